Source: an optimization exercise on an open RTL-to-GDS flow (aim: small area, a short achievable clock period and few clock cycles per item). Production flows keep margins and buffers that such runs may drop. In this exercise RTL edits were held to simulation tests only and were not proved equivalent to the original. Order is by start time. A run may have started before the one above it ended, and the first run may already hold edits. Not every run is shown, and edits may drop behaviour that the tests do not exercise. Power is estimated from default activity; no workload was simulated.

===== flow/run.sh =====
#!/bin/bash
# synth_recipe.tcl (not shown) runs the flow's synth.tcl, then flattens the netlist and writes it again
# the make line also repeats each setting of config.mk as NAME=value (left out here)
make -C /OpenROAD-flow-scripts/flow DESIGN_CONFIG=/design/flow/config.mk WORK_HOME=/design/flow/orfs CLKGATE_MAP_FILE= SYNTH_SCRIPT=/design/flow/synth_recipe.tcl finish

===== flow/design.v =====
module regn (
    input         clk,
    input         we,
    input  [4:0]  waddr,
    input  [31:0] wdata,
    input  [4:0]  raddr1,
    input  [4:0]  raddr2,
    output [31:0] rdata1,
    output [31:0] rdata2
);
    wire [31:0] wsel;
    dec5to32 wdec(.data_in(waddr), .data_out(wsel));
    reg [31:0] r [1:31];
    integer k;
    always @(posedge clk)
        for (k = 1; k < 32; k = k + 1)
            if (we && wsel[k]) r[k] <= wdata;
    assign rdata1 = (raddr1 == 5'd0) ? 32'd0 : r[raddr1];
    assign rdata2 = (raddr2 == 5'd0) ? 32'd0 : r[raddr2];
endmodule
module alu (
    input  [2:0]  f3,
    input         alt,       
    input         cmp,       
    input  [31:0] a,
    input  [31:0] b,
    output reg [31:0] result,
    output        taken
);
    wire        sub = alt | cmp;
    wire [32:0] sum = {1'b0, a} + {1'b0, b ^ {32{sub}}} + {32'd0, sub};
    wire        ltu = ~sum[32];
    wire        lt  = (a[31] ^ b[31]) ? a[31] : sum[31];
    wire        eq  = (a == b);
    wire t = f3[2] ? (f3[1] ? ltu : lt) : eq;
    assign taken = t ^ f3[0];
    wire        left = (f3 == 3'd1);
    wire [31:0] a_rev;
    genvar i;
    generate for (i = 0; i < 32; i = i + 1) begin : rev_in
        assign a_rev[i] = a[31 - i];
    end endgenerate
    wire [31:0] sh_in = left ? a_rev : a;
    wire signed [32:0] sh_x = {alt & a[31], sh_in};
    wire signed [32:0] sh_o = sh_x >>> b[4:0];
    wire [31:0] sh_l;
    generate for (i = 0; i < 32; i = i + 1) begin : rev_out
        assign sh_l[i] = sh_o[31 - i];
    end endgenerate
    always @(*) begin
        case (f3)
            3'd0: result = sum[31:0];
            3'd1: result = sh_l;
            3'd2: result = {31'd0, lt};
            3'd3: result = {31'd0, ltu};
            3'd4: result = a ^ b;
            3'd5: result = sh_o[31:0];
            3'd6: result = a | b;
            default: result = a & b;
        endcase
    end
endmodule
module dec5to32(
    input [4:0] data_in,
    output [31:0] data_out
);
assign data_out = 32'd1 << data_in;
endmodule
module LoadStoreUnit (
    input  [31:0] rdata,
    input  [1:0]  off,
    input  [2:0]  funct3,
    output reg [31:0] data_out
);
    wire [7:0]  lb = off[1] ? (off[0] ? rdata[31:24] : rdata[23:16])
                            : (off[0] ? rdata[15:8]  : rdata[7:0]);
    wire [15:0] lh = off[1] ? rdata[31:16] : rdata[15:0];
    always @(*) begin
        case (funct3[1:0])
            2'b00:   data_out = {{24{lb[7]  & ~funct3[2]}}, lb};
            2'b01:   data_out = {{16{lh[15] & ~funct3[2]}}, lh};
            default: data_out = rdata;
        endcase
    end
endmodule
module StoreLanes (
    input  [1:0]  off,
    input  [2:0]  funct3,
    input  [31:0] data_in,
    output reg [3:0]  be,
    output reg [31:0] wdata
);
    always @(*) begin
        case (funct3[1:0])
            2'b00: begin
                be    = 4'b0001 << off;
                wdata = {4{data_in[7:0]}};
            end
            2'b01: begin
                be    = off[1] ? 4'b1100 : 4'b0011;
                wdata = {2{data_in[15:0]}};
            end
            default: begin
                be    = 4'b1111;
                wdata = data_in;
            end
        endcase
    end
endmodule
module RISC_V_Processor_V0(
    input [31:0] command,
    input clk, reset,
    output [31:0] imem_addr,
    output dmem_req,
    output dmem_we,
    output [29:0] dmem_addr,
    output [3:0] dmem_be,
    output [31:0] dmem_wdata,
    input [31:0] dmem_rdata);
    reg  [29:0] pc_f;               
    reg         v_d;
    reg  [31:0] ir_d;
    reg  [29:0] pc_d;
    reg         v_e;
    reg  [31:0] a_e, b_e, x_e;      
    reg  [2:0]  f3_e;
    reg  [2:0]  f3_st_e;            
    reg         alt_e;              
    reg         cmp_e;              
    reg         br_e, pred_e, jalr_e, link_e, ld_e, st_e, wr_e;
    reg  [4:0]  rd_e;
    reg         m_req, m_we;
    reg  [29:0] m_addr;
    reg  [3:0]  m_be;
    reg  [31:0] m_wdata;
    reg         ld_wait, ld_wb;     
    reg  [4:0]  ld_rd;
    reg  [2:0]  ld_f3;
    reg  [1:0]  ld_off;
    assign imem_addr  = {pc_f, 2'b00};
    assign dmem_req   = m_req;
    assign dmem_we    = m_we;
    assign dmem_addr  = m_addr;
    assign dmem_be    = m_be;
    assign dmem_wdata = m_wdata;
    wire [31:0] alu_res;
    wire        alu_taken;
    wire [31:0] ld_val;
    LoadStoreUnit lsu_ld(.rdata(dmem_rdata), .off(ld_off), .funct3(ld_f3), .data_out(ld_val));
    wire        wb_en  = ld_wb ? (ld_rd != 5'd0) : (v_e & wr_e);
    wire [4:0]  wb_rd  = ld_wb ? ld_rd : rd_e;
    wire [31:0] wb_val = ld_wb ? ld_val : (link_e ? x_e : alu_res);
    wire [4:0] rs1 = ir_d[19:15];
    wire [4:0] rs2 = ir_d[24:20];
    wire [31:0] rf_a, rf_b;
    regn RF(.clk(clk), .we(wb_en), .waddr(wb_rd), .wdata(wb_val),
            .raddr1(rs1), .raddr2(rs2), .rdata1(rf_a), .rdata2(rf_b));
    wire [31:0] a_val = (wb_en && wb_rd == rs1) ? wb_val : rf_a;
    wire [31:0] b_val = (wb_en && wb_rd == rs2) ? wb_val : rf_b;
    wire [4:0] opc = ir_d[6:2];
    wire [2:0] f3  = ir_d[14:12];
    wire is_lui   = opc == 5'b01101;
    wire is_auipc = opc == 5'b00101;
    wire is_jal   = opc == 5'b11011;
    wire is_jalr  = opc == 5'b11001;
    wire is_br    = opc == 5'b11000;
    wire is_ld    = opc == 5'b00000;
    wire is_st    = opc == 5'b01000;
    wire is_opi   = opc == 5'b00100;
    wire is_op    = opc == 5'b01100;
    wire [31:0] imm_i = {{21{ir_d[31]}}, ir_d[30:20]};
    wire [31:0] imm_s = {{21{ir_d[31]}}, ir_d[30:25], ir_d[11:7]};
    wire [31:0] imm_b = {{20{ir_d[31]}}, ir_d[7], ir_d[30:25], ir_d[11:8], 1'b0};
    wire [31:0] imm_u = {ir_d[31:12], 12'b0};
    wire [31:0] imm_j = {{12{ir_d[31]}}, ir_d[19:12], ir_d[20], ir_d[30:21], 1'b0};
    wire [29:0] tgt_d = pc_d + (is_jal ? imm_j[31:2] : imm_b[31:2]);
    wire        pred_d = is_br & ir_d[31];             
    wire        redir_d = v_d & (is_jal | pred_d);
    wire [31:0] a_next = is_lui ? 32'd0 : is_auipc ? {pc_d, 2'b00} : a_val;
    wire [31:0] b_next = (is_op | is_br) ? b_val :
                         is_st ? imm_s :
                         (is_lui | is_auipc) ? imm_u : imm_i;
    wire [31:0] x_next = is_st ? b_val :
                         (is_jal | is_jalr | pred_d) ? {pc_f, 2'b00} : {tgt_d, 2'b00};
    alu ALU(.f3(f3_e), .alt(alt_e), .cmp(cmp_e), .a(a_e), .b(b_e),
            .result(alu_res), .taken(alu_taken));
    wire        mispred = v_e & br_e & (alu_taken ^ pred_e);
    wire        redir_e = mispred | (v_e & jalr_e);
    wire [29:0] tgt_e   = jalr_e ? alu_res[31:2] : x_e[31:2];
    wire stall = (v_e & ld_e) | ld_wait;
    wire [3:0]  st_be;
    wire [31:0] st_data;
    StoreLanes lsu_st(.off(alu_res[1:0]), .funct3(f3_st_e), .data_in(x_e), .be(st_be), .wdata(st_data));
    always @(posedge clk) begin
        if (reset) begin
            pc_f    <= 30'd0;
            v_d     <= 1'b0;
            v_e     <= 1'b0;
            m_req   <= 1'b0;
            ld_wait <= 1'b0;
            ld_wb   <= 1'b0;
        end else begin
            ld_wait <= v_e & ld_e;
            ld_wb   <= ld_wait;
            m_req   <= v_e & (ld_e | st_e);
            if (redir_e) begin
                pc_f <= tgt_e;
                v_d  <= 1'b0;
                v_e  <= 1'b0;
            end else if (stall) begin
                v_e  <= 1'b0;
            end else begin
                v_e <= v_d;
                if (redir_d) begin
                    pc_f <= tgt_d;
                    v_d  <= 1'b0;
                end else begin
                    pc_f <= pc_f + 30'd1;
                    v_d  <= 1'b1;
                end
            end
        end
    end
    always @(posedge clk) begin
        if (!stall && !redir_e) begin
            ir_d <= command;
            pc_d <= pc_f;
            a_e  <= a_next;
            b_e  <= b_next;
            x_e  <= x_next;
            f3_e <= (is_op | is_opi | is_br) ? f3 : 3'd0;
            f3_st_e <= f3;
            alt_e <= (is_op & ir_d[30] & (f3 == 3'd0 || f3 == 3'd5)) | (is_opi & ir_d[30] & f3 == 3'd5);
            cmp_e <= ((is_op | is_opi) & (f3 == 3'd2 || f3 == 3'd3)) | is_br;
            br_e   <= is_br;
            pred_e <= pred_d;
            jalr_e <= is_jalr;
            link_e <= is_jal | is_jalr;
            ld_e   <= is_ld;
            st_e   <= is_st;
            wr_e   <= (is_op | is_opi | is_lui | is_auipc | is_jal | is_jalr) & (ir_d[11:7] != 5'd0);
            rd_e   <= ir_d[11:7];
        end
        if (v_e & (ld_e | st_e)) begin
            m_we    <= st_e;
            m_addr  <= alu_res[31:2];
            m_be    <= st_be;
            m_wdata <= st_data;
        end
        if (v_e & ld_e) begin
            ld_rd  <= rd_e;
            ld_f3  <= f3_st_e;
            ld_off <= alu_res[1:0];
        end
    end
endmodule

===== flow/config.mk =====
export PLATFORM = sky130hd
export DESIGN_NAME = RISC_V_Processor_V0
export DESIGN_NICKNAME = RISC_V_Processor_V0
export VERILOG_FILES = /design/flow/design.v
export SDC_FILE = /design/flow/constraint.sdc
export NUM_CORES = 4
export LEC_CHECK = 0
export CAP_MARGIN = 30
export CORE_MARGIN = 2
export CORE_UTILIZATION = 30
export SETUP_SLACK_MARGIN = 0.3
export SLEW_MARGIN = 30

===== flow/constraint.sdc =====
create_clock -name core_clock -period 12.5 [get_ports {clk}]
set_input_delay 2.5000 -clock core_clock [delete_from_list [all_inputs] [get_ports {clk}]]
set_output_delay 2.5000 -clock core_clock [all_outputs]
set_load 0.01 [all_outputs]

==> results of run 1 <==
final timing paths:
| kind | slack (ps) | start | cells past startpoint | end |
|---|---|---|---|---|
| worst max-delay path | 5870 | alt_e$_DFFE_PP_ | 16 | a_e[2]$_SDFFCE_PP0P_ |
| worst max register to register | 5870 | alt_e$_DFFE_PP_ | 16 | a_e[2]$_SDFFCE_PP0P_ |
| worst min register to register | 450 | rd_e[0]$_DFFE_PP_ | 0 | ld_rd[0]$_DFFE_PP_ |
| worst min-delay path | 450 | rd_e[0]$_DFFE_PP_ | 0 | ld_rd[0]$_DFFE_PP_ |
state kept, by name, summed over array words and instances, names as in the netlist, 4 cells and up:
| name | cells |
|---|---|
| RF.r | 992 |
| a_e | 32 |
| b_e | 32 |
| m_wdata | 32 |
| x_e | 32 |
| ir_d | 30 |
| m_addr | 30 |
| pc_d | 30 |
| pc_f | 30 |
| ld_rd | 5 |
| rd_e | 5 |
| m_be | 4 |
kinds of logic (layout without fill, tap and decap cells):
group	Yosys count	in the layout	share of synthesized area (%)
AOI/OAI and AO/OA	1961	1961	21.52
xor gates and xnor gates	81	81	1.082
adders and majority gates	129	129	2.485
buffers and inverters	514	745	3.031
DFF	1280	1280	58.09
muxes	197	197	3.836
other	1	15	0.005720
and+or+nand+nor	1345	1345	9.952
metal layers:
layer,vias up,share of wire [%],track usage [%]
li1,22590,-,-
met5,-,0.13,1.038
met1,28380,34,35.20
met3,1620,16,11.12
met2,6032,41,41.48
met4,22,8.7,18.85
Yosys cell counts, types with 41 or more instances:
library cell and number:
a211oi_1 54, a21o_1 73, a21oi_1 369, a221oi_1 176, a222oi_1 66, a22o_1 159, a22oi_1 545, a31oi_1 47
buf_1 41, clkbuf_1 342, edfxtp_1 1245, ha_1 127, inv_1 103, mux2_2 64, mux2i_1 96, nand2_1 365
nand3_1 116, nand4_1 147, nor2_1 331, nor3_1 115, nor4_1 45, o21ai_0 187, xnor2_1 64
power breakdown:
group,switching [mW],internal (mW)
Combinational,4.23,1.53
Clock,1.83,2.42
Sequential,0.399,6.24
final cells by class:
class / instances / share of cell area, %
diodes: 13 / 0.04251
clock buffers: 163 / 4.856
clock inverters: 92 / 1.194
inverters: 106 / 0.5200
multi-input cells: 3715 / 34.55
flip-flops and latches: 1280 / 49.78
well taps: 2854 / 4.667
repair buffers: 384 / 4.394
==> summary.txt, run 1 <==
Worst setup path
  • Crit-path cells: nor2_4, buf_4, xnor2_1, ha_1, a21oi_1, o21ai_0, a211o_1, a22o_1, or4b_1, and4_4, and3_4, o41a_1, buf_4, nor2_4, buf_4, buf_12
  • Crit path capture type: flop
  • Critical Path Max Stage Delay: 570 ps
  • Crit path arrival time: 7020 ps
  • Setup Crit Path Kind: flop to flop
  • CP max FO: 124
  • Worst setup SP type: flop
  • Worst path bufs/invs: 4
  • Worst EP required: 12890 ps
  • Crit path top cell by count: buf_4
  • Slowest cell on the critical path: buf_4
  • Delay-heaviest family, CP: buffers and inverters

Clock network
  • CTS tree: yes
  • Skew-Pair Late Insertion Delay: 810 ps
  • CTS sink count: 1280
  • CTS Buf Count: 140
  • Clk pin slew, worst setup/hold paths: 60 ps
  • Clock root cell: clkbuf_16
  • # resized after CTS: 0
  • H-tree Lvls: 4
  • Hold buffers post-CTS: 0
  • Setup Fix Bufs, Post-CTS: 0
  • CTS max path bufs: 3

GRT
  • First-pass GRT wire length: 448800 microns
  • Largest net degree at the start of global routing: 125
  • Vias in the first global route: 54510
  • All-Layer GR Usage: 28.64%
  • Grt total ovfl: 0
  • Initial antenna violation count: 22

Run
  • Maxcap violations: 0

STA
  • Crit path time final: 6633 ps
  • Tcrit/Tclk final: 53.06%
  • Final Max Slew Viols: 0
  • Slew headroom: 11.24%
  • Fmax: 150.8 MHz
  • Final setup viols: 0
  • RSZ-0062 raised after global routing: false
  • Final worst-path setup slack: 5867 ps
  • Worst hold slack: 452.0 ps
  • Setup TNS: 0 ps
  • Worst slew pin tran: 1319 ps
  • Final setup skew: 51.66 ps
  • Hold violation count in the final report: 0

Synth
  • Post-synthesis sequential area ratio: 58.09%
  • Syn. warnings: 38
  • Mapped Cells: 5508
  • Register bit total from synthesis: 1280
  • Mapped Avg Cell Area: 11.90 sq um
  • Leading area contributor after synthesis: edfxtp_1
  • Ranking of synthesized cells by area: edfxtp_1 57%, a22oi_1 6.2%, a21oi_1 2.8%
  • Syn Std Cell Area: 65560 sq um
  • Top cell type's share of synthesized area: 57.02%
  • Number of enable flip-flop cells after synthesis: 1245
  • Top_reg_cell synth: edfxtp_1
  • Post-synth ARST share: 0%
  • Yosys cell types: 89

Routing
  • Initial DRC count: 11720
  • Post-DRT Antenna Nets: 0
  • DRC Markers: 0
  • Wire per inst: 38.58 microns
  • Final WL: 332000 microns
  • Routed vias: 58640
  • Drt pass-1 iters: 12
  • Vias per inst: 6.813

Pwr
  • Leak Pwr: 25.50 nW
  • Peak supply drop: 0.0001600 V
  • Overall power: 16.64 mW
  • P per Cell Area: 217.5 nW/um^2

Placed design
  • DP Area: 71710 sq um
  • Placer Congestion: 1.002
  • PortBufs: 161
  • DPL Wire Length: 202100 microns
  • Place WS: 5967 ps
  • Inst Count DP: 8336

Outcome
  • Status: timing/DRC/antenna clean

Layout
  • Register area: 38090 sq um
  • Most frequent cells in the layout: 1245 x edfxtp_1, 545 x a22oi_1, 367 x a21oi_1
  • Final non-filler cell total: 8607
  • Fillcell total: 21070
  • Post-layout instance area: 76520 sq um
  • Share of layout cells above drive strength 1: 12.56%
  • Layout area overhead: 16.71%
  • Footprint of the multi-input gates: 26440 sq um
  • Post-layout util: 35.24%
  • Final net count: 5822
  • Commonest non-fill, non-tap cell in the layout: edfxtp_1

Min path
  • Hold Path Class: flop to flop

Die
  • Core ar.: 217200 sq um
  • Die H: 471.5 microns
  • Initial Util: 30.19%
  • Die area: 222300 sq um
  • Rows: 171
  • Chip width: 471.5 microns
  • IO Count: 166
Testbench counts, summed over its fixed seeds: cycles 38,411, instrs 26,400.
==> run 2: changes to the inputs <==
--- a/flow/design.v
+++ b/flow/design.v
@@ -187,7 +187,12 @@
     wire        mispred = v_e & br_e & (alu_taken ^ pred_e);
     wire        redir_e = mispred | (v_e & jalr_e);
     wire [29:0] tgt_e   = jalr_e ? alu_res[31:2] : x_e[31:2];
-    wire stall = (v_e & ld_e) | ld_wait;
+    wire use1   = ~(is_lui | is_auipc | is_jal);
+    wire use2   = is_op | is_br | is_st;
+    wire wr_d   = is_op | is_opi | is_lui | is_auipc | is_jal | is_jalr;
+    wire dep_ld = (rd_e != 5'd0) & ((use1 & (rs1 == rd_e)) | (use2 & (rs2 == rd_e)) |
+                                    (wr_d & (ir_d[11:7] == rd_e)));
+    wire stall  = (v_e & ld_e & v_d & (is_ld | dep_ld)) | ld_wait;
     wire [3:0]  st_be;
     wire [31:0] st_data;
     StoreLanes lsu_st(.off(alu_res[1:0]), .funct3(f3_st_e), .data_in(x_e), .be(st_be), .wdata(st_data));
@@ -222,9 +227,13 @@
         end
     end
     always @(posedge clk) begin
-        if (!stall && !redir_e) begin
+        if (!stall) begin
             ir_d <= command;
             pc_d <= pc_f;
+        end
+    end
+    always @(posedge clk) begin
+        begin
             a_e  <= a_next;
             b_e  <= b_next;
             x_e  <= x_next;
@@ -238,10 +247,10 @@
             link_e <= is_jal | is_jalr;
             ld_e   <= is_ld;
             st_e   <= is_st;
-            wr_e   <= (is_op | is_opi | is_lui | is_auipc | is_jal | is_jalr) & (ir_d[11:7] != 5'd0);
+            wr_e   <= wr_d & (ir_d[11:7] != 5'd0);
             rd_e   <= ir_d[11:7];
         end
-        if (v_e & (ld_e | st_e)) begin
+        begin
             m_we    <= st_e;
             m_addr  <= alu_res[31:2];
             m_be    <= st_be;
--- a/flow/config.mk
+++ b/flow/config.mk
@@ -7,6 +7,7 @@
 export LEC_CHECK = 0
 export CAP_MARGIN = 30
 export CORE_MARGIN = 2
-export CORE_UTILIZATION = 30
+export CORE_UTILIZATION = 55
+export CTS_CLUSTER_SIZE = 30
 export SETUP_SLACK_MARGIN = 0.3
 export SLEW_MARGIN = 30
==> run 2 against run 1 <==
Compared with the run above:
- still clean on timing, DRC and antenna
- worst hold slack worse by 78 ps
- routed wire length fell by 8.4%
- register-to-register slack improved by 130 ps
- critical path depth down 1
- combinational power shrank 56%
- final area down 6.6%
- cell count down 19%
- clock skew fell by 23 ps
==> summary.txt, run 2 <==
Outcome
  • Status: timing/DRC/antenna clean

Synth
  • Yosys cell types: 85 (-4.5%)
  • Post-synth ARST share: 0% (unchanged)
  • Post-Synth XOR/XNOR Area: 1.682% (+0.60 points)
  • Top cell type's share of synthesized area: 51.04% (-6.0 points)
  • Mapped Avg Cell Area: 11.82 sq um (-0.67%)
  • Register bit total from synthesis: 1280 (unchanged)
  • Synth top cells by count: 1062 x edfxtp_1, 340 x nor2_1, 339 x a22oi_1
  • Post-synthesis sequential area ratio: 58.02% (-0.070 points)
  • Leading area contributor after synthesis: edfxtp_1
  • Syn. warnings: 38 (unchanged)
  • Mapped Cells: 5285 (-4.0%)
  • Number of enable flip-flop cells after synthesis: 1062 (-15%)
  • Top_reg_cell synth: edfxtp_1
  • Syn Std Cell Area: 62480 sq um (-4.7%)
  • Adder-Cell Fraction of Synth Area: 2.607% (+0.12 points)
  • Synth Area in Compound Gates: 22.03% (+0.51 points)
  • Multiplexer share of the synthesized area: 3.272% (-0.56 points)
  • Ranking of synthesized cells by area: edfxtp_1 51%, dfxtp_1 7.0%, a22oi_1 4.1%
  • Most common cell in the synthesized netlist: edfxtp_1
  • Main combinational cell family by area after synthesis: compound AO/OA/AOI/OAI gates
  • Synth Area in Simple Gates: 9.257% (-0.70 points)

GRT
  • Grt peak-use layer: met2
  • Largest net degree at the start of global routing: 73 (-42%)
  • GR Util met2: 70.94% (+29 points)
  • Met1 usage: 62.76% (+28 points)
  • Grt total ovfl: 0 (unchanged)
  • All-Layer GR Usage: 51.01% (+22 points)
  • Vias in the first global route: 51350 (-5.8%)
  • First-pass GRT wire length: 411300 microns (-8.3%)
  • Initial antenna violation count: 24 (+9.1%)
  • Grt met3 use: 22.38% (+11 points)

STA
  • Final setup skew: 28.60 ps (-23.06 ps)
  • Worst slew pin tran: 1209 ps (-109.8 ps)
  • Final Max Slew Viols: 0 (unchanged)
  • Final worst-path setup slack: 5996 ps (+129.2 ps)
  • Fmax: 153.8 MHz (+2.0%)
  • Setup TNS: 0 ps (unchanged)
  • Hold violation count in the final report: 0 (unchanged)
  • RSZ-0062 raised after global routing: false
  • Crit path time final: 6504 ps (-129.2 ps)
  • Tcrit/Tclk final: 52.03% (-1.0 points)
  • Worst hold slack: 373.5 ps (-78.44 ps)
  • Final setup viols: 0 (unchanged)
  • Slew headroom: 18.75% (+7.5 points)

Layout
  • Fillcell total: 8782 (-58%)
  • Share of layout cells above drive strength 1: 11.83% (-0.73 points)
  • Final net count: 5579 (-4.2%)
  • Register area: 36260 sq um (-4.8%)
  • Biggest register: RF.r
  • Footprint of the multi-input gates: 25180 sq um (-4.8%)
  • Max FFs per register: 992 (unchanged)
  • Layout area overhead: 14.38%
  • Commonest non-fill, non-tap cell in the layout: edfxtp_1
  • Most frequent cells in the layout: 1062 x edfxtp_1, 338 x a22oi_1, 308 x a21oi_1
  • Post-layout util: 63.44% (+28 points)

Clock network
  • Clk pin slew, worst setup/hold paths: 60 ps (about the same)
  • CTS sink count: 1280 (unchanged)
  • Hold buffers post-CTS: 0 (unchanged)
  • CTS Buf Count: 135 (-3.6%)
  • Clock root cell: clkbuf_16
  • H-tree Lvls: 4 (unchanged)
  • Setup Fix Bufs, Post-CTS: 0 (unchanged)
  • # resized after CTS: 0 (unchanged)
  • CTS tree: yes
  • Skew-Pair Late Insertion Delay: 780 ps (-30 ps)
  • CTS max path bufs: 3 (unchanged)

Die
  • Core ar.: 112700 sq um (-48%)
  • Chip width: 341.1 microns (-28%)
  • IO Count: 166 (unchanged)
  • Die H: 341.1 microns (-28%)
  • Rows: 123 (-28%)
  • Initial Util: 55.47% (+25 points)
  • Die area: 116300 sq um (-48%)

Worst setup path
  • CP max FO: 31 (-75%)
  • Worst EP required: 12710 ps (-180 ps)
  • Crit path capture type: flop
  • Critical Path Max Stage Delay: 940 ps (+370 ps)
  • Worst r2r src: alt_e$_DFF_P_
  • Crit path arrival time: 6710 ps (-310 ps)
  • Crit-path cells: nor2_4, buf_4, xnor2_1, ha_1, nand2_1, o31ai_1, a22oi_1, o221ai_1, a211o_1, a31oi_1, o2111ai_1, nand3b_1, mux2_2, a21oi_1, clkinv_1
  • Slowest cell on the critical path: clkinv_1
  • Setup crit start: alt_e$_DFF_P_
  • Worst setup SP type: flop
  • Setup Crit Path Kind: flop to flop

Routing
  • Initial DRC count: 12150 (+3.6%)
  • Post-DRT Antenna Nets: 0 (unchanged)
  • Drt pass-1 iters: 17 (+5)
  • Vias per inst: 8.085 (+19%)
  • DRC Markers: 0 (unchanged)
  • Routed vias: 56630 (-3.4%)
  • Final WL: 304200 microns (-8.4%)
  • Wire per inst: 43.42 microns (+13%)

Placed design
  • Placer Congestion: 1.038 (+3.5%)
  • PortBufs: 161 (unchanged)
  • DPL Wire Length: 181500 microns (-10%)
  • Place WS: 6455 ps (+488.8 ps)

Pwr
  • P per Cell Area: 170.2 nW/um^2 (-22%)
  • Leak Pwr: 24.25 nW (-4.9%)
  • Peak supply drop: 0.0001486 V (-7.2%)

Min path
  • Worst hold start: st_e$_DFF_P_
  • Hold Path Class: flop to flop

Run
  • Maxcap violations: 0 (unchanged)
## run 2: area by class of cell
class                      count  area share [%]
sequential                  1280           50.73
multi-input combinational   3499           35.22
clock buffer                 177           5.077
timing repair buffer         353           4.412
tap                         1500           2.626
clock inverter                72           1.294
inverter                     115          0.6040
antenna                        9         0.03151
## run 2: logic make-up (layout without fill, tap and decap cells)
| family | Yosys count | in the layout |
|---|---|---|
| muxes | 155 | 155 |
| adders and majority gates | 129 | 129 |
| DFF | 1280 | 1280 |
| buffers and inverters | 507 | 717 |
| and+or+nand+nor | 1221 | 1221 |
| xor gates and xnor gates | 120 | 120 |
| other | 1 | 11 |
| AOI/OAI and AO/OA | 1872 | 1872 |
## run 2: routing by layer
layer | wire length [microns] | up-vias
met5 | 419 | -
met4 | 30630 | 28
met3 | 53490 | 1812
met2 | 121400 | 6377
met1 | 98220 | 26800
li1 | - | 21610
## run 2: worst paths after layout
check	end	slack, ps	cells after the start
min reg2reg	m_we$_DFF_P_	370	0
max reg2reg	RF.r[19][27]$_DFFE_PP_	6000	15
max	RF.r[19][27]$_DFFE_PP_	6000	15
min	m_we$_DFF_P_	370	0
## run 2: where the power goes
group / internal [mW] / switching, mW / leakage, nW
Combinational: 0.732 / 1.80 / 10.5
Sequential: 5.24 / 0.192 / 11.5
Clock: 2.41 / 1.80 / 2.21
## run 2: metrics by stage
step                power, mW  area [sq um]  cells
finish                  12.17         71470   7005
CTS                     11.98         71320   6994
detailed placement      7.882         66770   6745
global route            12.35         71450   6996
global placement        7.860         66660   6742
floorplan               6.637         62490   5286
## run 2: critical path, delay by kind of cell (launching register included)
kind            cells  cell delay [ps]
xor+xnor            1              140
fa+ha+maj           1              370
flops               1              440
simple gates        3              490
mux                 1              350
buf+inv             2             1420
compound gates      7             2690
Testbench counts for the RTL of run 2, summed over its fixed seeds: cycles 36,060, instrs 26,400.
==> run 3: changes to the inputs <==
--- a/flow/design.v
+++ b/flow/design.v
@@ -21,17 +21,18 @@
 module alu (
     input  [2:0]  f3,
     input         alt,       
-    input         cmp,       
+    input         sub,       
     input  [31:0] a,
     input  [31:0] b,
+    output [31:0] sum,
     output reg [31:0] result,
     output        taken
 );
-    wire        sub = alt | cmp;
-    wire [32:0] sum = {1'b0, a} + {1'b0, b ^ {32{sub}}} + {32'd0, sub};
-    wire        ltu = ~sum[32];
-    wire        lt  = (a[31] ^ b[31]) ? a[31] : sum[31];
-    wire        eq  = (a == b);
+    wire [32:0] s   = {1'b0, a} + {1'b0, b} + {32'd0, sub};
+    assign sum = s[31:0];
+    wire        ltu = ~s[32];
+    wire        lt  = (a[31] ^ b[31]) ? s[31] : a[31];    
+    wire        eq  = &(a ^ b);                           
     wire t = f3[2] ? (f3[1] ? ltu : lt) : eq;
     assign taken = t ^ f3[0];
     wire        left = (f3 == 3'd1);
@@ -49,7 +50,7 @@
     end endgenerate
     always @(*) begin
         case (f3)
-            3'd0: result = sum[31:0];
+            3'd0: result = sum;
             3'd1: result = sh_l;
             3'd2: result = {31'd0, lt};
             3'd3: result = {31'd0, ltu};
@@ -126,7 +127,7 @@
     reg  [2:0]  f3_e;
     reg  [2:0]  f3_st_e;            
     reg         alt_e;              
-    reg         cmp_e;              
+    reg         sub_e;              
     reg         br_e, pred_e, jalr_e, link_e, ld_e, st_e, wr_e;
     reg  [4:0]  rd_e;
     reg         m_req, m_we;
@@ -155,8 +156,6 @@
     wire [31:0] rf_a, rf_b;
     regn RF(.clk(clk), .we(wb_en), .waddr(wb_rd), .wdata(wb_val),
             .raddr1(rs1), .raddr2(rs2), .rdata1(rf_a), .rdata2(rf_b));
-    wire [31:0] a_val = (wb_en && wb_rd == rs1) ? wb_val : rf_a;
-    wire [31:0] b_val = (wb_en && wb_rd == rs2) ? wb_val : rf_b;
     wire [4:0] opc = ir_d[6:2];
     wire [2:0] f3  = ir_d[14:12];
     wire is_lui   = opc == 5'b01101;
@@ -168,6 +167,8 @@
     wire is_st    = opc == 5'b01000;
     wire is_opi   = opc == 5'b00100;
     wire is_op    = opc == 5'b01100;
+    wire use1     = ~(is_lui | is_auipc | is_jal);    
+    wire use2     = is_op | is_br | is_st;            
     wire [31:0] imm_i = {{21{ir_d[31]}}, ir_d[30:20]};
     wire [31:0] imm_s = {{21{ir_d[31]}}, ir_d[30:25], ir_d[11:7]};
     wire [31:0] imm_b = {{20{ir_d[31]}}, ir_d[7], ir_d[30:25], ir_d[11:8], 1'b0};
@@ -176,26 +177,32 @@
     wire [29:0] tgt_d = pc_d + (is_jal ? imm_j[31:2] : imm_b[31:2]);
     wire        pred_d = is_br & ir_d[31];             
     wire        redir_d = v_d & (is_jal | pred_d);
-    wire [31:0] a_next = is_lui ? 32'd0 : is_auipc ? {pc_d, 2'b00} : a_val;
-    wire [31:0] b_next = (is_op | is_br) ? b_val :
-                         is_st ? imm_s :
-                         (is_lui | is_auipc) ? imm_u : imm_i;
-    wire [31:0] x_next = is_st ? b_val :
+    wire cmp_d = ((is_op | is_opi) & (f3 == 3'd2 || f3 == 3'd3)) | is_br;
+    wire sub_d = (is_op & ir_d[30] & (f3 == 3'd0)) | cmp_d;
+    wire rr2   = is_op | is_br;                        
+    wire fwd_a = wb_en & (wb_rd == rs1) & use1;
+    wire fwd_b = wb_en & (wb_rd == rs2) & rr2;
+    wire fwd_x = wb_en & (wb_rd == rs2) & is_st;
+    wire [31:0] a_reg  = is_lui ? 32'd0 : is_auipc ? {pc_d, 2'b00} : rf_a;
+    wire [31:0] b_reg  = rr2 ? rf_b : is_st ? imm_s : (is_lui | is_auipc) ? imm_u : imm_i;
+    wire [31:0] x_reg  = is_st ? rf_b :
                          (is_jal | is_jalr | pred_d) ? {pc_f, 2'b00} : {tgt_d, 2'b00};
-    alu ALU(.f3(f3_e), .alt(alt_e), .cmp(cmp_e), .a(a_e), .b(b_e),
-            .result(alu_res), .taken(alu_taken));
+    wire [31:0] a_next = fwd_a ? wb_val : a_reg;
+    wire [31:0] b_next = (fwd_b ? wb_val : b_reg) ^ {32{sub_d}};
+    wire [31:0] x_next = fwd_x ? wb_val : x_reg;
+    wire [31:0] alu_sum;
+    alu ALU(.f3(f3_e), .alt(alt_e), .sub(sub_e), .a(a_e), .b(b_e),
+            .sum(alu_sum), .result(alu_res), .taken(alu_taken));
     wire        mispred = v_e & br_e & (alu_taken ^ pred_e);
     wire        redir_e = mispred | (v_e & jalr_e);
-    wire [29:0] tgt_e   = jalr_e ? alu_res[31:2] : x_e[31:2];
-    wire use1   = ~(is_lui | is_auipc | is_jal);
-    wire use2   = is_op | is_br | is_st;
+    wire [29:0] tgt_e   = jalr_e ? alu_sum[31:2] : x_e[31:2];
     wire wr_d   = is_op | is_opi | is_lui | is_auipc | is_jal | is_jalr;
     wire dep_ld = (rd_e != 5'd0) & ((use1 & (rs1 == rd_e)) | (use2 & (rs2 == rd_e)) |
                                     (wr_d & (ir_d[11:7] == rd_e)));
     wire stall  = (v_e & ld_e & v_d & (is_ld | dep_ld)) | ld_wait;
     wire [3:0]  st_be;
     wire [31:0] st_data;
-    StoreLanes lsu_st(.off(alu_res[1:0]), .funct3(f3_st_e), .data_in(x_e), .be(st_be), .wdata(st_data));
+    StoreLanes lsu_st(.off(alu_sum[1:0]), .funct3(f3_st_e), .data_in(x_e), .be(st_be), .wdata(st_data));
     always @(posedge clk) begin
         if (reset) begin
             pc_f    <= 30'd0;
@@ -239,8 +246,8 @@
             x_e  <= x_next;
             f3_e <= (is_op | is_opi | is_br) ? f3 : 3'd0;
             f3_st_e <= f3;
-            alt_e <= (is_op & ir_d[30] & (f3 == 3'd0 || f3 == 3'd5)) | (is_opi & ir_d[30] & f3 == 3'd5);
-            cmp_e <= ((is_op | is_opi) & (f3 == 3'd2 || f3 == 3'd3)) | is_br;
+            alt_e <= (is_op | is_opi) & ir_d[30] & (f3 == 3'd5);
+            sub_e <= sub_d;
             br_e   <= is_br;
             pred_e <= pred_d;
             jalr_e <= is_jalr;
@@ -252,14 +259,14 @@
         end
         begin
             m_we    <= st_e;
-            m_addr  <= alu_res[31:2];
+            m_addr  <= alu_sum[31:2];
             m_be    <= st_be;
             m_wdata <= st_data;
         end
         if (v_e & ld_e) begin
             ld_rd  <= rd_e;
             ld_f3  <= f3_st_e;
-            ld_off <= alu_res[1:0];
-        end
-    end
-endmodule
+            ld_off <= alu_sum[1:0];
+        end
+    end
+endmodule
==> flow/flow/run.sh (new file) <==
#!/bin/bash
set -euo pipefail
bash standard.sh SETUP_SLACK_MARGIN=8.5 finish > flow_make.log 2>&1
==> flow/standard.sh (new file) <==
#!/bin/bash
# synth_recipe.tcl (not shown) runs the flow's synth.tcl, then flattens the netlist and writes it again
# the make line also repeats each setting of config.mk as NAME=value (left out here)
make -C /OpenROAD-flow-scripts/flow DESIGN_CONFIG=/design/flow/config.mk WORK_HOME=/design/flow/orfs CLKGATE_MAP_FILE= SYNTH_SCRIPT=/design/flow/synth_recipe.tcl "${@:-finish}"
removed: flow/run.sh
==> run 3 against run 2 <==
Compared with the run above:
- still clean
- synthesized area grew 0.65%
- clock skew is 7.1 ps higher
- critical path depth shrank 6
- core utilization grew 4.1 points
- total power grew 8.6%
- global-route usage is 5.7 points higher
- first-iteration DRC count increased by 15%
- clock-buffer cell count fell by 9
- flip-flop and latch count unchanged
- final area up 7.7%
- largest cell class unchanged
==> summary.txt, run 3 <==
Outcome
  • Status: timing/DRC/antenna clean

Clock network
  • CTS sink count: 1280 (unchanged)
  • CTS Buf Count: 133 (-1.5%)
  • CTS max path bufs: 3 (unchanged)
  • Hold buffers post-CTS: 0 (unchanged)
  • CTS tree: yes
  • Clk pin slew, worst setup/hold paths: 70 ps (about the same)
  • H-tree Lvls: 4 (unchanged)
  • Clock root cell: clkbuf_16
  • Skew-Pair Late Insertion Delay: 810 ps (+30 ps)

Synth
  • Syn Std Cell Area: 62890 sq um (+0.65%)
  • Most common cell in the synthesized netlist: edfxtp_1
  • Top cell type's share of synthesized area: 50.71% (-0.33 points)
  • Syn. warnings: 38 (unchanged)
  • Post-Synth XOR/XNOR Area: 1.601% (-0.081 points)
  • Post-synth ARST share: 0% (unchanged)
  • Top_reg_cell synth: edfxtp_1
  • Yosys cell types: 93 (+9.4%)
  • Synth Area in Compound Gates: 21.86% (-0.17 points)
  • Register bit total from synthesis: 1280 (unchanged)
  • Number of enable flip-flop cells after synthesis: 1062 (unchanged)
  • Post-synthesis sequential area ratio: 57.65% (-0.38 points)
  • Multiplexer share of the synthesized area: 3.913% (+0.64 points)
  • Main combinational cell family by area after synthesis: compound AO/OA/AOI/OAI gates
  • Mapped Avg Cell Area: 11.62 sq um (-1.7%)
  • Ranking of synthesized cells by area: edfxtp_1 51%, dfxtp_1 6.9%, a22oi_1 6.5%
  • Leading area contributor after synthesis: edfxtp_1
  • Adder-Cell Fraction of Synth Area: 1.966% (-0.64 points)
  • Synth Area in Simple Gates: 9.667% (+0.41 points)
  • Synth top cells by count: 1062 x edfxtp_1, 547 x a22oi_1, 395 x a21oi_1
  • Mapped Cells: 5411 (+2.4%)

Worst setup path
  • Levels on crit path: 9 (-6)
  • Slowest cell on the critical path: nor2_4
  • Crit-path cells: nand2b_2, nor2_4, buf_4, a221oi_1, nand4_1, nor3_2, nor2_1, a21oi_1, o21ai_1
  • CP max FO: 20 (-35%)
  • Worst r2r src: ir_d[18]$_DFFE_PN_
  • Crit path arrival time: 4820 ps (-1890 ps)
  • Path depth of the worst reg2reg path: 9 (-6)
  • Reg2Reg Setup Slack: 8300 ps (+2300 ps)
  • Worst path bufs/invs: 1 (-1)
  • Delay-heaviest family, CP: simple AND/OR/NAND/NOR gates
  • Crit path capture type: flop
  • Setup Crit Path Kind: flop to flop
  • Worst EP required: 13110 ps (+400 ps)
  • Worst setup SP type: flop
  • Setup crit start: ir_d[18]$_DFFE_PN_
  • Critical Path Max Stage Delay: 870 ps (-70 ps)

Routing
  • Vias per inst: 8.331 (+3.0%)
  • DRC Markers: 0 (unchanged)
  • Final WL: 341700 microns (+12%)
  • Wire per inst: 46.36 microns (+6.8%)
  • Drt pass-1 iters: 15 (-2)
  • Post-DRT Antenna Nets: 0 (unchanged)
  • Initial DRC count: 14010 (+15%)
  • Routed vias: 61400 (+8.4%)

STA
  • Slew headroom: 21.87% (+3.1 points)
  • Hold violation count in the final report: 0 (unchanged)
  • Setup TNS: 0 ps (unchanged)
  • Final setup skew: 35.67 ps (+7.068 ps)
  • Fmax: 238.0 MHz (+55%)
  • Final Max Slew Viols: 0 (unchanged)
  • Worst slew pin tran: 1172 ps (-37.52 ps)
  • Tcrit/Tclk final: 33.62% (-18 points)
  • Final setup viols: 0 (unchanged)
  • Worst hold slack: 376.1 ps (+2.537 ps)
  • Final worst-path setup slack: 8298 ps (+2301 ps)
  • RSZ-0062 raised after global routing: true
  • Crit path time final: 4202 ps (-2301 ps)

GRT
  • Vias in the first global route: 55670 (+8.4%)
  • Largest net degree at the start of global routing: 54 (-26%)
  • First-pass GRT wire length: 454000 microns (+10%)
  • All-Layer GR Usage: 56.69% (+5.7 points)
  • Initial antenna violation count: 20 (-17%)
  • Grt total ovfl: 0 (unchanged)

Layout
  • Layout area overhead: 22.35%
  • Fillcell total: 8572 (-2.4%)
  • Post-layout util: 67.57% (+4.1 points)
  • Biggest register: RF.r
  • Register area: 36450 sq um (+0.52%)
  • Max FFs per register: 992 (unchanged)
  • Commonest non-fill, non-tap cell in the layout: edfxtp_1
  • Most frequent cells in the layout: 1062 x edfxtp_1, 545 x a22oi_1, 353 x a21oi_1
  • Post-layout instance area: 76950 sq um (+7.7%)
  • Final net count: 5892 (+5.6%)
  • Share of layout cells above drive strength 1: 21.53% (+9.7 points)
  • Final non-filler cell total: 7370 (+5.2%)
  • Footprint of the multi-input gates: 27720 sq um (+10%)

Placed design
  • Placer Congestion: 1.046 (+0.82%)
  • Place WS: 6685 ps (+229.3 ps)
  • Inst Count DP: 6848 (+1.5%)
  • DPL Wire Length: 194300 microns (+7.1%)
  • DP Area: 67350 sq um (+0.88%)
  • PortBufs: 161 (unchanged)

Die
  • Chip width: 342.2 microns (+0.32%)
  • Die H: 342.2 microns (+0.32%)
  • Rows: 124 (+0.81%)
  • Core ar.: 113900 sq um (+1.1%)
  • Die area: 117100 sq um (+0.65%)
  • Initial Util: 55.23% (-0.24 points)
  • IO Count: 166 (unchanged)

Run
  • Maxcap violations: 0 (unchanged)

Min path
  • Worst hold start: st_e$_DFF_P_
  • Hold path cells: 0 (unchanged)
  • Hold Path Class: flop to flop

Pwr
  • Peak supply drop: 0.0001603 V (+7.9%)
  • Overall power: 13.22 mW (+8.6%)
  • Leak Pwr: 26.30 nW (+8.4%)
  • P per Cell Area: 171.8 nW/um^2 (+0.90%)
[run 3: report_power, final]
group	leakage [nW]	switching (mW)	internal [mW]
Clock	2.20	1.81	2.36
Combinational	12.5	2.41	1.23
Sequential	11.6	0.189	5.22
[run 3: worst paths after layout]
check                                       to
worst min-delay path              m_we$_DFF_P_
worst max register to register  a_e[2]$_DFF_P_
worst min register to register    m_we$_DFF_P_
worst max-delay path            a_e[2]$_DFF_P_
[run 3: metal layers]
metal	GRT usage (%)	share of wire [%]	wire length [microns]
met5	8.946	0.41	1388
met4	49.08	12	40770
met3	30.25	19	63330
met2	76.59	39	132400
met1	64.35	30	103800
[run 3: cell type report]
class	instances	share of cell area, %
repair buffers	580	7.372
flip-flops and latches	1280	47.36
diodes	20	0.06504
repair inverters	11	0.1024
multi-input cells	3602	36.02
clock buffers	168	4.738
clock inverters	76	1.153
inverters	121	0.7220
well taps	1512	2.459
[run 3: logic make-up after synthesis]
logic type                 Yosys count
AOI/OAI and AO/OA                 1935
xor gates and xnor gates           115
adders and majority gates           97
buffers and inverters              541
DFF                               1280
muxes                              187
other                                1
and+or+nand+nor                   1255
[run 3: repair_timing]
item / 4_1_cts / 5_1_grt
cloned: 34 / 4
pin swaps: 93 / 70
setup buffers: 158 / 60
gates resized for setup: 521 / 202
setup endpoints to repair: 1251 / 956
Testbench counts for the RTL of run 3, summed over its fixed seeds: cycles 36,060, instrs 26,400.
==> run 4: changes to the inputs <==
--- a/flow/design.v
+++ b/flow/design.v
@@ -125,37 +125,44 @@
     reg         v_e;
     reg  [31:0] a_e, b_e, x_e;      
     reg  [2:0]  f3_e;
-    reg  [2:0]  f3_st_e;            
+    reg  [2:0]  f3_m_e;             
+    reg  [1:0]  off_e;              
     reg         alt_e;              
     reg         sub_e;              
-    reg         br_e, pred_e, jalr_e, link_e, ld_e, st_e, wr_e;
+    reg         br_e, jalr_e, link_e, ld_e, wr_e;
     reg  [4:0]  rd_e;
-    reg         m_req, m_we;
+    reg         m_req, m_we;        
     reg  [29:0] m_addr;
     reg  [3:0]  m_be;
-    reg  [31:0] m_wdata;
-    reg         ld_wait, ld_wb;     
-    reg  [4:0]  ld_rd;
-    reg  [2:0]  ld_f3;
-    reg  [1:0]  ld_off;
+    reg         w_en, w_ld;
+    reg  [4:0]  w_rd;
+    reg  [31:0] w_res;
+    reg  [2:0]  w_f3;
+    reg  [1:0]  w_off;
     assign imem_addr  = {pc_f, 2'b00};
     assign dmem_req   = m_req;
     assign dmem_we    = m_we;
     assign dmem_addr  = m_addr;
     assign dmem_be    = m_be;
-    assign dmem_wdata = m_wdata;
-    wire [31:0] alu_res;
-    wire        alu_taken;
+    assign dmem_wdata = x_e;
     wire [31:0] ld_val;
-    LoadStoreUnit lsu_ld(.rdata(dmem_rdata), .off(ld_off), .funct3(ld_f3), .data_out(ld_val));
-    wire        wb_en  = ld_wb ? (ld_rd != 5'd0) : (v_e & wr_e);
-    wire [4:0]  wb_rd  = ld_wb ? ld_rd : rd_e;
-    wire [31:0] wb_val = ld_wb ? ld_val : (link_e ? x_e : alu_res);
+    LoadStoreUnit lsu_ld(.rdata(dmem_rdata), .off(w_off), .funct3(w_f3), .data_out(ld_val));
+    wire [31:0] w_val = w_ld ? ld_val : w_res;
     wire [4:0] rs1 = ir_d[19:15];
     wire [4:0] rs2 = ir_d[24:20];
+    wire [4:0] rd  = ir_d[11:7];
     wire [31:0] rf_a, rf_b;
-    regn RF(.clk(clk), .we(wb_en), .waddr(wb_rd), .wdata(wb_val),
+    regn RF(.clk(clk), .we(w_en), .waddr(w_rd), .wdata(w_val),
             .raddr1(rs1), .raddr2(rs2), .rdata1(rf_a), .rdata2(rf_b));
+    wire [31:0] alu_res, alu_sum;
+    wire        alu_taken;
+    alu ALU(.f3(f3_e), .alt(alt_e), .sub(sub_e), .a(a_e), .b(b_e),
+            .sum(alu_sum), .result(alu_res), .taken(alu_taken));
+    wire [31:0] e_val   = link_e ? x_e : alu_res;
+    wire        e_wr    = v_e & wr_e;                  
+    wire        e_ld    = v_e & ld_e & (rd_e != 5'd0);
+    wire        redir_e = v_e & ((br_e & alu_taken) | jalr_e);
+    wire [29:0] tgt_e   = jalr_e ? alu_sum[31:2] : x_e[31:2];
     wire [4:0] opc = ir_d[6:2];
     wire [2:0] f3  = ir_d[14:12];
     wire is_lui   = opc == 5'b01101;
@@ -169,60 +176,56 @@
     wire is_op    = opc == 5'b01100;
     wire use1     = ~(is_lui | is_auipc | is_jal);    
     wire use2     = is_op | is_br | is_st;            
+    wire wr_d     = is_op | is_opi | is_lui | is_auipc | is_jal | is_jalr;
+    wire mem_d    = is_ld | is_st;
     wire [31:0] imm_i = {{21{ir_d[31]}}, ir_d[30:20]};
     wire [31:0] imm_s = {{21{ir_d[31]}}, ir_d[30:25], ir_d[11:7]};
     wire [31:0] imm_b = {{20{ir_d[31]}}, ir_d[7], ir_d[30:25], ir_d[11:8], 1'b0};
     wire [31:0] imm_u = {ir_d[31:12], 12'b0};
     wire [31:0] imm_j = {{12{ir_d[31]}}, ir_d[19:12], ir_d[20], ir_d[30:21], 1'b0};
-    wire [29:0] tgt_d = pc_d + (is_jal ? imm_j[31:2] : imm_b[31:2]);
-    wire        pred_d = is_br & ir_d[31];             
-    wire        redir_d = v_d & (is_jal | pred_d);
+    wire [29:0] tgt_d   = pc_d + (is_jal ? imm_j[31:2] : imm_b[31:2]);
+    wire        redir_d = v_d & is_jal;
+    wire e1 = e_wr & (rd_e == rs1);
+    wire e2 = e_wr & (rd_e == rs2);
+    wire w1 = w_en & (w_rd == rs1);
+    wire w2 = w_en & (w_rd == rs2);
+    wire [31:0] a_rw  = w1 ? w_val : rf_a;
+    wire [31:0] b_rw  = w2 ? w_val : rf_b;
+    wire [31:0] a_val = e1 ? e_val : a_rw;
+    wire [31:0] b_val = e2 ? e_val : b_rw;
+    wire haz_ld   = e_ld & (((rd_e == rs1) & use1) | ((rd_e == rs2) & use2));
+    wire haz_base = mem_d & ((e_wr & (rd_e == rs1)) | (w_en & w_ld & (w_rd == rs1)));
+    wire stall    = v_d & (haz_ld | haz_base);
+    wire [31:0] base   = (w1 & ~w_ld) ? w_res : rf_a;
+    wire [31:0] addr_d = base + (is_st ? imm_s : imm_i);
+    wire [3:0]  be_d;
+    wire [31:0] st_unused;
+    StoreLanes lanes(.off(addr_d[1:0]), .funct3(f3), .data_in(32'd0), .be(be_d), .wdata(st_unused));
     wire cmp_d = ((is_op | is_opi) & (f3 == 3'd2 || f3 == 3'd3)) | is_br;
     wire sub_d = (is_op & ir_d[30] & (f3 == 3'd0)) | cmp_d;
     wire rr2   = is_op | is_br;                        
-    wire fwd_a = wb_en & (wb_rd == rs1) & use1;
-    wire fwd_b = wb_en & (wb_rd == rs2) & rr2;
-    wire fwd_x = wb_en & (wb_rd == rs2) & is_st;
-    wire [31:0] a_reg  = is_lui ? 32'd0 : is_auipc ? {pc_d, 2'b00} : rf_a;
-    wire [31:0] b_reg  = rr2 ? rf_b : is_st ? imm_s : (is_lui | is_auipc) ? imm_u : imm_i;
-    wire [31:0] x_reg  = is_st ? rf_b :
-                         (is_jal | is_jalr | pred_d) ? {pc_f, 2'b00} : {tgt_d, 2'b00};
-    wire [31:0] a_next = fwd_a ? wb_val : a_reg;
-    wire [31:0] b_next = (fwd_b ? wb_val : b_reg) ^ {32{sub_d}};
-    wire [31:0] x_next = fwd_x ? wb_val : x_reg;
-    wire [31:0] alu_sum;
-    alu ALU(.f3(f3_e), .alt(alt_e), .sub(sub_e), .a(a_e), .b(b_e),
-            .sum(alu_sum), .result(alu_res), .taken(alu_taken));
-    wire        mispred = v_e & br_e & (alu_taken ^ pred_e);
-    wire        redir_e = mispred | (v_e & jalr_e);
-    wire [29:0] tgt_e   = jalr_e ? alu_sum[31:2] : x_e[31:2];
-    wire wr_d   = is_op | is_opi | is_lui | is_auipc | is_jal | is_jalr;
-    wire dep_ld = (rd_e != 5'd0) & ((use1 & (rs1 == rd_e)) | (use2 & (rs2 == rd_e)) |
-                                    (wr_d & (ir_d[11:7] == rd_e)));
-    wire stall  = (v_e & ld_e & v_d & (is_ld | dep_ld)) | ld_wait;
-    wire [3:0]  st_be;
-    wire [31:0] st_data;
-    StoreLanes lsu_st(.off(alu_sum[1:0]), .funct3(f3_st_e), .data_in(x_e), .be(st_be), .wdata(st_data));
+    wire [31:0] a_next = is_lui ? 32'd0 : is_auipc ? {pc_d, 2'b00} : a_val;
+    wire [31:0] b_next = (rr2 ? b_val : (is_lui | is_auipc) ? imm_u : imm_i) ^ {32{sub_d}};
+    wire [31:0] st_x   = (f3[1:0] == 2'b00) ? {4{b_val[7:0]}} :
+                         (f3[1:0] == 2'b01) ? {2{b_val[15:0]}} : b_val;
+    wire [31:0] x_next = is_st ? st_x :
+                         (is_jal | is_jalr) ? {pc_f, 2'b00} : {tgt_d, 2'b00};
+    wire adv = ~redir_e & ~stall;                      
     always @(posedge clk) begin
         if (reset) begin
-            pc_f    <= 30'd0;
-            v_d     <= 1'b0;
-            v_e     <= 1'b0;
-            m_req   <= 1'b0;
-            ld_wait <= 1'b0;
-            ld_wb   <= 1'b0;
+            pc_f  <= 30'd0;
+            v_d   <= 1'b0;
+            v_e   <= 1'b0;
+            m_req <= 1'b0;
+            w_en  <= 1'b0;
         end else begin
-            ld_wait <= v_e & ld_e;
-            ld_wb   <= ld_wait;
-            m_req   <= v_e & (ld_e | st_e);
+            w_en  <= e_wr | e_ld;
+            v_e   <= adv & v_d;
+            m_req <= adv & v_d & mem_d;
             if (redir_e) begin
                 pc_f <= tgt_e;
                 v_d  <= 1'b0;
-                v_e  <= 1'b0;
-            end else if (stall) begin
-                v_e  <= 1'b0;
-            end else begin
-                v_e <= v_d;
+            end else if (!stall) begin
                 if (redir_d) begin
                     pc_f <= tgt_d;
                     v_d  <= 1'b0;
@@ -240,33 +243,27 @@
         end
     end
     always @(posedge clk) begin
-        begin
-            a_e  <= a_next;
-            b_e  <= b_next;
-            x_e  <= x_next;
-            f3_e <= (is_op | is_opi | is_br) ? f3 : 3'd0;
-            f3_st_e <= f3;
-            alt_e <= (is_op | is_opi) & ir_d[30] & (f3 == 3'd5);
-            sub_e <= sub_d;
-            br_e   <= is_br;
-            pred_e <= pred_d;
-            jalr_e <= is_jalr;
-            link_e <= is_jal | is_jalr;
-            ld_e   <= is_ld;
-            st_e   <= is_st;
-            wr_e   <= wr_d & (ir_d[11:7] != 5'd0);
-            rd_e   <= ir_d[11:7];
-        end
-        begin
-            m_we    <= st_e;
-            m_addr  <= alu_sum[31:2];
-            m_be    <= st_be;
-            m_wdata <= st_data;
-        end
-        if (v_e & ld_e) begin
-            ld_rd  <= rd_e;
-            ld_f3  <= f3_st_e;
-            ld_off <= alu_sum[1:0];
-        end
-    end
-endmodule
+        a_e    <= a_next;
+        b_e    <= b_next;
+        x_e    <= x_next;
+        f3_e   <= (is_op | is_opi | is_br) ? f3 : 3'd0;
+        f3_m_e <= f3;
+        off_e  <= addr_d[1:0];
+        alt_e  <= (is_op | is_opi) & ir_d[30] & (f3 == 3'd5);
+        sub_e  <= sub_d;
+        br_e   <= is_br;
+        jalr_e <= is_jalr;
+        link_e <= is_jal | is_jalr;
+        ld_e   <= is_ld;
+        wr_e   <= wr_d & (rd != 5'd0);
+        rd_e   <= rd;
+        m_we   <= is_st;
+        m_addr <= addr_d[31:2];
+        m_be   <= be_d;
+        w_ld   <= ld_e;
+        w_rd   <= rd_e;
+        w_res  <= e_val;
+        w_f3   <= f3_m_e;
+        w_off  <= off_e;
+    end
+endmodule
==> flow/run.sh (new file) <==
#!/bin/bash
# synth_recipe.tcl (not shown) runs the flow's synth.tcl, then flattens the netlist and writes it again
# the make line also repeats each setting of config.mk as NAME=value (left out here)
make -C /OpenROAD-flow-scripts/flow DESIGN_CONFIG=/design/flow/config.mk WORK_HOME=/design/flow/orfs CLKGATE_MAP_FILE= SYNTH_SCRIPT=/design/flow/synth_recipe.tcl finish
--- a/flow/config.mk
+++ b/flow/config.mk
@@ -7,7 +7,6 @@
 export LEC_CHECK = 0
 export CAP_MARGIN = 30
 export CORE_MARGIN = 2
-export CORE_UTILIZATION = 55
-export CTS_CLUSTER_SIZE = 30
+export CORE_UTILIZATION = 50
 export SETUP_SLACK_MARGIN = 0.3
 export SLEW_MARGIN = 30
removed: flow/flow/run.sh
removed: flow/standard.sh
==> run 4 against run 3 <==
Compared with the run above:
- die area is 15% higher
- via count is 0.96% higher
- total power is 4.4% lower
- still clean on timing, DRC and antenna
- synthesized area is 4.9% higher
- clock-buffer cell count is 3 lower
- critical path depth is 13 higher
- global-route usage is 5.8 points lower
==> summary.txt, run 4 <==
Routing
  • Final WL: 352300 microns (+3.1%)
  • Routed vias: 61990 (+0.96%)
  • DRC Markers: 0 (unchanged)
  • Drt pass-1 iters: 13 (-2)
  • Vias per inst: 7.780 (-6.6%)
  • Post-DRT Antenna Nets: 0 (unchanged)
  • Initial DRC count: 12980 (-7.4%)
  • Wire per inst: 44.21 microns (-4.6%)

GRT
  • All-Layer GR Usage: 50.85% (-5.8 points)
  • First-pass GRT wire length: 473600 microns (+4.3%)
  • Largest net degree at the start of global routing: 73 (+35%)
  • Initial antenna violation count: 17 (-15%)
  • Grt peak-use layer: met2
  • Met1 usage: 59.17% (-5.2 points)
  • GR Util met2: 73.60% (-3.0 points)
  • Vias in the first global route: 57290 (+2.9%)
  • Grt total ovfl: 0 (unchanged)
  • Grt met3 use: 19.96% (-10 points)

Layout
  • Post-layout instance area: 75550 sq um (-1.8%)
  • Biggest register: RF.r
  • Max FFs per register: 992 (unchanged)
  • Most frequent cells in the layout: 1052 x edfxtp_1, 784 x a22oi_1, 471 x nand2_1
  • Layout area overhead: 14.47%
  • Commonest non-fill, non-tap cell in the layout: edfxtp_1
  • Share of layout cells above drive strength 1: 12.10% (-9.4 points)
  • Final non-filler cell total: 7968 (+8.1%)
  • Fillcell total: 11050 (+29%)
  • Final net count: 6280 (+6.6%)

Die
  • Die H: 367.3 microns (+7.4%)
  • Die area: 134900 sq um (+15%)
  • Initial Util: 50.27% (-5.0 points)
  • Chip width: 367.3 microns (+7.4%)
  • Rows: 133 (+7.3%)
  • Core ar.: 131300 sq um (+15%)
  • IO Count: 166 (unchanged)

Clock network
  • H-tree Lvls: 4 (unchanged)
  • Clk pin slew, worst setup/hold paths: 60 ps (about the same)
  • # resized after CTS: 0 (-100%)
  • Clock root cell: clkbuf_16
  • Skew-Pair Late Insertion Delay: 820 ps (about the same)
  • CTS tree: yes
  • CTS max path bufs: 3 (unchanged)
  • Hold buffers post-CTS: 0 (unchanged)
  • CTS sink count: 1280 (unchanged)
  • CTS Buf Count: 137 (+3.0%)
  • Setup Fix Bufs, Post-CTS: 0 (-100%)

Min path
  • Hold Path Class: flop to flop
  • Hold path cells: 0 (unchanged)

Synth
  • Number of enable flip-flop cells after synthesis: 1052 (-0.94%)
  • Post-synthesis sequential area ratio: 54.77% (-2.9 points)
  • Ranking of synthesized cells by area: edfxtp_1 48%, a22oi_1 8.9%, dfxtp_1 6.9%
  • Post-synth ARST share: 0% (unchanged)
  • Syn Std Cell Area: 66010 sq um (+4.9%)
  • Synth top cells by count: 1052 x edfxtp_1, 784 x a22oi_1, 472 x nand2_1
  • Yosys cell types: 99 (+6.5%)
  • Mapped Cells: 6015 (+11%)
  • Top_reg_cell synth: edfxtp_1
  • Most common cell in the synthesized netlist: edfxtp_1
  • Leading area contributor after synthesis: edfxtp_1
  • Syn. warnings: 38 (unchanged)
  • Top cell type's share of synthesized area: 47.86% (-2.8 points)
  • Register bit total from synthesis: 1280 (unchanged)
  • Mapped Avg Cell Area: 10.97 sq um (-5.6%)

Worst setup path
  • Crit path arrival time: 7790 ps (+2970 ps)
  • Setup Crit Path Kind: flop to flop
  • Worst setup SP type: flop
  • CP max FO: 32 (+60%)
  • Crit path capture type: flop
  • Path depth of the worst reg2reg path: 22 (+13)
  • Worst EP required: 13180 ps (+70 ps)

Pwr
  • P per Cell Area: 167.3 nW/um^2 (-2.6%)
  • Leak Pwr: 26.26 nW (-0.13%)
  • Peak supply drop: 0.0001417 V (-12%)
  • Overall power: 12.64 mW (-4.4%)

Placed design
  • Placer Congestion: 1.037 (-0.93%)
  • PortBufs: 161 (unchanged)
  • DP Area: 70600 sq um (+4.8%)
  • DPL Wire Length: 220300 microns (+13%)
  • Inst Count DP: 7698 (+12%)

STA
  • Slew headroom: 19.72% (-2.2 points)
  • Fmax: 140.7 MHz (-41%)
  • Final setup viols: 0 (unchanged)
  • RSZ-0062 raised after global routing: false
  • Worst slew pin tran: 1195 ps (+23.11 ps)
  • Hold violation count in the final report: 0 (unchanged)
  • Final Max Slew Viols: 0 (unchanged)
  • Setup TNS: 0 ps (unchanged)
  • Final setup skew: 51.95 ps (+16.28 ps)
  • Worst hold slack: 322.1 ps (-53.99 ps)
  • Crit path time final: 7108 ps (+2905 ps)
  • Tcrit/Tclk final: 56.86% (+23 points)

Outcome
  • Status: timing/DRC/antenna clean

Run
  • Maxcap violations: 0 (unchanged)
==> run 4: cell types whose count changed after synthesis, sizes merged, moves of 35 or more <==
cell / previous run / this run
a221oi: 179 / 46
nor2: 338 / 422
a22o: 161 / 28
a22oi: 547 / 785
mux2: 35 / 70
nand3: 131 / 166
nand2: 297 / 472
a21oi: 395 / 440
==> run 4: final cells by class <==
type                            instances  area [sq um]  share of cell area (%)
Clock buffer                          165          3691                   4.885
Clock inverter                         87          1120                   1.482
Antenna cell                           15         37.54                 0.04968
Inverter                              123         462.9                  0.6127
Timing Repair Buffer                  379          3303                   4.372
Multi-Input combinational cell       4164         28580                   37.83
Tap cell                             1755          2196                   2.906
Sequential cell                      1280         36160                   47.86
==> run 4: path summary, 6_finish.rpt <==
check                      from                  to  slack [ps]
min reg2reg   f3_m_e[0]$_DFF_P_     w_f3[0]$_DFF_P_         320
min           f3_m_e[0]$_DFF_P_     w_f3[0]$_DFF_P_         320
max reg2reg  ir_d[15]$_DFFE_PN_  m_addr[28]$_DFF_P_        5390
max          ir_d[15]$_DFFE_PN_  m_addr[28]$_DFF_P_        5390
==> run 4: through the flow <==
stage	utilization, %	worst slack (ps)
after CTS	57.44	5776
after global placement	53.72	5860
after detailed placement	53.77	5791
final	57.54	5392
after floorplan	-	7005
after global routing	57.52	5432
==> run 4: worst max-delay path, cell delays in order, from the launching register on <==
cell and delay (ps):
edfxtp_1 360, buf_4 320, or3b_2 650, nor2_4 110, buf_4 780, a22oi_1 140, nand2_1 170, nor3_1 70
a21oi_1 880, mux2_2 310, ha_1 180, inv_1 70, fa_1 450, nor2b_1 130, o21a_1 150, o21ai_0 140
a311o_1 430, a211o_1 340, a21o_1 210, a2111oi_0 570, o21a_1 180, nor2_1 50, xnor2_1 250
==> run 4: cell families after synthesis <==
family                   synth area share, %
XOR/XNOR                               1.831
other                               0.005681
adder cells (fa/ha/maj)                2.491
AND/OR/NAND/NOR                        11.55
flip-flops                             54.78
AO/OA/AOI/OAI                          21.87
buffers and inverters                  3.342
multiplexers                           4.144
==> run 4: power by group <==
part	total (mW)	switching [mW]	internal [mW]
sequential	5.43	0.218	5.21
combinational	2.83	2.00	0.834
clock	4.37	1.87	2.50
==> run 4: routing by layer <==
| layer | vias up | part of all wire [%] |
|---|---|---|
| met3 | 2040 | 15 |
| met2 | 6437 | 41 |
| li1 | 23850 | - |
| met5 | - | 0.080 |
| met4 | 14 | 11 |
| met1 | 29650 | 32 |
Testbench counts for the RTL of run 4, summed over its fixed seeds: cycles 32,212, instrs 26,400.
==> run 5: changes to the inputs <==
--- a/flow/design.v
+++ b/flow/design.v
@@ -125,44 +125,37 @@
     reg         v_e;
     reg  [31:0] a_e, b_e, x_e;      
     reg  [2:0]  f3_e;
-    reg  [2:0]  f3_m_e;             
-    reg  [1:0]  off_e;              
+    reg  [2:0]  f3_st_e;            
     reg         alt_e;              
     reg         sub_e;              
-    reg         br_e, jalr_e, link_e, ld_e, wr_e;
+    reg         br_e, jalr_e, link_e, ld_e, st_e, wr_e;
     reg  [4:0]  rd_e;
-    reg         m_req, m_we;        
+    reg         m_req, m_we;
     reg  [29:0] m_addr;
     reg  [3:0]  m_be;
-    reg         w_en, w_ld;
-    reg  [4:0]  w_rd;
-    reg  [31:0] w_res;
-    reg  [2:0]  w_f3;
-    reg  [1:0]  w_off;
+    reg  [31:0] m_wdata;
+    reg         ld_wait, ld_wb;     
+    reg  [4:0]  ld_rd;
+    reg  [2:0]  ld_f3;
+    reg  [1:0]  ld_off;
     assign imem_addr  = {pc_f, 2'b00};
     assign dmem_req   = m_req;
     assign dmem_we    = m_we;
     assign dmem_addr  = m_addr;
     assign dmem_be    = m_be;
-    assign dmem_wdata = x_e;
+    assign dmem_wdata = m_wdata;
+    wire [31:0] alu_res;
+    wire        alu_taken;
     wire [31:0] ld_val;
-    LoadStoreUnit lsu_ld(.rdata(dmem_rdata), .off(w_off), .funct3(w_f3), .data_out(ld_val));
-    wire [31:0] w_val = w_ld ? ld_val : w_res;
+    LoadStoreUnit lsu_ld(.rdata(dmem_rdata), .off(ld_off), .funct3(ld_f3), .data_out(ld_val));
+    wire        wb_en  = ld_wb ? (ld_rd != 5'd0) : (v_e & wr_e);
+    wire [4:0]  wb_rd  = ld_wb ? ld_rd : rd_e;
+    wire [31:0] wb_val = ld_wb ? ld_val : (link_e ? x_e : alu_res);
     wire [4:0] rs1 = ir_d[19:15];
     wire [4:0] rs2 = ir_d[24:20];
-    wire [4:0] rd  = ir_d[11:7];
     wire [31:0] rf_a, rf_b;
-    regn RF(.clk(clk), .we(w_en), .waddr(w_rd), .wdata(w_val),
+    regn RF(.clk(clk), .we(wb_en), .waddr(wb_rd), .wdata(wb_val),
             .raddr1(rs1), .raddr2(rs2), .rdata1(rf_a), .rdata2(rf_b));
-    wire [31:0] alu_res, alu_sum;
-    wire        alu_taken;
-    alu ALU(.f3(f3_e), .alt(alt_e), .sub(sub_e), .a(a_e), .b(b_e),
-            .sum(alu_sum), .result(alu_res), .taken(alu_taken));
-    wire [31:0] e_val   = link_e ? x_e : alu_res;
-    wire        e_wr    = v_e & wr_e;                  
-    wire        e_ld    = v_e & ld_e & (rd_e != 5'd0);
-    wire        redir_e = v_e & ((br_e & alu_taken) | jalr_e);
-    wire [29:0] tgt_e   = jalr_e ? alu_sum[31:2] : x_e[31:2];
     wire [4:0] opc = ir_d[6:2];
     wire [2:0] f3  = ir_d[14:12];
     wire is_lui   = opc == 5'b01101;
@@ -176,56 +169,59 @@
     wire is_op    = opc == 5'b01100;
     wire use1     = ~(is_lui | is_auipc | is_jal);    
     wire use2     = is_op | is_br | is_st;            
-    wire wr_d     = is_op | is_opi | is_lui | is_auipc | is_jal | is_jalr;
-    wire mem_d    = is_ld | is_st;
     wire [31:0] imm_i = {{21{ir_d[31]}}, ir_d[30:20]};
     wire [31:0] imm_s = {{21{ir_d[31]}}, ir_d[30:25], ir_d[11:7]};
     wire [31:0] imm_b = {{20{ir_d[31]}}, ir_d[7], ir_d[30:25], ir_d[11:8], 1'b0};
     wire [31:0] imm_u = {ir_d[31:12], 12'b0};
     wire [31:0] imm_j = {{12{ir_d[31]}}, ir_d[19:12], ir_d[20], ir_d[30:21], 1'b0};
-    wire [29:0] tgt_d   = pc_d + (is_jal ? imm_j[31:2] : imm_b[31:2]);
-    wire        redir_d = v_d & is_jal;
-    wire e1 = e_wr & (rd_e == rs1);
-    wire e2 = e_wr & (rd_e == rs2);
-    wire w1 = w_en & (w_rd == rs1);
-    wire w2 = w_en & (w_rd == rs2);
-    wire [31:0] a_rw  = w1 ? w_val : rf_a;
-    wire [31:0] b_rw  = w2 ? w_val : rf_b;
-    wire [31:0] a_val = e1 ? e_val : a_rw;
-    wire [31:0] b_val = e2 ? e_val : b_rw;
-    wire haz_ld   = e_ld & (((rd_e == rs1) & use1) | ((rd_e == rs2) & use2));
-    wire haz_base = mem_d & ((e_wr & (rd_e == rs1)) | (w_en & w_ld & (w_rd == rs1)));
-    wire stall    = v_d & (haz_ld | haz_base);
-    wire [31:0] base   = (w1 & ~w_ld) ? w_res : rf_a;
-    wire [31:0] addr_d = base + (is_st ? imm_s : imm_i);
-    wire [3:0]  be_d;
-    wire [31:0] st_unused;
-    StoreLanes lanes(.off(addr_d[1:0]), .funct3(f3), .data_in(32'd0), .be(be_d), .wdata(st_unused));
+    wire [29:0] tgt_d = pc_d + (is_jal ? imm_j[31:2] : imm_b[31:2]);
+    wire        redir_d = v_d & is_jal;                
     wire cmp_d = ((is_op | is_opi) & (f3 == 3'd2 || f3 == 3'd3)) | is_br;
     wire sub_d = (is_op & ir_d[30] & (f3 == 3'd0)) | cmp_d;
     wire rr2   = is_op | is_br;                        
-    wire [31:0] a_next = is_lui ? 32'd0 : is_auipc ? {pc_d, 2'b00} : a_val;
-    wire [31:0] b_next = (rr2 ? b_val : (is_lui | is_auipc) ? imm_u : imm_i) ^ {32{sub_d}};
-    wire [31:0] st_x   = (f3[1:0] == 2'b00) ? {4{b_val[7:0]}} :
-                         (f3[1:0] == 2'b01) ? {2{b_val[15:0]}} : b_val;
-    wire [31:0] x_next = is_st ? st_x :
+    wire fwd_a = wb_en & (wb_rd == rs1) & use1;
+    wire fwd_b = wb_en & (wb_rd == rs2) & rr2;
+    wire fwd_x = wb_en & (wb_rd == rs2) & is_st;
+    wire [31:0] a_reg  = is_lui ? 32'd0 : is_auipc ? {pc_d, 2'b00} : rf_a;
+    wire [31:0] b_reg  = rr2 ? rf_b : is_st ? imm_s : (is_lui | is_auipc) ? imm_u : imm_i;
+    wire [31:0] x_reg  = is_st ? rf_b :
                          (is_jal | is_jalr) ? {pc_f, 2'b00} : {tgt_d, 2'b00};
-    wire adv = ~redir_e & ~stall;                      
+    wire [31:0] a_next = fwd_a ? wb_val : a_reg;
+    wire [31:0] b_next = (fwd_b ? wb_val : b_reg) ^ {32{sub_d}};
+    wire [31:0] x_next = fwd_x ? wb_val : x_reg;
+    wire [31:0] alu_sum;
+    alu ALU(.f3(f3_e), .alt(alt_e), .sub(sub_e), .a(a_e), .b(b_e),
+            .sum(alu_sum), .result(alu_res), .taken(alu_taken));
+    wire        mispred = v_e & br_e & alu_taken;
+    wire        redir_e = mispred | (v_e & jalr_e);
+    wire [29:0] tgt_e   = jalr_e ? alu_sum[31:2] : x_e[31:2];
+    wire wr_d   = is_op | is_opi | is_lui | is_auipc | is_jal | is_jalr;
+    wire dep_ld = (rd_e != 5'd0) & ((use1 & (rs1 == rd_e)) | (use2 & (rs2 == rd_e)) |
+                                    (wr_d & (ir_d[11:7] == rd_e)));
+    wire stall  = (v_e & ld_e & v_d & (is_ld | dep_ld)) | ld_wait;
+    wire [3:0]  st_be;
+    wire [31:0] st_data;
+    StoreLanes lsu_st(.off(alu_sum[1:0]), .funct3(f3_st_e), .data_in(x_e), .be(st_be), .wdata(st_data));
     always @(posedge clk) begin
         if (reset) begin
-            pc_f  <= 30'd0;
-            v_d   <= 1'b0;
-            v_e   <= 1'b0;
-            m_req <= 1'b0;
-            w_en  <= 1'b0;
+            pc_f    <= 30'd0;
+            v_d     <= 1'b0;
+            v_e     <= 1'b0;
+            m_req   <= 1'b0;
+            ld_wait <= 1'b0;
+            ld_wb   <= 1'b0;
         end else begin
-            w_en  <= e_wr | e_ld;
-            v_e   <= adv & v_d;
-            m_req <= adv & v_d & mem_d;
+            ld_wait <= v_e & ld_e;
+            ld_wb   <= ld_wait;
+            m_req   <= v_e & (ld_e | st_e);
             if (redir_e) begin
                 pc_f <= tgt_e;
                 v_d  <= 1'b0;
-            end else if (!stall) begin
+                v_e  <= 1'b0;
+            end else if (stall) begin
+                v_e  <= 1'b0;
+            end else begin
+                v_e <= v_d;
                 if (redir_d) begin
                     pc_f <= tgt_d;
                     v_d  <= 1'b0;
@@ -243,27 +239,32 @@
         end
     end
     always @(posedge clk) begin
-        a_e    <= a_next;
-        b_e    <= b_next;
-        x_e    <= x_next;
-        f3_e   <= (is_op | is_opi | is_br) ? f3 : 3'd0;
-        f3_m_e <= f3;
-        off_e  <= addr_d[1:0];
-        alt_e  <= (is_op | is_opi) & ir_d[30] & (f3 == 3'd5);
-        sub_e  <= sub_d;
-        br_e   <= is_br;
-        jalr_e <= is_jalr;
-        link_e <= is_jal | is_jalr;
-        ld_e   <= is_ld;
-        wr_e   <= wr_d & (rd != 5'd0);
-        rd_e   <= rd;
-        m_we   <= is_st;
-        m_addr <= addr_d[31:2];
-        m_be   <= be_d;
-        w_ld   <= ld_e;
-        w_rd   <= rd_e;
-        w_res  <= e_val;
-        w_f3   <= f3_m_e;
-        w_off  <= off_e;
-    end
-endmodule
+        begin
+            a_e  <= a_next;
+            b_e  <= b_next;
+            x_e  <= x_next;
+            f3_e <= (is_op | is_opi | is_br) ? f3 : 3'd0;
+            f3_st_e <= f3;
+            alt_e <= (is_op | is_opi) & ir_d[30] & (f3 == 3'd5);
+            sub_e <= sub_d;
+            br_e   <= is_br;
+            jalr_e <= is_jalr;
+            link_e <= is_jal | is_jalr;
+            ld_e   <= is_ld;
+            st_e   <= is_st;
+            wr_e   <= wr_d & (ir_d[11:7] != 5'd0);
+            rd_e   <= ir_d[11:7];
+        end
+        begin
+            m_we    <= st_e;
+            m_addr  <= alu_sum[31:2];
+            m_be    <= st_be;
+            m_wdata <= st_data;
+        end
+        if (v_e & ld_e) begin
+            ld_rd  <= rd_e;
+            ld_f3  <= f3_st_e;
+            ld_off <= alu_sum[1:0];
+        end
+    end
+endmodule
==> flow/flow/run.sh (new file) <==
#!/bin/bash
set -euo pipefail
bash standard.sh SETUP_SLACK_MARGIN=8.5 finish > flow_make.log 2>&1
==> flow/standard.sh (new file) <==
#!/bin/bash
# synth_recipe.tcl (not shown) runs the flow's synth.tcl, then flattens the netlist and writes it again
# the make line also repeats each setting of config.mk as NAME=value (left out here)
make -C /OpenROAD-flow-scripts/flow DESIGN_CONFIG=/design/flow/config.mk WORK_HOME=/design/flow/orfs CLKGATE_MAP_FILE= SYNTH_SCRIPT=/design/flow/synth_recipe.tcl "${@:-finish}"
--- a/flow/config.mk
+++ b/flow/config.mk
@@ -7,6 +7,5 @@
 export LEC_CHECK = 0
 export CAP_MARGIN = 30
 export CORE_MARGIN = 2
-export CORE_UTILIZATION = 50
-export SETUP_SLACK_MARGIN = 0.3
+export CORE_UTILIZATION = 45
 export SLEW_MARGIN = 30
removed: flow/run.sh
==> run 5 against run 4 <==
Compared with the run above:
- sequential power about the same
- synthesized cell count down 11%
- highest routed layer unchanged
- cell count down 4.4%
- combinational power up 28%
- global-route usage down 5.2 points
==> summary.txt, run 5 <==
Min path
  • Hold Path Class: flop to flop

Routing
  • Routed vias: 59360 (-4.2%)
  • Initial DRC count: 12900 (-0.55%)
  • Vias per inst: 7.794 (+0.19%)
  • Post-DRT Antenna Nets: 0 (unchanged)
  • Drt pass-1 iters: 12 (-1)
  • Wire per inst: 44.59 microns (+0.86%)
  • Final WL: 339600 microns (-3.6%)
  • DRC Markers: 0 (unchanged)

Synth
  • Multiplexer share of the synthesized area: 4.008% (-0.14 points)
  • Ranking of synthesized cells by area: edfxtp_1 51%, a22oi_1 7.1%, dfxtp_1 6.9%
  • Post-synthesis sequential area ratio: 57.90% (+3.1 points)
  • Synth Area in Compound Gates: 21.85% (about the same)
  • Leading area contributor after synthesis: edfxtp_1
  • Register bit total from synthesis: 1279 (-0.078%)
  • Post-Synth XOR/XNOR Area: 1.595% (-0.24 points)
  • Adder-Cell Fraction of Synth Area: 1.975% (-0.52 points)
  • Number of enable flip-flop cells after synthesis: 1062 (+0.95%)
  • Yosys cell types: 93 (-6.1%)
  • Syn Std Cell Area: 62590 sq um (-5.2%)
  • Top_reg_cell synth: edfxtp_1
  • Most common cell in the synthesized netlist: edfxtp_1
  • Top cell type's share of synthesized area: 50.95% (+3.1 points)
  • Main combinational cell family by area after synthesis: compound AO/OA/AOI/OAI gates
  • Syn. warnings: 38 (unchanged)
  • Post-synth ARST share: 0% (unchanged)
  • Mapped Cells: 5357 (-11%)
  • Synth top cells by count: 1062 x edfxtp_1, 596 x a22oi_1, 370 x a21oi_1
  • Synth Area in Simple Gates: 9.422% (-2.1 points)
  • Mapped Avg Cell Area: 11.68 sq um (+6.5%)

Outcome
  • Status: timing/DRC/antenna clean

Worst setup path
  • Setup Crit Path Kind: flop to flop
  • CP max FO: 20 (-38%)
  • Critical Path Max Stage Delay: 830 ps (-50 ps)
  • Crit path capture type: flop
  • Worst EP required: 13150 ps (-30 ps)
  • Worst setup SP type: flop
  • Crit-path cells: buf_4, buf_4, nand3b_1, nor2_4, buf_4, buf_4, a222oi_1, nand3_1, nor3_1, a211oi_1, a211oi_1, a21oi_1
  • Slowest cell on the critical path: nor3_1
  • Crit path top cell by count: buf_4
  • Crit path arrival time: 5010 ps (-2780 ps)

Pwr
  • Peak supply drop: 0.0001474 V (+4.0%)
  • Leak Pwr: 26.49 nW (+0.88%)
  • P per Cell Area: 169.4 nW/um^2 (+1.3%)

Clock network
  • CTS sink count: 1279 (-0.078%)
  • Skew-Pair Late Insertion Delay: 820 ps (about the same)
  • CTS max path bufs: 3 (unchanged)
  • Clock root cell: clkbuf_16
  • CTS Buf Count: 138 (+0.73%)
  • CTS tree: yes
  • Clk pin slew, worst setup/hold paths: 60 ps (about the same)
  • Hold buffers post-CTS: 0 (unchanged)
  • H-tree Lvls: 4 (unchanged)

Die
  • Chip width: 376.9 microns (+2.6%)
  • Rows: 136 (+2.3%)
  • Die area: 142100 sq um (+5.3%)
  • Core ar.: 137800 sq um (+5.0%)
  • Die H: 376.9 microns (+2.6%)
  • IO Count: 166 (unchanged)
  • Initial Util: 45.41% (-4.9 points)

STA
  • Final setup viols: 0 (unchanged)
  • Final Max Slew Viols: 0 (unchanged)
  • Fmax: 229.4 MHz (+63%)
  • Crit path time final: 4359 ps (-2749 ps)
  • Final setup skew: 63.36 ps (+11.41 ps)
  • Hold violation count in the final report: 0 (unchanged)
  • Setup TNS: 0 ps (unchanged)
  • Worst slew pin tran: 1383 ps (+188.2 ps)
  • Slew headroom: 7.075% (-13 points)
  • Tcrit/Tclk final: 34.87% (-22 points)
  • RSZ-0062 raised after global routing: true

Layout
  • Max FFs per register: 992 (unchanged)
  • Most frequent cells in the layout: 1062 x edfxtp_1, 592 x a22oi_1, 320 x a21oi_1
  • Layout area overhead: 24.01%
  • Biggest register: RF.r
  • Final non-filler cell total: 7616 (-4.4%)
  • Fillcell total: 11390 (+3.1%)
  • Share of layout cells above drive strength 1: 22.10% (+10 points)
  • Final net count: 5865 (-6.6%)
  • Commonest non-fill, non-tap cell in the layout: edfxtp_1

Placed design
  • Placer Congestion: 1.012 (-2.4%)
  • Inst Count DP: 7100 (-7.8%)
  • DPL Wire Length: 195000 microns (-11%)
  • PortBufs: 161 (unchanged)

GRT
  • First-pass GRT wire length: 446900 microns (-5.6%)
  • Vias in the first global route: 54280 (-5.3%)
  • Initial antenna violation count: 12 (-5)
  • Grt total ovfl: 0 (unchanged)
  • Largest net degree at the start of global routing: 57 (-22%)
  • All-Layer GR Usage: 45.70% (-5.2 points)

Run
  • Maxcap violations: 0 (unchanged)
[run 5: timing repair]
action | CTS | global route
gates cloned | 33 | 18
pin swaps | 93 | 105
buffers inserted | 114 | 89
gates resized for setup | 486 | 266
setup endpoints to repair | 1282 | 646
[run 5: final timing paths]
check	startpoint	endpoint	slack, ps	cells past startpoint
hold / removal	st_e$_DFF_P_	m_we$_DFF_P_	350	0
hold reg to reg	st_e$_DFF_P_	m_we$_DFF_P_	350	0
setup / recovery	ir_d[21]$_DFFE_PN_	x_e[9]$_DFF_P_	8140	12
setup reg to reg	ir_d[21]$_DFFE_PN_	x_e[9]$_DFF_P_	8140	12
[run 5: metal layers]
| metal | vias up | track usage, % | wire length, microns |
|---|---|---|---|
| met3 | 2063 | 21.67 | 59380 |
| met2 | 6530 | 63.57 | 134400 |
| li1 | 22260 | - | - |
| met5 | - | 1.475 | 369 |
| met1 | 28500 | 53.56 | 109000 |
| met4 | 16 | 36.63 | 36500 |
[run 5: final cells by class]
cell class                 instances  area (sq um)  share of cell area, %
sequential                      1279         36390                  46.88
multi-input combinational       3565         27860                  35.89
timing repair buffer             585          6003                  7.735
clock buffer                     174          3661                  4.717
tap                             1794          2245                  2.892
clock inverter                    73         804.5                  1.037
inverter                         123         544.3                 0.7013
timing repair inverter            10         77.57                0.09995
antenna                           13         32.53                0.04192
[run 5: where the power goes]
group	total, mW	leakage, nW	switching [mW]	internal, mW
clock	4.12	2.16	1.83	2.29
sequential	5.41	11.6	0.188	5.22
combinational	3.61	12.8	2.37	1.24
[run 5: worst max-delay path, delay by kind of cell, from the launching register on]
kind,cells,cell delay (ps)
compound gates,4,1390
buf+inv,4,1060
flops,1,330
simple gates,4,1370
[run 5: logic make-up after synthesis]
| group | count (synthesis) |
|---|---|
| AO/OA/AOI/OAI | 1912 |
| XOR/XNOR | 114 |
| adder cells (fa/ha/maj) | 97 |
| buffers and inverters | 529 |
| flip-flops | 1279 |
| multiplexers | 195 |
| other | 1 |
| AND/OR/NAND/NOR | 1230 |
[run 5: stage by stage]
stage	power, mW	hold slack (ps)	instance area (sq um)	util [%]	setup slack, ps
after floorplan	6.705	331.7	63200	-	7708
after global placement	7.931	336.7	67590	49.04	6352
after detailed placement	7.986	346.4	67710	49.12	6331
after CTS	12.51	357.0	75150	54.52	8264
after global routing	13.30	361.8	77580	56.29	8086
final	13.15	352.7	77610	56.31	8141
Testbench counts for the RTL of run 5, summed over its fixed seeds: cycles 35,586, instrs 26,400.
==> run 6: changes to the inputs <==
--- a/flow/config.mk
+++ b/flow/config.mk
@@ -8,4 +8,5 @@
 export CAP_MARGIN = 30
 export CORE_MARGIN = 2
 export CORE_UTILIZATION = 45
+export CTS_BUF_LIST = sky130_fd_sc_hd__clkbuf_8
 export SLEW_MARGIN = 30
==> run 6 against run 5 <==
Compared with the run above:
- largest cell class unchanged
- non-clock buffer count down 42
- synthesized area stayed put
- via count fell by 0.56%
- fmax up 3.8%
- still clean on timing, DRC and antenna
==> summary.txt, run 6 <==
Synth
  • Top_reg_cell synth: edfxtp_1
  • Syn Std Cell Area: 62590 sq um (unchanged)
  • Leading area contributor after synthesis: edfxtp_1
  • Register bit total from synthesis: 1279 (unchanged)
  • Post-synth ARST share: 0% (unchanged)
  • Number of enable flip-flop cells after synthesis: 1062 (unchanged)
  • Top cell type's share of synthesized area: 50.95% (unchanged)
  • Syn. warnings: 38 (unchanged)
  • Most common cell in the synthesized netlist: edfxtp_1
  • Synth top cells by count: 1062 x edfxtp_1, 596 x a22oi_1, 370 x a21oi_1
  • Mapped Avg Cell Area: 11.68 sq um (unchanged)
  • Post-synthesis sequential area ratio: 57.90% (unchanged)
  • Ranking of synthesized cells by area: edfxtp_1 51%, a22oi_1 7.1%, dfxtp_1 6.9%
  • Mapped Cells: 5357 (unchanged)
  • Yosys cell types: 93 (unchanged)

Routing
  • Drt pass-1 iters: 11 (-1)
  • DRC Markers: 0 (unchanged)
  • Initial DRC count: 12200 (-5.4%)
  • Final WL: 335400 microns (-1.2%)
  • Wire per inst: 43.55 microns (-2.3%)
  • Post-DRT Antenna Nets: 0 (unchanged)
  • Routed vias: 59030 (-0.56%)
  • Vias per inst: 7.665 (-1.7%)

Clock network
  • H-tree Lvls: 4 (unchanged)
  • Clock root cell: clkbuf_8
  • CTS sink count: 1279 (unchanged)
  • CTS max path bufs: 3 (unchanged)
  • CTS Buf Count: 204 (+48%)
  • Hold buffers post-CTS: 0 (unchanged)
  • Skew-Pair Late Insertion Delay: 1010 ps (+190 ps)
  • Clk pin slew, worst setup/hold paths: 70 ps (about the same)
  • CTS tree: yes

Placed design
  • DPL Wire Length: 195000 microns (unchanged)
  • PortBufs: 161 (unchanged)
  • Inst Count DP: 7100 (unchanged)
  • Placer Congestion: 1.012 (unchanged)

Run
  • Maxcap violations: 0 (unchanged)

Die
  • Core ar.: 137800 sq um (unchanged)
  • Chip width: 376.9 microns (unchanged)
  • IO Count: 166 (unchanged)
  • Initial Util: 45.41% (unchanged)
  • Die area: 142100 sq um (unchanged)
  • Rows: 136 (unchanged)
  • Die H: 376.9 microns (unchanged)

Min path
  • Hold Path Class: flop to flop
  • Hold path cells: 0 (unchanged)

Layout
  • Commonest non-fill, non-tap cell in the layout: edfxtp_1
  • Most frequent cells in the layout: 1062 x edfxtp_1, 594 x a22oi_1, 325 x a21oi_1
  • Final net count: 5882 (+0.29%)
  • Max FFs per register: 992 (unchanged)
  • Share of layout cells above drive strength 1: 23.82% (+1.7 points)
  • Layout area overhead: 21.46%
  • Final non-filler cell total: 7701 (+1.1%)
  • Fillcell total: 11610 (+2.0%)
  • Biggest register: RF.r

Pwr
  • Net Switching: 4.263 mW (-3.0%)
  • Sequential share of power: 43.3% (+2.1 points)
  • Leak Pwr: 26.06 nW (-1.6%)
  • Sw frac: 34.10% (+0.67 points)
  • Internal power: 8.238 mW (-5.9%)
  • P per Cell Area: 164.5 nW/um^2 (-2.9%)
  • Peak supply drop: 0.0001032 V (-30%)
  • Comb power frac: 26.1% (-1.4 points)
  • Clk pwr share: 30.7% (-0.7 points)
  • Overall power: 12.50 mW (-4.9%)

STA
  • Slew headroom: 22.49% (+15 points)
  • RSZ-0062 raised after global routing: true
  • Fmax: 238.1 MHz (+3.8%)
  • Hold violation count in the final report: 0 (unchanged)
  • Crit path time final: 4200 ps (-159.5 ps)
  • Worst hold slack: 351.9 ps (-0.8280 ps)
  • Final Max Slew Viols: 0 (unchanged)
  • Tcrit/Tclk final: 33.60% (-1.3 points)
  • Final setup viols: 0 (unchanged)
  • Final setup skew: 82.40 ps (+19.03 ps)
  • Worst slew pin tran: 1163 ps (-220.6 ps)
  • Setup TNS: 0 ps (unchanged)

Worst setup path
  • Crit path capture type: flop
  • Crit path top cell by count: buf_4
  • Worst setup SP type: flop
  • Worst EP required: 13290 ps (+140 ps)
  • Setup Crit Path Kind: flop to flop
  • Path depth of the worst reg2reg path: 10 (-2)
  • Crit-path cells: nand2b_2, nor2_4, buf_4, buf_4, a221oi_1, nand4_1, nor3_1, nor2_1, a21oi_1, o22ai_1
  • Crit path arrival time: 4990 ps (-20 ps)
  • Slowest cell on the critical path: nor3_1
  • CP max FO: 17 (-15%)
  • Critical Path Max Stage Delay: 860 ps (+30 ps)

GRT
  • Vias in the first global route: 54670 (+0.71%)
  • Grt total ovfl: 0 (unchanged)
  • All-Layer GR Usage: 45.67% (about the same)
  • Initial antenna violation count: 15 (+3)
  • Largest net degree at the start of global routing: 57 (unchanged)
  • First-pass GRT wire length: 446800 microns (about the same)

Outcome
  • Status: timing/DRC/antenna clean
## run 6: changes by cell type in the layout (fill, tap and decap cells not counted), moves of 11 or more
cell / before / now
clkbuf_8: 4 / 222
clkbuf_16: 150 / 4
buf_2: 0 / 88
dlygate4sd2_1: 84 / 1
inv_1: 103 / 145
clkbuf_1: 31 / 0
clkinv_1: 22 / 50
buf_6: 43 / 27
buf_12: 41 / 30
buf_4: 303 / 314
clkdlybuf4s15_1: 11 / 0
## run 6: logic make-up after synthesis
logic type	synth area share, %
AO/OA/AOI/OAI	21.85
flip-flops	57.90
AND/OR/NAND/NOR	9.422
buffers and inverters	3.247
multiplexers	4.008
XOR/XNOR	1.595
adder cells (fa/ha/maj)	1.975
other	0.005992
## run 6: path summary, 6_finish.rpt
| check | slack, ps | endpoint | startpoint |
|---|---|---|---|
| worst max-delay path | 8300 | a_e[9]$_DFF_P_ | ir_d[18]$_DFFE_PN_ |
| worst min-delay path | 350 | m_we$_DFF_P_ | st_e$_DFF_P_ |
| worst max register to register | 8300 | a_e[9]$_DFF_P_ | ir_d[18]$_DFFE_PN_ |
| worst min register to register | 350 | m_we$_DFF_P_ | st_e$_DFF_P_ |
## run 6: final cells by class
cell class | instances | area [sq um] | share of cell area, %
repair buffers | 543 | 4901 | 6.447
flip-flops and latches | 1279 | 36410 | 47.90
repair inverters | 8 | 62.56 | 0.08230
well taps | 1794 | 2245 | 2.953
clock inverters | 158 | 1227 | 1.615
inverters | 123 | 540.5 | 0.7110
diodes | 14 | 35.03 | 0.04609
clock buffers | 222 | 3055 | 4.019
multi-input cells | 3560 | 27540 | 36.23
## run 6: stage by stage
step	worst slack, ps	instance area (sq um)	util (%)
5_1_grt	8156	75990	55.13
3_3_place_gp	6352	67590	49.04
2_1_floorplan	7708	63200	-
6_report	8300	76020	55.15
4_1_cts	8375	74440	54.01
3_5_place_dp	6331	67710	49.12
## run 6: worst max-delay path: cells and delay by family (launching register included)
family	cells	cell delay [ps]
buffers and inverters	2	680
AO/OA/AOI/OAI	3	820
flip-flops	1	730
AND/OR/NAND/NOR	5	1770
## run 6: power by group through the flow
stage	logic (mW)	registers, mW	clock network (mW)
global route	3.29	5.41	3.99
global placement	2.43	5.50	0
detailed placement	2.49	5.50	0
finish	3.26	5.41	3.83
floorplan	1.28	5.42	0
CTS	2.93	5.39	3.81
## run 6: timing repair
action                                  in CTS  in global routing
resized for setup                          749                191
pin swaps                                   76                 71
gates cloned                                27                  5
setup buffers                              123                 50
endpoints found under the setup margin    1282                675
## run 6: metal layers
metal / vias up / GRT usage [%] / share of wire (%)
met4: 14 / 35.95 / 10
met5: - / 0.5489 / 0.12
met2: 6488 / 63.95 / 40
met3: 1979 / 21.16 / 17
met1: 28220 / 53.84 / 32
li1: 22330 / - / -
==> run 7: changes to the inputs <==
--- a/flow/design.v
+++ b/flow/design.v
@@ -198,7 +198,8 @@
     wire wr_d   = is_op | is_opi | is_lui | is_auipc | is_jal | is_jalr;
     wire dep_ld = (rd_e != 5'd0) & ((use1 & (rs1 == rd_e)) | (use2 & (rs2 == rd_e)) |
                                     (wr_d & (ir_d[11:7] == rd_e)));
-    wire stall  = (v_e & ld_e & v_d & (is_ld | dep_ld)) | ld_wait;
+    wire dep_w  = (ld_rd != 5'd0) & ((use1 & (rs1 == ld_rd)) | (use2 & (rs2 == ld_rd)));
+    wire stall  = v_d & ((v_e & ld_e & (is_ld | dep_ld)) | (ld_wait & (wr_d | is_ld | dep_w)));
     wire [3:0]  st_be;
     wire [31:0] st_data;
     StoreLanes lsu_st(.off(alu_sum[1:0]), .funct3(f3_st_e), .data_in(x_e), .be(st_be), .wdata(st_data));
==> run 7 against run 6 <==
Compared with the run above:
- critical path depth unchanged
- highest routed layer unchanged
- synthesized area rose by 2.2%
- fmax up 0.14%
- routed wire length is 7.0% higher
- register-to-register slack barely moved
- global-route usage up 1.7 points
- flip-flop and latch count unchanged
- via count up 4.5%
- combinational power increased by 2%
==> summary.txt, run 7 <==
Clock network
  • Clock root cell: clkbuf_8
  • CTS max path bufs: 3 (unchanged)
  • Skew-Pair Late Insertion Delay: 990 ps (-20 ps)
  • H-tree Lvls: 4 (unchanged)
  • Hold buffers post-CTS: 0 (unchanged)
  • Clk pin slew, worst setup/hold paths: 70 ps (about the same)
  • CTS Buf Count: 207 (+1.5%)
  • CTS tree: yes
  • CTS sink count: 1279 (unchanged)

Die
  • Core ar.: 141400 sq um (+2.6%)
  • IO Count: 166 (unchanged)
  • Chip width: 381.1 microns (+1.1%)
  • Initial Util: 45.25% (-0.16 points)
  • Die area: 145200 sq um (+2.2%)
  • Rows: 138 (+1.5%)
  • Die H: 381.1 microns (+1.1%)

Synth
  • Ranking of synthesized cells by area: edfxtp_1 50%, dfxtp_1 6.8%, a22oi_1 6.1%
  • Number of enable flip-flop cells after synthesis: 1062 (unchanged)
  • Register bit total from synthesis: 1279 (unchanged)
  • Mapped Cells: 5575 (+4.1%)
  • Yosys cell types: 101 (+8.6%)
  • Syn Std Cell Area: 63990 sq um (+2.2%)
  • Top_reg_cell synth: edfxtp_1
  • Mapped Avg Cell Area: 11.48 sq um (-1.8%)
  • Synth top cells by count: 1062 x edfxtp_1, 518 x a22oi_1, 356 x clkbuf_1
  • Leading area contributor after synthesis: edfxtp_1
  • Post-synth ARST share: 0% (unchanged)
  • Top cell type's share of synthesized area: 49.84% (-1.1 points)
  • Syn. warnings: 38 (unchanged)
  • Post-synthesis sequential area ratio: 56.63% (-1.3 points)
  • Most common cell in the synthesized netlist: edfxtp_1

Run
  • Maxcap violations: 0 (unchanged)

STA
  • Hold violation count in the final report: 0 (unchanged)
  • Crit path time final: 4194 ps (-5.850 ps)
  • Setup TNS: 0 ps (unchanged)
  • Tcrit/Tclk final: 33.55% (-0.047 points)
  • Final Max Slew Viols: 0 (unchanged)
  • Worst slew pin tran: 1174 ps (+11.49 ps)
  • Final setup viols: 0 (unchanged)
  • Slew headroom: 21.13% (-1.4 points)
  • Fmax: 238.4 MHz (+0.14%)
  • Final setup skew: 104.1 ps (+21.68 ps)
  • RSZ-0062 raised after global routing: true

Min path
  • WHS Endpoint: m_we$_DFF_P_
  • Worst hold start: st_e$_DFF_P_
  • Hold Path Class: flop to flop
  • Hold path cells: 0 (unchanged)

Worst setup path
  • CP max FO: 17 (unchanged)
  • Reg2Reg Setup Slack: 8310 ps (about the same)
  • RR Endpoint: a_e[2]$_DFF_P_
  • Crit path arrival time: 4990 ps (about the same)
  • Worst setup SP type: flop
  • Path depth of the worst reg2reg path: 10 (unchanged)
  • Slowest cell on the critical path: buf_4
  • Worst EP required: 13290 ps (about the same)
  • Crit path top cell by count: buf_4
  • Crit-path cells: nand2b_2, nor4b_2, buf_4, buf_4, a22oi_1, nand3_1, nor3_1, nor2_1, a21oi_1, o21ai_0
  • Crit path capture type: flop
  • Critical Path Max Stage Delay: 570 ps (-290 ps)
  • Setup Crit Path Kind: flop to flop
  • Worst r2r src: ir_d[19]$_DFFE_PN_

Layout
  • Max FFs per register: 992 (unchanged)
  • Most frequent cells in the layout: 1062 x edfxtp_1, 515 x a22oi_1, 305 x a21oi_1
  • Biggest register: RF.r
  • Final net count: 6064 (+3.1%)
  • Share of layout cells above drive strength 1: 21.49% (-2.3 points)
  • Commonest non-fill, non-tap cell in the layout: edfxtp_1
  • Layout area overhead: 19.61%
  • Post-layout util: 54.12% (-1.0 points)

Pwr
  • Peak supply drop: 0.0001180 V (+14%)
  • P per Cell Area: 163.8 nW/um^2 (-0.42%)
  • Leak Pwr: 26.69 nW (+2.4%)
  • Overall power: 12.53 mW (+0.27%)

Placed design
  • DPL Wire Length: 208400 microns (+6.9%)
  • PortBufs: 161 (unchanged)
  • Placer Congestion: 1.048 (+3.6%)

Routing
  • Final WL: 358800 microns (+7.0%)
  • Vias per inst: 7.722 (+0.75%)
  • Wire per inst: 44.92 microns (+3.1%)
  • DRC Markers: 0 (unchanged)
  • Routed vias: 61690 (+4.5%)
  • Post-DRT Antenna Nets: 0 (unchanged)
  • Initial DRC count: 13550 (+11%)
  • Drt pass-1 iters: 14 (+3)

GRT
  • Vias in the first global route: 56220 (+2.8%)
  • Grt total ovfl: 0 (unchanged)
  • Initial antenna violation count: 19 (+4)
  • Largest net degree at the start of global routing: 59 (+3.5%)
  • All-Layer GR Usage: 47.38% (+1.7 points)
  • First-pass GRT wire length: 474200 microns (+6.1%)

Outcome
  • Status: timing/DRC/antenna clean
==> run 7: changes by cell type after synthesis, moves of 20 or more <==
cell	previous run	this run
nand3_1	110	178
a22oi_1	596	518
a211oi_1	83	112
and2_1	19	51
a21oi_1	370	341
and3_1	37	92
mux2_2	55	35
nor2b_1	13	39
==> run 7: through the flow <==
stage                     instance area [sq um]  setup WS [ps]  instances  hold WS, ps
after global routing                      76490           8426       7969        356.1
after global placement                    68820           6480       7402        348.7
after detailed placement                  68950           6517       7407        353.5
after CTS                                 75280           8352       7923        352.5
final                                     76540           8306       7989        353.0
after floorplan                           64340           7985       5576        331.7
==> run 7: worst max-delay path by stage <==
stage	from	cells past startpoint	slack, ps	to
after global routing	dmem_rdata[31]	11	8430	b_e[9]$_DFF_P_
final	ir_d[19]$_DFFE_PN_	10	8310	a_e[2]$_DFF_P_
after detailed placement	b_e[4]$_DFF_P_	14	6520	x_e[20]$_DFF_P_
after floorplan	dmem_rdata[31]	9	7980	b_e[9]$_DFF_P_
after CTS	b_e[4]$_DFF_P_	15	8350	b_e[20]$_DFF_P_
after global placement	dmem_rdata[31]	10	6480	b_e[14]$_DFF_P_
==> run 7: layout make-up <==
cell class	instances	area (sq um)
clock inverter	165	1199
fill	12100	64870
clock buffer	220	3028
timing repair inverter	3	22.52
timing repair buffer	534	4737
inverter	112	457.9
antenna	22	55.05
multi-input combinational	3764	28280
tap	1890	2365
sequential	1279	36400
==> run 7: logic make-up (layout without fill, tap and decap cells) <==
kind of cell    after synthesis  count (layout)  synth area share (%)
flops                      1279            1279                 56.63
fa+ha+maj                    97              97                 1.932
mux                         170             170                 3.627
simple gates               1437            1444                 11.18
xor+xnor                    111             111                 1.519
compound gates             1932            1940                 21.77
other cells                   1              24              0.005860
buf+inv                     548            1034                 3.330
==> run 7: where the power goes <==
part           leakage (nW)  switching (mW)  internal, mW  total [mW]
combinational          12.8            2.29          1.05        3.34
clock                  2.34            1.85          1.94        3.79
sequential             11.5           0.184          5.22        5.40
total                  26.7            4.33          8.21        12.5
==> run 7: repair_timing <==
action	CTS	global route
setup buffers	110	37
cloned	21	7
resized for setup	728	180
pin swaps	44	46
endpoints found under the setup margin	1259	849
==> run 7: critical path: cells and delay by family, from the launching register on <==
family,cells,cell delay (ps)
AO/OA/AOI/OAI,3,780
buffers and inverters,2,1110
flip-flops,1,520
AND/OR/NAND/NOR,5,1600
==> run 7: metal layers <==
layer | global-route usage [%] | share of wire (%) | vias to the layer above
met4 | 37.04 | 10 | 18
li1 | - | - | 23130
met3 | 21.88 | 17 | 2023
met2 | 66.40 | 40 | 6697
met1 | 55.94 | 32 | 29820
met5 | 0.5291 | 0.14 | -
Testbench counts for the RTL of run 7, summed over its fixed seeds: cycles 34,779, instrs 26,400.
==> run 8: changes to the inputs <==
--- a/flow/design.v
+++ b/flow/design.v
@@ -3,10 +3,10 @@
     input         we,
     input  [4:0]  waddr,
     input  [31:0] wdata,
-    input  [4:0]  raddr1,
-    input  [4:0]  raddr2,
-    output [31:0] rdata1,
-    output [31:0] rdata2
+    input  [31:0] rsel1,
+    input  [31:0] rsel2,
+    output reg [31:0] rdata1,
+    output reg [31:0] rdata2
 );
     wire [31:0] wsel;
     dec5to32 wdec(.data_in(waddr), .data_out(wsel));
@@ -15,8 +15,14 @@
     always @(posedge clk)
         for (k = 1; k < 32; k = k + 1)
             if (we && wsel[k]) r[k] <= wdata;
-    assign rdata1 = (raddr1 == 5'd0) ? 32'd0 : r[raddr1];
-    assign rdata2 = (raddr2 == 5'd0) ? 32'd0 : r[raddr2];
+    always @(*) begin
+        rdata1 = 32'd0;
+        rdata2 = 32'd0;
+        for (k = 1; k < 32; k = k + 1) begin
+            rdata1 = rdata1 | ({32{rsel1[k]}} & r[k]);
+            rdata2 = rdata2 | ({32{rsel2[k]}} & r[k]);
+        end
+    end
 endmodule
 module alu (
     input  [2:0]  f3,
@@ -154,8 +160,12 @@
     wire [4:0] rs1 = ir_d[19:15];
     wire [4:0] rs2 = ir_d[24:20];
     wire [31:0] rf_a, rf_b;
+    reg  [31:0] rsel1_d, rsel2_d;
+    wire [31:0] rsel1_f, rsel2_f;
+    dec5to32 dec_rs1(.data_in(command[19:15]), .data_out(rsel1_f));
+    dec5to32 dec_rs2(.data_in(command[24:20]), .data_out(rsel2_f));
     regn RF(.clk(clk), .we(wb_en), .waddr(wb_rd), .wdata(wb_val),
-            .raddr1(rs1), .raddr2(rs2), .rdata1(rf_a), .rdata2(rf_b));
+            .rsel1(rsel1_d), .rsel2(rsel2_d), .rdata1(rf_a), .rdata2(rf_b));
     wire [4:0] opc = ir_d[6:2];
     wire [2:0] f3  = ir_d[14:12];
     wire is_lui   = opc == 5'b01101;
@@ -237,6 +247,8 @@
         if (!stall) begin
             ir_d <= command;
             pc_d <= pc_f;
+            rsel1_d <= rsel1_f;
+            rsel2_d <= rsel2_f;
         end
     end
     always @(posedge clk) begin
--- a/flow/config.mk
+++ b/flow/config.mk
@@ -7,6 +7,6 @@
 export LEC_CHECK = 0
 export CAP_MARGIN = 30
 export CORE_MARGIN = 2
-export CORE_UTILIZATION = 45
+export CORE_UTILIZATION = 55
 export CTS_BUF_LIST = sky130_fd_sc_hd__clkbuf_8
 export SLEW_MARGIN = 30
==> run 8 against run 7 <==
Compared with the run above:
- final area rose by 0.39%
- critical path depth is 8 higher
- die area down 18%
- clock power grew 1%
- critical path type unchanged
- still clean
- fmax shrank 7.8%
- setup slack worse by 360 ps
- largest cell class unchanged
- global-route usage increased by 7.5 points
==> summary.txt, run 8 <==
Run
  • Maxcap violations: 0 (unchanged)

Worst setup path
  • Crit path capture type: flop
  • Crit path top cell by count: nand2_2
  • Setup Crit Path Kind: flop to flop
  • Crit-path cells: inv_1, ha_4, nand2_1, o31ai_4, nand2_2, a211oi_2, o31a_1, nand2_2, a21boi_2, o21ai_1, nand2b_1, fa_2, a221o_2, a221oi_2, a21o_4, clkinvlp_4, buf_6, buf_16
  • CP max FO: 8 (-9)
  • Slowest cell on the critical path: fa_2
  • Critical Path Max Stage Delay: 500 ps (-70 ps)
  • Worst r2r src: b_e[13]$_DFF_P_
  • Delay-heaviest family, CP: compound AO/OA/AOI/OAI gates
  • Crit path arrival time: 5270 ps (+280 ps)
  • Worst EP required: 13220 ps (-70 ps)
  • Reg2Reg Setup Slack: 7950 ps (-360 ps)
  • Setup crit start: b_e[13]$_DFF_P_
  • Worst path bufs/invs: 4 (+2)
  • Worst setup SP type: flop

Placed design
  • Inst Count DP: 6707 (-9.5%)
  • Placer Congestion: 1.063 (+1.4%)
  • DPL Wire Length: 181800 microns (-13%)
  • PortBufs: 161 (unchanged)
  • DP Area: 67770 sq um (-1.7%)

Synth
  • Top cell type's share of synthesized area: 52.98% (+3.1 points)
  • Most common cell in the synthesized netlist: edfxtp_1
  • Leading area contributor after synthesis: edfxtp_1
  • Mapped Cells: 5273 (-5.4%)
  • Yosys cell types: 85 (-16%)
  • Syn Std Cell Area: 63700 sq um (-0.45%)
  • Synth top cells by count: 1124 x edfxtp_1, 425 x a22oi_1, 338 x clkbuf_1
  • Mapped Avg Cell Area: 12.08 sq um (+5.3%)
  • Number of enable flip-flop cells after synthesis: 1124 (+5.8%)
  • Post-synthesis sequential area ratio: 59.80% (+3.2 points)
  • Syn. warnings: 6 (-84%)
  • Register bit total from synthesis: 1341 (+4.8%)
  • Post-synth ARST share: 0% (unchanged)
  • Ranking of synthesized cells by area: edfxtp_1 53%, dfxtp_1 6.8%, a22oi_1 5.0%
  • Top_reg_cell synth: edfxtp_1

GRT
  • All-Layer GR Usage: 54.85% (+7.5 points)
  • Largest net degree at the start of global routing: 72 (+22%)
  • First-pass GRT wire length: 443600 microns (-6.4%)
  • Vias in the first global route: 55340 (-1.6%)
  • Grt total ovfl: 0 (unchanged)
  • Initial antenna violation count: 26 (+7)

Min path
  • Worst hold start: st_e$_DFF_P_
  • Hold Path Class: flop to flop

Die
  • Chip width: 344.3 microns (-9.6%)
  • Die area: 118600 sq um (-18%)
  • IO Count: 166 (unchanged)
  • Initial Util: 55.56% (+10 points)
  • Rows: 124 (-10%)
  • Die H: 344.3 microns (-9.6%)
  • Core ar.: 114700 sq um (-19%)

Clock network
  • Clk pin slew, worst setup/hold paths: 70 ps (about the same)
  • Clock root cell: clkbuf_8
  • Skew-Pair Late Insertion Delay: 1010 ps (+20 ps)
  • CTS max path bufs: 3 (unchanged)
  • Hold buffers post-CTS: 0 (unchanged)
  • CTS Buf Count: 209 (+0.97%)
  • H-tree Lvls: 4 (unchanged)
  • CTS sink count: 1341 (+4.8%)
  • CTS tree: yes

STA
  • Hold violation count in the final report: 0 (unchanged)
  • Crit path time final: 4550 ps (+356.4 ps)
  • Final setup viols: 0 (unchanged)
  • Worst hold slack: 359.4 ps (+6.395 ps)
  • Setup TNS: 0 ps (unchanged)
  • Worst slew pin tran: 1269 ps (+95.31 ps)
  • Final setup skew: 72.99 ps (-31.09 ps)
  • Slew headroom: 15.37% (-5.8 points)
  • RSZ-0062 raised after global routing: true
  • Fmax: 219.8 MHz (-7.8%)
  • Final Max Slew Viols: 0 (unchanged)
  • Tcrit/Tclk final: 36.40% (+2.9 points)

Pwr
  • P per Cell Area: 169.4 nW/um^2 (+3.4%)
  • Leak Pwr: 26.91 nW (+0.81%)
  • Peak supply drop: 0.0001237 V (+4.9%)

Routing
  • Vias per inst: 8.217 (+6.4%)
  • Initial DRC count: 13330 (-1.6%)
  • Final WL: 336700 microns (-6.2%)
  • Drt pass-1 iters: 15 (+1)
  • DRC Markers: 0 (unchanged)
  • Wire per inst: 45.50 microns (+1.3%)
  • Post-DRT Antenna Nets: 0 (unchanged)
  • Routed vias: 60790 (-1.5%)

Layout
  • Max FFs per register: 992 (unchanged)
  • Post-layout util: 67.02% (+13 points)
  • Share of layout cells above drive strength 1: 22.89% (+1.4 points)
  • Most frequent cells in the layout: 1124 x edfxtp_1, 421 x a22oi_1, 320 x buf_4
  • Post-layout instance area: 76840 sq um (+0.39%)
  • Biggest register: RF.r
  • Final net count: 5856 (-3.4%)
  • Layout area overhead: 20.62%
  • Commonest non-fill, non-tap cell in the layout: edfxtp_1
  • Fillcell total: 8626 (-29%)
  • Final non-filler cell total: 7399 (-7.4%)

Outcome
  • Status: timing/DRC/antenna clean
-- run 8: stage by stage --
stage / power (mW) / setup WS, ps
2_1_floorplan: 6.916 / 7909
3_3_place_gp: 8.088 / 6166
3_5_place_dp: 8.120 / 6152
4_1_cts: 12.39 / 8148
5_1_grt: 13.13 / 7928
6_report: 13.02 / 7950
-- run 8: power breakdown --
part / internal [mW] / switching (mW) / total, mW
Sequential: 5.48 / 0.168 / 5.64
Combinational: 1.19 / 2.34 / 3.54
Clock: 1.92 / 1.92 / 3.84
Total: 8.58 / 4.44 / 13.0
-- run 8: metal layers --
| layer | track usage [%] | part of all wire [%] |
|---|---|---|
| met5 | 1.162 | 0.21 |
| met4 | 43.79 | 12 |
| met2 | 75.32 | 39 |
| met1 | 63.47 | 31 |
| met3 | 29.23 | 19 |
-- run 8: repair_timing --
item / in CTS / in global routing
resized for setup: 767 / 197
hold endpoints to repair: 0 / 0
cloned: 42 / 17
endpoints found under the setup margin: 1342 / 867
setup buffers: 139 / 86
pin swaps: 83 / 102
-- run 8: cell type report --
| cell class | count | area (sq um) | area share (%) |
|---|---|---|---|
| clock inverter | 156 | 1154 | 1.501 |
| clock buffer | 222 | 3055 | 3.976 |
| multi-input combinational | 3411 | 26200 | 34.10 |
| antenna | 28 | 70.07 | 0.09119 |
| inverter | 132 | 625.6 | 0.8142 |
| timing repair buffer | 571 | 5310 | 6.911 |
| sequential | 1341 | 38340 | 49.89 |
| timing repair inverter | 26 | 197.7 | 0.2573 |
| tap | 1512 | 1892 | 2.462 |
-- run 8: cell families (layout without fill, tap and decap cells) --
group	count (synthesis)	after routing	share of synthesized area, %
simple gates	1153	1154	8.721
mux	119	119	2.618
fa+ha+maj	98	98	1.972
buf+inv	536	1107	3.239
other cells	1	30	0.005887
compound gates	1902	1915	21.95
xor+xnor	123	123	1.691
flops	1341	1341	59.80
-- run 8: worst paths after layout --
| path | depth (start not counted) | to |
|---|---|---|
| worst max-delay path | 18 | RF.r[19][31]$_DFFE_PP_ |
| worst max register to register | 18 | RF.r[19][31]$_DFFE_PP_ |
| worst min register to register | 0 | m_we$_DFF_P_ |
| worst min-delay path | 0 | m_we$_DFF_P_ |
Testbench counts for the RTL of run 8, summed over its fixed seeds: cycles 34,779, instrs 26,400.
==> run 9: changes to the inputs <==
--- a/flow/design.v
+++ b/flow/design.v
@@ -3,10 +3,10 @@
     input         we,
     input  [4:0]  waddr,
     input  [31:0] wdata,
-    input  [31:0] rsel1,
-    input  [31:0] rsel2,
-    output reg [31:0] rdata1,
-    output reg [31:0] rdata2
+    input  [4:0]  raddr1,
+    input  [4:0]  raddr2,
+    output [31:0] rdata1,
+    output [31:0] rdata2
 );
     wire [31:0] wsel;
     dec5to32 wdec(.data_in(waddr), .data_out(wsel));
@@ -15,14 +15,8 @@
     always @(posedge clk)
         for (k = 1; k < 32; k = k + 1)
             if (we && wsel[k]) r[k] <= wdata;
-    always @(*) begin
-        rdata1 = 32'd0;
-        rdata2 = 32'd0;
-        for (k = 1; k < 32; k = k + 1) begin
-            rdata1 = rdata1 | ({32{rsel1[k]}} & r[k]);
-            rdata2 = rdata2 | ({32{rsel2[k]}} & r[k]);
-        end
-    end
+    assign rdata1 = (raddr1 == 5'd0) ? 32'd0 : r[raddr1];
+    assign rdata2 = (raddr2 == 5'd0) ? 32'd0 : r[raddr2];
 endmodule
 module alu (
     input  [2:0]  f3,
@@ -160,12 +154,8 @@
     wire [4:0] rs1 = ir_d[19:15];
     wire [4:0] rs2 = ir_d[24:20];
     wire [31:0] rf_a, rf_b;
-    reg  [31:0] rsel1_d, rsel2_d;
-    wire [31:0] rsel1_f, rsel2_f;
-    dec5to32 dec_rs1(.data_in(command[19:15]), .data_out(rsel1_f));
-    dec5to32 dec_rs2(.data_in(command[24:20]), .data_out(rsel2_f));
     regn RF(.clk(clk), .we(wb_en), .waddr(wb_rd), .wdata(wb_val),
-            .rsel1(rsel1_d), .rsel2(rsel2_d), .rdata1(rf_a), .rdata2(rf_b));
+            .raddr1(rs1), .raddr2(rs2), .rdata1(rf_a), .rdata2(rf_b));
     wire [4:0] opc = ir_d[6:2];
     wire [2:0] f3  = ir_d[14:12];
     wire is_lui   = opc == 5'b01101;
@@ -247,8 +237,6 @@
         if (!stall) begin
             ir_d <= command;
             pc_d <= pc_f;
-            rsel1_d <= rsel1_f;
-            rsel2_d <= rsel2_f;
         end
     end
     always @(posedge clk) begin
==> flow/flow/run.sh (replaced) <==
#!/bin/bash
set -euo pipefail
bash standard.sh SETUP_SLACK_MARGIN=8.8 finish > flow_make.log 2>&1
--- a/flow/config.mk
+++ b/flow/config.mk
@@ -7,6 +7,6 @@
 export LEC_CHECK = 0
 export CAP_MARGIN = 30
 export CORE_MARGIN = 2
-export CORE_UTILIZATION = 55
+export CORE_UTILIZATION = 45
 export CTS_BUF_LIST = sky130_fd_sc_hd__clkbuf_8
 export SLEW_MARGIN = 30
==> run 9 against run 8 <==
Compared with the run above:
- now fails the layout checks on max-capacitance violations, max-slew violations
- sequential share of layout area down 4.4 points
- clock-buffer cell count increased by 1
- clock skew up 4.7 ps
- setup slack gained 570 ps
- clock power is 5.2% lower
- highest routed layer unchanged
- routed wire length increased by 8.6%
- largest cell class unchanged
- cell count up 9.8%
==> summary.txt, run 9 <==
Synth
  • Post-synthesis sequential area ratio: 56.63% (-3.2 points)
  • Synth top cells by count: 1062 x edfxtp_1, 518 x a22oi_1, 356 x clkbuf_1
  • Yosys cell types: 101 (+19%)
  • Ranking of synthesized cells by area: edfxtp_1 50%, dfxtp_1 6.8%, a22oi_1 6.1%
  • Syn Std Cell Area: 63990 sq um (+0.45%)
  • Number of enable flip-flop cells after synthesis: 1062 (-5.5%)
  • Mapped Cells: 5575 (+5.7%)
  • Mapped Avg Cell Area: 11.48 sq um (-5.0%)
  • Most common cell in the synthesized netlist: edfxtp_1
  • Post-synth ARST share: 0% (unchanged)
  • Leading area contributor after synthesis: edfxtp_1
  • Syn. warnings: 38 (+32)
  • Top_reg_cell synth: edfxtp_1
  • Top cell type's share of synthesized area: 49.84% (-3.1 points)
  • Register bit total from synthesis: 1279 (-4.6%)

Routing
  • Wire per inst: 45.00 microns (-1.1%)
  • Final WL: 365600 microns (+8.6%)
  • Post-DRT Antenna Nets: 0 (unchanged)
  • DRC Markers: 0 (unchanged)
  • Drt pass-1 iters: 14 (-1)
  • Vias per inst: 7.782 (-5.3%)
  • Initial DRC count: 13380 (+0.37%)
  • Routed vias: 63240 (+4.0%)

Outcome
  • SO Faults: max-capacitance violations, max-slew violations
  • Status: failed layout checks

Pwr
  • P per Cell Area: 162.5 nW/um^2 (-4.1%)
  • Peak supply drop: 0.0001183 V (-4.4%)
  • Leak Pwr: 28.08 nW (+4.4%)

Worst setup path
  • Delay-heaviest family, CP: flip-flops
  • Setup Crit Path Kind: flop to output port
  • Crit path arrival time: 1480 ps (-3790 ps)
  • Crit-path cells: buf_6
  • Critical Path Max Stage Delay: 370 ps (-130 ps)
  • Worst path bufs/invs: 1 (-3)
  • Worst setup SP type: flop
  • CP max FO: 1 (-7)
  • Crit path capture type: output port
  • Slowest cell on the critical path: dfxtp_2
  • Worst EP required: 10000 ps (-3220 ps)

STA
  • Worst slew pin tran: 2095 ps (+825.7 ps)
  • Crit path time final: 3982 ps (-568.0 ps)
  • Hold violation count in the final report: 0 (unchanged)
  • RSZ-0062 raised after global routing: true
  • Fmax: 251.1 MHz (+14%)
  • Final setup viols: 0 (unchanged)
  • Final setup skew: 77.71 ps (+4.720 ps)
  • Tcrit/Tclk final: 31.86% (-4.5 points)
  • Final Max Slew Viols: 5 (+5)
  • Slew headroom: -39.67% (-55 points)
  • Setup TNS: 0 ps (unchanged)
  • Final worst-path setup slack: 8518 ps (+568.0 ps)

Die
  • Core ar.: 141400 sq um (+23%)
  • IO Count: 166 (unchanged)
  • Die H: 381.1 microns (+11%)
  • Initial Util: 45.25% (-10 points)
  • Chip width: 381.1 microns (+11%)
  • Rows: 138 (+11%)
  • Die area: 145200 sq um (+22%)

Layout
  • Max FFs per register: 992 (unchanged)
  • Final net count: 6213 (+6.1%)
  • Post-layout instance area: 80190 sq um (+4.4%)
  • Biggest register: RF.r
  • Commonest non-fill, non-tap cell in the layout: edfxtp_1
  • Most frequent cells in the layout: 1062 x edfxtp_1, 513 x a22oi_1, 338 x buf_4
  • Final non-filler cell total: 8126 (+9.8%)
  • Layout area overhead: 25.31%
  • Share of layout cells above drive strength 1: 26.12% (+3.2 points)

Clock network
  • Skew-Pair Late Insertion Delay: 1000 ps (about the same)
  • CTS tree: yes
  • H-tree Lvls: 4 (unchanged)
  • Clock root cell: clkbuf_8
  • CTS max path bufs: 3 (unchanged)
  • CTS Buf Count: 210 (+0.48%)
  • Hold buffers post-CTS: 0 (unchanged)
  • Clk pin slew, worst setup/hold paths: 80 ps (about the same)
  • CTS sink count: 1279 (-4.6%)

Placed design
  • DP Area: 68940 sq um (+1.7%)
  • Placer Congestion: 1.056 (-0.62%)
  • Inst Count DP: 7395 (+10%)
  • DPL Wire Length: 203800 microns (+12%)
  • PortBufs: 161 (unchanged)
  • Place WS: 6700 ps (+548.2 ps)

GRT
  • Grt total ovfl: 0 (unchanged)
  • Vias in the first global route: 56890 (+2.8%)
  • Largest net degree at the start of global routing: 59 (-18%)
  • First-pass GRT wire length: 477700 microns (+7.7%)
  • Initial antenna violation count: 23 (-12%)
  • All-Layer GR Usage: 47.78% (-7.1 points)

Min path
  • Hold Path Class: flop to flop

Run
  • Maxcap violations: 1 (+1)
## run 9: cell count changes after synthesis, moves of 40 or more
cell | previous run | this run
a21oi_1 | 287 | 341
nand2_1 | 243 | 306
a221oi_1 | 269 | 176
and2_1 | 11 | 51
a22o_1 | 251 | 160
a22oi_1 | 425 | 518
edfxtp_1 | 1124 | 1062
and3_1 | 31 | 92
## run 9: area by class of cell
type                    count  area (sq um)
multi-input cells        3772         29550
clock buffers             223          3069
repair buffers            670          7172
clock inverters           157         947.2
well taps                1890          2365
repair inverters            5         38.79
flip-flops and latches   1279         36510
diodes                     18         45.04
fillers                 11800         61230
inverters                 112         493.0
## run 9: final timing paths
path	from	to	slack [ps]	cells after the start
max reg2reg	ir_d[24]$_DFFE_PN_	b_e[15]$_DFF_P_	8580	11
min reg2reg	st_e$_DFF_P_	m_we$_DFF_P_	340	0
min	st_e$_DFF_P_	m_we$_DFF_P_	340	0
max	m_addr[20]$_DFF_P_	dmem_addr[20]	8520	1
## run 9: timing repair
item / in CTS / in global routing
pin swaps: 91 / 109
gates resized for setup: 1065 / 318
buffers inserted: 164 / 111
gates cloned: 38 / 20
endpoints found under the setup margin: 1275 / 1055
## run 9: metal layers
metal / track usage (%) / up-vias / share of wire, %
li1: - / 23450 / -
met1: 55.97 / 30180 / 32
met2: 65.26 / 7372 / 39
met3: 25.23 / 2204 / 18
met4: 36.94 / 32 / 11
met5: 0.5952 / - / 0.23
## run 9: cell families after synthesis
kind of cell    after synthesis  share of synthesized area [%]
fa+ha+maj                    97                          1.932
buf+inv                     548                          3.330
compound gates             1932                          21.77
other cells                   1                       0.005860
xor+xnor                    111                          1.519
flops                      1279                          56.63
simple gates               1437                          11.18
mux                         170                          3.627
## run 9: where the power goes
group	internal, mW	switching [mW]	leakage, nW	total, mW
logic	1.43	2.54	14.2	3.97
clock network	1.79	1.85	2.34	3.64
registers	5.23	0.197	11.6	5.43
## run 9: per-stage QoR
stage          power (mW)  utilization [%]  hold WS [ps]
2_1_floorplan       6.742                -         331.7
3_3_place_gp        7.980            48.66         358.9
3_5_place_dp        8.019            48.75         358.6
4_1_cts             12.28            54.73         347.9
5_1_grt             13.15            56.68         341.6
6_report            13.03            56.70         336.0
Testbench counts for the RTL of run 9, summed over its fixed seeds: cycles 34,779, instrs 26,400.
==> run 10: changes to the inputs <==
==> flow/flow/run.sh (replaced) <==
#!/bin/bash
set -euo pipefail
bash standard.sh SETUP_SLACK_MARGIN=8.2 finish > flow_make.log 2>&1
--- a/flow/config.mk
+++ b/flow/config.mk
@@ -7,6 +7,6 @@
 export LEC_CHECK = 0
 export CAP_MARGIN = 30
 export CORE_MARGIN = 2
-export CORE_UTILIZATION = 45
+export CORE_UTILIZATION = 50
 export CTS_BUF_LIST = sky130_fd_sc_hd__clkbuf_8
 export SLEW_MARGIN = 30
==> run 10 against run 9 <==
Compared with the run above:
- now clean on timing, DRC and antenna
- critical path type is now flop to flop
- clock power rose by 3%
- synthesized area stayed put
- clock skew shrank 19 ps
- sequential share of layout area increased by 3.1 points
- highest routed layer unchanged
- flip-flop and latch count did not move
- largest power group unchanged
- via count down 3.6%
- final area down 6.9%
- global-route usage grew 3.8 points
- core utilization grew 1.9 points
==> summary.txt, run 10 <==
Outcome
  • Status: timing/DRC/antenna clean

Routing
  • Routed vias: 60940 (-3.6%)
  • DRC Markers: 0 (unchanged)
  • Initial DRC count: 12660 (-5.4%)
  • Post-DRT Antenna Nets: 0 (unchanged)
  • Final WL: 346900 microns (-5.1%)
  • Drt pass-1 iters: 10 (-4)
  • Vias per inst: 7.944 (+2.1%)
  • Wire per inst: 45.23 microns (+0.51%)

Layout
  • Commonest non-fill, non-tap cell in the layout: edfxtp_1
  • Final net count: 5972 (-3.9%)
  • Most frequent cells in the layout: 1062 x edfxtp_1, 516 x a22oi_1, 319 x a21oi_1
  • Layout area overhead: 16.69%
  • Post-layout util: 58.63% (+1.9 points)
  • Max FFs per register: 992 (unchanged)
  • Biggest register: RF.r
  • Final non-filler cell total: 7671 (-5.6%)
  • Share of layout cells above drive strength 1: 16.92% (-9.2 points)
  • Post-layout instance area: 74670 sq um (-6.9%)

STA
  • Slew headroom: 22.79% (+62 points)
  • Tcrit/Tclk final: 36.60% (+4.7 points)
  • Crit path time final: 4575 ps (+592.9 ps)
  • Worst hold slack: 361.7 ps (+25.75 ps)
  • Final setup viols: 0 (unchanged)
  • Fmax: 218.6 MHz (-13%)
  • Final worst-path setup slack: 7925 ps (-592.9 ps)
  • Final Max Slew Viols: 0 (-5)
  • Worst slew pin tran: 1158 ps (-937.0 ps)
  • RSZ-0062 raised after global routing: true
  • Hold violation count in the final report: 0 (unchanged)
  • Setup TNS: 0 ps (unchanged)
  • Final setup skew: 58.78 ps (-18.93 ps)

Synth
  • Adder-Cell Fraction of Synth Area: 1.932% (unchanged)
  • Synth Area in Simple Gates: 11.18% (unchanged)
  • Synth Area in Compound Gates: 21.77% (unchanged)
  • Top_reg_cell synth: edfxtp_1
  • Top cell type's share of synthesized area: 49.84% (unchanged)
  • Synth top cells by count: 1062 x edfxtp_1, 518 x a22oi_1, 356 x clkbuf_1
  • Leading area contributor after synthesis: edfxtp_1
  • Post-synth ARST share: 0% (unchanged)
  • Mapped Avg Cell Area: 11.48 sq um (unchanged)
  • Post-Synth XOR/XNOR Area: 1.519% (unchanged)
  • Mapped Cells: 5575 (unchanged)
  • Main combinational cell family by area after synthesis: compound AO/OA/AOI/OAI gates
  • Syn. warnings: 38 (unchanged)
  • Yosys cell types: 101 (unchanged)
  • Multiplexer share of the synthesized area: 3.627% (unchanged)
  • Ranking of synthesized cells by area: edfxtp_1 50%, dfxtp_1 6.8%, a22oi_1 6.1%
  • Syn Std Cell Area: 63990 sq um (unchanged)
  • Most common cell in the synthesized netlist: edfxtp_1
  • Post-synthesis sequential area ratio: 56.63% (unchanged)
  • Register bit total from synthesis: 1279 (unchanged)
  • Number of enable flip-flop cells after synthesis: 1062 (unchanged)

Worst setup path
  • Path depth of the worst reg2reg path: 12 (+1)
  • Crit path capture type: flop
  • CP max FO: 23 (+22)
  • Reg2Reg Setup Slack: 7920 ps (-660 ps)
  • Setup Crit Path Kind: flop to flop
  • Worst setup SP type: flop
  • Crit path arrival time: 5430 ps (+3950 ps)
  • RR Endpoint: b_e[3]$_DFF_P_
  • Worst EP required: 13350 ps (+3350 ps)
  • Worst r2r src: ir_d[20]$_DFFE_PN_

GRT
  • Grt total ovfl: 0 (unchanged)
  • Grt met3 use: 23.68% (-1.6 points)
  • Vias in the first global route: 55790 (-1.9%)
  • Largest net degree at the start of global routing: 62 (+5.1%)
  • First-pass GRT wire length: 462300 microns (-3.2%)
  • Grt peak-use layer: met2
  • All-Layer GR Usage: 51.57% (+3.8 points)
  • GR Util met2: 72.05% (+6.8 points)
  • Initial antenna violation count: 26 (+13%)
  • Met1 usage: 60.71% (+4.7 points)

Die
  • Initial Util: 50.24% (+5.0 points)
  • IO Count: 166 (unchanged)
  • Die H: 361.7 microns (-5.1%)
  • Chip width: 361.7 microns (-5.1%)
  • Core ar.: 127400 sq um (-9.9%)
  • Die area: 130900 sq um (-9.9%)
  • Rows: 131 (-5.1%)

Clock network
  • CTS Buf Count: 206 (-1.9%)
  • CTS sink count: 1279 (unchanged)
  • Clk pin slew, worst setup/hold paths: 70 ps (about the same)
  • Skew-Pair Late Insertion Delay: 1010 ps (about the same)
  • Hold buffers post-CTS: 0 (unchanged)
  • Clock root cell: clkbuf_8
  • H-tree Lvls: 4 (unchanged)
  • CTS max path bufs: 3 (unchanged)
  • CTS tree: yes

Placed design
  • Placer Congestion: 1.067 (+1.0%)
  • PortBufs: 161 (unchanged)
  • Place WS: 6418 ps (-281.9 ps)
  • DPL Wire Length: 205700 microns (+0.92%)
  • Inst Count DP: 7173 (-3.0%)
  • DP Area: 68680 sq um (-0.38%)

Pwr
  • Overall power: 12.17 mW (-6.6%)
  • Clk pwr share: 30.7% (+2.8 points)
  • Net Switching: 4.166 mW (-9.2%)
  • P per Cell Area: 163.0 nW/um^2 (+0.27%)
  • Sequential share of power: 44.5% (+2.9 points)
  • Sw frac: 34.23% (-0.99 points)
  • Peak supply drop: 0.0001246 V (+5.3%)
  • Comb power frac: 24.8% (-5.7 points)
  • Internal power: 8.003 mW (-5.2%)
  • Leak Pwr: 26.13 nW (-7.0%)

Run
  • Maxcap violations: 0 (-1)

Min path
  • Worst hold start: st_e$_DFF_P_
  • Hold path cells: 0 (unchanged)
  • WHS Endpoint: m_we$_DFF_P_
  • Hold Path Class: flop to flop
## run 10: routing by layer
layer	wire, microns	share of wire (%)	up-vias
met5	715	0.21	-
met4	36990	11	28
met3	57740	17	2050
met2	139300	40	6706
met1	112200	32	29220
li1	-	-	22940
## run 10: cell families (layout without fill, tap and decap cells)
group,Yosys count,in the layout
flops,1279,1279
xor+xnor,111,111
simple gates,1437,1440
fa+ha+maj,97,97
other cells,1,25
buf+inv,548,951
mux,170,170
compound gates,1932,1936
## run 10: worst max-delay path, stage by stage (launching register included)
cell and delay [ps]:
edfxtp_1 320, buf_4 370, nor2b_2 420, buf_4 440, and2_4 470, buf_4 580, a22oi_1 150, nand3_1 150
nor4_1 80, nor3_1 570, nor3_1 120, a211o_1 310, a211oi_2 370
## run 10: timing repair
item,4_1_cts,5_1_grt
pin swaps,24,13
buffers inserted,47,31
gates resized for setup,300,73
gates cloned,8,3
setup endpoints to repair,1081,735
## run 10: power by group through the flow
stage               registers [mW]  clock network, mW  logic, mW
detailed placement            5.49                  0       2.57
finish                        5.41               3.74       3.02
global route                  5.41               3.88       3.05
CTS                           5.39               3.71       2.78
global placement              5.50                  0       2.50
floorplan                     5.42                  0       1.31
## run 10: worst max-delay path by stage
stage,start,end,slack (ps),cells after the start
after floorplan,dmem_rdata[31],b_e[9]$_DFF_P_,7970,9
after global placement,dmem_rdata[31],RF.r[19][13]$_DFFE_PP_,6280,7
after detailed placement,dmem_rdata[31],b_e[13]$_DFF_P_,6420,10
after CTS,b_e[2]$_DFF_P_,RF.r[11][20]$_DFFE_PP_,8190,14
after global routing,ir_d[20]$_DFFE_PN_,b_e[29]$_DFF_P_,8050,13
final,ir_d[20]$_DFFE_PN_,b_e[3]$_DFF_P_,7920,12
## run 10: cell type report
type	count	area, sq um
multi-input cells	3756	27550
repair buffers	451	4058
inverters	112	447.9
flip-flops and latches	1279	36330
fillers	10610	52690
diodes	23	57.56
repair inverters	3	22.52
clock buffers	217	2987
clock inverters	168	1141
well taps	1662	2079
==> run 11: changes to the inputs <==
==> flow/flow/run.sh (replaced) <==
#!/bin/bash
set -euo pipefail
bash standard.sh SETUP_SLACK_MARGIN=8.5 finish > flow_make.log 2>&1
--- a/flow/config.mk
+++ b/flow/config.mk
@@ -5,8 +5,8 @@
 export SDC_FILE = /design/flow/constraint.sdc
 export NUM_CORES = 4
 export LEC_CHECK = 0
-export CAP_MARGIN = 30
+export CAP_MARGIN = 20
 export CORE_MARGIN = 2
-export CORE_UTILIZATION = 50
+export CORE_UTILIZATION = 45
 export CTS_BUF_LIST = sky130_fd_sc_hd__clkbuf_8
-export SLEW_MARGIN = 30
+export SLEW_MARGIN = 20
==> run 11 against run 10 <==
Compared with the run above:
- still clean on timing, DRC and antenna
- cell count is 4.0% higher
- synthesized area is the same
- clock power is 4% lower
- clock-buffer cell count increased by 11
- sequential power hardly changed
- setup slack better by 370 ps
- synthesized cell count did not move
- sequential share of layout area fell by 0.95 points
- register-to-register slack better by 370 ps
- critical path type unchanged
==> summary.txt, run 11 <==
Routing
  • Routed vias: 61730 (+1.3%)
  • Post-DRT Antenna Nets: 0 (unchanged)
  • Drt pass-1 iters: 9 (-1)
  • Vias per inst: 7.739 (-2.6%)
  • Final WL: 361300 microns (+4.1%)
  • DRC Markers: 0 (unchanged)
  • Initial DRC count: 13760 (+8.7%)
  • Wire per inst: 45.30 microns (+0.15%)

GRT
  • Grt total ovfl: 0 (unchanged)
  • Grt peak-use layer: met2
  • Initial antenna violation count: 20 (-23%)
  • Met1 usage: 56.19% (-4.5 points)
  • Vias in the first global route: 56240 (+0.80%)
  • First-pass GRT wire length: 477400 microns (+3.3%)
  • Grt met3 use: 23.63% (-0.047 points)
  • Largest net degree at the start of global routing: 59 (-4.8%)
  • All-Layer GR Usage: 47.86% (-3.7 points)
  • GR Util met2: 66.55% (-5.5 points)

STA
  • Crit path time final: 4206 ps (-369.1 ps)
  • Final setup viols: 0 (unchanged)
  • Final Max Slew Viols: 0 (unchanged)
  • Final setup skew: 95.41 ps (+36.63 ps)
  • Worst slew pin tran: 1195 ps (+37.28 ps)
  • Fmax: 237.7 MHz (+8.8%)
  • RSZ-0062 raised after global routing: true
  • Slew headroom: 19.70% (-3.1 points)
  • Hold violation count in the final report: 0 (unchanged)
  • Tcrit/Tclk final: 33.65% (-3.0 points)
  • Setup TNS: 0 ps (unchanged)

Pwr
  • Comb power frac: 27.1% (+2.3 points)
  • Net Switching: 4.336 mW (+4.1%)
  • Clk pwr share: 29.2% (-1.5 points)
  • Sw frac: 35.10% (+0.86 points)
  • Leak Pwr: 26.52 nW (+1.5%)
  • Peak supply drop: 0.0001504 V (+21%)
  • Sequential share of power: 43.7% (-0.8 points)
  • P per Cell Area: 161.9 nW/um^2 (-0.68%)
  • Internal power: 8.018 mW (+0.20%)

Clock network
  • CTS sink count: 1279 (unchanged)
  • Clk pin slew, worst setup/hold paths: 70 ps (about the same)
  • Clock root cell: clkbuf_8
  • CTS tree: yes
  • CTS max path bufs: 3 (unchanged)
  • Hold buffers post-CTS: 0 (unchanged)
  • H-tree Lvls: 4 (unchanged)
  • CTS Buf Count: 209 (+1.5%)
  • Skew-Pair Late Insertion Delay: 1000 ps (about the same)

Worst setup path
  • Crit path capture type: flop
  • Slowest cell on the critical path: a31oi_1
  • Worst EP required: 13300 ps (-50 ps)
  • Setup Crit Path Kind: flop to flop
  • CP max FO: 25 (+8.7%)
  • Critical Path Max Stage Delay: 830 ps (+250 ps)
  • Crit path top cell by count: buf_4
  • Worst setup SP type: flop
  • Crit-path cells: buf_4, and2_0, buf_4, and2_2, buf_6, a22oi_1, and4_1, a31oi_1, a21oi_1, nand4b_1, nand2_1, xnor2_1
  • Crit path arrival time: 5010 ps (-420 ps)

Outcome
  • Status: timing/DRC/antenna clean

Synth
  • Register bit total from synthesis: 1279 (unchanged)
  • Number of enable flip-flop cells after synthesis: 1062 (unchanged)
  • Most common cell in the synthesized netlist: edfxtp_1
  • Post-synthesis sequential area ratio: 56.63% (unchanged)
  • Top cell type's share of synthesized area: 49.84% (unchanged)
  • Syn Std Cell Area: 63990 sq um (unchanged)
  • Mapped Cells: 5575 (unchanged)
  • Top_reg_cell synth: edfxtp_1
  • Syn. warnings: 38 (unchanged)
  • Leading area contributor after synthesis: edfxtp_1
  • Mapped Avg Cell Area: 11.48 sq um (unchanged)
  • Post-synth ARST share: 0% (unchanged)
  • Yosys cell types: 101 (unchanged)
  • Ranking of synthesized cells by area: edfxtp_1 50%, dfxtp_1 6.8%, a22oi_1 6.1%
  • Synth top cells by count: 1062 x edfxtp_1, 518 x a22oi_1, 356 x clkbuf_1

Die
  • Die H: 381.1 microns (+5.3%)
  • IO Count: 166 (unchanged)
  • Chip width: 381.1 microns (+5.3%)
  • Die area: 145200 sq um (+11%)
  • Core ar.: 141400 sq um (+11%)
  • Initial Util: 45.25% (-5.0 points)
  • Rows: 138 (+5.3%)

Layout
  • Final net count: 6061 (+1.5%)
  • Most frequent cells in the layout: 1062 x edfxtp_1, 514 x a22oi_1, 307 x a21oi_1
  • Max FFs per register: 992 (unchanged)
  • Fillcell total: 12100 (+14%)
  • Commonest non-fill, non-tap cell in the layout: edfxtp_1
  • Layout area overhead: 19.28%
  • Share of layout cells above drive strength 1: 21.35% (+4.4 points)
  • Biggest register: RF.r
  • Post-layout instance area: 76330 sq um (+2.2%)

Run
  • Maxcap violations: 0 (unchanged)

Placed design
  • Placer Congestion: 1.048 (-1.8%)
  • DP Area: 68830 sq um (+0.22%)
  • DPL Wire Length: 208200 microns (+1.2%)
  • PortBufs: 161 (unchanged)

Min path
  • Hold Path Class: flop to flop
## run 11: cell counts after synthesis
Identical to the previous run, type by type.
## run 11: cell type report
cell class | count | area, sq um | share of cell area [%]
inverters | 112 | 479.2 | 0.6278
repair buffers | 530 | 4741 | 6.211
clock buffers | 228 | 3138 | 4.111
flip-flops and latches | 1279 | 36410 | 47.70
clock inverters | 156 | 889.6 | 1.166
multi-input cells | 3763 | 28250 | 37.01
well taps | 1890 | 2365 | 3.098
repair inverters | 3 | 22.52 | 0.02951
diodes | 15 | 37.54 | 0.04918
## run 11: metal layers
| layer | wire [microns] | vias to the layer above |
|---|---|---|
| met5 | 389 | - |
| met4 | 37840 | 18 |
| met3 | 63160 | 2101 |
| met2 | 143700 | 6927 |
| met1 | 116200 | 29570 |
| li1 | - | 23110 |
## run 11: worst paths after layout
kind                      startpoint               to  slack, ps  depth (start not counted)
setup / recovery  ir_d[24]$_DFFE_PN_  b_e[27]$_DFF_P_       8290                         12
hold / removal          st_e$_DFF_P_     m_we$_DFF_P_        360                          0
setup reg to reg  ir_d[24]$_DFFE_PN_  b_e[27]$_DFF_P_       8290                         12
hold reg to reg         st_e$_DFF_P_     m_we$_DFF_P_        360                          0
## run 11: repair_timing
item | in CTS | in global routing
endpoints found under the hold margin | 0 | 0
setup buffers | 117 | 26
endpoints found under the setup margin | 1259 | 773
cloned | 23 | 6
gates resized for setup | 778 | 140
pin swaps | 52 | 31
## run 11: logic make-up after synthesis
| group | Yosys count | synth area share (%) |
|---|---|---|
| XOR/XNOR | 111 | 1.519 |
| buffers and inverters | 548 | 3.330 |
| other | 1 | 0.005860 |
| multiplexers | 170 | 3.627 |
| flip-flops | 1279 | 56.63 |
| AND/OR/NAND/NOR | 1437 | 11.18 |
| adder cells (fa/ha/maj) | 97 | 1.932 |
| AO/OA/AOI/OAI | 1932 | 21.77 |
## run 11: critical path, delay by kind of cell (launching register included)
kind | cells | cell delay, ps
simple gates | 5 | 1150
buf+inv | 3 | 1220
flops | 1 | 320
compound gates | 3 | 1220
xor+xnor | 1 | 120
## run 11: metrics by stage
| step | setup WS, ps | std cells | hold WS, ps | power, mW | util, % |
|---|---|---|---|---|---|
| 6_report | 8294 | 7976 | 359.3 | 12.35 | 53.97 |
| 3_3_place_gp | 6480 | 7402 | 348.7 | 8.036 | 48.66 |
| 2_1_floorplan | 7985 | 5576 | 331.7 | 6.728 | - |
| 5_1_grt | 8398 | 7962 | 366.5 | 12.52 | 53.95 |
| 4_1_cts | 8411 | 7926 | 361.8 | 11.95 | 53.24 |
| 3_5_place_dp | 6472 | 7402 | 353.5 | 8.048 | 48.67 |
## run 11: power by group through the flow
stage	Clock (mW)	Combinational (mW)	Sequential (mW)
global placement	0	2.54	5.49
CTS	3.58	3.00	5.38
finish	3.60	3.35	5.40
detailed placement	0	2.55	5.50
floorplan	0	1.31	5.41
global route	3.76	3.36	5.40
==> run 12: changes to the inputs <==
==> flow/flow/run.sh (replaced) <==
#!/bin/bash
set -euo pipefail
bash standard.sh SETUP_SLACK_MARGIN=8.6 finish > flow_make.log 2>&1
--- a/flow/config.mk
+++ b/flow/config.mk
@@ -5,8 +5,8 @@
 export SDC_FILE = /design/flow/constraint.sdc
 export NUM_CORES = 4
 export LEC_CHECK = 0
-export CAP_MARGIN = 20
+export CAP_MARGIN = 30
 export CORE_MARGIN = 2
 export CORE_UTILIZATION = 45
 export CTS_BUF_LIST = sky130_fd_sc_hd__clkbuf_8
-export SLEW_MARGIN = 20
+export SLEW_MARGIN = 30
==> run 12 against run 11 <==
Compared with the run above:
- clock power increased by 3%
- global-route usage decreased by 0.074 points
- critical path type unchanged
- combinational power increased by 3%
- fmax increased by 1.3%
- clock skew decreased by 27 ps
- critical path depth unchanged
- die area unchanged
- critical endpoint is now b_e[14]$_DFF_P_
- now fails the layout checks on max-capacitance violations, max-slew violations
- register-to-register slack improved by 50 ps
- non-clock buffer count increased by 27
- flip-flop and latch count unchanged
==> summary.txt, run 12 <==
GRT
  • Grt total ovfl: 0 (unchanged)
  • Vias in the first global route: 56710 (+0.85%)
  • First-pass GRT wire length: 476300 microns (-0.23%)
  • Initial antenna violation count: 28 (+40%)
  • All-Layer GR Usage: 47.79% (-0.074 points)
  • Largest net degree at the start of global routing: 62 (+5.1%)

STA
  • Final setup viols: 0 (unchanged)
  • Setup TNS: 0 ps (unchanged)
  • Hold violation count in the final report: 0 (unchanged)
  • RSZ-0062 raised after global routing: true
  • Worst hold slack: 355.6 ps (-3.743 ps)
  • Fmax: 240.7 MHz (+1.3%)
  • Worst slew pin tran: 2035 ps (+839.4 ps)
  • Final worst-path setup slack: 8346 ps (+52.20 ps)
  • Tcrit/Tclk final: 33.23% (-0.42 points)
  • Crit path time final: 4154 ps (-52.20 ps)
  • Final setup skew: 68.71 ps (-26.71 ps)
  • Slew headroom: -35.65% (-55 points)
  • Final Max Slew Viols: 5 (+5)

Synth
  • Number of enable flip-flop cells after synthesis: 1062 (unchanged)
  • Syn. warnings: 38 (unchanged)
  • Top_reg_cell synth: edfxtp_1
  • Register bit total from synthesis: 1279 (unchanged)
  • Synth top cells by count: 1062 x edfxtp_1, 518 x a22oi_1, 356 x clkbuf_1
  • Post-synthesis sequential area ratio: 56.63% (unchanged)
  • Post-synth ARST share: 0% (unchanged)
  • Leading area contributor after synthesis: edfxtp_1
  • Ranking of synthesized cells by area: edfxtp_1 50%, dfxtp_1 6.8%, a22oi_1 6.1%
  • Syn Std Cell Area: 63990 sq um (unchanged)
  • Top cell type's share of synthesized area: 49.84% (unchanged)
  • Mapped Cells: 5575 (unchanged)
  • Yosys cell types: 101 (unchanged)
  • Mapped Avg Cell Area: 11.48 sq um (unchanged)
  • Most common cell in the synthesized netlist: edfxtp_1

Layout
  • Final net count: 6086 (+0.41%)
  • Fillcell total: 12130 (+0.25%)
  • Most frequent cells in the layout: 1062 x edfxtp_1, 515 x a22oi_1, 310 x buf_4
  • Post-layout instance area: 77310 sq um (+1.3%)
  • Share of layout cells above drive strength 1: 22.97% (+1.6 points)
  • Footprint of the multi-input gates: 28550 sq um (+1.1%)
  • Register area: 36450 sq um (+0.11%)
  • Max FFs per register: 992 (unchanged)
  • Biggest register: RF.r
  • Commonest non-fill, non-tap cell in the layout: edfxtp_1
  • Layout area overhead: 20.81%

Placed design
  • PortBufs: 161 (unchanged)
  • DP Area: 69040 sq um (+0.31%)
  • Placer Congestion: 1.028 (-1.9%)
  • DPL Wire Length: 208700 microns (+0.23%)
  • Place WS: 6540 ps (+67.64 ps)

Worst setup path
  • RR Endpoint: b_e[14]$_DFF_P_
  • Slowest cell on the critical path: nor3_2
  • Worst EP required: 13370 ps (+70 ps)
  • Setup Crit Path Kind: flop to flop
  • Crit-path cells: buf_8, and2_0, buf_4, and2_4, buf_4, a22oi_1, nand4_1, nor4_1, nor3_2, a21oi_2, mux2i_1, xnor2_1
  • CP max FO: 26 (+4.0%)
  • Worst r2r src: ir_d[20]$_DFFE_PN_
  • Worst setup SP type: flop
  • Crit path top cell by count: buf_4
  • Reg2Reg Setup Slack: 8350 ps (+50 ps)
  • Critical Path Max Stage Delay: 670 ps (-160 ps)
  • Path depth of the worst reg2reg path: 12 (unchanged)
  • Crit path capture type: flop
  • Crit path arrival time: 5020 ps (about the same)

Outcome
  • Status: failed layout checks
  • SO Faults: max-capacitance violations, max-slew violations

Pwr
  • Sequential share of power: 43.2% (-0.5 points)
  • Peak supply drop: 0.0001102 V (-27%)
  • Clk pwr share: 29.4% (+0.2 points)
  • Leak Pwr: 26.97 nW (+1.7%)
  • Internal power: 8.220 mW (+2.5%)
  • Net Switching: 4.344 mW (+0.19%)
  • Comb power frac: 27.4% (+0.3 points)
  • P per Cell Area: 162.5 nW/um^2 (+0.41%)
  • Sw frac: 34.58% (-0.52 points)

Clock network
  • Skew-Pair Late Insertion Delay: 1000 ps (about the same)
  • CTS max path bufs: 3 (unchanged)
  • CTS sink count: 1279 (unchanged)
  • Hold buffers post-CTS: 0 (unchanged)
  • Clock root cell: clkbuf_8
  • Clk pin slew, worst setup/hold paths: 90 ps (+20 ps)
  • CTS Buf Count: 203 (-2.9%)
  • H-tree Lvls: 4 (unchanged)
  • CTS tree: yes

Min path
  • Hold path cells: 0 (unchanged)
  • Worst hold start: st_e$_DFF_P_
  • WHS Endpoint: m_we$_DFF_P_
  • Hold Path Class: flop to flop

Routing
  • Wire per inst: 45.32 microns (about the same)
  • Final WL: 362400 microns (+0.30%)
  • Routed vias: 62040 (+0.51%)
  • Drt pass-1 iters: 13 (+4)
  • DRC Markers: 0 (unchanged)
  • Post-DRT Antenna Nets: 0 (unchanged)
  • Vias per inst: 7.759 (+0.26%)
  • Initial DRC count: 13330 (-3.1%)

Die
  • Chip width: 381.1 microns (unchanged)
  • IO Count: 166 (unchanged)
  • Die area: 145200 sq um (unchanged)
  • Die H: 381.1 microns (unchanged)
  • Rows: 138 (unchanged)
  • Core ar.: 141400 sq um (unchanged)
  • Initial Util: 45.25% (unchanged)

Run
  • Maxcap violations: 1 (+1)
==> run 12: cell counts after synthesis <==
Identical to the previous run, type by type.
==> run 12: final cells by class <==
type	count	share of cell area, %
Sequential cell	1279	47.15
Multi-Input combinational cell	3765	36.93
Timing Repair Buffer	557	6.903
Clock buffer	220	3.917
Tap cell	1890	3.059
Clock inverter	149	1.330
Inverter	112	0.6086
Antenna cell	19	0.06150
Timing Repair inverter	5	0.04532
==> run 12: what timing repair did <==
action,4_1_cts,5_1_grt
endpoints found under the setup margin,1232,1020
buffers inserted,114,49
gates resized for setup,844,222
gates cloned,21,12
pin swaps,62,57
==> run 12: how the worst max path moves through the flow <==
stage	from	endpoint	slack, ps	depth (start not counted)
floorplan	dmem_rdata[31]	b_e[9]$_DFF_P_	7980	9
global placement	b_e[1]$_DFF_P_	x_e[20]$_DFF_P_	6620	15
detailed placement	b_e[1]$_DFF_P_	x_e[20]$_DFF_P_	6540	15
CTS	pc_f[24]$_SDFFE_PP0P_	imem_addr[26]	8500	1
global route	pc_f[24]$_SDFFE_PP0P_	imem_addr[26]	8500	1
finish	ir_d[20]$_DFFE_PN_	b_e[14]$_DFF_P_	8350	12
==> run 12: kinds of logic (layout without fill, tap and decap cells) <==
logic type | after synthesis | count (layout) | synth area share (%)
AO/OA/AOI/OAI | 1932 | 1942 | 21.77
AND/OR/NAND/NOR | 1437 | 1443 | 11.18
flip-flops | 1279 | 1279 | 56.63
buffers and inverters | 548 | 1043 | 3.330
multiplexers | 170 | 170 | 3.627
XOR/XNOR | 111 | 111 | 1.519
adder cells (fa/ha/maj) | 97 | 97 | 1.932
other | 1 | 21 | 0.005860
==> run 12: power by group through the flow <==
stage               clock network, mW  registers, mW  logic, mW
floorplan                           0           5.41       1.32
global placement                    0           5.49       2.51
detailed placement                  0           5.49       2.57
CTS                              3.67           5.39       3.00
global route                     3.85           5.42       3.45
finish                           3.70           5.42       3.45
==> run 12: through the flow <==
step,std cells,total power [mW],utilization (%)
final,7996,12.56,54.67
after CTS,7915,12.06,53.49
after global routing,7984,12.72,54.65
after detailed placement,7411,8.061,48.82
after global placement,7403,8.007,48.69
after floorplan,5576,6.732,-
==> run 12: critical path, delay by kind of cell, from the launching register on <==
kind	cells	cell delay (ps)
AOI/OAI and AO/OA	2	440
and+or+nand+nor	5	1560
xor gates and xnor gates	1	150
DFF	1	370
buffers and inverters	3	1220
muxes	1	240
==> run 12: layer usage <==
layer	wire, microns	up-vias	track usage, %	share of wire [%]
li1	-	23140	-	-
met1	115400	29670	55.46	32
met2	142000	6879	66.02	39
met3	64000	2320	24.27	18
met4	40490	31	38.11	11
met5	470	-	0.9921	0.13
==> run 13: changes to the inputs <==
--- a/flow/design.v
+++ b/flow/design.v
@@ -130,31 +130,45 @@
     reg         sub_e;              
     reg         br_e, jalr_e, link_e, ld_e, st_e, wr_e;
     reg  [4:0]  rd_e;
-    reg         m_req, m_we;
+    reg         m_req, m_we;        
     reg  [29:0] m_addr;
     reg  [3:0]  m_be;
     reg  [31:0] m_wdata;
-    reg         ld_wait, ld_wb;     
-    reg  [4:0]  ld_rd;
-    reg  [2:0]  ld_f3;
-    reg  [1:0]  ld_off;
+    reg         lm_v, lw_v;         
+    reg  [4:0]  lm_rd, lw_rd;
+    reg  [2:0]  lm_f3, lw_f3;
+    reg  [1:0]  lm_off, lw_off;
+    reg         lb_v;               
+    reg  [4:0]  lb_rd;
+    reg  [31:0] lb_val;
     assign imem_addr  = {pc_f, 2'b00};
     assign dmem_req   = m_req;
     assign dmem_we    = m_we;
     assign dmem_addr  = m_addr;
     assign dmem_be    = m_be;
     assign dmem_wdata = m_wdata;
-    wire [31:0] alu_res;
+    wire [31:0] alu_res, alu_sum;
     wire        alu_taken;
+    alu ALU(.f3(f3_e), .alt(alt_e), .sub(sub_e), .a(a_e), .b(b_e),
+            .sum(alu_sum), .result(alu_res), .taken(alu_taken));
+    wire [31:0] e_val   = link_e ? x_e : alu_res;
+    wire        e_wr    = v_e & wr_e;
+    wire        redir_e = v_e & ((br_e & alu_taken) | jalr_e);
+    wire [29:0] tgt_e   = jalr_e ? alu_sum[31:2] : x_e[31:2];
+    wire [3:0]  st_be;
+    wire [31:0] st_data;
+    StoreLanes lsu_st(.off(alu_sum[1:0]), .funct3(f3_st_e), .data_in(x_e), .be(st_be), .wdata(st_data));
     wire [31:0] ld_val;
-    LoadStoreUnit lsu_ld(.rdata(dmem_rdata), .off(ld_off), .funct3(ld_f3), .data_out(ld_val));
-    wire        wb_en  = ld_wb ? (ld_rd != 5'd0) : (v_e & wr_e);
-    wire [4:0]  wb_rd  = ld_wb ? ld_rd : rd_e;
-    wire [31:0] wb_val = ld_wb ? ld_val : (link_e ? x_e : alu_res);
+    LoadStoreUnit lsu_ld(.rdata(dmem_rdata), .off(lw_off), .funct3(lw_f3), .data_out(ld_val));
+    wire        rf_we    = e_wr | lb_v;
+    wire [4:0]  rf_waddr = e_wr ? rd_e : lb_rd;
+    wire [31:0] rf_wdata = e_wr ? e_val : lb_val;
+    wire        lb_drain = lb_v & ~e_wr;
     wire [4:0] rs1 = ir_d[19:15];
     wire [4:0] rs2 = ir_d[24:20];
+    wire [4:0] rd  = ir_d[11:7];
     wire [31:0] rf_a, rf_b;
-    regn RF(.clk(clk), .we(wb_en), .waddr(wb_rd), .wdata(wb_val),
+    regn RF(.clk(clk), .we(rf_we), .waddr(rf_waddr), .wdata(rf_wdata),
             .raddr1(rs1), .raddr2(rs2), .rdata1(rf_a), .rdata2(rf_b));
     wire [4:0] opc = ir_d[6:2];
     wire [2:0] f3  = ir_d[14:12];
@@ -169,52 +183,60 @@
     wire is_op    = opc == 5'b01100;
     wire use1     = ~(is_lui | is_auipc | is_jal);    
     wire use2     = is_op | is_br | is_st;            
+    wire wr_d     = is_op | is_opi | is_lui | is_auipc | is_jal | is_jalr;
     wire [31:0] imm_i = {{21{ir_d[31]}}, ir_d[30:20]};
     wire [31:0] imm_s = {{21{ir_d[31]}}, ir_d[30:25], ir_d[11:7]};
     wire [31:0] imm_b = {{20{ir_d[31]}}, ir_d[7], ir_d[30:25], ir_d[11:8], 1'b0};
     wire [31:0] imm_u = {ir_d[31:12], 12'b0};
     wire [31:0] imm_j = {{12{ir_d[31]}}, ir_d[19:12], ir_d[20], ir_d[30:21], 1'b0};
-    wire [29:0] tgt_d = pc_d + (is_jal ? imm_j[31:2] : imm_b[31:2]);
-    wire        redir_d = v_d & is_jal;                
+    wire [29:0] tgt_d   = pc_d + (is_jal ? imm_j[31:2] : imm_b[31:2]);
+    wire        redir_d = v_d & is_jal;
+    wire e1 = e_wr & (rd_e == rs1);
+    wire e2 = e_wr & (rd_e == rs2);
+    wire l1 = lw_v & (lw_rd == rs1);
+    wire l2 = lw_v & (lw_rd == rs2);
+    wire b1 = lb_v & (lb_rd == rs1);
+    wire b2 = lb_v & (lb_rd == rs2);
+    wire [31:0] a_rb  = b1 ? lb_val : rf_a;
+    wire [31:0] b_rb  = b2 ? lb_val : rf_b;
+    wire le     = v_e & ld_e & (rd_e != 5'd0);
+    wire haz_ld = (le   & (((rd_e  == rs1) & use1) | ((rd_e  == rs2) & use2))) |
+                  (lm_v & (((lm_rd == rs1) & use1) | ((lm_rd == rs2) & use2)));
+    wire haz_lb = lm_v & ((lb_v & e_wr) | lw_v);
+    wire stall  = v_d & (haz_ld | haz_lb);
     wire cmp_d = ((is_op | is_opi) & (f3 == 3'd2 || f3 == 3'd3)) | is_br;
     wire sub_d = (is_op & ir_d[30] & (f3 == 3'd0)) | cmp_d;
     wire rr2   = is_op | is_br;                        
-    wire fwd_a = wb_en & (wb_rd == rs1) & use1;
-    wire fwd_b = wb_en & (wb_rd == rs2) & rr2;
-    wire fwd_x = wb_en & (wb_rd == rs2) & is_st;
-    wire [31:0] a_reg  = is_lui ? 32'd0 : is_auipc ? {pc_d, 2'b00} : rf_a;
-    wire [31:0] b_reg  = rr2 ? rf_b : is_st ? imm_s : (is_lui | is_auipc) ? imm_u : imm_i;
-    wire [31:0] x_reg  = is_st ? rf_b :
+    wire fe_a  = e1 & use1;
+    wire fl_a  = l1 & use1;
+    wire fe_b  = e2 & rr2;
+    wire fl_b  = l2 & rr2;
+    wire fe_x  = e2 & is_st;
+    wire fl_x  = l2 & is_st;
+    wire [31:0] a_reg  = is_lui ? 32'd0 : is_auipc ? {pc_d, 2'b00} : a_rb;
+    wire [31:0] b_reg  = rr2 ? b_rb : is_st ? imm_s : (is_lui | is_auipc) ? imm_u : imm_i;
+    wire [31:0] x_reg  = is_st ? b_rb :
                          (is_jal | is_jalr) ? {pc_f, 2'b00} : {tgt_d, 2'b00};
-    wire [31:0] a_next = fwd_a ? wb_val : a_reg;
-    wire [31:0] b_next = (fwd_b ? wb_val : b_reg) ^ {32{sub_d}};
-    wire [31:0] x_next = fwd_x ? wb_val : x_reg;
-    wire [31:0] alu_sum;
-    alu ALU(.f3(f3_e), .alt(alt_e), .sub(sub_e), .a(a_e), .b(b_e),
-            .sum(alu_sum), .result(alu_res), .taken(alu_taken));
-    wire        mispred = v_e & br_e & alu_taken;
-    wire        redir_e = mispred | (v_e & jalr_e);
-    wire [29:0] tgt_e   = jalr_e ? alu_sum[31:2] : x_e[31:2];
-    wire wr_d   = is_op | is_opi | is_lui | is_auipc | is_jal | is_jalr;
-    wire dep_ld = (rd_e != 5'd0) & ((use1 & (rs1 == rd_e)) | (use2 & (rs2 == rd_e)) |
-                                    (wr_d & (ir_d[11:7] == rd_e)));
-    wire dep_w  = (ld_rd != 5'd0) & ((use1 & (rs1 == ld_rd)) | (use2 & (rs2 == ld_rd)));
-    wire stall  = v_d & ((v_e & ld_e & (is_ld | dep_ld)) | (ld_wait & (wr_d | is_ld | dep_w)));
-    wire [3:0]  st_be;
-    wire [31:0] st_data;
-    StoreLanes lsu_st(.off(alu_sum[1:0]), .funct3(f3_st_e), .data_in(x_e), .be(st_be), .wdata(st_data));
+    wire [31:0] a_next = fe_a ? e_val : fl_a ? ld_val : a_reg;
+    wire [31:0] b_next = (fe_b ? e_val : fl_b ? ld_val : b_reg) ^ {32{sub_d}};
+    wire [31:0] x_next = fe_x ? e_val : fl_x ? ld_val : x_reg;
     always @(posedge clk) begin
         if (reset) begin
-            pc_f    <= 30'd0;
-            v_d     <= 1'b0;
-            v_e     <= 1'b0;
-            m_req   <= 1'b0;
-            ld_wait <= 1'b0;
-            ld_wb   <= 1'b0;
+            pc_f  <= 30'd0;
+            v_d   <= 1'b0;
+            v_e   <= 1'b0;
+            m_req <= 1'b0;
+            lm_v  <= 1'b0;
+            lw_v  <= 1'b0;
+            lb_v  <= 1'b0;
         end else begin
-            ld_wait <= v_e & ld_e;
-            ld_wb   <= ld_wait;
-            m_req   <= v_e & (ld_e | st_e);
+            m_req <= v_e & (ld_e | st_e);
+            lm_v  <= le;
+            lw_v  <= lm_v & ~(e_wr & (rd_e == lm_rd));
+            if (lw_v)
+                lb_v <= ~(e_wr & (rd_e == lw_rd));
+            else
+                lb_v <= lb_v & ~lb_drain & ~(e_wr & (rd_e == lb_rd));
             if (redir_e) begin
                 pc_f <= tgt_e;
                 v_d  <= 1'b0;
@@ -240,32 +262,33 @@
         end
     end
     always @(posedge clk) begin
-        begin
-            a_e  <= a_next;
-            b_e  <= b_next;
-            x_e  <= x_next;
-            f3_e <= (is_op | is_opi | is_br) ? f3 : 3'd0;
-            f3_st_e <= f3;
-            alt_e <= (is_op | is_opi) & ir_d[30] & (f3 == 3'd5);
-            sub_e <= sub_d;
-            br_e   <= is_br;
-            jalr_e <= is_jalr;
-            link_e <= is_jal | is_jalr;
-            ld_e   <= is_ld;
-            st_e   <= is_st;
-            wr_e   <= wr_d & (ir_d[11:7] != 5'd0);
-            rd_e   <= ir_d[11:7];
+        a_e     <= a_next;
+        b_e     <= b_next;
+        x_e     <= x_next;
+        f3_e    <= (is_op | is_opi | is_br) ? f3 : 3'd0;
+        f3_st_e <= f3;
+        alt_e   <= (is_op | is_opi) & ir_d[30] & (f3 == 3'd5);
+        sub_e   <= sub_d;
+        br_e    <= is_br;
+        jalr_e  <= is_jalr;
+        link_e  <= is_jal | is_jalr;
+        ld_e    <= is_ld;
+        st_e    <= is_st;
+        wr_e    <= wr_d & (rd != 5'd0);
+        rd_e    <= rd;
+        m_we    <= st_e;
+        m_addr  <= alu_sum[31:2];
+        m_be    <= st_be;
+        m_wdata <= st_data;
+        lm_rd   <= rd_e;
+        lm_f3   <= f3_st_e;
+        lm_off  <= alu_sum[1:0];
+        lw_rd   <= lm_rd;
+        lw_f3   <= lm_f3;
+        lw_off  <= lm_off;
+        if (lw_v) begin
+            lb_rd  <= lw_rd;
+            lb_val <= ld_val;
         end
-        begin
-            m_we    <= st_e;
-            m_addr  <= alu_sum[31:2];
-            m_be    <= st_be;
-            m_wdata <= st_data;
-        end
-        if (v_e & ld_e) begin
-            ld_rd  <= rd_e;
-            ld_f3  <= f3_st_e;
-            ld_off <= alu_sum[1:0];
-        end
-    end
-endmodule
+    end
+endmodule
==> flow/flow/run.sh (replaced) <==
#!/bin/bash
set -euo pipefail
bash standard.sh SETUP_SLACK_MARGIN=8.5 finish > flow_make.log 2>&1
==> run 13 against run 12 <==
Compared with the run above:
- now clean on timing, DRC and antenna
- synthesized cell count up 11%
- first-iteration DRC count up 7.4%
- critical path depth down 1
- clock skew up 49 ps
- combinational power down 23%
- cell count up 8.5%
- setup slack worse by 34 ps
- clock-buffer cell count up 10
- critical endpoint is now a_e[2]$_DFF_P_
==> summary.txt, run 13 <==
Clock network
  • H-tree Lvls: 4 (unchanged)
  • Skew-Pair Late Insertion Delay: 1020 ps (+20 ps)
  • CTS sink count: 1327 (+3.8%)
  • Clock root cell: clkbuf_8
  • CTS tree: yes
  • CTS max path bufs: 3 (unchanged)
  • Clk pin slew, worst setup/hold paths: 60 ps (-30 ps)
  • CTS Buf Count: 217 (+6.9%)

Min path
  • Worst hold start: lm_f3[1]$_DFF_P_
  • Hold Path Class: flop to flop

Synth
  • Number of enable flip-flop cells after synthesis: 1089 (+2.5%)
  • Register bit total from synthesis: 1327 (+3.8%)
  • Mapped Cells: 6206 (+11%)
  • Synth top cells by count: 1089 x edfxtp_1, 594 x a22oi_1, 458 x nand3_1
  • Leading area contributor after synthesis: edfxtp_1
  • Post-synth ARST share: 0% (unchanged)
  • Most common cell in the synthesized netlist: edfxtp_1
  • Mapped Avg Cell Area: 10.91 sq um (-4.9%)
  • Syn Std Cell Area: 67710 sq um (+5.8%)
  • Top cell type's share of synthesized area: 48.30% (-1.5 points)
  • Ranking of synthesized cells by area: edfxtp_1 48%, dfxtp_1 7.0%, a22oi_1 6.6%
  • Top_reg_cell synth: edfxtp_1
  • Post-synthesis sequential area ratio: 55.34% (-1.3 points)
  • Syn. warnings: 38 (unchanged)
  • Yosys cell types: 91 (-9.9%)

GRT
  • Grt total ovfl: 0 (unchanged)
  • All-Layer GR Usage: 46.07% (-1.7 points)
  • Initial antenna violation count: 26 (-7.1%)
  • Largest net degree at the start of global routing: 67 (+8.1%)
  • Vias in the first global route: 60000 (+5.8%)
  • First-pass GRT wire length: 488300 microns (+2.5%)

Routing
  • Routed vias: 65220 (+5.1%)
  • Vias per inst: 7.517 (-3.1%)
  • Initial DRC count: 14310 (+7.4%)
  • DRC Markers: 0 (unchanged)
  • Final WL: 365600 microns (+0.91%)
  • Wire per inst: 42.14 microns (-7.0%)
  • Drt pass-1 iters: 12 (-1)
  • Post-DRT Antenna Nets: 0 (unchanged)

STA
  • Worst slew pin tran: 1152 ps (-883.0 ps)
  • Hold violation count in the final report: 0 (unchanged)
  • Setup TNS: 0 ps (unchanged)
  • Slew headroom: 23.21% (+59 points)
  • Tcrit/Tclk final: 33.50% (+0.27 points)
  • Final setup skew: 117.2 ps (+48.54 ps)
  • Final Max Slew Viols: 0 (-5)
  • RSZ-0062 raised after global routing: true
  • Crit path time final: 4188 ps (+34.02 ps)
  • Fmax: 238.8 MHz (-0.81%)
  • Final setup viols: 0 (unchanged)

Pwr
  • P per Cell Area: 144.5 nW/um^2 (-11%)
  • Overall power: 11.62 mW (-7.5%)
  • Peak supply drop: 0.0001068 V (-3.1%)
  • Leak Pwr: 28.59 nW (+6.0%)

Layout
  • Share of layout cells above drive strength 1: 19.66% (-3.3 points)
  • Fillcell total: 13120 (+8.2%)
  • Most frequent cells in the layout: 1089 x edfxtp_1, 592 x a22oi_1, 453 x nand3_1
  • Register area: 37630 sq um (+3.2%)
  • Max FFs per register: 992 (unchanged)
  • Layout area overhead: 18.77%
  • Post-layout util: 53.76% (-0.91 points)
  • Biggest register: RF.r
  • Final net count: 6618 (+8.7%)
  • Commonest non-fill, non-tap cell in the layout: edfxtp_1
  • Footprint of the multi-input gates: 30580 sq um (+7.1%)

Worst setup path
  • Delay-heaviest family, CP: buffers and inverters
  • Setup crit start: ir_d[15]$_DFFE_PN_
  • Worst r2r src: ir_d[15]$_DFFE_PN_
  • Worst setup SP type: flop
  • CP max FO: 26 (unchanged)
  • Crit-path cells: buf_4, nor3b_2, and2_2, buf_4, a22oi_1, nand4_1, nor4_1, buf_4, o21ai_0, a22oi_1, a31oi_2
  • Slowest cell on the critical path: buf_4
  • Crit path top cell by count: buf_4
  • Setup Crit Path Kind: flop to flop
  • Critical Path Max Stage Delay: 720 ps (+50 ps)
  • Worst path bufs/invs: 3 (unchanged)
  • Crit path arrival time: 4930 ps (-90 ps)
  • Worst EP required: 13240 ps (-130 ps)
  • Reg2Reg Setup Slack: 8310 ps (-30 ps)
  • Crit path capture type: flop

Die
  • Die H: 391.9 microns (+2.8%)
  • Die area: 153600 sq um (+5.7%)
  • Core ar.: 149600 sq um (+5.8%)
  • IO Count: 166 (unchanged)
  • Initial Util: 45.26% (about the same)
  • Chip width: 391.9 microns (+2.8%)
  • Rows: 142 (+2.9%)

Placed design
  • PortBufs: 161 (unchanged)
  • DPL Wire Length: 221800 microns (+6.3%)
  • Placer Congestion: 1.077 (+4.8%)

Run
  • Maxcap violations: 0 (-1)

Outcome
  • Status: timing/DRC/antenna clean
## run 13: metal layers
layer	vias up	track usage, %	part of all wire, %
met5	-	0.4785	0.063
met4	14	38.47	11
met3	2132	17.99	16
met2	6944	65.86	41
met1	31100	54.41	32
li1	25030	-	-
## run 13: layout make-up
class | count | area share (%)
flip-flops and latches | 1327 | 46.79
clock inverters | 173 | 1.463
clock buffers | 230 | 3.936
inverters | 128 | 0.6441
multi-input cells | 4256 | 38.02
diodes | 21 | 0.06535
repair buffers | 525 | 5.939
well taps | 2016 | 3.137
## run 13: worst paths after layout
path / cells past startpoint / to
worst max-delay path: 11 / a_e[2]$_DFF_P_
worst min-delay path: 0 / lw_f3[1]$_DFF_P_
worst max register to register: 11 / a_e[2]$_DFF_P_
worst min register to register: 0 / lw_f3[1]$_DFF_P_
## run 13: power breakdown
part | leakage [nW] | internal (mW) | switching, mW
clock network | 2.47 | 1.96 | 1.94
registers | 12.0 | 4.90 | 0.187
logic | 14.2 | 0.875 | 1.76
total | 28.6 | 7.73 | 3.89
## run 13: per-stage QoR
stage / worst slack [ps] / cells / hold WS (ps) / cell area [sq um]
6_report: 8312 / 8676 / 306.7 / 80420
5_1_grt: 8393 / 8658 / 306.0 / 80370
4_1_cts: 8455 / 8595 / 307.4 / 78970
3_5_place_dp: 6289 / 8109 / 312.1 / 72500
3_3_place_gp: 6370 / 8106 / 310.7 / 72330
2_1_floorplan: 8164 / 6207 / 309.6 / 67880
## run 13: logic make-up after synthesis
logic type | after synthesis | share of synthesized area, %
mux | 154 | 3.271
fa+ha+maj | 97 | 1.826
other cells | 1 | 0.005539
xor+xnor | 134 | 1.733
flops | 1327 | 55.34
compound gates | 1895 | 19.50
simple gates | 1963 | 14.67
buf+inv | 635 | 3.663
## run 13: timing repair
| item | CTS | global route |
|---|---|---|
| pin swaps | 37 | 44 |
| hold buffers | 0 | 0 |
| buffers inserted | 69 | 53 |
| endpoints found under the hold margin | 0 | 0 |
| setup endpoints to repair | 1268 | 1126 |
| cloned | 14 | 6 |
| resized for setup | 839 | 175 |
## run 13: worst reg2reg max path, delay by kind of cell, from the launching register on
kind / cells / cell delay (ps)
AO/OA/AOI/OAI: 4 / 1190
buffers and inverters: 3 / 1270
flip-flops: 1 / 320
AND/OR/NAND/NOR: 4 / 1180
Testbench counts for the RTL of run 13, summed over its fixed seeds: cycles 32,868, instrs 26,400.

## what the ideal ports hide
No port has a modelled driver above. Below, the same layouts with a new extraction and two added sets of constraints.
Step 1 sets driving cells, clkbuf_16 on the clock port and buf_2 on the other inputs (assumed; they add their load-dependent delay and slew).
Step 2, shift: input delay + t, output delay - t, t = (earliest + latest rising clock arrival at the registers) / 2. This alone moves slack from input paths to output paths.
a / b / c = no drivers / after step 1 / after step 2; a / b = the first two.
| run | t, ns | setup slack, ns | hold slack, ns | worst slew at a driven data input, ns |
|---|---|---|---|---|
| run 1 | 0.865 | 5.867 / 5.867 / 5.867 | 0.452 / 0.452 / 0.452 | 0.08 |
| run 2 | 0.848 | 5.996 / 5.996 / 5.996 | 0.374 / 0.374 / 0.374 | 0.04 |
| run 3 | 0.876 | 8.298 / 8.298 / 7.531 | 0.376 / 0.376 / 0.376 | 0.06 |
| run 4 | 0.869 | 5.392 / 5.392 / 5.392 | 0.322 / 0.322 / 0.322 | 0.05 |
| run 5 | 0.867 | 8.141 / 8.141 / 7.380 | 0.353 / 0.353 / 0.353 | 0.05 |
| run 6 | 1.041 | 8.300 / 8.300 / 7.507 | 0.352 / 0.352 / 0.352 | 0.05 |
| run 7 | 1.016 | 8.306 / 8.306 / 7.417 | 0.353 / 0.353 / 0.353 | 0.06 |
| run 8 | 1.056 | 7.950 / 7.950 / 7.363 | 0.359 / 0.359 / 0.359 | 0.09 |
| run 9 | 1.036 | 8.518 / 8.442 / 7.583 | 0.336 / 0.336 / 0.336 | 0.06 |
| run 10 | 1.054 | 7.925 / 7.925 / 7.095 | 0.362 / 0.362 / 0.362 | 0.04 |
| run 11 | 1.029 | 8.294 / 8.294 / 7.426 | 0.359 / 0.359 / 0.359 | 0.05 |
| run 12 | 1.039 | 8.346 / 8.346 / 7.498 | 0.356 / 0.356 / 0.356 | 0.06 |
| run 13 | 1.048 | 8.312 / 8.312 / 7.485 | 0.307 / 0.307 / 0.307 | 0.04 |
The setup slack of run 9, which loses most, moves by -0.076 ns with the drivers and by -0.935 ns with both steps.
